This design comes from an exercise in tuning for small area on the open sky130 flow, not from production work. The RTL was checked by simulation tests, not by an equivalence proof against the original design. Order is by start time. A run may have started before the one above it ended, and the first run may already hold edits. Not every run is shown, and edits may drop behaviour that the tests do not exercise. No activity file was given, so power comes from the tool's default toggle rates.

File: flow/run.sh
#!/bin/bash
# synth_recipe.tcl (not shown) runs the flow's synth.tcl, then flattens the netlist and writes it again
# the make line also repeats each setting of config.mk as NAME=value (left out here)
make -C /OpenROAD-flow-scripts/flow DESIGN_CONFIG=/design/flow/config.mk WORK_HOME=/design/flow/orfs CLKGATE_MAP_FILE= SYNTH_SCRIPT=/design/flow/synth_recipe.tcl finish
File: flow/design.v
module Conv(
  input        clock,
  input        reset,
  input  [1:0] io_mask_0,
  input  [1:0] io_mask_1,
  input  [1:0] io_mask_2,
  input  [1:0] io_mask_3,
  input  [1:0] io_mask_4,
  input  [1:0] io_mask_5,
  input  [1:0] io_mask_6,
  input  [1:0] io_mask_7,
  input  [1:0] io_mask_8,
  input  [1:0] io_mask_9,
  input  [1:0] io_mask_10,
  input  [1:0] io_mask_11,
  input  [1:0] io_mask_12,
  input  [1:0] io_mask_13,
  input  [1:0] io_mask_14,
  input  [1:0] io_mask_15,
  input  [1:0] io_mask_16,
  input  [1:0] io_mask_17,
  input  [1:0] io_mask_18,
  input  [1:0] io_mask_19,
  input  [1:0] io_mask_20,
  input  [1:0] io_mask_21,
  input  [1:0] io_mask_22,
  input  [1:0] io_mask_23,
  input  [1:0] io_mask_24,
  input  [1:0] io_weights_0,
  input  [1:0] io_weights_1,
  input  [1:0] io_weights_2,
  input  [1:0] io_weights_3,
  input  [1:0] io_weights_4,
  input  [1:0] io_weights_5,
  input  [1:0] io_weights_6,
  input  [1:0] io_weights_7,
  input  [1:0] io_weights_8,
  output [3:0] io_out_0,
  output [3:0] io_out_1,
  output [3:0] io_out_2,
  output [3:0] io_out_3,
  output [3:0] io_out_4,
  output [3:0] io_out_5,
  output [3:0] io_out_6,
  output [3:0] io_out_7,
  output [3:0] io_out_8,
  output [3:0] io_out_9,
  output [3:0] io_out_10,
  output [3:0] io_out_11,
  output [3:0] io_out_12,
  output [3:0] io_out_13,
  output [3:0] io_out_14,
  output [3:0] io_out_15,
  output [3:0] io_out_16,
  output [3:0] io_out_17,
  output [3:0] io_out_18,
  output [3:0] io_out_19,
  output [3:0] io_out_20,
  output [3:0] io_out_21,
  output [3:0] io_out_22,
  output [3:0] io_out_23,
  output [3:0] io_out_24
);
  reg  [49:0] m1, m2;
  reg         r1, r2;
  reg  [49:0] res;
  wire [49:0] mask = {io_mask_24, io_mask_23, io_mask_22, io_mask_21, io_mask_20, io_mask_19, io_mask_18, io_mask_17, io_mask_16, io_mask_15, io_mask_14, io_mask_13, io_mask_12, io_mask_11, io_mask_10, io_mask_9, io_mask_8, io_mask_7, io_mask_6, io_mask_5, io_mask_4, io_mask_3, io_mask_2, io_mask_1, io_mask_0};
  wire [17:0] wraw = {io_weights_8, io_weights_7, io_weights_6, io_weights_5, io_weights_4, io_weights_3, io_weights_2, io_weights_1, io_weights_0};
  wire        clr = reset | r1 | r2;
  wire [17:0] w = wraw & {18{~clr}};
  wire [49:0] conv;
  wire [3:0] t0 = {(m2[0] & w[8]), (m2[2] & w[10]), (m2[10] & w[14]), (m2[12] & w[16])};
  wire [3:0] c0 = t0[0] + t0[1] + t0[2] + t0[3];
  assign conv[0] = c0[0];
  assign conv[1] = c0[1] ^ (m2[1] & w[8]) ^ (m2[0] & w[9]) ^ (m2[3] & w[10]) ^ (m2[2] & w[11]) ^ (m2[11] & w[14]) ^ (m2[10] & w[15]) ^ (m2[13] & w[16]) ^ (m2[12] & w[17]);
  wire [5:0] t1 = {(m2[0] & w[6]), (m2[2] & w[8]), (m2[4] & w[10]), (m2[10] & w[12]), (m2[12] & w[14]), (m2[14] & w[16])};
  wire [3:0] c1 = t1[0] + t1[1] + t1[2] + t1[3] + t1[4] + t1[5];
  assign conv[2] = c1[0];
  assign conv[3] = c1[1] ^ (m2[1] & w[6]) ^ (m2[0] & w[7]) ^ (m2[3] & w[8]) ^ (m2[2] & w[9]) ^ (m2[5] & w[10]) ^ (m2[4] & w[11]) ^ (m2[11] & w[12]) ^ (m2[10] & w[13]) ^ (m2[13] & w[14]) ^ (m2[12] & w[15]) ^ (m2[15] & w[16]) ^ (m2[14] & w[17]);
  wire [5:0] t2 = {(m2[2] & w[6]), (m2[4] & w[8]), (m2[6] & w[10]), (m2[12] & w[12]), (m2[14] & w[14]), (m2[16] & w[16])};
  wire [3:0] c2 = t2[0] + t2[1] + t2[2] + t2[3] + t2[4] + t2[5];
  assign conv[4] = c2[0];
  assign conv[5] = c2[1] ^ (m2[3] & w[6]) ^ (m2[2] & w[7]) ^ (m2[5] & w[8]) ^ (m2[4] & w[9]) ^ (m2[7] & w[10]) ^ (m2[6] & w[11]) ^ (m2[13] & w[12]) ^ (m2[12] & w[13]) ^ (m2[15] & w[14]) ^ (m2[14] & w[15]) ^ (m2[17] & w[16]) ^ (m2[16] & w[17]);
  wire [5:0] t3 = {(m2[4] & w[6]), (m2[6] & w[8]), (m2[8] & w[10]), (m2[14] & w[12]), (m2[16] & w[14]), (m2[18] & w[16])};
  wire [3:0] c3 = t3[0] + t3[1] + t3[2] + t3[3] + t3[4] + t3[5];
  assign conv[6] = c3[0];
  assign conv[7] = c3[1] ^ (m2[5] & w[6]) ^ (m2[4] & w[7]) ^ (m2[7] & w[8]) ^ (m2[6] & w[9]) ^ (m2[9] & w[10]) ^ (m2[8] & w[11]) ^ (m2[15] & w[12]) ^ (m2[14] & w[13]) ^ (m2[17] & w[14]) ^ (m2[16] & w[15]) ^ (m2[19] & w[16]) ^ (m2[18] & w[17]);
  wire [3:0] t4 = {(m2[6] & w[6]), (m2[8] & w[8]), (m2[16] & w[12]), (m2[18] & w[14])};
  wire [3:0] c4 = t4[0] + t4[1] + t4[2] + t4[3];
  assign conv[8] = c4[0];
  assign conv[9] = c4[1] ^ (m2[7] & w[6]) ^ (m2[6] & w[7]) ^ (m2[9] & w[8]) ^ (m2[8] & w[9]) ^ (m2[17] & w[12]) ^ (m2[16] & w[13]) ^ (m2[19] & w[14]) ^ (m2[18] & w[15]);
  wire [5:0] t5 = {(m2[0] & w[2]), (m2[2] & w[4]), (m2[10] & w[8]), (m2[12] & w[10]), (m2[20] & w[14]), (m2[22] & w[16])};
  wire [3:0] c5 = t5[0] + t5[1] + t5[2] + t5[3] + t5[4] + t5[5];
  assign conv[10] = c5[0];
  assign conv[11] = c5[1] ^ (m2[1] & w[2]) ^ (m2[0] & w[3]) ^ (m2[3] & w[4]) ^ (m2[2] & w[5]) ^ (m2[11] & w[8]) ^ (m2[10] & w[9]) ^ (m2[13] & w[10]) ^ (m2[12] & w[11]) ^ (m2[21] & w[14]) ^ (m2[20] & w[15]) ^ (m2[23] & w[16]) ^ (m2[22] & w[17]);
  wire [8:0] t6 = {(m2[0] & w[0]), (m2[2] & w[2]), (m2[4] & w[4]), (m2[10] & w[6]), (m2[12] & w[8]), (m2[14] & w[10]), (m2[20] & w[12]), (m2[22] & w[14]), (m2[24] & w[16])};
  wire [3:0] c6 = t6[0] + t6[1] + t6[2] + t6[3] + t6[4] + t6[5] + t6[6] + t6[7] + t6[8];
  assign conv[12] = c6[0];
  assign conv[13] = c6[1] ^ (m2[1] & w[0]) ^ (m2[0] & w[1]) ^ (m2[3] & w[2]) ^ (m2[2] & w[3]) ^ (m2[5] & w[4]) ^ (m2[4] & w[5]) ^ (m2[11] & w[6]) ^ (m2[10] & w[7]) ^ (m2[13] & w[8]) ^ (m2[12] & w[9]) ^ (m2[15] & w[10]) ^ (m2[14] & w[11]) ^ (m2[21] & w[12]) ^ (m2[20] & w[13]) ^ (m2[23] & w[14]) ^ (m2[22] & w[15]) ^ (m2[25] & w[16]) ^ (m2[24] & w[17]);
  wire [8:0] t7 = {(m2[2] & w[0]), (m2[4] & w[2]), (m2[6] & w[4]), (m2[12] & w[6]), (m2[14] & w[8]), (m2[16] & w[10]), (m2[22] & w[12]), (m2[24] & w[14]), (m2[26] & w[16])};
  wire [3:0] c7 = t7[0] + t7[1] + t7[2] + t7[3] + t7[4] + t7[5] + t7[6] + t7[7] + t7[8];
  assign conv[14] = c7[0];
  assign conv[15] = c7[1] ^ (m2[3] & w[0]) ^ (m2[2] & w[1]) ^ (m2[5] & w[2]) ^ (m2[4] & w[3]) ^ (m2[7] & w[4]) ^ (m2[6] & w[5]) ^ (m2[13] & w[6]) ^ (m2[12] & w[7]) ^ (m2[15] & w[8]) ^ (m2[14] & w[9]) ^ (m2[17] & w[10]) ^ (m2[16] & w[11]) ^ (m2[23] & w[12]) ^ (m2[22] & w[13]) ^ (m2[25] & w[14]) ^ (m2[24] & w[15]) ^ (m2[27] & w[16]) ^ (m2[26] & w[17]);
  wire [8:0] t8 = {(m2[4] & w[0]), (m2[6] & w[2]), (m2[8] & w[4]), (m2[14] & w[6]), (m2[16] & w[8]), (m2[18] & w[10]), (m2[24] & w[12]), (m2[26] & w[14]), (m2[28] & w[16])};
  wire [3:0] c8 = t8[0] + t8[1] + t8[2] + t8[3] + t8[4] + t8[5] + t8[6] + t8[7] + t8[8];
  assign conv[16] = c8[0];
  assign conv[17] = c8[1] ^ (m2[5] & w[0]) ^ (m2[4] & w[1]) ^ (m2[7] & w[2]) ^ (m2[6] & w[3]) ^ (m2[9] & w[4]) ^ (m2[8] & w[5]) ^ (m2[15] & w[6]) ^ (m2[14] & w[7]) ^ (m2[17] & w[8]) ^ (m2[16] & w[9]) ^ (m2[19] & w[10]) ^ (m2[18] & w[11]) ^ (m2[25] & w[12]) ^ (m2[24] & w[13]) ^ (m2[27] & w[14]) ^ (m2[26] & w[15]) ^ (m2[29] & w[16]) ^ (m2[28] & w[17]);
  wire [5:0] t9 = {(m2[6] & w[0]), (m2[8] & w[2]), (m2[16] & w[6]), (m2[18] & w[8]), (m2[26] & w[12]), (m2[28] & w[14])};
  wire [3:0] c9 = t9[0] + t9[1] + t9[2] + t9[3] + t9[4] + t9[5];
  assign conv[18] = c9[0];
  assign conv[19] = c9[1] ^ (m2[7] & w[0]) ^ (m2[6] & w[1]) ^ (m2[9] & w[2]) ^ (m2[8] & w[3]) ^ (m2[17] & w[6]) ^ (m2[16] & w[7]) ^ (m2[19] & w[8]) ^ (m2[18] & w[9]) ^ (m2[27] & w[12]) ^ (m2[26] & w[13]) ^ (m2[29] & w[14]) ^ (m2[28] & w[15]);
  wire [5:0] t10 = {(m2[10] & w[2]), (m2[12] & w[4]), (m2[20] & w[8]), (m2[22] & w[10]), (m2[30] & w[14]), (m2[32] & w[16])};
  wire [3:0] c10 = t10[0] + t10[1] + t10[2] + t10[3] + t10[4] + t10[5];
  assign conv[20] = c10[0];
  assign conv[21] = c10[1] ^ (m2[11] & w[2]) ^ (m2[10] & w[3]) ^ (m2[13] & w[4]) ^ (m2[12] & w[5]) ^ (m2[21] & w[8]) ^ (m2[20] & w[9]) ^ (m2[23] & w[10]) ^ (m2[22] & w[11]) ^ (m2[31] & w[14]) ^ (m2[30] & w[15]) ^ (m2[33] & w[16]) ^ (m2[32] & w[17]);
  wire [8:0] t11 = {(m2[10] & w[0]), (m2[12] & w[2]), (m2[14] & w[4]), (m2[20] & w[6]), (m2[22] & w[8]), (m2[24] & w[10]), (m2[30] & w[12]), (m2[32] & w[14]), (m2[34] & w[16])};
  wire [3:0] c11 = t11[0] + t11[1] + t11[2] + t11[3] + t11[4] + t11[5] + t11[6] + t11[7] + t11[8];
  assign conv[22] = c11[0];
  assign conv[23] = c11[1] ^ (m2[11] & w[0]) ^ (m2[10] & w[1]) ^ (m2[13] & w[2]) ^ (m2[12] & w[3]) ^ (m2[15] & w[4]) ^ (m2[14] & w[5]) ^ (m2[21] & w[6]) ^ (m2[20] & w[7]) ^ (m2[23] & w[8]) ^ (m2[22] & w[9]) ^ (m2[25] & w[10]) ^ (m2[24] & w[11]) ^ (m2[31] & w[12]) ^ (m2[30] & w[13]) ^ (m2[33] & w[14]) ^ (m2[32] & w[15]) ^ (m2[35] & w[16]) ^ (m2[34] & w[17]);
  wire [8:0] t12 = {(m2[12] & w[0]), (m2[14] & w[2]), (m2[16] & w[4]), (m2[22] & w[6]), (m2[24] & w[8]), (m2[26] & w[10]), (m2[32] & w[12]), (m2[34] & w[14]), (m2[36] & w[16])};
  wire [3:0] c12 = t12[0] + t12[1] + t12[2] + t12[3] + t12[4] + t12[5] + t12[6] + t12[7] + t12[8];
  assign conv[24] = c12[0];
  assign conv[25] = c12[1] ^ (m2[13] & w[0]) ^ (m2[12] & w[1]) ^ (m2[15] & w[2]) ^ (m2[14] & w[3]) ^ (m2[17] & w[4]) ^ (m2[16] & w[5]) ^ (m2[23] & w[6]) ^ (m2[22] & w[7]) ^ (m2[25] & w[8]) ^ (m2[24] & w[9]) ^ (m2[27] & w[10]) ^ (m2[26] & w[11]) ^ (m2[33] & w[12]) ^ (m2[32] & w[13]) ^ (m2[35] & w[14]) ^ (m2[34] & w[15]) ^ (m2[37] & w[16]) ^ (m2[36] & w[17]);
  wire [8:0] t13 = {(m2[14] & w[0]), (m2[16] & w[2]), (m2[18] & w[4]), (m2[24] & w[6]), (m2[26] & w[8]), (m2[28] & w[10]), (m2[34] & w[12]), (m2[36] & w[14]), (m2[38] & w[16])};
  wire [3:0] c13 = t13[0] + t13[1] + t13[2] + t13[3] + t13[4] + t13[5] + t13[6] + t13[7] + t13[8];
  assign conv[26] = c13[0];
  assign conv[27] = c13[1] ^ (m2[15] & w[0]) ^ (m2[14] & w[1]) ^ (m2[17] & w[2]) ^ (m2[16] & w[3]) ^ (m2[19] & w[4]) ^ (m2[18] & w[5]) ^ (m2[25] & w[6]) ^ (m2[24] & w[7]) ^ (m2[27] & w[8]) ^ (m2[26] & w[9]) ^ (m2[29] & w[10]) ^ (m2[28] & w[11]) ^ (m2[35] & w[12]) ^ (m2[34] & w[13]) ^ (m2[37] & w[14]) ^ (m2[36] & w[15]) ^ (m2[39] & w[16]) ^ (m2[38] & w[17]);
  wire [5:0] t14 = {(m2[16] & w[0]), (m2[18] & w[2]), (m2[26] & w[6]), (m2[28] & w[8]), (m2[36] & w[12]), (m2[38] & w[14])};
  wire [3:0] c14 = t14[0] + t14[1] + t14[2] + t14[3] + t14[4] + t14[5];
  assign conv[28] = c14[0];
  assign conv[29] = c14[1] ^ (m2[17] & w[0]) ^ (m2[16] & w[1]) ^ (m2[19] & w[2]) ^ (m2[18] & w[3]) ^ (m2[27] & w[6]) ^ (m2[26] & w[7]) ^ (m2[29] & w[8]) ^ (m2[28] & w[9]) ^ (m2[37] & w[12]) ^ (m2[36] & w[13]) ^ (m2[39] & w[14]) ^ (m2[38] & w[15]);
  wire [5:0] t15 = {(m2[20] & w[2]), (m2[22] & w[4]), (m2[30] & w[8]), (m2[32] & w[10]), (m2[40] & w[14]), (m2[42] & w[16])};
  wire [3:0] c15 = t15[0] + t15[1] + t15[2] + t15[3] + t15[4] + t15[5];
  assign conv[30] = c15[0];
  assign conv[31] = c15[1] ^ (m2[21] & w[2]) ^ (m2[20] & w[3]) ^ (m2[23] & w[4]) ^ (m2[22] & w[5]) ^ (m2[31] & w[8]) ^ (m2[30] & w[9]) ^ (m2[33] & w[10]) ^ (m2[32] & w[11]) ^ (m2[41] & w[14]) ^ (m2[40] & w[15]) ^ (m2[43] & w[16]) ^ (m2[42] & w[17]);
  wire [8:0] t16 = {(m2[20] & w[0]), (m2[22] & w[2]), (m2[24] & w[4]), (m2[30] & w[6]), (m2[32] & w[8]), (m2[34] & w[10]), (m2[40] & w[12]), (m2[42] & w[14]), (m2[44] & w[16])};
  wire [3:0] c16 = t16[0] + t16[1] + t16[2] + t16[3] + t16[4] + t16[5] + t16[6] + t16[7] + t16[8];
  assign conv[32] = c16[0];
  assign conv[33] = c16[1] ^ (m2[21] & w[0]) ^ (m2[20] & w[1]) ^ (m2[23] & w[2]) ^ (m2[22] & w[3]) ^ (m2[25] & w[4]) ^ (m2[24] & w[5]) ^ (m2[31] & w[6]) ^ (m2[30] & w[7]) ^ (m2[33] & w[8]) ^ (m2[32] & w[9]) ^ (m2[35] & w[10]) ^ (m2[34] & w[11]) ^ (m2[41] & w[12]) ^ (m2[40] & w[13]) ^ (m2[43] & w[14]) ^ (m2[42] & w[15]) ^ (m2[45] & w[16]) ^ (m2[44] & w[17]);
  wire [8:0] t17 = {(m2[22] & w[0]), (m2[24] & w[2]), (m2[26] & w[4]), (m2[32] & w[6]), (m2[34] & w[8]), (m2[36] & w[10]), (m2[42] & w[12]), (m2[44] & w[14]), (m2[46] & w[16])};
  wire [3:0] c17 = t17[0] + t17[1] + t17[2] + t17[3] + t17[4] + t17[5] + t17[6] + t17[7] + t17[8];
  assign conv[34] = c17[0];
  assign conv[35] = c17[1] ^ (m2[23] & w[0]) ^ (m2[22] & w[1]) ^ (m2[25] & w[2]) ^ (m2[24] & w[3]) ^ (m2[27] & w[4]) ^ (m2[26] & w[5]) ^ (m2[33] & w[6]) ^ (m2[32] & w[7]) ^ (m2[35] & w[8]) ^ (m2[34] & w[9]) ^ (m2[37] & w[10]) ^ (m2[36] & w[11]) ^ (m2[43] & w[12]) ^ (m2[42] & w[13]) ^ (m2[45] & w[14]) ^ (m2[44] & w[15]) ^ (m2[47] & w[16]) ^ (m2[46] & w[17]);
  wire [8:0] t18 = {(m2[24] & w[0]), (m2[26] & w[2]), (m2[28] & w[4]), (m2[34] & w[6]), (m2[36] & w[8]), (m2[38] & w[10]), (m2[44] & w[12]), (m2[46] & w[14]), (m2[48] & w[16])};
  wire [3:0] c18 = t18[0] + t18[1] + t18[2] + t18[3] + t18[4] + t18[5] + t18[6] + t18[7] + t18[8];
  assign conv[36] = c18[0];
  assign conv[37] = c18[1] ^ (m2[25] & w[0]) ^ (m2[24] & w[1]) ^ (m2[27] & w[2]) ^ (m2[26] & w[3]) ^ (m2[29] & w[4]) ^ (m2[28] & w[5]) ^ (m2[35] & w[6]) ^ (m2[34] & w[7]) ^ (m2[37] & w[8]) ^ (m2[36] & w[9]) ^ (m2[39] & w[10]) ^ (m2[38] & w[11]) ^ (m2[45] & w[12]) ^ (m2[44] & w[13]) ^ (m2[47] & w[14]) ^ (m2[46] & w[15]) ^ (m2[49] & w[16]) ^ (m2[48] & w[17]);
  wire [5:0] t19 = {(m2[26] & w[0]), (m2[28] & w[2]), (m2[36] & w[6]), (m2[38] & w[8]), (m2[46] & w[12]), (m2[48] & w[14])};
  wire [3:0] c19 = t19[0] + t19[1] + t19[2] + t19[3] + t19[4] + t19[5];
  assign conv[38] = c19[0];
  assign conv[39] = c19[1] ^ (m2[27] & w[0]) ^ (m2[26] & w[1]) ^ (m2[29] & w[2]) ^ (m2[28] & w[3]) ^ (m2[37] & w[6]) ^ (m2[36] & w[7]) ^ (m2[39] & w[8]) ^ (m2[38] & w[9]) ^ (m2[47] & w[12]) ^ (m2[46] & w[13]) ^ (m2[49] & w[14]) ^ (m2[48] & w[15]);
  wire [3:0] t20 = {(m2[30] & w[2]), (m2[32] & w[4]), (m2[40] & w[8]), (m2[42] & w[10])};
  wire [3:0] c20 = t20[0] + t20[1] + t20[2] + t20[3];
  assign conv[40] = c20[0];
  assign conv[41] = c20[1] ^ (m2[31] & w[2]) ^ (m2[30] & w[3]) ^ (m2[33] & w[4]) ^ (m2[32] & w[5]) ^ (m2[41] & w[8]) ^ (m2[40] & w[9]) ^ (m2[43] & w[10]) ^ (m2[42] & w[11]);
  wire [5:0] t21 = {(m2[30] & w[0]), (m2[32] & w[2]), (m2[34] & w[4]), (m2[40] & w[6]), (m2[42] & w[8]), (m2[44] & w[10])};
  wire [3:0] c21 = t21[0] + t21[1] + t21[2] + t21[3] + t21[4] + t21[5];
  assign conv[42] = c21[0];
  assign conv[43] = c21[1] ^ (m2[31] & w[0]) ^ (m2[30] & w[1]) ^ (m2[33] & w[2]) ^ (m2[32] & w[3]) ^ (m2[35] & w[4]) ^ (m2[34] & w[5]) ^ (m2[41] & w[6]) ^ (m2[40] & w[7]) ^ (m2[43] & w[8]) ^ (m2[42] & w[9]) ^ (m2[45] & w[10]) ^ (m2[44] & w[11]);
  wire [5:0] t22 = {(m2[32] & w[0]), (m2[34] & w[2]), (m2[36] & w[4]), (m2[42] & w[6]), (m2[44] & w[8]), (m2[46] & w[10])};
  wire [3:0] c22 = t22[0] + t22[1] + t22[2] + t22[3] + t22[4] + t22[5];
  assign conv[44] = c22[0];
  assign conv[45] = c22[1] ^ (m2[33] & w[0]) ^ (m2[32] & w[1]) ^ (m2[35] & w[2]) ^ (m2[34] & w[3]) ^ (m2[37] & w[4]) ^ (m2[36] & w[5]) ^ (m2[43] & w[6]) ^ (m2[42] & w[7]) ^ (m2[45] & w[8]) ^ (m2[44] & w[9]) ^ (m2[47] & w[10]) ^ (m2[46] & w[11]);
  wire [5:0] t23 = {(m2[34] & w[0]), (m2[36] & w[2]), (m2[38] & w[4]), (m2[44] & w[6]), (m2[46] & w[8]), (m2[48] & w[10])};
  wire [3:0] c23 = t23[0] + t23[1] + t23[2] + t23[3] + t23[4] + t23[5];
  assign conv[46] = c23[0];
  assign conv[47] = c23[1] ^ (m2[35] & w[0]) ^ (m2[34] & w[1]) ^ (m2[37] & w[2]) ^ (m2[36] & w[3]) ^ (m2[39] & w[4]) ^ (m2[38] & w[5]) ^ (m2[45] & w[6]) ^ (m2[44] & w[7]) ^ (m2[47] & w[8]) ^ (m2[46] & w[9]) ^ (m2[49] & w[10]) ^ (m2[48] & w[11]);
  wire [3:0] t24 = {(m2[36] & w[0]), (m2[38] & w[2]), (m2[46] & w[6]), (m2[48] & w[8])};
  wire [3:0] c24 = t24[0] + t24[1] + t24[2] + t24[3];
  assign conv[48] = c24[0];
  assign conv[49] = c24[1] ^ (m2[37] & w[0]) ^ (m2[36] & w[1]) ^ (m2[39] & w[2]) ^ (m2[38] & w[3]) ^ (m2[47] & w[6]) ^ (m2[46] & w[7]) ^ (m2[49] & w[8]) ^ (m2[48] & w[9]);
  always @(posedge clock) begin
    m1  <= mask;
    m2  <= m1;
    r1  <= reset;
    r2  <= r1;
    res <= conv;
  end
  assign io_out_0 = {2'b00, res[1:0]};
  assign io_out_1 = {2'b00, res[3:2]};
  assign io_out_2 = {2'b00, res[5:4]};
  assign io_out_3 = {2'b00, res[7:6]};
  assign io_out_4 = {2'b00, res[9:8]};
  assign io_out_5 = {2'b00, res[11:10]};
  assign io_out_6 = {2'b00, res[13:12]};
  assign io_out_7 = {2'b00, res[15:14]};
  assign io_out_8 = {2'b00, res[17:16]};
  assign io_out_9 = {2'b00, res[19:18]};
  assign io_out_10 = {2'b00, res[21:20]};
  assign io_out_11 = {2'b00, res[23:22]};
  assign io_out_12 = {2'b00, res[25:24]};
  assign io_out_13 = {2'b00, res[27:26]};
  assign io_out_14 = {2'b00, res[29:28]};
  assign io_out_15 = {2'b00, res[31:30]};
  assign io_out_16 = {2'b00, res[33:32]};
  assign io_out_17 = {2'b00, res[35:34]};
  assign io_out_18 = {2'b00, res[37:36]};
  assign io_out_19 = {2'b00, res[39:38]};
  assign io_out_20 = {2'b00, res[41:40]};
  assign io_out_21 = {2'b00, res[43:42]};
  assign io_out_22 = {2'b00, res[45:44]};
  assign io_out_23 = {2'b00, res[47:46]};
  assign io_out_24 = {2'b00, res[49:48]};
endmodule
File: flow/config.mk
export PLATFORM = sky130hd
export DESIGN_NAME = Conv
export DESIGN_NICKNAME = Conv
export VERILOG_FILES = /design/flow/design.v
export SDC_FILE = /design/flow/constraint.sdc
export NUM_CORES = 4
export LEC_CHECK = 0
export CAP_MARGIN = 20
export CORE_MARGIN = 2
export CORE_UTILIZATION = 40
export SLEW_MARGIN = 20
File: flow/constraint.sdc
create_clock -name core_clock -period 6.5 [get_ports {clock}]
set_input_delay 1.3000 -clock core_clock [delete_from_list [all_inputs] [get_ports {clock}]]
set_output_delay 1.3000 -clock core_clock [all_outputs]
set_load 0.01 [all_outputs]
==> results of run 1 <==
==> cell families after synthesis <==
family,count (synthesis),share of synthesized area [%]
fa+ha+maj,80,13.03
buf+inv,170,8.299
other cells,1,0.03299
xor+xnor,385,30.76
flops,152,26.77
simple gates,537,21.10
==> registers in the layout (all words and copies together), names as in the netlist <==
name and count:
r2 1, r1 1, res 50, m2 50
m1 50
==> area by class of cell <==
type,count,area [um^2]
clock buffer,18,439.2
multi-input combinational,1052,7570
fill,2711,14730
timing repair buffer,151,1439
inverter,9,33.78
sequential,152,3043
tap,378,473.0
clock inverter,14,127.6
==> synth_stat cells, drive strengths merged, types with 9 or more instances <==
| cell type | instances | area (um^2) |
|---|---|---|
| and3 | 142 | 888.4 |
| clkbuf | 55 | 211.5 |
| dfxtp | 152 | 3043 |
| ha | 16 | 200.2 |
| xor2 | 77 | 674.4 |
| nor2 | 14 | 52.55 |
| nand3 | 9 | 45.04 |
| nand2 | 367 | 1383 |
| xnor2 | 300 | 2643 |
| inv | 9 | 33.78 |
| buf | 106 | 698.2 |
| fa | 64 | 1281 |
==> final timing paths <==
kind | depth (start not counted) | slack, ns | to
max | 14 | 1.29 | res[27]
min | 0 | 0.33 | m2[45]
max reg2reg | 13 | 2.27 | res[27]
min reg2reg | 0 | 0.33 | m2[45]
==> critical path, stage by stage <==
cell	delay [ns]
clkdlybuf4s50_1	0.44
nor3_2	0.34
and2_1	0.47
nand2_1	0.15
fa_1	0.55
inv_1	0.06
fa_1	0.51
fa_1	0.52
fa_1	0.44
xnor2_1	0.19
xnor2_1	0.16
xnor2_1	0.16
xnor2_1	0.15
xnor2_1	0.13
==> power by group through the flow <==
stage,Combinational [mW],Clock [mW],Sequential [mW]
after floorplan,0.619,0,1.07
after global placement,0.866,0,1.08
after detailed placement,0.876,0,1.08
after CTS,0.879,0.993,1.06
after global routing,0.953,1.04,1.06
final,0.887,0.970,1.06
==> routing by layer <==
layer	wire length, um	vias to the layer above
met5	0	-
met1	14530	4213
li1	-	4062
met2	14430	492
met3	3064	57
met4	660	0
==> metrics by stage <==
step / area [um^2] / instances
6_report: 13130 / 1774
5_1_grt: 13130 / 1774
4_1_cts: 13130 / 1774
3_5_place_dp: 12560 / 1742
3_3_place_gp: 12560 / 1742
2_1_floorplan: 11550 / 1374
==> notes.md, run 1 <==
WHS=about 0.33 ns; CTS clk-pin slew, worst paths=roughly 0.070 ns; H-tree Lvls=4; Hold/Removal Path Class=reg2reg; Mapped Area=11,370 um^2; commonest non-fill, non-tap cell in the layout=nand2_1; final period utilization=80.18%; Seq pwr share=36.3%; outcome=complete, no violations; root buffer cell=clkbuf_16; hold path startpoint=m1[45]; Peak VDD IR=0.1984 mV; Antenna Violating Nets Remaining=0; die area=between 20,000 and 30,000 um^2; setup bufs post-CTS=0; DP HPWL=20.91 mm; final slew viol count=0; initial antenna violation count=0; Routed WL per cell=18.42 um; post-synthesis area per instance=between 8 and 9 um^2; Final Wtd Congestion=around 0.83; synth unique cells=22; Layout Nets=approximately 1,500; Comb pwr share=30.4%; Clk Latency, worst-skew pair=0.44 ns; port bufs=119; Max Root-Sink Buffers=2; worst-margin pin slew=1.192 ns; ANT cells=0; Switch Pwr=about 0.96 mW; Hold Fails Final Rpt=0; met1 GRT Util=31.19%; Setup crit start=reset; crit end category=register; Max Cap Viol=0; gr ovfl total=0; clock power share=33.3%; Core ar.=27,860 um^2; site row count=61; first-pass GRT wire length=50.49 mm; Cells after Synth=approximately 1,300; M3 GR Usage=4.068%; Tot GR Track Use=21.94%; Final Util=47.11%; I/O Pins=170; minimum clock period=between 5 and 6 ns; RSZ-0062 raised after global routing=false; Post-Place Setup Slack=approximately 0.85 ns; final setup fails=0; CTS tree=built; Clock Skews=0.02167 ns; Arrival @ worst endpoint=5.57 ns; sequential share of the synthesized area=26.77%; Data required, critical path=6.86 ns; Iter 0 DRT Violations=850; DRT Wirelength=32.68 mm; Primary FF master, synth=dfxtp_1; Die Ht=172.6 um; Pwr Total=2.915 mW; number of flops mapped to enable cells by yosys=0; relative slew slack=between 20% and 30%; GRT busiest layer=met2; layout cells sized above 1=between 5 and 6%; r2r startpoint=r1; Die Span X=172.6 um; pin count of the biggest net entering global routing=104; clock sinks=152; CTS Hold Bufs=0; startpoint types=input pin; DR pass1 iterations=5; initial core utilization=40.80%; Power Density=222.1 nW/um^2; GR Layer Usage met2=33.62%; crit path kind=in2reg; Power Internal=1.952 mW; sw frac=33.03%; Vias/cell=4.974; synthesis warning total=1; Vias=between 8,000 and 9,000; DRC viols=0; Synth async-reset ratio=0%; largest fanout on the critical path=10; commonest cells after routing, fill and taps aside=nand2_1, xnor2_1, dfxtp_1; Leak=5.909 nW; setup_tns=0 ns; Post-CTS Resized=0; fin worst setup slack=1.288 ns; flops & latches, synth=around 150; Peak Freq=~0.19 GHz; P&R area growth vs syn=15.47%; number of global-route vias before repair=8,694; CTS buffer count=17
==> run 2, diff against run 1 <==
==> flow/design.v (replaced) <==
module ConvFA(input a, input b, input c, output s, output co);
  assign s  = a ^ b ^ c;
  assign co = (a & b) | (a & c) | (b & c);
endmodule
module ConvP1(input m0, input m1, input x, input d1, input d2, input d3, output y);
  assign y = ~((m1 & d1) | (m0 & d2) | (x & d3));
endmodule
module ConvNand(input a, input b, output y);
  assign y = ~(a & b);
endmodule
module ConvNor(input a, input b, output y);
  assign y = ~(a | b);
endmodule
module ConvXor(input a, input b, output y);
  assign y = a ^ b;
endmodule
module ConvXnor(input a, input b, output y);
  assign y = ~(a ^ b);
endmodule
module Conv(input clock, input reset,
  input [1:0] io_mask_0,
  input [1:0] io_mask_1,
  input [1:0] io_mask_2,
  input [1:0] io_mask_3,
  input [1:0] io_mask_4,
  input [1:0] io_mask_5,
  input [1:0] io_mask_6,
  input [1:0] io_mask_7,
  input [1:0] io_mask_8,
  input [1:0] io_mask_9,
  input [1:0] io_mask_10,
  input [1:0] io_mask_11,
  input [1:0] io_mask_12,
  input [1:0] io_mask_13,
  input [1:0] io_mask_14,
  input [1:0] io_mask_15,
  input [1:0] io_mask_16,
  input [1:0] io_mask_17,
  input [1:0] io_mask_18,
  input [1:0] io_mask_19,
  input [1:0] io_mask_20,
  input [1:0] io_mask_21,
  input [1:0] io_mask_22,
  input [1:0] io_mask_23,
  input [1:0] io_mask_24,
  input [1:0] io_weights_0,
  input [1:0] io_weights_1,
  input [1:0] io_weights_2,
  input [1:0] io_weights_3,
  input [1:0] io_weights_4,
  input [1:0] io_weights_5,
  input [1:0] io_weights_6,
  input [1:0] io_weights_7,
  input [1:0] io_weights_8,
  output [3:0] io_out_0,
  output [3:0] io_out_1,
  output [3:0] io_out_2,
  output [3:0] io_out_3,
  output [3:0] io_out_4,
  output [3:0] io_out_5,
  output [3:0] io_out_6,
  output [3:0] io_out_7,
  output [3:0] io_out_8,
  output [3:0] io_out_9,
  output [3:0] io_out_10,
  output [3:0] io_out_11,
  output [3:0] io_out_12,
  output [3:0] io_out_13,
  output [3:0] io_out_14,
  output [3:0] io_out_15,
  output [3:0] io_out_16,
  output [3:0] io_out_17,
  output [3:0] io_out_18,
  output [3:0] io_out_19,
  output [3:0] io_out_20,
  output [3:0] io_out_21,
  output [3:0] io_out_22,
  output [3:0] io_out_23,
  output [3:0] io_out_24
);
  reg [49:0] m1, m2; reg r1, r2; reg [49:0] res;
  wire [49:0] mask = {io_mask_24, io_mask_23, io_mask_22, io_mask_21, io_mask_20, io_mask_19, io_mask_18, io_mask_17, io_mask_16, io_mask_15, io_mask_14, io_mask_13, io_mask_12, io_mask_11, io_mask_10, io_mask_9, io_mask_8, io_mask_7, io_mask_6, io_mask_5, io_mask_4, io_mask_3, io_mask_2, io_mask_1, io_mask_0};
  wire [17:0] w = {io_weights_8, io_weights_7, io_weights_6, io_weights_5, io_weights_4, io_weights_3, io_weights_2, io_weights_1, io_weights_0};
  wire en = ~(reset | r1 | r2);
  wire [8:0] g0, d1, d2, d3; wire [24:0] x;
  assign g0[0] = w[0] & en; assign d1[0] = w[0] & ~w[1] & en; assign d2[0] = ~w[0] & w[1] & en; assign d3[0] = w[0] & w[1] & en;
  assign g0[1] = w[2] & en; assign d1[1] = w[2] & ~w[3] & en; assign d2[1] = ~w[2] & w[3] & en; assign d3[1] = w[2] & w[3] & en;
  assign g0[2] = w[4] & en; assign d1[2] = w[4] & ~w[5] & en; assign d2[2] = ~w[4] & w[5] & en; assign d3[2] = w[4] & w[5] & en;
  assign g0[3] = w[6] & en; assign d1[3] = w[6] & ~w[7] & en; assign d2[3] = ~w[6] & w[7] & en; assign d3[3] = w[6] & w[7] & en;
  assign g0[4] = w[8] & en; assign d1[4] = w[8] & ~w[9] & en; assign d2[4] = ~w[8] & w[9] & en; assign d3[4] = w[8] & w[9] & en;
  assign g0[5] = w[10] & en; assign d1[5] = w[10] & ~w[11] & en; assign d2[5] = ~w[10] & w[11] & en; assign d3[5] = w[10] & w[11] & en;
  assign g0[6] = w[12] & en; assign d1[6] = w[12] & ~w[13] & en; assign d2[6] = ~w[12] & w[13] & en; assign d3[6] = w[12] & w[13] & en;
  assign g0[7] = w[14] & en; assign d1[7] = w[14] & ~w[15] & en; assign d2[7] = ~w[14] & w[15] & en; assign d3[7] = w[14] & w[15] & en;
  assign g0[8] = w[16] & en; assign d1[8] = w[16] & ~w[17] & en; assign d2[8] = ~w[16] & w[17] & en; assign d3[8] = w[16] & w[17] & en;
  ConvXor xp0 (.a(m2[0]), .b(m2[1]), .y(x[0]));
  ConvXor xp1 (.a(m2[2]), .b(m2[3]), .y(x[1]));
  ConvXor xp2 (.a(m2[4]), .b(m2[5]), .y(x[2]));
  ConvXor xp3 (.a(m2[6]), .b(m2[7]), .y(x[3]));
  ConvXor xp4 (.a(m2[8]), .b(m2[9]), .y(x[4]));
  ConvXor xp5 (.a(m2[10]), .b(m2[11]), .y(x[5]));
  ConvXor xp6 (.a(m2[12]), .b(m2[13]), .y(x[6]));
  ConvXor xp7 (.a(m2[14]), .b(m2[15]), .y(x[7]));
  ConvXor xp8 (.a(m2[16]), .b(m2[17]), .y(x[8]));
  ConvXor xp9 (.a(m2[18]), .b(m2[19]), .y(x[9]));
  ConvXor xp10 (.a(m2[20]), .b(m2[21]), .y(x[10]));
  ConvXor xp11 (.a(m2[22]), .b(m2[23]), .y(x[11]));
  ConvXor xp12 (.a(m2[24]), .b(m2[25]), .y(x[12]));
  ConvXor xp13 (.a(m2[26]), .b(m2[27]), .y(x[13]));
  ConvXor xp14 (.a(m2[28]), .b(m2[29]), .y(x[14]));
  ConvXor xp15 (.a(m2[30]), .b(m2[31]), .y(x[15]));
  ConvXor xp16 (.a(m2[32]), .b(m2[33]), .y(x[16]));
  ConvXor xp17 (.a(m2[34]), .b(m2[35]), .y(x[17]));
  ConvXor xp18 (.a(m2[36]), .b(m2[37]), .y(x[18]));
  ConvXor xp19 (.a(m2[38]), .b(m2[39]), .y(x[19]));
  ConvXor xp20 (.a(m2[40]), .b(m2[41]), .y(x[20]));
  ConvXor xp21 (.a(m2[42]), .b(m2[43]), .y(x[21]));
  ConvXor xp22 (.a(m2[44]), .b(m2[45]), .y(x[22]));
  ConvXor xp23 (.a(m2[46]), .b(m2[47]), .y(x[23]));
  ConvXor xp24 (.a(m2[48]), .b(m2[49]), .y(x[24]));
  wire [49:0] conv;
  wire n0_1; ConvNand gn0_1 (.a(m2[0]), .b(g0[4]), .y(n0_1));
  wire n0_2; ConvNand gn0_2 (.a(m2[2]), .b(g0[5]), .y(n0_2));
  wire n0_3; ConvNand gn0_3 (.a(m2[10]), .b(g0[7]), .y(n0_3));
  wire n0_4; ConvNand gn0_4 (.a(m2[12]), .b(g0[8]), .y(n0_4));
  wire n0_5;
  ConvP1 gn0_5 (.m0(m2[0]), .m1(m2[1]), .x(x[0]), .d1(d1[4]), .d2(d2[4]), .d3(d3[4]), .y(n0_5));
  wire n0_6;
  ConvP1 gn0_6 (.m0(m2[2]), .m1(m2[3]), .x(x[1]), .d1(d1[5]), .d2(d2[5]), .d3(d3[5]), .y(n0_6));
  wire n0_7;
  ConvP1 gn0_7 (.m0(m2[10]), .m1(m2[11]), .x(x[5]), .d1(d1[7]), .d2(d2[7]), .d3(d3[7]), .y(n0_7));
  wire n0_8;
  ConvP1 gn0_8 (.m0(m2[12]), .m1(m2[13]), .x(x[6]), .d1(d1[8]), .d2(d2[8]), .d3(d3[8]), .y(n0_8));
  wire n0_9, n0_10; ConvFA gn0_9 (.a(n0_1), .b(n0_2), .c(n0_3), .s(n0_9), .co(n0_10));
  wire n0_11, n0_12; ConvXnor gn0_11 (.a(n0_9), .b(n0_4), .y(n0_11)); ConvNor gn0_12 (.a(n0_9), .b(n0_4), .y(n0_12));
  assign conv[0] = ~n0_11;
  wire n0_13; ConvXor gn0_13 (.a(n0_5), .b(n0_6), .y(n0_13));
  wire n0_14; ConvXor gn0_14 (.a(n0_7), .b(n0_8), .y(n0_14));
  wire n0_15; ConvXor gn0_15 (.a(n0_10), .b(n0_12), .y(n0_15));
  wire n0_16; ConvXor gn0_16 (.a(n0_13), .b(n0_14), .y(n0_16));
  wire n0_17; ConvXnor gn0_17 (.a(n0_16), .b(n0_15), .y(n0_17));
  assign conv[1] = n0_17;
  wire n1_1; ConvNand gn1_1 (.a(m2[0]), .b(g0[3]), .y(n1_1));
  wire n1_2; ConvNand gn1_2 (.a(m2[2]), .b(g0[4]), .y(n1_2));
  wire n1_3; ConvNand gn1_3 (.a(m2[4]), .b(g0[5]), .y(n1_3));
  wire n1_4; ConvNand gn1_4 (.a(m2[10]), .b(g0[6]), .y(n1_4));
  wire n1_5; ConvNand gn1_5 (.a(m2[12]), .b(g0[7]), .y(n1_5));
  wire n1_6; ConvNand gn1_6 (.a(m2[14]), .b(g0[8]), .y(n1_6));
  wire n1_7;
  ConvP1 gn1_7 (.m0(m2[0]), .m1(m2[1]), .x(x[0]), .d1(d1[3]), .d2(d2[3]), .d3(d3[3]), .y(n1_7));
  wire n1_8;
  ConvP1 gn1_8 (.m0(m2[2]), .m1(m2[3]), .x(x[1]), .d1(d1[4]), .d2(d2[4]), .d3(d3[4]), .y(n1_8));
  wire n1_9;
  ConvP1 gn1_9 (.m0(m2[4]), .m1(m2[5]), .x(x[2]), .d1(d1[5]), .d2(d2[5]), .d3(d3[5]), .y(n1_9));
  wire n1_10;
  ConvP1 gn1_10 (.m0(m2[10]), .m1(m2[11]), .x(x[5]), .d1(d1[6]), .d2(d2[6]), .d3(d3[6]), .y(n1_10));
  wire n1_11;
  ConvP1 gn1_11 (.m0(m2[12]), .m1(m2[13]), .x(x[6]), .d1(d1[7]), .d2(d2[7]), .d3(d3[7]), .y(n1_11));
  wire n1_12;
  ConvP1 gn1_12 (.m0(m2[14]), .m1(m2[15]), .x(x[7]), .d1(d1[8]), .d2(d2[8]), .d3(d3[8]), .y(n1_12));
  wire n1_13, n1_14; ConvFA gn1_13 (.a(n1_1), .b(n1_2), .c(n1_3), .s(n1_13), .co(n1_14));
  wire n1_15, n1_16; ConvFA gn1_15 (.a(n1_4), .b(n1_5), .c(n1_6), .s(n1_15), .co(n1_16));
  wire n1_17, n1_18; ConvXnor gn1_17 (.a(n1_13), .b(n1_15), .y(n1_17)); ConvNor gn1_18 (.a(n1_13), .b(n1_15), .y(n1_18));
  assign conv[2] = ~n1_17;
  wire n1_19; ConvXor gn1_19 (.a(n1_7), .b(n1_8), .y(n1_19));
  wire n1_20; ConvXor gn1_20 (.a(n1_9), .b(n1_10), .y(n1_20));
  wire n1_21; ConvXor gn1_21 (.a(n1_11), .b(n1_12), .y(n1_21));
  wire n1_22; ConvXor gn1_22 (.a(n1_14), .b(n1_16), .y(n1_22));
  wire n1_23; ConvXor gn1_23 (.a(n1_19), .b(n1_20), .y(n1_23));
  wire n1_24; ConvXor gn1_24 (.a(n1_21), .b(n1_22), .y(n1_24));
  wire n1_25; ConvXor gn1_25 (.a(n1_23), .b(n1_24), .y(n1_25));
  wire n1_26; ConvXor gn1_26 (.a(n1_25), .b(n1_18), .y(n1_26));
  assign conv[3] = n1_26;
  wire n2_1; ConvNand gn2_1 (.a(m2[2]), .b(g0[3]), .y(n2_1));
  wire n2_2; ConvNand gn2_2 (.a(m2[4]), .b(g0[4]), .y(n2_2));
  wire n2_3; ConvNand gn2_3 (.a(m2[6]), .b(g0[5]), .y(n2_3));
  wire n2_4; ConvNand gn2_4 (.a(m2[12]), .b(g0[6]), .y(n2_4));
  wire n2_5; ConvNand gn2_5 (.a(m2[14]), .b(g0[7]), .y(n2_5));
  wire n2_6; ConvNand gn2_6 (.a(m2[16]), .b(g0[8]), .y(n2_6));
  wire n2_7;
  ConvP1 gn2_7 (.m0(m2[2]), .m1(m2[3]), .x(x[1]), .d1(d1[3]), .d2(d2[3]), .d3(d3[3]), .y(n2_7));
  wire n2_8;
  ConvP1 gn2_8 (.m0(m2[4]), .m1(m2[5]), .x(x[2]), .d1(d1[4]), .d2(d2[4]), .d3(d3[4]), .y(n2_8));
  wire n2_9;
  ConvP1 gn2_9 (.m0(m2[6]), .m1(m2[7]), .x(x[3]), .d1(d1[5]), .d2(d2[5]), .d3(d3[5]), .y(n2_9));
  wire n2_10;
  ConvP1 gn2_10 (.m0(m2[12]), .m1(m2[13]), .x(x[6]), .d1(d1[6]), .d2(d2[6]), .d3(d3[6]), .y(n2_10));
  wire n2_11;
  ConvP1 gn2_11 (.m0(m2[14]), .m1(m2[15]), .x(x[7]), .d1(d1[7]), .d2(d2[7]), .d3(d3[7]), .y(n2_11));
  wire n2_12;
  ConvP1 gn2_12 (.m0(m2[16]), .m1(m2[17]), .x(x[8]), .d1(d1[8]), .d2(d2[8]), .d3(d3[8]), .y(n2_12));
  wire n2_13, n2_14; ConvFA gn2_13 (.a(n2_1), .b(n2_2), .c(n2_3), .s(n2_13), .co(n2_14));
  wire n2_15, n2_16; ConvFA gn2_15 (.a(n2_4), .b(n2_5), .c(n2_6), .s(n2_15), .co(n2_16));
  wire n2_17, n2_18; ConvXnor gn2_17 (.a(n2_13), .b(n2_15), .y(n2_17)); ConvNor gn2_18 (.a(n2_13), .b(n2_15), .y(n2_18));
  assign conv[4] = ~n2_17;
  wire n2_19; ConvXor gn2_19 (.a(n2_7), .b(n2_8), .y(n2_19));
  wire n2_20; ConvXor gn2_20 (.a(n2_9), .b(n2_10), .y(n2_20));
  wire n2_21; ConvXor gn2_21 (.a(n2_11), .b(n2_12), .y(n2_21));
  wire n2_22; ConvXor gn2_22 (.a(n2_14), .b(n2_16), .y(n2_22));
  wire n2_23; ConvXor gn2_23 (.a(n2_19), .b(n2_20), .y(n2_23));
  wire n2_24; ConvXor gn2_24 (.a(n2_21), .b(n2_22), .y(n2_24));
  wire n2_25; ConvXor gn2_25 (.a(n2_23), .b(n2_24), .y(n2_25));
  wire n2_26; ConvXor gn2_26 (.a(n2_25), .b(n2_18), .y(n2_26));
  assign conv[5] = n2_26;
  wire n3_1; ConvNand gn3_1 (.a(m2[4]), .b(g0[3]), .y(n3_1));
  wire n3_2; ConvNand gn3_2 (.a(m2[6]), .b(g0[4]), .y(n3_2));
  wire n3_3; ConvNand gn3_3 (.a(m2[8]), .b(g0[5]), .y(n3_3));
  wire n3_4; ConvNand gn3_4 (.a(m2[14]), .b(g0[6]), .y(n3_4));
  wire n3_5; ConvNand gn3_5 (.a(m2[16]), .b(g0[7]), .y(n3_5));
  wire n3_6; ConvNand gn3_6 (.a(m2[18]), .b(g0[8]), .y(n3_6));
  wire n3_7;
  ConvP1 gn3_7 (.m0(m2[4]), .m1(m2[5]), .x(x[2]), .d1(d1[3]), .d2(d2[3]), .d3(d3[3]), .y(n3_7));
  wire n3_8;
  ConvP1 gn3_8 (.m0(m2[6]), .m1(m2[7]), .x(x[3]), .d1(d1[4]), .d2(d2[4]), .d3(d3[4]), .y(n3_8));
  wire n3_9;
  ConvP1 gn3_9 (.m0(m2[8]), .m1(m2[9]), .x(x[4]), .d1(d1[5]), .d2(d2[5]), .d3(d3[5]), .y(n3_9));
  wire n3_10;
  ConvP1 gn3_10 (.m0(m2[14]), .m1(m2[15]), .x(x[7]), .d1(d1[6]), .d2(d2[6]), .d3(d3[6]), .y(n3_10));
  wire n3_11;
  ConvP1 gn3_11 (.m0(m2[16]), .m1(m2[17]), .x(x[8]), .d1(d1[7]), .d2(d2[7]), .d3(d3[7]), .y(n3_11));
  wire n3_12;
  ConvP1 gn3_12 (.m0(m2[18]), .m1(m2[19]), .x(x[9]), .d1(d1[8]), .d2(d2[8]), .d3(d3[8]), .y(n3_12));
  wire n3_13, n3_14; ConvFA gn3_13 (.a(n3_1), .b(n3_2), .c(n3_3), .s(n3_13), .co(n3_14));
  wire n3_15, n3_16; ConvFA gn3_15 (.a(n3_4), .b(n3_5), .c(n3_6), .s(n3_15), .co(n3_16));
  wire n3_17, n3_18; ConvXnor gn3_17 (.a(n3_13), .b(n3_15), .y(n3_17)); ConvNor gn3_18 (.a(n3_13), .b(n3_15), .y(n3_18));
  assign conv[6] = ~n3_17;
  wire n3_19; ConvXor gn3_19 (.a(n3_7), .b(n3_8), .y(n3_19));
  wire n3_20; ConvXor gn3_20 (.a(n3_9), .b(n3_10), .y(n3_20));
  wire n3_21; ConvXor gn3_21 (.a(n3_11), .b(n3_12), .y(n3_21));
  wire n3_22; ConvXor gn3_22 (.a(n3_14), .b(n3_16), .y(n3_22));
  wire n3_23; ConvXor gn3_23 (.a(n3_19), .b(n3_20), .y(n3_23));
  wire n3_24; ConvXor gn3_24 (.a(n3_21), .b(n3_22), .y(n3_24));
  wire n3_25; ConvXor gn3_25 (.a(n3_23), .b(n3_24), .y(n3_25));
  wire n3_26; ConvXor gn3_26 (.a(n3_25), .b(n3_18), .y(n3_26));
  assign conv[7] = n3_26;
  wire n4_1; ConvNand gn4_1 (.a(m2[6]), .b(g0[3]), .y(n4_1));
  wire n4_2; ConvNand gn4_2 (.a(m2[8]), .b(g0[4]), .y(n4_2));
  wire n4_3; ConvNand gn4_3 (.a(m2[16]), .b(g0[6]), .y(n4_3));
  wire n4_4; ConvNand gn4_4 (.a(m2[18]), .b(g0[7]), .y(n4_4));
  wire n4_5;
  ConvP1 gn4_5 (.m0(m2[6]), .m1(m2[7]), .x(x[3]), .d1(d1[3]), .d2(d2[3]), .d3(d3[3]), .y(n4_5));
  wire n4_6;
  ConvP1 gn4_6 (.m0(m2[8]), .m1(m2[9]), .x(x[4]), .d1(d1[4]), .d2(d2[4]), .d3(d3[4]), .y(n4_6));
  wire n4_7;
  ConvP1 gn4_7 (.m0(m2[16]), .m1(m2[17]), .x(x[8]), .d1(d1[6]), .d2(d2[6]), .d3(d3[6]), .y(n4_7));
  wire n4_8;
  ConvP1 gn4_8 (.m0(m2[18]), .m1(m2[19]), .x(x[9]), .d1(d1[7]), .d2(d2[7]), .d3(d3[7]), .y(n4_8));
  wire n4_9, n4_10; ConvFA gn4_9 (.a(n4_1), .b(n4_2), .c(n4_3), .s(n4_9), .co(n4_10));
  wire n4_11, n4_12; ConvXnor gn4_11 (.a(n4_9), .b(n4_4), .y(n4_11)); ConvNor gn4_12 (.a(n4_9), .b(n4_4), .y(n4_12));
  assign conv[8] = ~n4_11;
  wire n4_13; ConvXor gn4_13 (.a(n4_5), .b(n4_6), .y(n4_13));
  wire n4_14; ConvXor gn4_14 (.a(n4_7), .b(n4_8), .y(n4_14));
  wire n4_15; ConvXor gn4_15 (.a(n4_10), .b(n4_12), .y(n4_15));
  wire n4_16; ConvXor gn4_16 (.a(n4_13), .b(n4_14), .y(n4_16));
  wire n4_17; ConvXnor gn4_17 (.a(n4_16), .b(n4_15), .y(n4_17));
  assign conv[9] = n4_17;
  wire n5_1; ConvNand gn5_1 (.a(m2[0]), .b(g0[1]), .y(n5_1));
  wire n5_2; ConvNand gn5_2 (.a(m2[2]), .b(g0[2]), .y(n5_2));
  wire n5_3; ConvNand gn5_3 (.a(m2[10]), .b(g0[4]), .y(n5_3));
  wire n5_4; ConvNand gn5_4 (.a(m2[12]), .b(g0[5]), .y(n5_4));
  wire n5_5; ConvNand gn5_5 (.a(m2[20]), .b(g0[7]), .y(n5_5));
  wire n5_6; ConvNand gn5_6 (.a(m2[22]), .b(g0[8]), .y(n5_6));
  wire n5_7;
  ConvP1 gn5_7 (.m0(m2[0]), .m1(m2[1]), .x(x[0]), .d1(d1[1]), .d2(d2[1]), .d3(d3[1]), .y(n5_7));
  wire n5_8;
  ConvP1 gn5_8 (.m0(m2[2]), .m1(m2[3]), .x(x[1]), .d1(d1[2]), .d2(d2[2]), .d3(d3[2]), .y(n5_8));
  wire n5_9;
  ConvP1 gn5_9 (.m0(m2[10]), .m1(m2[11]), .x(x[5]), .d1(d1[4]), .d2(d2[4]), .d3(d3[4]), .y(n5_9));
  wire n5_10;
  ConvP1 gn5_10 (.m0(m2[12]), .m1(m2[13]), .x(x[6]), .d1(d1[5]), .d2(d2[5]), .d3(d3[5]), .y(n5_10));
  wire n5_11;
  ConvP1 gn5_11 (.m0(m2[20]), .m1(m2[21]), .x(x[10]), .d1(d1[7]), .d2(d2[7]), .d3(d3[7]), .y(n5_11));
  wire n5_12;
  ConvP1 gn5_12 (.m0(m2[22]), .m1(m2[23]), .x(x[11]), .d1(d1[8]), .d2(d2[8]), .d3(d3[8]), .y(n5_12));
  wire n5_13, n5_14; ConvFA gn5_13 (.a(n5_1), .b(n5_2), .c(n5_3), .s(n5_13), .co(n5_14));
  wire n5_15, n5_16; ConvFA gn5_15 (.a(n5_4), .b(n5_5), .c(n5_6), .s(n5_15), .co(n5_16));
  wire n5_17, n5_18; ConvXnor gn5_17 (.a(n5_13), .b(n5_15), .y(n5_17)); ConvNor gn5_18 (.a(n5_13), .b(n5_15), .y(n5_18));
  assign conv[10] = ~n5_17;
  wire n5_19; ConvXor gn5_19 (.a(n5_7), .b(n5_8), .y(n5_19));
  wire n5_20; ConvXor gn5_20 (.a(n5_9), .b(n5_10), .y(n5_20));
  wire n5_21; ConvXor gn5_21 (.a(n5_11), .b(n5_12), .y(n5_21));
  wire n5_22; ConvXor gn5_22 (.a(n5_14), .b(n5_16), .y(n5_22));
  wire n5_23; ConvXor gn5_23 (.a(n5_19), .b(n5_20), .y(n5_23));
  wire n5_24; ConvXor gn5_24 (.a(n5_21), .b(n5_22), .y(n5_24));
  wire n5_25; ConvXor gn5_25 (.a(n5_23), .b(n5_24), .y(n5_25));
  wire n5_26; ConvXor gn5_26 (.a(n5_25), .b(n5_18), .y(n5_26));
  assign conv[11] = n5_26;
  wire n6_1; ConvNand gn6_1 (.a(m2[0]), .b(g0[0]), .y(n6_1));
  wire n6_2; ConvNand gn6_2 (.a(m2[2]), .b(g0[1]), .y(n6_2));
  wire n6_3; ConvNand gn6_3 (.a(m2[4]), .b(g0[2]), .y(n6_3));
  wire n6_4; ConvNand gn6_4 (.a(m2[10]), .b(g0[3]), .y(n6_4));
  wire n6_5; ConvNand gn6_5 (.a(m2[12]), .b(g0[4]), .y(n6_5));
  wire n6_6; ConvNand gn6_6 (.a(m2[14]), .b(g0[5]), .y(n6_6));
  wire n6_7; ConvNand gn6_7 (.a(m2[20]), .b(g0[6]), .y(n6_7));
  wire n6_8; ConvNand gn6_8 (.a(m2[22]), .b(g0[7]), .y(n6_8));
  wire n6_9; ConvNand gn6_9 (.a(m2[24]), .b(g0[8]), .y(n6_9));
  wire n6_10;
  ConvP1 gn6_10 (.m0(m2[0]), .m1(m2[1]), .x(x[0]), .d1(d1[0]), .d2(d2[0]), .d3(d3[0]), .y(n6_10));
  wire n6_11;
  ConvP1 gn6_11 (.m0(m2[2]), .m1(m2[3]), .x(x[1]), .d1(d1[1]), .d2(d2[1]), .d3(d3[1]), .y(n6_11));
  wire n6_12;
  ConvP1 gn6_12 (.m0(m2[4]), .m1(m2[5]), .x(x[2]), .d1(d1[2]), .d2(d2[2]), .d3(d3[2]), .y(n6_12));
  wire n6_13;
  ConvP1 gn6_13 (.m0(m2[10]), .m1(m2[11]), .x(x[5]), .d1(d1[3]), .d2(d2[3]), .d3(d3[3]), .y(n6_13));
  wire n6_14;
  ConvP1 gn6_14 (.m0(m2[12]), .m1(m2[13]), .x(x[6]), .d1(d1[4]), .d2(d2[4]), .d3(d3[4]), .y(n6_14));
  wire n6_15;
  ConvP1 gn6_15 (.m0(m2[14]), .m1(m2[15]), .x(x[7]), .d1(d1[5]), .d2(d2[5]), .d3(d3[5]), .y(n6_15));
  wire n6_16;
  ConvP1 gn6_16 (.m0(m2[20]), .m1(m2[21]), .x(x[10]), .d1(d1[6]), .d2(d2[6]), .d3(d3[6]), .y(n6_16));
  wire n6_17;
  ConvP1 gn6_17 (.m0(m2[22]), .m1(m2[23]), .x(x[11]), .d1(d1[7]), .d2(d2[7]), .d3(d3[7]), .y(n6_17));
  wire n6_18;
  ConvP1 gn6_18 (.m0(m2[24]), .m1(m2[25]), .x(x[12]), .d1(d1[8]), .d2(d2[8]), .d3(d3[8]), .y(n6_18));
  wire n6_19, n6_20; ConvFA gn6_19 (.a(n6_1), .b(n6_2), .c(n6_3), .s(n6_19), .co(n6_20));
  wire n6_21, n6_22; ConvFA gn6_21 (.a(n6_4), .b(n6_5), .c(n6_6), .s(n6_21), .co(n6_22));
  wire n6_23, n6_24; ConvFA gn6_23 (.a(n6_7), .b(n6_8), .c(n6_9), .s(n6_23), .co(n6_24));
  wire n6_25, n6_26; ConvFA gn6_25 (.a(n6_19), .b(n6_21), .c(n6_23), .s(n6_25), .co(n6_26));
  assign conv[12] = ~n6_25;
  wire n6_27; ConvXor gn6_27 (.a(n6_10), .b(n6_11), .y(n6_27));
  wire n6_28; ConvXor gn6_28 (.a(n6_12), .b(n6_13), .y(n6_28));
  wire n6_29; ConvXor gn6_29 (.a(n6_14), .b(n6_15), .y(n6_29));
  wire n6_30; ConvXor gn6_30 (.a(n6_16), .b(n6_17), .y(n6_30));
  wire n6_31; ConvXor gn6_31 (.a(n6_18), .b(n6_20), .y(n6_31));
  wire n6_32; ConvXor gn6_32 (.a(n6_22), .b(n6_24), .y(n6_32));
  wire n6_33; ConvXor gn6_33 (.a(n6_27), .b(n6_28), .y(n6_33));
  wire n6_34; ConvXor gn6_34 (.a(n6_29), .b(n6_30), .y(n6_34));
  wire n6_35; ConvXor gn6_35 (.a(n6_31), .b(n6_32), .y(n6_35));
  wire n6_36; ConvXor gn6_36 (.a(n6_33), .b(n6_34), .y(n6_36));
  wire n6_37; ConvXor gn6_37 (.a(n6_35), .b(n6_26), .y(n6_37));
  wire n6_38; ConvXnor gn6_38 (.a(n6_36), .b(n6_37), .y(n6_38));
  assign conv[13] = n6_38;
  wire n7_1; ConvNand gn7_1 (.a(m2[2]), .b(g0[0]), .y(n7_1));
  wire n7_2; ConvNand gn7_2 (.a(m2[4]), .b(g0[1]), .y(n7_2));
  wire n7_3; ConvNand gn7_3 (.a(m2[6]), .b(g0[2]), .y(n7_3));
  wire n7_4; ConvNand gn7_4 (.a(m2[12]), .b(g0[3]), .y(n7_4));
  wire n7_5; ConvNand gn7_5 (.a(m2[14]), .b(g0[4]), .y(n7_5));
  wire n7_6; ConvNand gn7_6 (.a(m2[16]), .b(g0[5]), .y(n7_6));
  wire n7_7; ConvNand gn7_7 (.a(m2[22]), .b(g0[6]), .y(n7_7));
  wire n7_8; ConvNand gn7_8 (.a(m2[24]), .b(g0[7]), .y(n7_8));
  wire n7_9; ConvNand gn7_9 (.a(m2[26]), .b(g0[8]), .y(n7_9));
  wire n7_10;
  ConvP1 gn7_10 (.m0(m2[2]), .m1(m2[3]), .x(x[1]), .d1(d1[0]), .d2(d2[0]), .d3(d3[0]), .y(n7_10));
  wire n7_11;
  ConvP1 gn7_11 (.m0(m2[4]), .m1(m2[5]), .x(x[2]), .d1(d1[1]), .d2(d2[1]), .d3(d3[1]), .y(n7_11));
  wire n7_12;
  ConvP1 gn7_12 (.m0(m2[6]), .m1(m2[7]), .x(x[3]), .d1(d1[2]), .d2(d2[2]), .d3(d3[2]), .y(n7_12));
  wire n7_13;
  ConvP1 gn7_13 (.m0(m2[12]), .m1(m2[13]), .x(x[6]), .d1(d1[3]), .d2(d2[3]), .d3(d3[3]), .y(n7_13));
  wire n7_14;
  ConvP1 gn7_14 (.m0(m2[14]), .m1(m2[15]), .x(x[7]), .d1(d1[4]), .d2(d2[4]), .d3(d3[4]), .y(n7_14));
  wire n7_15;
  ConvP1 gn7_15 (.m0(m2[16]), .m1(m2[17]), .x(x[8]), .d1(d1[5]), .d2(d2[5]), .d3(d3[5]), .y(n7_15));
  wire n7_16;
  ConvP1 gn7_16 (.m0(m2[22]), .m1(m2[23]), .x(x[11]), .d1(d1[6]), .d2(d2[6]), .d3(d3[6]), .y(n7_16));
  wire n7_17;
  ConvP1 gn7_17 (.m0(m2[24]), .m1(m2[25]), .x(x[12]), .d1(d1[7]), .d2(d2[7]), .d3(d3[7]), .y(n7_17));
  wire n7_18;
  ConvP1 gn7_18 (.m0(m2[26]), .m1(m2[27]), .x(x[13]), .d1(d1[8]), .d2(d2[8]), .d3(d3[8]), .y(n7_18));
  wire n7_19, n7_20; ConvFA gn7_19 (.a(n7_1), .b(n7_2), .c(n7_3), .s(n7_19), .co(n7_20));
  wire n7_21, n7_22; ConvFA gn7_21 (.a(n7_4), .b(n7_5), .c(n7_6), .s(n7_21), .co(n7_22));
  wire n7_23, n7_24; ConvFA gn7_23 (.a(n7_7), .b(n7_8), .c(n7_9), .s(n7_23), .co(n7_24));
  wire n7_25, n7_26; ConvFA gn7_25 (.a(n7_19), .b(n7_21), .c(n7_23), .s(n7_25), .co(n7_26));
  assign conv[14] = ~n7_25;
  wire n7_27; ConvXor gn7_27 (.a(n7_10), .b(n7_11), .y(n7_27));
  wire n7_28; ConvXor gn7_28 (.a(n7_12), .b(n7_13), .y(n7_28));
  wire n7_29; ConvXor gn7_29 (.a(n7_14), .b(n7_15), .y(n7_29));
  wire n7_30; ConvXor gn7_30 (.a(n7_16), .b(n7_17), .y(n7_30));
  wire n7_31; ConvXor gn7_31 (.a(n7_18), .b(n7_20), .y(n7_31));
  wire n7_32; ConvXor gn7_32 (.a(n7_22), .b(n7_24), .y(n7_32));
  wire n7_33; ConvXor gn7_33 (.a(n7_27), .b(n7_28), .y(n7_33));
  wire n7_34; ConvXor gn7_34 (.a(n7_29), .b(n7_30), .y(n7_34));
  wire n7_35; ConvXor gn7_35 (.a(n7_31), .b(n7_32), .y(n7_35));
  wire n7_36; ConvXor gn7_36 (.a(n7_33), .b(n7_34), .y(n7_36));
  wire n7_37; ConvXor gn7_37 (.a(n7_35), .b(n7_26), .y(n7_37));
  wire n7_38; ConvXnor gn7_38 (.a(n7_36), .b(n7_37), .y(n7_38));
  assign conv[15] = n7_38;
  wire n8_1; ConvNand gn8_1 (.a(m2[4]), .b(g0[0]), .y(n8_1));
  wire n8_2; ConvNand gn8_2 (.a(m2[6]), .b(g0[1]), .y(n8_2));
  wire n8_3; ConvNand gn8_3 (.a(m2[8]), .b(g0[2]), .y(n8_3));
  wire n8_4; ConvNand gn8_4 (.a(m2[14]), .b(g0[3]), .y(n8_4));
  wire n8_5; ConvNand gn8_5 (.a(m2[16]), .b(g0[4]), .y(n8_5));
  wire n8_6; ConvNand gn8_6 (.a(m2[18]), .b(g0[5]), .y(n8_6));
  wire n8_7; ConvNand gn8_7 (.a(m2[24]), .b(g0[6]), .y(n8_7));
  wire n8_8; ConvNand gn8_8 (.a(m2[26]), .b(g0[7]), .y(n8_8));
  wire n8_9; ConvNand gn8_9 (.a(m2[28]), .b(g0[8]), .y(n8_9));
  wire n8_10;
  ConvP1 gn8_10 (.m0(m2[4]), .m1(m2[5]), .x(x[2]), .d1(d1[0]), .d2(d2[0]), .d3(d3[0]), .y(n8_10));
  wire n8_11;
  ConvP1 gn8_11 (.m0(m2[6]), .m1(m2[7]), .x(x[3]), .d1(d1[1]), .d2(d2[1]), .d3(d3[1]), .y(n8_11));
  wire n8_12;
  ConvP1 gn8_12 (.m0(m2[8]), .m1(m2[9]), .x(x[4]), .d1(d1[2]), .d2(d2[2]), .d3(d3[2]), .y(n8_12));
  wire n8_13;
  ConvP1 gn8_13 (.m0(m2[14]), .m1(m2[15]), .x(x[7]), .d1(d1[3]), .d2(d2[3]), .d3(d3[3]), .y(n8_13));
  wire n8_14;
  ConvP1 gn8_14 (.m0(m2[16]), .m1(m2[17]), .x(x[8]), .d1(d1[4]), .d2(d2[4]), .d3(d3[4]), .y(n8_14));
  wire n8_15;
  ConvP1 gn8_15 (.m0(m2[18]), .m1(m2[19]), .x(x[9]), .d1(d1[5]), .d2(d2[5]), .d3(d3[5]), .y(n8_15));
  wire n8_16;
  ConvP1 gn8_16 (.m0(m2[24]), .m1(m2[25]), .x(x[12]), .d1(d1[6]), .d2(d2[6]), .d3(d3[6]), .y(n8_16));
  wire n8_17;
  ConvP1 gn8_17 (.m0(m2[26]), .m1(m2[27]), .x(x[13]), .d1(d1[7]), .d2(d2[7]), .d3(d3[7]), .y(n8_17));
  wire n8_18;
  ConvP1 gn8_18 (.m0(m2[28]), .m1(m2[29]), .x(x[14]), .d1(d1[8]), .d2(d2[8]), .d3(d3[8]), .y(n8_18));
  wire n8_19, n8_20; ConvFA gn8_19 (.a(n8_1), .b(n8_2), .c(n8_3), .s(n8_19), .co(n8_20));
  wire n8_21, n8_22; ConvFA gn8_21 (.a(n8_4), .b(n8_5), .c(n8_6), .s(n8_21), .co(n8_22));
  wire n8_23, n8_24; ConvFA gn8_23 (.a(n8_7), .b(n8_8), .c(n8_9), .s(n8_23), .co(n8_24));
  wire n8_25, n8_26; ConvFA gn8_25 (.a(n8_19), .b(n8_21), .c(n8_23), .s(n8_25), .co(n8_26));
  assign conv[16] = ~n8_25;
  wire n8_27; ConvXor gn8_27 (.a(n8_10), .b(n8_11), .y(n8_27));
  wire n8_28; ConvXor gn8_28 (.a(n8_12), .b(n8_13), .y(n8_28));
  wire n8_29; ConvXor gn8_29 (.a(n8_14), .b(n8_15), .y(n8_29));
  wire n8_30; ConvXor gn8_30 (.a(n8_16), .b(n8_17), .y(n8_30));
  wire n8_31; ConvXor gn8_31 (.a(n8_18), .b(n8_20), .y(n8_31));
  wire n8_32; ConvXor gn8_32 (.a(n8_22), .b(n8_24), .y(n8_32));
  wire n8_33; ConvXor gn8_33 (.a(n8_27), .b(n8_28), .y(n8_33));
  wire n8_34; ConvXor gn8_34 (.a(n8_29), .b(n8_30), .y(n8_34));
  wire n8_35; ConvXor gn8_35 (.a(n8_31), .b(n8_32), .y(n8_35));
  wire n8_36; ConvXor gn8_36 (.a(n8_33), .b(n8_34), .y(n8_36));
  wire n8_37; ConvXor gn8_37 (.a(n8_35), .b(n8_26), .y(n8_37));
  wire n8_38; ConvXnor gn8_38 (.a(n8_36), .b(n8_37), .y(n8_38));
  assign conv[17] = n8_38;
  wire n9_1; ConvNand gn9_1 (.a(m2[6]), .b(g0[0]), .y(n9_1));
  wire n9_2; ConvNand gn9_2 (.a(m2[8]), .b(g0[1]), .y(n9_2));
  wire n9_3; ConvNand gn9_3 (.a(m2[16]), .b(g0[3]), .y(n9_3));
  wire n9_4; ConvNand gn9_4 (.a(m2[18]), .b(g0[4]), .y(n9_4));
  wire n9_5; ConvNand gn9_5 (.a(m2[26]), .b(g0[6]), .y(n9_5));
  wire n9_6; ConvNand gn9_6 (.a(m2[28]), .b(g0[7]), .y(n9_6));
  wire n9_7;
  ConvP1 gn9_7 (.m0(m2[6]), .m1(m2[7]), .x(x[3]), .d1(d1[0]), .d2(d2[0]), .d3(d3[0]), .y(n9_7));
  wire n9_8;
  ConvP1 gn9_8 (.m0(m2[8]), .m1(m2[9]), .x(x[4]), .d1(d1[1]), .d2(d2[1]), .d3(d3[1]), .y(n9_8));
  wire n9_9;
  ConvP1 gn9_9 (.m0(m2[16]), .m1(m2[17]), .x(x[8]), .d1(d1[3]), .d2(d2[3]), .d3(d3[3]), .y(n9_9));
  wire n9_10;
  ConvP1 gn9_10 (.m0(m2[18]), .m1(m2[19]), .x(x[9]), .d1(d1[4]), .d2(d2[4]), .d3(d3[4]), .y(n9_10));
  wire n9_11;
  ConvP1 gn9_11 (.m0(m2[26]), .m1(m2[27]), .x(x[13]), .d1(d1[6]), .d2(d2[6]), .d3(d3[6]), .y(n9_11));
  wire n9_12;
  ConvP1 gn9_12 (.m0(m2[28]), .m1(m2[29]), .x(x[14]), .d1(d1[7]), .d2(d2[7]), .d3(d3[7]), .y(n9_12));
  wire n9_13, n9_14; ConvFA gn9_13 (.a(n9_1), .b(n9_2), .c(n9_3), .s(n9_13), .co(n9_14));
  wire n9_15, n9_16; ConvFA gn9_15 (.a(n9_4), .b(n9_5), .c(n9_6), .s(n9_15), .co(n9_16));
  wire n9_17, n9_18; ConvXnor gn9_17 (.a(n9_13), .b(n9_15), .y(n9_17)); ConvNor gn9_18 (.a(n9_13), .b(n9_15), .y(n9_18));
  assign conv[18] = ~n9_17;
  wire n9_19; ConvXor gn9_19 (.a(n9_7), .b(n9_8), .y(n9_19));
  wire n9_20; ConvXor gn9_20 (.a(n9_9), .b(n9_10), .y(n9_20));
  wire n9_21; ConvXor gn9_21 (.a(n9_11), .b(n9_12), .y(n9_21));
  wire n9_22; ConvXor gn9_22 (.a(n9_14), .b(n9_16), .y(n9_22));
  wire n9_23; ConvXor gn9_23 (.a(n9_19), .b(n9_20), .y(n9_23));
  wire n9_24; ConvXor gn9_24 (.a(n9_21), .b(n9_22), .y(n9_24));
  wire n9_25; ConvXor gn9_25 (.a(n9_23), .b(n9_24), .y(n9_25));
  wire n9_26; ConvXor gn9_26 (.a(n9_25), .b(n9_18), .y(n9_26));
  assign conv[19] = n9_26;
  wire n10_1; ConvNand gn10_1 (.a(m2[10]), .b(g0[1]), .y(n10_1));
  wire n10_2; ConvNand gn10_2 (.a(m2[12]), .b(g0[2]), .y(n10_2));
  wire n10_3; ConvNand gn10_3 (.a(m2[20]), .b(g0[4]), .y(n10_3));
  wire n10_4; ConvNand gn10_4 (.a(m2[22]), .b(g0[5]), .y(n10_4));
  wire n10_5; ConvNand gn10_5 (.a(m2[30]), .b(g0[7]), .y(n10_5));
  wire n10_6; ConvNand gn10_6 (.a(m2[32]), .b(g0[8]), .y(n10_6));
  wire n10_7;
  ConvP1 gn10_7 (.m0(m2[10]), .m1(m2[11]), .x(x[5]), .d1(d1[1]), .d2(d2[1]), .d3(d3[1]), .y(n10_7));
  wire n10_8;
  ConvP1 gn10_8 (.m0(m2[12]), .m1(m2[13]), .x(x[6]), .d1(d1[2]), .d2(d2[2]), .d3(d3[2]), .y(n10_8));
  wire n10_9;
  ConvP1 gn10_9 (.m0(m2[20]), .m1(m2[21]), .x(x[10]), .d1(d1[4]), .d2(d2[4]), .d3(d3[4]), .y(n10_9));
  wire n10_10;
  ConvP1 gn10_10 (.m0(m2[22]), .m1(m2[23]), .x(x[11]), .d1(d1[5]), .d2(d2[5]), .d3(d3[5]), .y(n10_10));
  wire n10_11;
  ConvP1 gn10_11 (.m0(m2[30]), .m1(m2[31]), .x(x[15]), .d1(d1[7]), .d2(d2[7]), .d3(d3[7]), .y(n10_11));
  wire n10_12;
  ConvP1 gn10_12 (.m0(m2[32]), .m1(m2[33]), .x(x[16]), .d1(d1[8]), .d2(d2[8]), .d3(d3[8]), .y(n10_12));
  wire n10_13, n10_14; ConvFA gn10_13 (.a(n10_1), .b(n10_2), .c(n10_3), .s(n10_13), .co(n10_14));
  wire n10_15, n10_16; ConvFA gn10_15 (.a(n10_4), .b(n10_5), .c(n10_6), .s(n10_15), .co(n10_16));
  wire n10_17, n10_18; ConvXnor gn10_17 (.a(n10_13), .b(n10_15), .y(n10_17)); ConvNor gn10_18 (.a(n10_13), .b(n10_15), .y(n10_18));
  assign conv[20] = ~n10_17;
  wire n10_19; ConvXor gn10_19 (.a(n10_7), .b(n10_8), .y(n10_19));
  wire n10_20; ConvXor gn10_20 (.a(n10_9), .b(n10_10), .y(n10_20));
  wire n10_21; ConvXor gn10_21 (.a(n10_11), .b(n10_12), .y(n10_21));
  wire n10_22; ConvXor gn10_22 (.a(n10_14), .b(n10_16), .y(n10_22));
  wire n10_23; ConvXor gn10_23 (.a(n10_19), .b(n10_20), .y(n10_23));
  wire n10_24; ConvXor gn10_24 (.a(n10_21), .b(n10_22), .y(n10_24));
  wire n10_25; ConvXor gn10_25 (.a(n10_23), .b(n10_24), .y(n10_25));
  wire n10_26; ConvXor gn10_26 (.a(n10_25), .b(n10_18), .y(n10_26));
  assign conv[21] = n10_26;
  wire n11_1; ConvNand gn11_1 (.a(m2[10]), .b(g0[0]), .y(n11_1));
  wire n11_2; ConvNand gn11_2 (.a(m2[12]), .b(g0[1]), .y(n11_2));
  wire n11_3; ConvNand gn11_3 (.a(m2[14]), .b(g0[2]), .y(n11_3));
  wire n11_4; ConvNand gn11_4 (.a(m2[20]), .b(g0[3]), .y(n11_4));
  wire n11_5; ConvNand gn11_5 (.a(m2[22]), .b(g0[4]), .y(n11_5));
  wire n11_6; ConvNand gn11_6 (.a(m2[24]), .b(g0[5]), .y(n11_6));
  wire n11_7; ConvNand gn11_7 (.a(m2[30]), .b(g0[6]), .y(n11_7));
  wire n11_8; ConvNand gn11_8 (.a(m2[32]), .b(g0[7]), .y(n11_8));
  wire n11_9; ConvNand gn11_9 (.a(m2[34]), .b(g0[8]), .y(n11_9));
  wire n11_10;
  ConvP1 gn11_10 (.m0(m2[10]), .m1(m2[11]), .x(x[5]), .d1(d1[0]), .d2(d2[0]), .d3(d3[0]), .y(n11_10));
  wire n11_11;
  ConvP1 gn11_11 (.m0(m2[12]), .m1(m2[13]), .x(x[6]), .d1(d1[1]), .d2(d2[1]), .d3(d3[1]), .y(n11_11));
  wire n11_12;
  ConvP1 gn11_12 (.m0(m2[14]), .m1(m2[15]), .x(x[7]), .d1(d1[2]), .d2(d2[2]), .d3(d3[2]), .y(n11_12));
  wire n11_13;
  ConvP1 gn11_13 (.m0(m2[20]), .m1(m2[21]), .x(x[10]), .d1(d1[3]), .d2(d2[3]), .d3(d3[3]), .y(n11_13));
  wire n11_14;
  ConvP1 gn11_14 (.m0(m2[22]), .m1(m2[23]), .x(x[11]), .d1(d1[4]), .d2(d2[4]), .d3(d3[4]), .y(n11_14));
  wire n11_15;
  ConvP1 gn11_15 (.m0(m2[24]), .m1(m2[25]), .x(x[12]), .d1(d1[5]), .d2(d2[5]), .d3(d3[5]), .y(n11_15));
  wire n11_16;
  ConvP1 gn11_16 (.m0(m2[30]), .m1(m2[31]), .x(x[15]), .d1(d1[6]), .d2(d2[6]), .d3(d3[6]), .y(n11_16));
  wire n11_17;
  ConvP1 gn11_17 (.m0(m2[32]), .m1(m2[33]), .x(x[16]), .d1(d1[7]), .d2(d2[7]), .d3(d3[7]), .y(n11_17));
  wire n11_18;
  ConvP1 gn11_18 (.m0(m2[34]), .m1(m2[35]), .x(x[17]), .d1(d1[8]), .d2(d2[8]), .d3(d3[8]), .y(n11_18));
  wire n11_19, n11_20; ConvFA gn11_19 (.a(n11_1), .b(n11_2), .c(n11_3), .s(n11_19), .co(n11_20));
  wire n11_21, n11_22; ConvFA gn11_21 (.a(n11_4), .b(n11_5), .c(n11_6), .s(n11_21), .co(n11_22));
  wire n11_23, n11_24; ConvFA gn11_23 (.a(n11_7), .b(n11_8), .c(n11_9), .s(n11_23), .co(n11_24));
  wire n11_25, n11_26; ConvFA gn11_25 (.a(n11_19), .b(n11_21), .c(n11_23), .s(n11_25), .co(n11_26));
  assign conv[22] = ~n11_25;
  wire n11_27; ConvXor gn11_27 (.a(n11_10), .b(n11_11), .y(n11_27));
  wire n11_28; ConvXor gn11_28 (.a(n11_12), .b(n11_13), .y(n11_28));
  wire n11_29; ConvXor gn11_29 (.a(n11_14), .b(n11_15), .y(n11_29));
  wire n11_30; ConvXor gn11_30 (.a(n11_16), .b(n11_17), .y(n11_30));
  wire n11_31; ConvXor gn11_31 (.a(n11_18), .b(n11_20), .y(n11_31));
  wire n11_32; ConvXor gn11_32 (.a(n11_22), .b(n11_24), .y(n11_32));
  wire n11_33; ConvXor gn11_33 (.a(n11_27), .b(n11_28), .y(n11_33));
  wire n11_34; ConvXor gn11_34 (.a(n11_29), .b(n11_30), .y(n11_34));
  wire n11_35; ConvXor gn11_35 (.a(n11_31), .b(n11_32), .y(n11_35));
  wire n11_36; ConvXor gn11_36 (.a(n11_33), .b(n11_34), .y(n11_36));
  wire n11_37; ConvXor gn11_37 (.a(n11_35), .b(n11_26), .y(n11_37));
  wire n11_38; ConvXnor gn11_38 (.a(n11_36), .b(n11_37), .y(n11_38));
  assign conv[23] = n11_38;
  wire n12_1; ConvNand gn12_1 (.a(m2[12]), .b(g0[0]), .y(n12_1));
  wire n12_2; ConvNand gn12_2 (.a(m2[14]), .b(g0[1]), .y(n12_2));
  wire n12_3; ConvNand gn12_3 (.a(m2[16]), .b(g0[2]), .y(n12_3));
  wire n12_4; ConvNand gn12_4 (.a(m2[22]), .b(g0[3]), .y(n12_4));
  wire n12_5; ConvNand gn12_5 (.a(m2[24]), .b(g0[4]), .y(n12_5));
  wire n12_6; ConvNand gn12_6 (.a(m2[26]), .b(g0[5]), .y(n12_6));
  wire n12_7; ConvNand gn12_7 (.a(m2[32]), .b(g0[6]), .y(n12_7));
  wire n12_8; ConvNand gn12_8 (.a(m2[34]), .b(g0[7]), .y(n12_8));
  wire n12_9; ConvNand gn12_9 (.a(m2[36]), .b(g0[8]), .y(n12_9));
  wire n12_10;
  ConvP1 gn12_10 (.m0(m2[12]), .m1(m2[13]), .x(x[6]), .d1(d1[0]), .d2(d2[0]), .d3(d3[0]), .y(n12_10));
  wire n12_11;
  ConvP1 gn12_11 (.m0(m2[14]), .m1(m2[15]), .x(x[7]), .d1(d1[1]), .d2(d2[1]), .d3(d3[1]), .y(n12_11));
  wire n12_12;
  ConvP1 gn12_12 (.m0(m2[16]), .m1(m2[17]), .x(x[8]), .d1(d1[2]), .d2(d2[2]), .d3(d3[2]), .y(n12_12));
  wire n12_13;
  ConvP1 gn12_13 (.m0(m2[22]), .m1(m2[23]), .x(x[11]), .d1(d1[3]), .d2(d2[3]), .d3(d3[3]), .y(n12_13));
  wire n12_14;
  ConvP1 gn12_14 (.m0(m2[24]), .m1(m2[25]), .x(x[12]), .d1(d1[4]), .d2(d2[4]), .d3(d3[4]), .y(n12_14));
  wire n12_15;
  ConvP1 gn12_15 (.m0(m2[26]), .m1(m2[27]), .x(x[13]), .d1(d1[5]), .d2(d2[5]), .d3(d3[5]), .y(n12_15));
  wire n12_16;
  ConvP1 gn12_16 (.m0(m2[32]), .m1(m2[33]), .x(x[16]), .d1(d1[6]), .d2(d2[6]), .d3(d3[6]), .y(n12_16));
  wire n12_17;
  ConvP1 gn12_17 (.m0(m2[34]), .m1(m2[35]), .x(x[17]), .d1(d1[7]), .d2(d2[7]), .d3(d3[7]), .y(n12_17));
  wire n12_18;
  ConvP1 gn12_18 (.m0(m2[36]), .m1(m2[37]), .x(x[18]), .d1(d1[8]), .d2(d2[8]), .d3(d3[8]), .y(n12_18));
  wire n12_19, n12_20; ConvFA gn12_19 (.a(n12_1), .b(n12_2), .c(n12_3), .s(n12_19), .co(n12_20));
  wire n12_21, n12_22; ConvFA gn12_21 (.a(n12_4), .b(n12_5), .c(n12_6), .s(n12_21), .co(n12_22));
  wire n12_23, n12_24; ConvFA gn12_23 (.a(n12_7), .b(n12_8), .c(n12_9), .s(n12_23), .co(n12_24));
  wire n12_25, n12_26; ConvFA gn12_25 (.a(n12_19), .b(n12_21), .c(n12_23), .s(n12_25), .co(n12_26));
  assign conv[24] = ~n12_25;
  wire n12_27; ConvXor gn12_27 (.a(n12_10), .b(n12_11), .y(n12_27));
  wire n12_28; ConvXor gn12_28 (.a(n12_12), .b(n12_13), .y(n12_28));
  wire n12_29; ConvXor gn12_29 (.a(n12_14), .b(n12_15), .y(n12_29));
  wire n12_30; ConvXor gn12_30 (.a(n12_16), .b(n12_17), .y(n12_30));
  wire n12_31; ConvXor gn12_31 (.a(n12_18), .b(n12_20), .y(n12_31));
  wire n12_32; ConvXor gn12_32 (.a(n12_22), .b(n12_24), .y(n12_32));
  wire n12_33; ConvXor gn12_33 (.a(n12_27), .b(n12_28), .y(n12_33));
  wire n12_34; ConvXor gn12_34 (.a(n12_29), .b(n12_30), .y(n12_34));
  wire n12_35; ConvXor gn12_35 (.a(n12_31), .b(n12_32), .y(n12_35));
  wire n12_36; ConvXor gn12_36 (.a(n12_33), .b(n12_34), .y(n12_36));
  wire n12_37; ConvXor gn12_37 (.a(n12_35), .b(n12_26), .y(n12_37));
  wire n12_38; ConvXnor gn12_38 (.a(n12_36), .b(n12_37), .y(n12_38));
  assign conv[25] = n12_38;
  wire n13_1; ConvNand gn13_1 (.a(m2[14]), .b(g0[0]), .y(n13_1));
  wire n13_2; ConvNand gn13_2 (.a(m2[16]), .b(g0[1]), .y(n13_2));
  wire n13_3; ConvNand gn13_3 (.a(m2[18]), .b(g0[2]), .y(n13_3));
  wire n13_4; ConvNand gn13_4 (.a(m2[24]), .b(g0[3]), .y(n13_4));
  wire n13_5; ConvNand gn13_5 (.a(m2[26]), .b(g0[4]), .y(n13_5));
  wire n13_6; ConvNand gn13_6 (.a(m2[28]), .b(g0[5]), .y(n13_6));
  wire n13_7; ConvNand gn13_7 (.a(m2[34]), .b(g0[6]), .y(n13_7));
  wire n13_8; ConvNand gn13_8 (.a(m2[36]), .b(g0[7]), .y(n13_8));
  wire n13_9; ConvNand gn13_9 (.a(m2[38]), .b(g0[8]), .y(n13_9));
  wire n13_10;
  ConvP1 gn13_10 (.m0(m2[14]), .m1(m2[15]), .x(x[7]), .d1(d1[0]), .d2(d2[0]), .d3(d3[0]), .y(n13_10));
  wire n13_11;
  ConvP1 gn13_11 (.m0(m2[16]), .m1(m2[17]), .x(x[8]), .d1(d1[1]), .d2(d2[1]), .d3(d3[1]), .y(n13_11));
  wire n13_12;
  ConvP1 gn13_12 (.m0(m2[18]), .m1(m2[19]), .x(x[9]), .d1(d1[2]), .d2(d2[2]), .d3(d3[2]), .y(n13_12));
  wire n13_13;
  ConvP1 gn13_13 (.m0(m2[24]), .m1(m2[25]), .x(x[12]), .d1(d1[3]), .d2(d2[3]), .d3(d3[3]), .y(n13_13));
  wire n13_14;
  ConvP1 gn13_14 (.m0(m2[26]), .m1(m2[27]), .x(x[13]), .d1(d1[4]), .d2(d2[4]), .d3(d3[4]), .y(n13_14));
  wire n13_15;
  ConvP1 gn13_15 (.m0(m2[28]), .m1(m2[29]), .x(x[14]), .d1(d1[5]), .d2(d2[5]), .d3(d3[5]), .y(n13_15));
  wire n13_16;
  ConvP1 gn13_16 (.m0(m2[34]), .m1(m2[35]), .x(x[17]), .d1(d1[6]), .d2(d2[6]), .d3(d3[6]), .y(n13_16));
  wire n13_17;
  ConvP1 gn13_17 (.m0(m2[36]), .m1(m2[37]), .x(x[18]), .d1(d1[7]), .d2(d2[7]), .d3(d3[7]), .y(n13_17));
  wire n13_18;
  ConvP1 gn13_18 (.m0(m2[38]), .m1(m2[39]), .x(x[19]), .d1(d1[8]), .d2(d2[8]), .d3(d3[8]), .y(n13_18));
  wire n13_19, n13_20; ConvFA gn13_19 (.a(n13_1), .b(n13_2), .c(n13_3), .s(n13_19), .co(n13_20));
  wire n13_21, n13_22; ConvFA gn13_21 (.a(n13_4), .b(n13_5), .c(n13_6), .s(n13_21), .co(n13_22));
  wire n13_23, n13_24; ConvFA gn13_23 (.a(n13_7), .b(n13_8), .c(n13_9), .s(n13_23), .co(n13_24));
  wire n13_25, n13_26; ConvFA gn13_25 (.a(n13_19), .b(n13_21), .c(n13_23), .s(n13_25), .co(n13_26));
  assign conv[26] = ~n13_25;
  wire n13_27; ConvXor gn13_27 (.a(n13_10), .b(n13_11), .y(n13_27));
  wire n13_28; ConvXor gn13_28 (.a(n13_12), .b(n13_13), .y(n13_28));
  wire n13_29; ConvXor gn13_29 (.a(n13_14), .b(n13_15), .y(n13_29));
  wire n13_30; ConvXor gn13_30 (.a(n13_16), .b(n13_17), .y(n13_30));
  wire n13_31; ConvXor gn13_31 (.a(n13_18), .b(n13_20), .y(n13_31));
  wire n13_32; ConvXor gn13_32 (.a(n13_22), .b(n13_24), .y(n13_32));
  wire n13_33; ConvXor gn13_33 (.a(n13_27), .b(n13_28), .y(n13_33));
  wire n13_34; ConvXor gn13_34 (.a(n13_29), .b(n13_30), .y(n13_34));
  wire n13_35; ConvXor gn13_35 (.a(n13_31), .b(n13_32), .y(n13_35));
  wire n13_36; ConvXor gn13_36 (.a(n13_33), .b(n13_34), .y(n13_36));
  wire n13_37; ConvXor gn13_37 (.a(n13_35), .b(n13_26), .y(n13_37));
  wire n13_38; ConvXnor gn13_38 (.a(n13_36), .b(n13_37), .y(n13_38));
  assign conv[27] = n13_38;
  wire n14_1; ConvNand gn14_1 (.a(m2[16]), .b(g0[0]), .y(n14_1));
  wire n14_2; ConvNand gn14_2 (.a(m2[18]), .b(g0[1]), .y(n14_2));
  wire n14_3; ConvNand gn14_3 (.a(m2[26]), .b(g0[3]), .y(n14_3));
  wire n14_4; ConvNand gn14_4 (.a(m2[28]), .b(g0[4]), .y(n14_4));
  wire n14_5; ConvNand gn14_5 (.a(m2[36]), .b(g0[6]), .y(n14_5));
  wire n14_6; ConvNand gn14_6 (.a(m2[38]), .b(g0[7]), .y(n14_6));
  wire n14_7;
  ConvP1 gn14_7 (.m0(m2[16]), .m1(m2[17]), .x(x[8]), .d1(d1[0]), .d2(d2[0]), .d3(d3[0]), .y(n14_7));
  wire n14_8;
  ConvP1 gn14_8 (.m0(m2[18]), .m1(m2[19]), .x(x[9]), .d1(d1[1]), .d2(d2[1]), .d3(d3[1]), .y(n14_8));
  wire n14_9;
  ConvP1 gn14_9 (.m0(m2[26]), .m1(m2[27]), .x(x[13]), .d1(d1[3]), .d2(d2[3]), .d3(d3[3]), .y(n14_9));
  wire n14_10;
  ConvP1 gn14_10 (.m0(m2[28]), .m1(m2[29]), .x(x[14]), .d1(d1[4]), .d2(d2[4]), .d3(d3[4]), .y(n14_10));
  wire n14_11;
  ConvP1 gn14_11 (.m0(m2[36]), .m1(m2[37]), .x(x[18]), .d1(d1[6]), .d2(d2[6]), .d3(d3[6]), .y(n14_11));
  wire n14_12;
  ConvP1 gn14_12 (.m0(m2[38]), .m1(m2[39]), .x(x[19]), .d1(d1[7]), .d2(d2[7]), .d3(d3[7]), .y(n14_12));
  wire n14_13, n14_14; ConvFA gn14_13 (.a(n14_1), .b(n14_2), .c(n14_3), .s(n14_13), .co(n14_14));
  wire n14_15, n14_16; ConvFA gn14_15 (.a(n14_4), .b(n14_5), .c(n14_6), .s(n14_15), .co(n14_16));
  wire n14_17, n14_18; ConvXnor gn14_17 (.a(n14_13), .b(n14_15), .y(n14_17)); ConvNor gn14_18 (.a(n14_13), .b(n14_15), .y(n14_18));
  assign conv[28] = ~n14_17;
  wire n14_19; ConvXor gn14_19 (.a(n14_7), .b(n14_8), .y(n14_19));
  wire n14_20; ConvXor gn14_20 (.a(n14_9), .b(n14_10), .y(n14_20));
  wire n14_21; ConvXor gn14_21 (.a(n14_11), .b(n14_12), .y(n14_21));
  wire n14_22; ConvXor gn14_22 (.a(n14_14), .b(n14_16), .y(n14_22));
  wire n14_23; ConvXor gn14_23 (.a(n14_19), .b(n14_20), .y(n14_23));
  wire n14_24; ConvXor gn14_24 (.a(n14_21), .b(n14_22), .y(n14_24));
  wire n14_25; ConvXor gn14_25 (.a(n14_23), .b(n14_24), .y(n14_25));
  wire n14_26; ConvXor gn14_26 (.a(n14_25), .b(n14_18), .y(n14_26));
  assign conv[29] = n14_26;
  wire n15_1; ConvNand gn15_1 (.a(m2[20]), .b(g0[1]), .y(n15_1));
  wire n15_2; ConvNand gn15_2 (.a(m2[22]), .b(g0[2]), .y(n15_2));
  wire n15_3; ConvNand gn15_3 (.a(m2[30]), .b(g0[4]), .y(n15_3));
  wire n15_4; ConvNand gn15_4 (.a(m2[32]), .b(g0[5]), .y(n15_4));
  wire n15_5; ConvNand gn15_5 (.a(m2[40]), .b(g0[7]), .y(n15_5));
  wire n15_6; ConvNand gn15_6 (.a(m2[42]), .b(g0[8]), .y(n15_6));
  wire n15_7;
  ConvP1 gn15_7 (.m0(m2[20]), .m1(m2[21]), .x(x[10]), .d1(d1[1]), .d2(d2[1]), .d3(d3[1]), .y(n15_7));
  wire n15_8;
  ConvP1 gn15_8 (.m0(m2[22]), .m1(m2[23]), .x(x[11]), .d1(d1[2]), .d2(d2[2]), .d3(d3[2]), .y(n15_8));
  wire n15_9;
  ConvP1 gn15_9 (.m0(m2[30]), .m1(m2[31]), .x(x[15]), .d1(d1[4]), .d2(d2[4]), .d3(d3[4]), .y(n15_9));
  wire n15_10;
  ConvP1 gn15_10 (.m0(m2[32]), .m1(m2[33]), .x(x[16]), .d1(d1[5]), .d2(d2[5]), .d3(d3[5]), .y(n15_10));
  wire n15_11;
  ConvP1 gn15_11 (.m0(m2[40]), .m1(m2[41]), .x(x[20]), .d1(d1[7]), .d2(d2[7]), .d3(d3[7]), .y(n15_11));
  wire n15_12;
  ConvP1 gn15_12 (.m0(m2[42]), .m1(m2[43]), .x(x[21]), .d1(d1[8]), .d2(d2[8]), .d3(d3[8]), .y(n15_12));
  wire n15_13, n15_14; ConvFA gn15_13 (.a(n15_1), .b(n15_2), .c(n15_3), .s(n15_13), .co(n15_14));
  wire n15_15, n15_16; ConvFA gn15_15 (.a(n15_4), .b(n15_5), .c(n15_6), .s(n15_15), .co(n15_16));
  wire n15_17, n15_18; ConvXnor gn15_17 (.a(n15_13), .b(n15_15), .y(n15_17)); ConvNor gn15_18 (.a(n15_13), .b(n15_15), .y(n15_18));
  assign conv[30] = ~n15_17;
  wire n15_19; ConvXor gn15_19 (.a(n15_7), .b(n15_8), .y(n15_19));
  wire n15_20; ConvXor gn15_20 (.a(n15_9), .b(n15_10), .y(n15_20));
  wire n15_21; ConvXor gn15_21 (.a(n15_11), .b(n15_12), .y(n15_21));
  wire n15_22; ConvXor gn15_22 (.a(n15_14), .b(n15_16), .y(n15_22));
  wire n15_23; ConvXor gn15_23 (.a(n15_19), .b(n15_20), .y(n15_23));
  wire n15_24; ConvXor gn15_24 (.a(n15_21), .b(n15_22), .y(n15_24));
  wire n15_25; ConvXor gn15_25 (.a(n15_23), .b(n15_24), .y(n15_25));
  wire n15_26; ConvXor gn15_26 (.a(n15_25), .b(n15_18), .y(n15_26));
  assign conv[31] = n15_26;
  wire n16_1; ConvNand gn16_1 (.a(m2[20]), .b(g0[0]), .y(n16_1));
  wire n16_2; ConvNand gn16_2 (.a(m2[22]), .b(g0[1]), .y(n16_2));
  wire n16_3; ConvNand gn16_3 (.a(m2[24]), .b(g0[2]), .y(n16_3));
  wire n16_4; ConvNand gn16_4 (.a(m2[30]), .b(g0[3]), .y(n16_4));
  wire n16_5; ConvNand gn16_5 (.a(m2[32]), .b(g0[4]), .y(n16_5));
  wire n16_6; ConvNand gn16_6 (.a(m2[34]), .b(g0[5]), .y(n16_6));
  wire n16_7; ConvNand gn16_7 (.a(m2[40]), .b(g0[6]), .y(n16_7));
  wire n16_8; ConvNand gn16_8 (.a(m2[42]), .b(g0[7]), .y(n16_8));
  wire n16_9; ConvNand gn16_9 (.a(m2[44]), .b(g0[8]), .y(n16_9));
  wire n16_10;
  ConvP1 gn16_10 (.m0(m2[20]), .m1(m2[21]), .x(x[10]), .d1(d1[0]), .d2(d2[0]), .d3(d3[0]), .y(n16_10));
  wire n16_11;
  ConvP1 gn16_11 (.m0(m2[22]), .m1(m2[23]), .x(x[11]), .d1(d1[1]), .d2(d2[1]), .d3(d3[1]), .y(n16_11));
  wire n16_12;
  ConvP1 gn16_12 (.m0(m2[24]), .m1(m2[25]), .x(x[12]), .d1(d1[2]), .d2(d2[2]), .d3(d3[2]), .y(n16_12));
  wire n16_13;
  ConvP1 gn16_13 (.m0(m2[30]), .m1(m2[31]), .x(x[15]), .d1(d1[3]), .d2(d2[3]), .d3(d3[3]), .y(n16_13));
  wire n16_14;
  ConvP1 gn16_14 (.m0(m2[32]), .m1(m2[33]), .x(x[16]), .d1(d1[4]), .d2(d2[4]), .d3(d3[4]), .y(n16_14));
  wire n16_15;
  ConvP1 gn16_15 (.m0(m2[34]), .m1(m2[35]), .x(x[17]), .d1(d1[5]), .d2(d2[5]), .d3(d3[5]), .y(n16_15));
  wire n16_16;
  ConvP1 gn16_16 (.m0(m2[40]), .m1(m2[41]), .x(x[20]), .d1(d1[6]), .d2(d2[6]), .d3(d3[6]), .y(n16_16));
  wire n16_17;
  ConvP1 gn16_17 (.m0(m2[42]), .m1(m2[43]), .x(x[21]), .d1(d1[7]), .d2(d2[7]), .d3(d3[7]), .y(n16_17));
  wire n16_18;
  ConvP1 gn16_18 (.m0(m2[44]), .m1(m2[45]), .x(x[22]), .d1(d1[8]), .d2(d2[8]), .d3(d3[8]), .y(n16_18));
  wire n16_19, n16_20; ConvFA gn16_19 (.a(n16_1), .b(n16_2), .c(n16_3), .s(n16_19), .co(n16_20));
  wire n16_21, n16_22; ConvFA gn16_21 (.a(n16_4), .b(n16_5), .c(n16_6), .s(n16_21), .co(n16_22));
  wire n16_23, n16_24; ConvFA gn16_23 (.a(n16_7), .b(n16_8), .c(n16_9), .s(n16_23), .co(n16_24));
  wire n16_25, n16_26; ConvFA gn16_25 (.a(n16_19), .b(n16_21), .c(n16_23), .s(n16_25), .co(n16_26));
  assign conv[32] = ~n16_25;
  wire n16_27; ConvXor gn16_27 (.a(n16_10), .b(n16_11), .y(n16_27));
  wire n16_28; ConvXor gn16_28 (.a(n16_12), .b(n16_13), .y(n16_28));
  wire n16_29; ConvXor gn16_29 (.a(n16_14), .b(n16_15), .y(n16_29));
  wire n16_30; ConvXor gn16_30 (.a(n16_16), .b(n16_17), .y(n16_30));
  wire n16_31; ConvXor gn16_31 (.a(n16_18), .b(n16_20), .y(n16_31));
  wire n16_32; ConvXor gn16_32 (.a(n16_22), .b(n16_24), .y(n16_32));
  wire n16_33; ConvXor gn16_33 (.a(n16_27), .b(n16_28), .y(n16_33));
  wire n16_34; ConvXor gn16_34 (.a(n16_29), .b(n16_30), .y(n16_34));
  wire n16_35; ConvXor gn16_35 (.a(n16_31), .b(n16_32), .y(n16_35));
  wire n16_36; ConvXor gn16_36 (.a(n16_33), .b(n16_34), .y(n16_36));
  wire n16_37; ConvXor gn16_37 (.a(n16_35), .b(n16_26), .y(n16_37));
  wire n16_38; ConvXnor gn16_38 (.a(n16_36), .b(n16_37), .y(n16_38));
  assign conv[33] = n16_38;
  wire n17_1; ConvNand gn17_1 (.a(m2[22]), .b(g0[0]), .y(n17_1));
  wire n17_2; ConvNand gn17_2 (.a(m2[24]), .b(g0[1]), .y(n17_2));
  wire n17_3; ConvNand gn17_3 (.a(m2[26]), .b(g0[2]), .y(n17_3));
  wire n17_4; ConvNand gn17_4 (.a(m2[32]), .b(g0[3]), .y(n17_4));
  wire n17_5; ConvNand gn17_5 (.a(m2[34]), .b(g0[4]), .y(n17_5));
  wire n17_6; ConvNand gn17_6 (.a(m2[36]), .b(g0[5]), .y(n17_6));
  wire n17_7; ConvNand gn17_7 (.a(m2[42]), .b(g0[6]), .y(n17_7));
  wire n17_8; ConvNand gn17_8 (.a(m2[44]), .b(g0[7]), .y(n17_8));
  wire n17_9; ConvNand gn17_9 (.a(m2[46]), .b(g0[8]), .y(n17_9));
  wire n17_10;
  ConvP1 gn17_10 (.m0(m2[22]), .m1(m2[23]), .x(x[11]), .d1(d1[0]), .d2(d2[0]), .d3(d3[0]), .y(n17_10));
  wire n17_11;
  ConvP1 gn17_11 (.m0(m2[24]), .m1(m2[25]), .x(x[12]), .d1(d1[1]), .d2(d2[1]), .d3(d3[1]), .y(n17_11));
  wire n17_12;
  ConvP1 gn17_12 (.m0(m2[26]), .m1(m2[27]), .x(x[13]), .d1(d1[2]), .d2(d2[2]), .d3(d3[2]), .y(n17_12));
  wire n17_13;
  ConvP1 gn17_13 (.m0(m2[32]), .m1(m2[33]), .x(x[16]), .d1(d1[3]), .d2(d2[3]), .d3(d3[3]), .y(n17_13));
  wire n17_14;
  ConvP1 gn17_14 (.m0(m2[34]), .m1(m2[35]), .x(x[17]), .d1(d1[4]), .d2(d2[4]), .d3(d3[4]), .y(n17_14));
  wire n17_15;
  ConvP1 gn17_15 (.m0(m2[36]), .m1(m2[37]), .x(x[18]), .d1(d1[5]), .d2(d2[5]), .d3(d3[5]), .y(n17_15));
  wire n17_16;
  ConvP1 gn17_16 (.m0(m2[42]), .m1(m2[43]), .x(x[21]), .d1(d1[6]), .d2(d2[6]), .d3(d3[6]), .y(n17_16));
  wire n17_17;
  ConvP1 gn17_17 (.m0(m2[44]), .m1(m2[45]), .x(x[22]), .d1(d1[7]), .d2(d2[7]), .d3(d3[7]), .y(n17_17));
  wire n17_18;
  ConvP1 gn17_18 (.m0(m2[46]), .m1(m2[47]), .x(x[23]), .d1(d1[8]), .d2(d2[8]), .d3(d3[8]), .y(n17_18));
  wire n17_19, n17_20; ConvFA gn17_19 (.a(n17_1), .b(n17_2), .c(n17_3), .s(n17_19), .co(n17_20));
  wire n17_21, n17_22; ConvFA gn17_21 (.a(n17_4), .b(n17_5), .c(n17_6), .s(n17_21), .co(n17_22));
  wire n17_23, n17_24; ConvFA gn17_23 (.a(n17_7), .b(n17_8), .c(n17_9), .s(n17_23), .co(n17_24));
  wire n17_25, n17_26; ConvFA gn17_25 (.a(n17_19), .b(n17_21), .c(n17_23), .s(n17_25), .co(n17_26));
  assign conv[34] = ~n17_25;
  wire n17_27; ConvXor gn17_27 (.a(n17_10), .b(n17_11), .y(n17_27));
  wire n17_28; ConvXor gn17_28 (.a(n17_12), .b(n17_13), .y(n17_28));
  wire n17_29; ConvXor gn17_29 (.a(n17_14), .b(n17_15), .y(n17_29));
  wire n17_30; ConvXor gn17_30 (.a(n17_16), .b(n17_17), .y(n17_30));
  wire n17_31; ConvXor gn17_31 (.a(n17_18), .b(n17_20), .y(n17_31));
  wire n17_32; ConvXor gn17_32 (.a(n17_22), .b(n17_24), .y(n17_32));
  wire n17_33; ConvXor gn17_33 (.a(n17_27), .b(n17_28), .y(n17_33));
  wire n17_34; ConvXor gn17_34 (.a(n17_29), .b(n17_30), .y(n17_34));
  wire n17_35; ConvXor gn17_35 (.a(n17_31), .b(n17_32), .y(n17_35));
  wire n17_36; ConvXor gn17_36 (.a(n17_33), .b(n17_34), .y(n17_36));
  wire n17_37; ConvXor gn17_37 (.a(n17_35), .b(n17_26), .y(n17_37));
  wire n17_38; ConvXnor gn17_38 (.a(n17_36), .b(n17_37), .y(n17_38));
  assign conv[35] = n17_38;
  wire n18_1; ConvNand gn18_1 (.a(m2[24]), .b(g0[0]), .y(n18_1));
  wire n18_2; ConvNand gn18_2 (.a(m2[26]), .b(g0[1]), .y(n18_2));
  wire n18_3; ConvNand gn18_3 (.a(m2[28]), .b(g0[2]), .y(n18_3));
  wire n18_4; ConvNand gn18_4 (.a(m2[34]), .b(g0[3]), .y(n18_4));
  wire n18_5; ConvNand gn18_5 (.a(m2[36]), .b(g0[4]), .y(n18_5));
  wire n18_6; ConvNand gn18_6 (.a(m2[38]), .b(g0[5]), .y(n18_6));
  wire n18_7; ConvNand gn18_7 (.a(m2[44]), .b(g0[6]), .y(n18_7));
  wire n18_8; ConvNand gn18_8 (.a(m2[46]), .b(g0[7]), .y(n18_8));
  wire n18_9; ConvNand gn18_9 (.a(m2[48]), .b(g0[8]), .y(n18_9));
  wire n18_10;
  ConvP1 gn18_10 (.m0(m2[24]), .m1(m2[25]), .x(x[12]), .d1(d1[0]), .d2(d2[0]), .d3(d3[0]), .y(n18_10));
  wire n18_11;
  ConvP1 gn18_11 (.m0(m2[26]), .m1(m2[27]), .x(x[13]), .d1(d1[1]), .d2(d2[1]), .d3(d3[1]), .y(n18_11));
  wire n18_12;
  ConvP1 gn18_12 (.m0(m2[28]), .m1(m2[29]), .x(x[14]), .d1(d1[2]), .d2(d2[2]), .d3(d3[2]), .y(n18_12));
  wire n18_13;
  ConvP1 gn18_13 (.m0(m2[34]), .m1(m2[35]), .x(x[17]), .d1(d1[3]), .d2(d2[3]), .d3(d3[3]), .y(n18_13));
  wire n18_14;
  ConvP1 gn18_14 (.m0(m2[36]), .m1(m2[37]), .x(x[18]), .d1(d1[4]), .d2(d2[4]), .d3(d3[4]), .y(n18_14));
  wire n18_15;
  ConvP1 gn18_15 (.m0(m2[38]), .m1(m2[39]), .x(x[19]), .d1(d1[5]), .d2(d2[5]), .d3(d3[5]), .y(n18_15));
  wire n18_16;
  ConvP1 gn18_16 (.m0(m2[44]), .m1(m2[45]), .x(x[22]), .d1(d1[6]), .d2(d2[6]), .d3(d3[6]), .y(n18_16));
  wire n18_17;
  ConvP1 gn18_17 (.m0(m2[46]), .m1(m2[47]), .x(x[23]), .d1(d1[7]), .d2(d2[7]), .d3(d3[7]), .y(n18_17));
  wire n18_18;
  ConvP1 gn18_18 (.m0(m2[48]), .m1(m2[49]), .x(x[24]), .d1(d1[8]), .d2(d2[8]), .d3(d3[8]), .y(n18_18));
  wire n18_19, n18_20; ConvFA gn18_19 (.a(n18_1), .b(n18_2), .c(n18_3), .s(n18_19), .co(n18_20));
  wire n18_21, n18_22; ConvFA gn18_21 (.a(n18_4), .b(n18_5), .c(n18_6), .s(n18_21), .co(n18_22));
  wire n18_23, n18_24; ConvFA gn18_23 (.a(n18_7), .b(n18_8), .c(n18_9), .s(n18_23), .co(n18_24));
  wire n18_25, n18_26; ConvFA gn18_25 (.a(n18_19), .b(n18_21), .c(n18_23), .s(n18_25), .co(n18_26));
  assign conv[36] = ~n18_25;
  wire n18_27; ConvXor gn18_27 (.a(n18_10), .b(n18_11), .y(n18_27));
  wire n18_28; ConvXor gn18_28 (.a(n18_12), .b(n18_13), .y(n18_28));
  wire n18_29; ConvXor gn18_29 (.a(n18_14), .b(n18_15), .y(n18_29));
  wire n18_30; ConvXor gn18_30 (.a(n18_16), .b(n18_17), .y(n18_30));
  wire n18_31; ConvXor gn18_31 (.a(n18_18), .b(n18_20), .y(n18_31));
  wire n18_32; ConvXor gn18_32 (.a(n18_22), .b(n18_24), .y(n18_32));
  wire n18_33; ConvXor gn18_33 (.a(n18_27), .b(n18_28), .y(n18_33));
  wire n18_34; ConvXor gn18_34 (.a(n18_29), .b(n18_30), .y(n18_34));
  wire n18_35; ConvXor gn18_35 (.a(n18_31), .b(n18_32), .y(n18_35));
  wire n18_36; ConvXor gn18_36 (.a(n18_33), .b(n18_34), .y(n18_36));
  wire n18_37; ConvXor gn18_37 (.a(n18_35), .b(n18_26), .y(n18_37));
  wire n18_38; ConvXnor gn18_38 (.a(n18_36), .b(n18_37), .y(n18_38));
  assign conv[37] = n18_38;
  wire n19_1; ConvNand gn19_1 (.a(m2[26]), .b(g0[0]), .y(n19_1));
  wire n19_2; ConvNand gn19_2 (.a(m2[28]), .b(g0[1]), .y(n19_2));
  wire n19_3; ConvNand gn19_3 (.a(m2[36]), .b(g0[3]), .y(n19_3));
  wire n19_4; ConvNand gn19_4 (.a(m2[38]), .b(g0[4]), .y(n19_4));
  wire n19_5; ConvNand gn19_5 (.a(m2[46]), .b(g0[6]), .y(n19_5));
  wire n19_6; ConvNand gn19_6 (.a(m2[48]), .b(g0[7]), .y(n19_6));
  wire n19_7;
  ConvP1 gn19_7 (.m0(m2[26]), .m1(m2[27]), .x(x[13]), .d1(d1[0]), .d2(d2[0]), .d3(d3[0]), .y(n19_7));
  wire n19_8;
  ConvP1 gn19_8 (.m0(m2[28]), .m1(m2[29]), .x(x[14]), .d1(d1[1]), .d2(d2[1]), .d3(d3[1]), .y(n19_8));
  wire n19_9;
  ConvP1 gn19_9 (.m0(m2[36]), .m1(m2[37]), .x(x[18]), .d1(d1[3]), .d2(d2[3]), .d3(d3[3]), .y(n19_9));
  wire n19_10;
  ConvP1 gn19_10 (.m0(m2[38]), .m1(m2[39]), .x(x[19]), .d1(d1[4]), .d2(d2[4]), .d3(d3[4]), .y(n19_10));
  wire n19_11;
  ConvP1 gn19_11 (.m0(m2[46]), .m1(m2[47]), .x(x[23]), .d1(d1[6]), .d2(d2[6]), .d3(d3[6]), .y(n19_11));
  wire n19_12;
  ConvP1 gn19_12 (.m0(m2[48]), .m1(m2[49]), .x(x[24]), .d1(d1[7]), .d2(d2[7]), .d3(d3[7]), .y(n19_12));
  wire n19_13, n19_14; ConvFA gn19_13 (.a(n19_1), .b(n19_2), .c(n19_3), .s(n19_13), .co(n19_14));
  wire n19_15, n19_16; ConvFA gn19_15 (.a(n19_4), .b(n19_5), .c(n19_6), .s(n19_15), .co(n19_16));
  wire n19_17, n19_18; ConvXnor gn19_17 (.a(n19_13), .b(n19_15), .y(n19_17)); ConvNor gn19_18 (.a(n19_13), .b(n19_15), .y(n19_18));
  assign conv[38] = ~n19_17;
  wire n19_19; ConvXor gn19_19 (.a(n19_7), .b(n19_8), .y(n19_19));
  wire n19_20; ConvXor gn19_20 (.a(n19_9), .b(n19_10), .y(n19_20));
  wire n19_21; ConvXor gn19_21 (.a(n19_11), .b(n19_12), .y(n19_21));
  wire n19_22; ConvXor gn19_22 (.a(n19_14), .b(n19_16), .y(n19_22));
  wire n19_23; ConvXor gn19_23 (.a(n19_19), .b(n19_20), .y(n19_23));
  wire n19_24; ConvXor gn19_24 (.a(n19_21), .b(n19_22), .y(n19_24));
  wire n19_25; ConvXor gn19_25 (.a(n19_23), .b(n19_24), .y(n19_25));
  wire n19_26; ConvXor gn19_26 (.a(n19_25), .b(n19_18), .y(n19_26));
  assign conv[39] = n19_26;
  wire n20_1; ConvNand gn20_1 (.a(m2[30]), .b(g0[1]), .y(n20_1));
  wire n20_2; ConvNand gn20_2 (.a(m2[32]), .b(g0[2]), .y(n20_2));
  wire n20_3; ConvNand gn20_3 (.a(m2[40]), .b(g0[4]), .y(n20_3));
  wire n20_4; ConvNand gn20_4 (.a(m2[42]), .b(g0[5]), .y(n20_4));
  wire n20_5;
  ConvP1 gn20_5 (.m0(m2[30]), .m1(m2[31]), .x(x[15]), .d1(d1[1]), .d2(d2[1]), .d3(d3[1]), .y(n20_5));
  wire n20_6;
  ConvP1 gn20_6 (.m0(m2[32]), .m1(m2[33]), .x(x[16]), .d1(d1[2]), .d2(d2[2]), .d3(d3[2]), .y(n20_6));
  wire n20_7;
  ConvP1 gn20_7 (.m0(m2[40]), .m1(m2[41]), .x(x[20]), .d1(d1[4]), .d2(d2[4]), .d3(d3[4]), .y(n20_7));
  wire n20_8;
  ConvP1 gn20_8 (.m0(m2[42]), .m1(m2[43]), .x(x[21]), .d1(d1[5]), .d2(d2[5]), .d3(d3[5]), .y(n20_8));
  wire n20_9, n20_10; ConvFA gn20_9 (.a(n20_1), .b(n20_2), .c(n20_3), .s(n20_9), .co(n20_10));
  wire n20_11, n20_12; ConvXnor gn20_11 (.a(n20_9), .b(n20_4), .y(n20_11)); ConvNor gn20_12 (.a(n20_9), .b(n20_4), .y(n20_12));
  assign conv[40] = ~n20_11;
  wire n20_13; ConvXor gn20_13 (.a(n20_5), .b(n20_6), .y(n20_13));
  wire n20_14; ConvXor gn20_14 (.a(n20_7), .b(n20_8), .y(n20_14));
  wire n20_15; ConvXor gn20_15 (.a(n20_10), .b(n20_12), .y(n20_15));
  wire n20_16; ConvXor gn20_16 (.a(n20_13), .b(n20_14), .y(n20_16));
  wire n20_17; ConvXnor gn20_17 (.a(n20_16), .b(n20_15), .y(n20_17));
  assign conv[41] = n20_17;
  wire n21_1; ConvNand gn21_1 (.a(m2[30]), .b(g0[0]), .y(n21_1));
  wire n21_2; ConvNand gn21_2 (.a(m2[32]), .b(g0[1]), .y(n21_2));
  wire n21_3; ConvNand gn21_3 (.a(m2[34]), .b(g0[2]), .y(n21_3));
  wire n21_4; ConvNand gn21_4 (.a(m2[40]), .b(g0[3]), .y(n21_4));
  wire n21_5; ConvNand gn21_5 (.a(m2[42]), .b(g0[4]), .y(n21_5));
  wire n21_6; ConvNand gn21_6 (.a(m2[44]), .b(g0[5]), .y(n21_6));
  wire n21_7;
  ConvP1 gn21_7 (.m0(m2[30]), .m1(m2[31]), .x(x[15]), .d1(d1[0]), .d2(d2[0]), .d3(d3[0]), .y(n21_7));
  wire n21_8;
  ConvP1 gn21_8 (.m0(m2[32]), .m1(m2[33]), .x(x[16]), .d1(d1[1]), .d2(d2[1]), .d3(d3[1]), .y(n21_8));
  wire n21_9;
  ConvP1 gn21_9 (.m0(m2[34]), .m1(m2[35]), .x(x[17]), .d1(d1[2]), .d2(d2[2]), .d3(d3[2]), .y(n21_9));
  wire n21_10;
  ConvP1 gn21_10 (.m0(m2[40]), .m1(m2[41]), .x(x[20]), .d1(d1[3]), .d2(d2[3]), .d3(d3[3]), .y(n21_10));
  wire n21_11;
  ConvP1 gn21_11 (.m0(m2[42]), .m1(m2[43]), .x(x[21]), .d1(d1[4]), .d2(d2[4]), .d3(d3[4]), .y(n21_11));
  wire n21_12;
  ConvP1 gn21_12 (.m0(m2[44]), .m1(m2[45]), .x(x[22]), .d1(d1[5]), .d2(d2[5]), .d3(d3[5]), .y(n21_12));
  wire n21_13, n21_14; ConvFA gn21_13 (.a(n21_1), .b(n21_2), .c(n21_3), .s(n21_13), .co(n21_14));
  wire n21_15, n21_16; ConvFA gn21_15 (.a(n21_4), .b(n21_5), .c(n21_6), .s(n21_15), .co(n21_16));
  wire n21_17, n21_18; ConvXnor gn21_17 (.a(n21_13), .b(n21_15), .y(n21_17)); ConvNor gn21_18 (.a(n21_13), .b(n21_15), .y(n21_18));
  assign conv[42] = ~n21_17;
  wire n21_19; ConvXor gn21_19 (.a(n21_7), .b(n21_8), .y(n21_19));
  wire n21_20; ConvXor gn21_20 (.a(n21_9), .b(n21_10), .y(n21_20));
  wire n21_21; ConvXor gn21_21 (.a(n21_11), .b(n21_12), .y(n21_21));
  wire n21_22; ConvXor gn21_22 (.a(n21_14), .b(n21_16), .y(n21_22));
  wire n21_23; ConvXor gn21_23 (.a(n21_19), .b(n21_20), .y(n21_23));
  wire n21_24; ConvXor gn21_24 (.a(n21_21), .b(n21_22), .y(n21_24));
  wire n21_25; ConvXor gn21_25 (.a(n21_23), .b(n21_24), .y(n21_25));
  wire n21_26; ConvXor gn21_26 (.a(n21_25), .b(n21_18), .y(n21_26));
  assign conv[43] = n21_26;
  wire n22_1; ConvNand gn22_1 (.a(m2[32]), .b(g0[0]), .y(n22_1));
  wire n22_2; ConvNand gn22_2 (.a(m2[34]), .b(g0[1]), .y(n22_2));
  wire n22_3; ConvNand gn22_3 (.a(m2[36]), .b(g0[2]), .y(n22_3));
  wire n22_4; ConvNand gn22_4 (.a(m2[42]), .b(g0[3]), .y(n22_4));
  wire n22_5; ConvNand gn22_5 (.a(m2[44]), .b(g0[4]), .y(n22_5));
  wire n22_6; ConvNand gn22_6 (.a(m2[46]), .b(g0[5]), .y(n22_6));
  wire n22_7;
  ConvP1 gn22_7 (.m0(m2[32]), .m1(m2[33]), .x(x[16]), .d1(d1[0]), .d2(d2[0]), .d3(d3[0]), .y(n22_7));
  wire n22_8;
  ConvP1 gn22_8 (.m0(m2[34]), .m1(m2[35]), .x(x[17]), .d1(d1[1]), .d2(d2[1]), .d3(d3[1]), .y(n22_8));
  wire n22_9;
  ConvP1 gn22_9 (.m0(m2[36]), .m1(m2[37]), .x(x[18]), .d1(d1[2]), .d2(d2[2]), .d3(d3[2]), .y(n22_9));
  wire n22_10;
  ConvP1 gn22_10 (.m0(m2[42]), .m1(m2[43]), .x(x[21]), .d1(d1[3]), .d2(d2[3]), .d3(d3[3]), .y(n22_10));
  wire n22_11;
  ConvP1 gn22_11 (.m0(m2[44]), .m1(m2[45]), .x(x[22]), .d1(d1[4]), .d2(d2[4]), .d3(d3[4]), .y(n22_11));
  wire n22_12;
  ConvP1 gn22_12 (.m0(m2[46]), .m1(m2[47]), .x(x[23]), .d1(d1[5]), .d2(d2[5]), .d3(d3[5]), .y(n22_12));
  wire n22_13, n22_14; ConvFA gn22_13 (.a(n22_1), .b(n22_2), .c(n22_3), .s(n22_13), .co(n22_14));
  wire n22_15, n22_16; ConvFA gn22_15 (.a(n22_4), .b(n22_5), .c(n22_6), .s(n22_15), .co(n22_16));
  wire n22_17, n22_18; ConvXnor gn22_17 (.a(n22_13), .b(n22_15), .y(n22_17)); ConvNor gn22_18 (.a(n22_13), .b(n22_15), .y(n22_18));
  assign conv[44] = ~n22_17;
  wire n22_19; ConvXor gn22_19 (.a(n22_7), .b(n22_8), .y(n22_19));
  wire n22_20; ConvXor gn22_20 (.a(n22_9), .b(n22_10), .y(n22_20));
  wire n22_21; ConvXor gn22_21 (.a(n22_11), .b(n22_12), .y(n22_21));
  wire n22_22; ConvXor gn22_22 (.a(n22_14), .b(n22_16), .y(n22_22));
  wire n22_23; ConvXor gn22_23 (.a(n22_19), .b(n22_20), .y(n22_23));
  wire n22_24; ConvXor gn22_24 (.a(n22_21), .b(n22_22), .y(n22_24));
  wire n22_25; ConvXor gn22_25 (.a(n22_23), .b(n22_24), .y(n22_25));
  wire n22_26; ConvXor gn22_26 (.a(n22_25), .b(n22_18), .y(n22_26));
  assign conv[45] = n22_26;
  wire n23_1; ConvNand gn23_1 (.a(m2[34]), .b(g0[0]), .y(n23_1));
  wire n23_2; ConvNand gn23_2 (.a(m2[36]), .b(g0[1]), .y(n23_2));
  wire n23_3; ConvNand gn23_3 (.a(m2[38]), .b(g0[2]), .y(n23_3));
  wire n23_4; ConvNand gn23_4 (.a(m2[44]), .b(g0[3]), .y(n23_4));
  wire n23_5; ConvNand gn23_5 (.a(m2[46]), .b(g0[4]), .y(n23_5));
  wire n23_6; ConvNand gn23_6 (.a(m2[48]), .b(g0[5]), .y(n23_6));
  wire n23_7;
  ConvP1 gn23_7 (.m0(m2[34]), .m1(m2[35]), .x(x[17]), .d1(d1[0]), .d2(d2[0]), .d3(d3[0]), .y(n23_7));
  wire n23_8;
  ConvP1 gn23_8 (.m0(m2[36]), .m1(m2[37]), .x(x[18]), .d1(d1[1]), .d2(d2[1]), .d3(d3[1]), .y(n23_8));
  wire n23_9;
  ConvP1 gn23_9 (.m0(m2[38]), .m1(m2[39]), .x(x[19]), .d1(d1[2]), .d2(d2[2]), .d3(d3[2]), .y(n23_9));
  wire n23_10;
  ConvP1 gn23_10 (.m0(m2[44]), .m1(m2[45]), .x(x[22]), .d1(d1[3]), .d2(d2[3]), .d3(d3[3]), .y(n23_10));
  wire n23_11;
  ConvP1 gn23_11 (.m0(m2[46]), .m1(m2[47]), .x(x[23]), .d1(d1[4]), .d2(d2[4]), .d3(d3[4]), .y(n23_11));
  wire n23_12;
  ConvP1 gn23_12 (.m0(m2[48]), .m1(m2[49]), .x(x[24]), .d1(d1[5]), .d2(d2[5]), .d3(d3[5]), .y(n23_12));
  wire n23_13, n23_14; ConvFA gn23_13 (.a(n23_1), .b(n23_2), .c(n23_3), .s(n23_13), .co(n23_14));
  wire n23_15, n23_16; ConvFA gn23_15 (.a(n23_4), .b(n23_5), .c(n23_6), .s(n23_15), .co(n23_16));
  wire n23_17, n23_18; ConvXnor gn23_17 (.a(n23_13), .b(n23_15), .y(n23_17)); ConvNor gn23_18 (.a(n23_13), .b(n23_15), .y(n23_18));
  assign conv[46] = ~n23_17;
  wire n23_19; ConvXor gn23_19 (.a(n23_7), .b(n23_8), .y(n23_19));
  wire n23_20; ConvXor gn23_20 (.a(n23_9), .b(n23_10), .y(n23_20));
  wire n23_21; ConvXor gn23_21 (.a(n23_11), .b(n23_12), .y(n23_21));
  wire n23_22; ConvXor gn23_22 (.a(n23_14), .b(n23_16), .y(n23_22));
  wire n23_23; ConvXor gn23_23 (.a(n23_19), .b(n23_20), .y(n23_23));
  wire n23_24; ConvXor gn23_24 (.a(n23_21), .b(n23_22), .y(n23_24));
  wire n23_25; ConvXor gn23_25 (.a(n23_23), .b(n23_24), .y(n23_25));
  wire n23_26; ConvXor gn23_26 (.a(n23_25), .b(n23_18), .y(n23_26));
  assign conv[47] = n23_26;
  wire n24_1; ConvNand gn24_1 (.a(m2[36]), .b(g0[0]), .y(n24_1));
  wire n24_2; ConvNand gn24_2 (.a(m2[38]), .b(g0[1]), .y(n24_2));
  wire n24_3; ConvNand gn24_3 (.a(m2[46]), .b(g0[3]), .y(n24_3));
  wire n24_4; ConvNand gn24_4 (.a(m2[48]), .b(g0[4]), .y(n24_4));
  wire n24_5;
  ConvP1 gn24_5 (.m0(m2[36]), .m1(m2[37]), .x(x[18]), .d1(d1[0]), .d2(d2[0]), .d3(d3[0]), .y(n24_5));
  wire n24_6;
  ConvP1 gn24_6 (.m0(m2[38]), .m1(m2[39]), .x(x[19]), .d1(d1[1]), .d2(d2[1]), .d3(d3[1]), .y(n24_6));
  wire n24_7;
  ConvP1 gn24_7 (.m0(m2[46]), .m1(m2[47]), .x(x[23]), .d1(d1[3]), .d2(d2[3]), .d3(d3[3]), .y(n24_7));
  wire n24_8;
  ConvP1 gn24_8 (.m0(m2[48]), .m1(m2[49]), .x(x[24]), .d1(d1[4]), .d2(d2[4]), .d3(d3[4]), .y(n24_8));
  wire n24_9, n24_10; ConvFA gn24_9 (.a(n24_1), .b(n24_2), .c(n24_3), .s(n24_9), .co(n24_10));
  wire n24_11, n24_12; ConvXnor gn24_11 (.a(n24_9), .b(n24_4), .y(n24_11)); ConvNor gn24_12 (.a(n24_9), .b(n24_4), .y(n24_12));
  assign conv[48] = ~n24_11;
  wire n24_13; ConvXor gn24_13 (.a(n24_5), .b(n24_6), .y(n24_13));
  wire n24_14; ConvXor gn24_14 (.a(n24_7), .b(n24_8), .y(n24_14));
  wire n24_15; ConvXor gn24_15 (.a(n24_10), .b(n24_12), .y(n24_15));
  wire n24_16; ConvXor gn24_16 (.a(n24_13), .b(n24_14), .y(n24_16));
  wire n24_17; ConvXnor gn24_17 (.a(n24_16), .b(n24_15), .y(n24_17));
  assign conv[49] = n24_17;
  always @(posedge clock) begin m1<=mask; m2<=m1; r1<=reset; r2<=r1; res<=conv; end
  assign io_out_0 = {2'b00, res[1:0]};
  assign io_out_1 = {2'b00, res[3:2]};
  assign io_out_2 = {2'b00, res[5:4]};
  assign io_out_3 = {2'b00, res[7:6]};
  assign io_out_4 = {2'b00, res[9:8]};
  assign io_out_5 = {2'b00, res[11:10]};
  assign io_out_6 = {2'b00, res[13:12]};
  assign io_out_7 = {2'b00, res[15:14]};
  assign io_out_8 = {2'b00, res[17:16]};
  assign io_out_9 = {2'b00, res[19:18]};
  assign io_out_10 = {2'b00, res[21:20]};
  assign io_out_11 = {2'b00, res[23:22]};
  assign io_out_12 = {2'b00, res[25:24]};
  assign io_out_13 = {2'b00, res[27:26]};
  assign io_out_14 = {2'b00, res[29:28]};
  assign io_out_15 = {2'b00, res[31:30]};
  assign io_out_16 = {2'b00, res[33:32]};
  assign io_out_17 = {2'b00, res[35:34]};
  assign io_out_18 = {2'b00, res[37:36]};
  assign io_out_19 = {2'b00, res[39:38]};
  assign io_out_20 = {2'b00, res[41:40]};
  assign io_out_21 = {2'b00, res[43:42]};
  assign io_out_22 = {2'b00, res[45:44]};
  assign io_out_23 = {2'b00, res[47:46]};
  assign io_out_24 = {2'b00, res[49:48]};
endmodule
--- a/flow/config.mk
+++ b/flow/config.mk
@@ -10,2 +10,3 @@
 export CORE_UTILIZATION = 40
 export SLEW_MARGIN = 20
+export SYNTH_HIERARCHICAL = 1
==> run 2 against run 1 <==
- non-clock buffer count shrank 11
- sequential cell count is the same
- sequential share of layout area grew 2.0 points
- total power shrank 9.8%
- design area shrank 7.8%
- synthesized area shrank 13%
- fmax grew 14%
- final cell count shrank 19%
- clock skew shrank 0.011 ns
- utilization grew 2.8 points
- worst setup slack gained 0.65 ns
- global-route usage grew 2.8 points
- critical endpoint unchanged
==> notes.md, run 2 <==
Post-CTS Resized=0 (unchanged); WP buf/inv=2 (unchanged); Met3 Routed Length=4.050 mm (+32%); final setup fails=0 (unchanged); CP cell instances=clkdlybuf4s50_1 -> nor3_2 -> and2_1 -> buf_4 -> nand2_1 -> fa_1 -> fa_1 -> xor2_1 -> xnor2_1; area of all placed cells without fillers=12,100 um^2 (-7.8%); Max Cap Viol=0 (unchanged); r2r setup slk=2.93 ns (+0.66 ns); largest fanout on the critical path=18 (+8); Core ar.=24,250 um^2 (-13%); Layout Nets=1,241 (-19%); Cells after Synth=952 (-28%); outcome=complete, no violations; Reg2Reg Capture Point=res[27]; setup_tns=0 ns (unchanged); CTS Hold Bufs=0 (unchanged); number of flops mapped to enable cells by yosys=0 (unchanged); commonest cells after routing, fill and taps aside=xor2_1, nand2_1, a222oi_1; largest family of logic cells by synthesized area=XOR/XNOR gates; Power Density=217.3 nW/um^2 (-2.1%); Die Span X=160.9 um (-6.8%); Antenna Violating Nets Remaining=0 (unchanged); Peak VDD IR=0.1331 mV (-33%); Die Ht=160.9 um (-6.8%); port bufs=119 (unchanged); initial core utilization=40.60% (-0.21 points); Crit path max-delay family=simple AND/OR/NAND/NOR gates; DRT Wirelength=32.61 mm (-0.23%); layout cells sized above 1=5.898% (+0.88 points); final period utilization=70.14% (-10 points); WL met1=13.03 mm (-10%); Iter 0 DRT Violations=2,100 (+150%); Clk Latency, worst-skew pair=0.43 ns (about the same); CTS tree=built; r2r startpoint=r1; Synth area leader=dfxtp_1; Post-Synth Adder-Cell Area=13.01% (-0.018 points); Leak=4.380 nW (-26%); gr ovfl total=0 (unchanged); Largest regs=m1: 50 flops, m2: 50 flops, res: 50 flops; sequential share of the synthesized area=30.91% (+4.1 points); synthesis warning total=7 (+6); CTS buffer count=17 (unchanged); initial antenna violation count=0 (unchanged); die area=25,880 um^2 (-13%); Pwr Total=2.630 mW (-9.8%); root buffer cell=clkbuf_16; H-tree Lvls=4 (unchanged); Final Instance Count excl. Fillers=1,443 (-19%); Worst path max stage delay=0.68 ns (+0.13 ns); Synth Area in Compound Gates=17.18% (+17 points); Vias=8,718 (-1.2%); Final Wtd Congestion=0.8166 (-2.2%); minimum clock period=4.559 ns (-0.6531 ns); crit end category=register; site row count=57 (-6.6%); DR top layer=met4; Hold Fails Final Rpt=0 (unchanged); dominant cell by count in the synthesized netlist=xor2_1; routed wl met2=14.12 mm (-2.2%); largest cells by area after synthesis=dfxtp_1, xor2_1, a222oi_1; worst reg2reg path depth=8 (-5); flops & latches, synth=152 (unchanged); CP max-delay cell=nor3_2; clock sinks=152 (unchanged); hold path startpoint=m1[35]; relative slew slack=17.68% (-2.6 points); Synth Area in Simple Gates=10.24% (-11 points); Clock Skews=0.01073 ns (-0.01094 ns); Primary FF master, synth=dfxtp_1; P&R area growth vs syn=22.93%; Vias/cell=6.042 (+21%); commonest non-fill, non-tap cell in the layout=xor2_1; crit path kind=in2reg; Data required, critical path=6.81 ns (-0.05 ns); Synth top area share=30.91% (+4.1 points); worst-margin pin slew=1.234 ns (+0.04189 ns); Hold/Removal Path Class=reg2reg; number of global-route vias before repair=8,705 (+0.13%); fin worst setup slack=1.941 ns (+0.6531 ns); Synth async-reset ratio=0% (unchanged); startpoint types=input pin; DR pass1 iterations=16 (+11); post-synthesis area per instance=10.34 um^2 (+21%); Max Root-Sink Buffers=2 (unchanged); setup bufs post-CTS=0 (unchanged); DP HPWL=18.90 mm (-9.7%); Final Util=49.91% (+2.8 points); Peak Freq=0.2194 GHz (+14%); RSZ-0062 raised after global routing=false; synth unique cells=18 (-18%); most used cell, CP=fa_1; Synth Area in XOR/XNOR=23.58% (-7.2 points); Hold Path End=m2[35]; Mapped Area=9844 um^2 (-13%); Placed Instances=1,409 (-19%); WHS=0.3198 ns (-0.006410 ns); Routed WL per cell=22.60 um (+23%); post-synthesis mux area share=0% (unchanged); DRC viols=0 (unchanged); Post-synth top cells=xor2_1, a222oi_1, nand2_1, dfxtp_1, fa_1; ANT cells=0 (unchanged); Arrival @ worst endpoint=4.87 ns (-0.70 ns); worst hold stages=0 (unchanged); Tot GR Track Use=24.70% (+2.8 points); fill count=2,321 (-14%); final slew viol count=0 (unchanged); first-pass GRT wire length=49.11 mm (-2.7%); I/O Pins=170 (unchanged); Cell Area, Placed=11,450 um^2 (-8.9%); pin count of the biggest net entering global routing=26 (-75%); Post-Place Setup Slack=1.545 ns (+0.6912 ns); CTS clk-pin slew, worst paths=0.06 ns (about the same)
[run 2: cell type report]
| type | instances | area, um^2 | share of cell area (%) |
|---|---|---|---|
| clock buffer | 20 | 436.7 | 3.608 |
| multi-input combinational | 771 | 6579 | 54.36 |
| tap | 324 | 405.4 | 3.350 |
| clock inverter | 11 | 172.7 | 1.427 |
| sequential | 152 | 3043 | 25.14 |
| timing repair buffer | 140 | 1371 | 11.33 |
| inverter | 25 | 93.84 | 0.7754 |
[run 2: worst max-delay path by stage]
stage | start | end | depth (start not counted)
3_3_place_gp | reset | res[35] | 8
5_1_grt | reset | res[43] | 9
2_1_floorplan | reset | res[19] | 8
4_1_cts | reset | res[25] | 8
3_5_place_dp | reset | res[25] | 8
6_report | reset | res[27] | 9
[run 2: routing by layer]
metal  GRT usage, %  up-vias
met3          6.379      114
met5              0        -
met1          32.82     4176
met2          37.14      661
met4          12.58        0
li1               -     3767
[run 2: cells by family after synthesis]
logic type      Yosys count
fa+ha+maj                64
other cells               1
xor+xnor                265
buf+inv                  78
simple gates            223
compound gates          169
flops                   152
[run 2: Yosys stat by module (local to each module, per instance)]
module | cells | flops+latches
ConvXnor | 1 | 0
ConvNor | 1 | 0
ConvXor | 1 | 0
Conv | 269 | 152
ConvNand | 1 | 0
ConvP1 | 1 | 0
ConvFA | 1 | 0
[run 2: power by group]
group	total (mW)	switching [mW]	leakage (nW)	internal, mW
Sequential	1.10	0.0767	1.28	1.02
Combinational	0.486	0.254	2.81	0.232
Clock	1.05	0.406	0.295	0.643
==> run 3, diff against run 2 <==
--- a/flow/design.v
+++ b/flow/design.v
@@ -132,6 +132,6 @@
   ConvP1 gn0_8 (.m0(m2[12]), .m1(m2[13]), .x(x[6]), .d1(d1[8]), .d2(d2[8]), .d3(d3[8]), .y(n0_8));
   wire n0_9, n0_10; ConvFA gn0_9 (.a(n0_1), .b(n0_2), .c(n0_3), .s(n0_9), .co(n0_10));
-  wire n0_11, n0_12; ConvXnor gn0_11 (.a(n0_9), .b(n0_4), .y(n0_11)); ConvNor gn0_12 (.a(n0_9), .b(n0_4), .y(n0_12));
-  assign conv[0] = ~n0_11;
+  wire n0_11, n0_12; ConvXor gn0_11 (.a(n0_9), .b(n0_4), .y(n0_11)); ConvNor gn0_12 (.a(n0_9), .b(n0_4), .y(n0_12));
+  assign conv[0] = n0_11;
   wire n0_13; ConvXor gn0_13 (.a(n0_5), .b(n0_6), .y(n0_13));
   wire n0_14; ConvXor gn0_14 (.a(n0_7), .b(n0_8), .y(n0_14));
@@ -160,6 +160,6 @@
   wire n1_13, n1_14; ConvFA gn1_13 (.a(n1_1), .b(n1_2), .c(n1_3), .s(n1_13), .co(n1_14));
   wire n1_15, n1_16; ConvFA gn1_15 (.a(n1_4), .b(n1_5), .c(n1_6), .s(n1_15), .co(n1_16));
-  wire n1_17, n1_18; ConvXnor gn1_17 (.a(n1_13), .b(n1_15), .y(n1_17)); ConvNor gn1_18 (.a(n1_13), .b(n1_15), .y(n1_18));
-  assign conv[2] = ~n1_17;
+  wire n1_17, n1_18; ConvXor gn1_17 (.a(n1_13), .b(n1_15), .y(n1_17)); ConvNor gn1_18 (.a(n1_13), .b(n1_15), .y(n1_18));
+  assign conv[2] = n1_17;
   wire n1_19; ConvXor gn1_19 (.a(n1_7), .b(n1_8), .y(n1_19));
   wire n1_20; ConvXor gn1_20 (.a(n1_9), .b(n1_10), .y(n1_20));
@@ -191,6 +191,6 @@
   wire n2_13, n2_14; ConvFA gn2_13 (.a(n2_1), .b(n2_2), .c(n2_3), .s(n2_13), .co(n2_14));
   wire n2_15, n2_16; ConvFA gn2_15 (.a(n2_4), .b(n2_5), .c(n2_6), .s(n2_15), .co(n2_16));
-  wire n2_17, n2_18; ConvXnor gn2_17 (.a(n2_13), .b(n2_15), .y(n2_17)); ConvNor gn2_18 (.a(n2_13), .b(n2_15), .y(n2_18));
-  assign conv[4] = ~n2_17;
+  wire n2_17, n2_18; ConvXor gn2_17 (.a(n2_13), .b(n2_15), .y(n2_17)); ConvNor gn2_18 (.a(n2_13), .b(n2_15), .y(n2_18));
+  assign conv[4] = n2_17;
   wire n2_19; ConvXor gn2_19 (.a(n2_7), .b(n2_8), .y(n2_19));
   wire n2_20; ConvXor gn2_20 (.a(n2_9), .b(n2_10), .y(n2_20));
@@ -222,6 +222,6 @@
   wire n3_13, n3_14; ConvFA gn3_13 (.a(n3_1), .b(n3_2), .c(n3_3), .s(n3_13), .co(n3_14));
   wire n3_15, n3_16; ConvFA gn3_15 (.a(n3_4), .b(n3_5), .c(n3_6), .s(n3_15), .co(n3_16));
-  wire n3_17, n3_18; ConvXnor gn3_17 (.a(n3_13), .b(n3_15), .y(n3_17)); ConvNor gn3_18 (.a(n3_13), .b(n3_15), .y(n3_18));
-  assign conv[6] = ~n3_17;
+  wire n3_17, n3_18; ConvXor gn3_17 (.a(n3_13), .b(n3_15), .y(n3_17)); ConvNor gn3_18 (.a(n3_13), .b(n3_15), .y(n3_18));
+  assign conv[6] = n3_17;
   wire n3_19; ConvXor gn3_19 (.a(n3_7), .b(n3_8), .y(n3_19));
   wire n3_20; ConvXor gn3_20 (.a(n3_9), .b(n3_10), .y(n3_20));
@@ -246,6 +246,6 @@
   ConvP1 gn4_8 (.m0(m2[18]), .m1(m2[19]), .x(x[9]), .d1(d1[7]), .d2(d2[7]), .d3(d3[7]), .y(n4_8));
   wire n4_9, n4_10; ConvFA gn4_9 (.a(n4_1), .b(n4_2), .c(n4_3), .s(n4_9), .co(n4_10));
-  wire n4_11, n4_12; ConvXnor gn4_11 (.a(n4_9), .b(n4_4), .y(n4_11)); ConvNor gn4_12 (.a(n4_9), .b(n4_4), .y(n4_12));
-  assign conv[8] = ~n4_11;
+  wire n4_11, n4_12; ConvXor gn4_11 (.a(n4_9), .b(n4_4), .y(n4_11)); ConvNor gn4_12 (.a(n4_9), .b(n4_4), .y(n4_12));
+  assign conv[8] = n4_11;
   wire n4_13; ConvXor gn4_13 (.a(n4_5), .b(n4_6), .y(n4_13));
   wire n4_14; ConvXor gn4_14 (.a(n4_7), .b(n4_8), .y(n4_14));
@@ -274,6 +274,6 @@
   wire n5_13, n5_14; ConvFA gn5_13 (.a(n5_1), .b(n5_2), .c(n5_3), .s(n5_13), .co(n5_14));
   wire n5_15, n5_16; ConvFA gn5_15 (.a(n5_4), .b(n5_5), .c(n5_6), .s(n5_15), .co(n5_16));
-  wire n5_17, n5_18; ConvXnor gn5_17 (.a(n5_13), .b(n5_15), .y(n5_17)); ConvNor gn5_18 (.a(n5_13), .b(n5_15), .y(n5_18));
-  assign conv[10] = ~n5_17;
+  wire n5_17, n5_18; ConvXor gn5_17 (.a(n5_13), .b(n5_15), .y(n5_17)); ConvNor gn5_18 (.a(n5_13), .b(n5_15), .y(n5_18));
+  assign conv[10] = n5_17;
   wire n5_19; ConvXor gn5_19 (.a(n5_7), .b(n5_8), .y(n5_19));
   wire n5_20; ConvXor gn5_20 (.a(n5_9), .b(n5_10), .y(n5_20));
@@ -440,6 +440,6 @@
   wire n9_13, n9_14; ConvFA gn9_13 (.a(n9_1), .b(n9_2), .c(n9_3), .s(n9_13), .co(n9_14));
   wire n9_15, n9_16; ConvFA gn9_15 (.a(n9_4), .b(n9_5), .c(n9_6), .s(n9_15), .co(n9_16));
-  wire n9_17, n9_18; ConvXnor gn9_17 (.a(n9_13), .b(n9_15), .y(n9_17)); ConvNor gn9_18 (.a(n9_13), .b(n9_15), .y(n9_18));
-  assign conv[18] = ~n9_17;
+  wire n9_17, n9_18; ConvXor gn9_17 (.a(n9_13), .b(n9_15), .y(n9_17)); ConvNor gn9_18 (.a(n9_13), .b(n9_15), .y(n9_18));
+  assign conv[18] = n9_17;
   wire n9_19; ConvXor gn9_19 (.a(n9_7), .b(n9_8), .y(n9_19));
   wire n9_20; ConvXor gn9_20 (.a(n9_9), .b(n9_10), .y(n9_20));
@@ -471,6 +471,6 @@
   wire n10_13, n10_14; ConvFA gn10_13 (.a(n10_1), .b(n10_2), .c(n10_3), .s(n10_13), .co(n10_14));
   wire n10_15, n10_16; ConvFA gn10_15 (.a(n10_4), .b(n10_5), .c(n10_6), .s(n10_15), .co(n10_16));
-  wire n10_17, n10_18; ConvXnor gn10_17 (.a(n10_13), .b(n10_15), .y(n10_17)); ConvNor gn10_18 (.a(n10_13), .b(n10_15), .y(n10_18));
-  assign conv[20] = ~n10_17;
+  wire n10_17, n10_18; ConvXor gn10_17 (.a(n10_13), .b(n10_15), .y(n10_17)); ConvNor gn10_18 (.a(n10_13), .b(n10_15), .y(n10_18));
+  assign conv[20] = n10_17;
   wire n10_19; ConvXor gn10_19 (.a(n10_7), .b(n10_8), .y(n10_19));
   wire n10_20; ConvXor gn10_20 (.a(n10_9), .b(n10_10), .y(n10_20));
@@ -637,6 +637,6 @@
   wire n14_13, n14_14; ConvFA gn14_13 (.a(n14_1), .b(n14_2), .c(n14_3), .s(n14_13), .co(n14_14));
   wire n14_15, n14_16; ConvFA gn14_15 (.a(n14_4), .b(n14_5), .c(n14_6), .s(n14_15), .co(n14_16));
-  wire n14_17, n14_18; ConvXnor gn14_17 (.a(n14_13), .b(n14_15), .y(n14_17)); ConvNor gn14_18 (.a(n14_13), .b(n14_15), .y(n14_18));
-  assign conv[28] = ~n14_17;
+  wire n14_17, n14_18; ConvXor gn14_17 (.a(n14_13), .b(n14_15), .y(n14_17)); ConvNor gn14_18 (.a(n14_13), .b(n14_15), .y(n14_18));
+  assign conv[28] = n14_17;
   wire n14_19; ConvXor gn14_19 (.a(n14_7), .b(n14_8), .y(n14_19));
   wire n14_20; ConvXor gn14_20 (.a(n14_9), .b(n14_10), .y(n14_20));
@@ -668,6 +668,6 @@
   wire n15_13, n15_14; ConvFA gn15_13 (.a(n15_1), .b(n15_2), .c(n15_3), .s(n15_13), .co(n15_14));
   wire n15_15, n15_16; ConvFA gn15_15 (.a(n15_4), .b(n15_5), .c(n15_6), .s(n15_15), .co(n15_16));
-  wire n15_17, n15_18; ConvXnor gn15_17 (.a(n15_13), .b(n15_15), .y(n15_17)); ConvNor gn15_18 (.a(n15_13), .b(n15_15), .y(n15_18));
-  assign conv[30] = ~n15_17;
+  wire n15_17, n15_18; ConvXor gn15_17 (.a(n15_13), .b(n15_15), .y(n15_17)); ConvNor gn15_18 (.a(n15_13), .b(n15_15), .y(n15_18));
+  assign conv[30] = n15_17;
   wire n15_19; ConvXor gn15_19 (.a(n15_7), .b(n15_8), .y(n15_19));
   wire n15_20; ConvXor gn15_20 (.a(n15_9), .b(n15_10), .y(n15_20));
@@ -834,6 +834,6 @@
   wire n19_13, n19_14; ConvFA gn19_13 (.a(n19_1), .b(n19_2), .c(n19_3), .s(n19_13), .co(n19_14));
   wire n19_15, n19_16; ConvFA gn19_15 (.a(n19_4), .b(n19_5), .c(n19_6), .s(n19_15), .co(n19_16));
-  wire n19_17, n19_18; ConvXnor gn19_17 (.a(n19_13), .b(n19_15), .y(n19_17)); ConvNor gn19_18 (.a(n19_13), .b(n19_15), .y(n19_18));
-  assign conv[38] = ~n19_17;
+  wire n19_17, n19_18; ConvXor gn19_17 (.a(n19_13), .b(n19_15), .y(n19_17)); ConvNor gn19_18 (.a(n19_13), .b(n19_15), .y(n19_18));
+  assign conv[38] = n19_17;
   wire n19_19; ConvXor gn19_19 (.a(n19_7), .b(n19_8), .y(n19_19));
   wire n19_20; ConvXor gn19_20 (.a(n19_9), .b(n19_10), .y(n19_20));
@@ -858,6 +858,6 @@
   ConvP1 gn20_8 (.m0(m2[42]), .m1(m2[43]), .x(x[21]), .d1(d1[5]), .d2(d2[5]), .d3(d3[5]), .y(n20_8));
   wire n20_9, n20_10; ConvFA gn20_9 (.a(n20_1), .b(n20_2), .c(n20_3), .s(n20_9), .co(n20_10));
-  wire n20_11, n20_12; ConvXnor gn20_11 (.a(n20_9), .b(n20_4), .y(n20_11)); ConvNor gn20_12 (.a(n20_9), .b(n20_4), .y(n20_12));
-  assign conv[40] = ~n20_11;
+  wire n20_11, n20_12; ConvXor gn20_11 (.a(n20_9), .b(n20_4), .y(n20_11)); ConvNor gn20_12 (.a(n20_9), .b(n20_4), .y(n20_12));
+  assign conv[40] = n20_11;
   wire n20_13; ConvXor gn20_13 (.a(n20_5), .b(n20_6), .y(n20_13));
   wire n20_14; ConvXor gn20_14 (.a(n20_7), .b(n20_8), .y(n20_14));
@@ -886,6 +886,6 @@
   wire n21_13, n21_14; ConvFA gn21_13 (.a(n21_1), .b(n21_2), .c(n21_3), .s(n21_13), .co(n21_14));
   wire n21_15, n21_16; ConvFA gn21_15 (.a(n21_4), .b(n21_5), .c(n21_6), .s(n21_15), .co(n21_16));
-  wire n21_17, n21_18; ConvXnor gn21_17 (.a(n21_13), .b(n21_15), .y(n21_17)); ConvNor gn21_18 (.a(n21_13), .b(n21_15), .y(n21_18));
-  assign conv[42] = ~n21_17;
+  wire n21_17, n21_18; ConvXor gn21_17 (.a(n21_13), .b(n21_15), .y(n21_17)); ConvNor gn21_18 (.a(n21_13), .b(n21_15), .y(n21_18));
+  assign conv[42] = n21_17;
   wire n21_19; ConvXor gn21_19 (.a(n21_7), .b(n21_8), .y(n21_19));
   wire n21_20; ConvXor gn21_20 (.a(n21_9), .b(n21_10), .y(n21_20));
@@ -917,6 +917,6 @@
   wire n22_13, n22_14; ConvFA gn22_13 (.a(n22_1), .b(n22_2), .c(n22_3), .s(n22_13), .co(n22_14));
   wire n22_15, n22_16; ConvFA gn22_15 (.a(n22_4), .b(n22_5), .c(n22_6), .s(n22_15), .co(n22_16));
-  wire n22_17, n22_18; ConvXnor gn22_17 (.a(n22_13), .b(n22_15), .y(n22_17)); ConvNor gn22_18 (.a(n22_13), .b(n22_15), .y(n22_18));
-  assign conv[44] = ~n22_17;
+  wire n22_17, n22_18; ConvXor gn22_17 (.a(n22_13), .b(n22_15), .y(n22_17)); ConvNor gn22_18 (.a(n22_13), .b(n22_15), .y(n22_18));
+  assign conv[44] = n22_17;
   wire n22_19; ConvXor gn22_19 (.a(n22_7), .b(n22_8), .y(n22_19));
   wire n22_20; ConvXor gn22_20 (.a(n22_9), .b(n22_10), .y(n22_20));
@@ -948,6 +948,6 @@
   wire n23_13, n23_14; ConvFA gn23_13 (.a(n23_1), .b(n23_2), .c(n23_3), .s(n23_13), .co(n23_14));
   wire n23_15, n23_16; ConvFA gn23_15 (.a(n23_4), .b(n23_5), .c(n23_6), .s(n23_15), .co(n23_16));
-  wire n23_17, n23_18; ConvXnor gn23_17 (.a(n23_13), .b(n23_15), .y(n23_17)); ConvNor gn23_18 (.a(n23_13), .b(n23_15), .y(n23_18));
-  assign conv[46] = ~n23_17;
+  wire n23_17, n23_18; ConvXor gn23_17 (.a(n23_13), .b(n23_15), .y(n23_17)); ConvNor gn23_18 (.a(n23_13), .b(n23_15), .y(n23_18));
+  assign conv[46] = n23_17;
   wire n23_19; ConvXor gn23_19 (.a(n23_7), .b(n23_8), .y(n23_19));
   wire n23_20; ConvXor gn23_20 (.a(n23_9), .b(n23_10), .y(n23_20));
@@ -972,6 +972,6 @@
   ConvP1 gn24_8 (.m0(m2[48]), .m1(m2[49]), .x(x[24]), .d1(d1[4]), .d2(d2[4]), .d3(d3[4]), .y(n24_8));
   wire n24_9, n24_10; ConvFA gn24_9 (.a(n24_1), .b(n24_2), .c(n24_3), .s(n24_9), .co(n24_10));
-  wire n24_11, n24_12; ConvXnor gn24_11 (.a(n24_9), .b(n24_4), .y(n24_11)); ConvNor gn24_12 (.a(n24_9), .b(n24_4), .y(n24_12));
-  assign conv[48] = ~n24_11;
+  wire n24_11, n24_12; ConvXor gn24_11 (.a(n24_9), .b(n24_4), .y(n24_11)); ConvNor gn24_12 (.a(n24_9), .b(n24_4), .y(n24_12));
+  assign conv[48] = n24_11;
   wire n24_13; ConvXor gn24_13 (.a(n24_5), .b(n24_6), .y(n24_13));
   wire n24_14; ConvXor gn24_14 (.a(n24_7), .b(n24_8), .y(n24_14));
==> flow/flow/run.sh (new file) <==
#!/bin/bash
# The standard layout with three changes: ports are buffered with the smallest buffer
# (buf_1); the clock tree is built from clkbuf_8 without dummy loads; and the constant-0
# outputs share the one tie cell synthesis made instead of getting a tie cell each.
# make's full output goes to standard_make.log here; ORFS keeps each step's log in orfs/logs.
set -euo pipefail
bash standard.sh \
  "BUFFER_PORTS_ARGS=-buffer_cell sky130_fd_sc_hd__buf_1" \
  "CTS_ARGS=-sink_clustering_enable -repair_clock_nets -buf_list sky130_fd_sc_hd__clkbuf_8 -dont_use_dummy_load" \
  SKIP_REPAIR_TIE_FANOUT=1 \
  finish > standard_make.log 2>&1
==> flow/standard.sh (new file) <==
#!/bin/bash
# synth_recipe.tcl (not shown) runs the flow's synth.tcl, then flattens the netlist and writes it again
# the make line also repeats each setting of config.mk as NAME=value (left out here)
make -C /OpenROAD-flow-scripts/flow DESIGN_CONFIG=/design/flow/config.mk WORK_HOME=/design/flow/orfs CLKGATE_MAP_FILE= SYNTH_SCRIPT=/design/flow/synth_recipe.tcl "${@:-finish}"
removed: flow/run.sh
==> run 3 against run 2 <==
- still clean
- routed wire length fell by 2.1%
- sequential cell count did not move
- critical path depth fell by 1
- first-iteration DRC count rose by 2.5%
- non-clock buffer count fell by 1
- final cell count fell by 5.5%
- clock skew rose by 0.014 ns
- synthesized cell count fell by 1.7%
- clock-buffer cell count fell by 3
- design area fell by 11%
- worst hold slack got worse by 0.011 ns
==> notes.md, run 3 <==
first-pass GRT wire length=47.73 mm (-2.8%); CTS Hold Bufs=0 (unchanged); initial core utilization=40.47% (-0.13 points); fill count=2,422 (+4.4%); Clk Latency, worst-skew pair=0.46 ns (+0.03 ns); Synth Area in Compound Gates=17.29% (+0.11 points); Max Cap Viol=0 (unchanged); Post-Place Setup Slack=1.880 ns (+0.3344 ns); most used cell, CP=fa_1; Seq pwr share=54.0% (+12 points); CP cell instances=buf_1 -> nor3_2 -> and2_1 -> nand2_1 -> fa_1 -> fa_1 -> xor2_1 -> xnor2_1; Synth Area in XOR/XNOR=23.72% (+0.14 points); outcome=complete, no violations; die area=25,730 um^2 (-0.60%); Max Root-Sink Buffers=2 (unchanged); minimum clock period=4.181 ns (-0.3777 ns); Worst path max stage delay=0.87 ns (+0.19 ns); synthesis warning total=7 (unchanged); relative slew slack=18.71% (+1.0 points); WP buf/inv=1 (-1); Hold Fails Final Rpt=0 (unchanged); DR pass1 iterations=14 (-2); Power Internal=1.386 mW (-27%); Arrival @ worst endpoint=4.50 ns (-0.37 ns); fin worst setup slack=2.319 ns (+0.3777 ns); Post-Synth Adder-Cell Area=13.09% (+0.080 points); Vias=8,474 (-2.8%); M3 GR Usage=5.449% (-0.93 points); Final Wtd Congestion=0.8489 (+4.0%); Hold/Removal Path Class=reg2reg; Layout Nets=1,175 (-5.3%); Data required, critical path=6.82 ns (about the same); Power Density=188.4 nW/um^2 (-13%); final period utilization=64.33% (-5.8 points); CTS clk-pin slew, worst paths=0.08 ns (+0.02 ns); setup_tns=0 ns (unchanged); H-tree Lvls=4 (unchanged); sequential share of the synthesized area=31.10% (+0.19 points); post-synthesis mux area share=0% (unchanged); Comb pwr share=19.3% (+0.8 points); commonest cells after routing, fill and taps aside=xor2_1, nand2_1, a222oi_1; clock sinks=152 (unchanged); largest fanout on the critical path=18 (unchanged); Post-synth top cells=xor2_1, a222oi_1, nand2_1, dfxtp_1, fa_1; Synth top area share=31.10% (+0.19 points); Synth Area in Simple Gates=10.31% (+0.063 points); DRC viols=0 (unchanged); number of global-route vias before repair=8,351 (-4.1%); WHS=0.3092 ns (-0.01068 ns); worst hold stages=0 (unchanged); CTS buffer count=17 (unchanged); Switch Pwr=0.6357 mW (-14%); Cells after Synth=936 (-1.7%); largest cells by area after synthesis=dfxtp_1, xor2_1, a222oi_1; Crit path max-delay family=simple AND/OR/NAND/NOR gates; CP max-delay cell=and2_1; initial antenna violation count=0 (unchanged); port bufs=119 (unchanged); Mapped Area=9784 um^2 (-0.61%); crit end category=register; ANT cells=0 (unchanged); dominant cell by count in the synthesized netlist=xor2_1; Antenna Violating Nets Remaining=0 (unchanged); Synth area leader=dfxtp_1; GRT busiest layer=met2; Die Ht=160.4 um (-0.30%); Iter 0 DRT Violations=2,153 (+2.5%); root buffer cell=clkbuf_8; layout cells sized above 1=5.197% (-0.70 points); Pwr Total=2.022 mW (-23%); Largest regs=m1: 50 flops, m2: 50 flops, res: 50 flops; Synth async-reset ratio=0% (unchanged); RSZ-0062 raised after global routing=false; Peak VDD IR=0.09615 mV (-28%); crit path kind=in2reg; synth unique cells=18 (unchanged); number of cells on the critical path=8 (-1); site row count=57 (unchanged); Primary FF master, synth=dfxtp_1; largest family of logic cells by synthesized area=XOR/XNOR gates; pin count of the biggest net entering global routing=51 (+96%); Leak=3.585 nW (-18%); gr ovfl total=0 (unchanged); r2r setup slk=2.93 ns (about the same); post-synthesis area per instance=10.45 um^2 (+1.1%); commonest non-fill, non-tap cell in the layout=xor2_1; Clock Skews=0.02452 ns (+0.01378 ns); Die Span X=160.4 um (-0.30%); setup bufs post-CTS=0 (unchanged); DRT Wirelength=31.93 mm (-2.1%); Routed WL per cell=23.43 um (+3.7%); final slew viol count=0 (unchanged); I/O Pins=170 (unchanged); Cell Area, Placed=10,460 um^2 (-8.7%); worst reg2reg path depth=7 (-1); Peak Freq=0.2392 GHz (+9.0%); Post-CTS Resized=0 (unchanged); final setup fails=0 (unchanged); P&R area growth vs syn=9.668%; CTS tree=built; startpoint types=input pin; area of all placed cells without fillers=10,730 um^2 (-11%); sw frac=31.44% (+3.4 points); flops & latches, synth=152 (unchanged); GR Layer Usage met2=36.54% (-0.60 points); Vias/cell=6.217 (+2.9%); number of flops mapped to enable cells by yosys=0 (unchanged); worst-margin pin slew=1.218 ns (-0.01545 ns); clock power share=26.7% (-13 points); Tot GR Track Use=24.16% (-0.54 points); Core ar.=24,180 um^2 (-0.29%); met1 GRT Util=33.46% (+0.64 points); DP HPWL=18.91 mm (about the same)
-- run 3: cell types whose count changed after synthesis, sizes merged --
cell / change
inv: -16
xor2: +16
xnor2: -16
-- run 3: area by class of cell --
type,count,area [um^2],area share (%)
multi-input combinational,722,6395,59.60
sequential,152,3043,28.36
timing repair buffer,139,619.3,5.772
tap,324,405.4,3.778
clock buffer,17,234.0,2.180
inverter,9,33.78,0.3148
-- run 3: final timing paths --
check                               end   start
worst max-delay path            res[25]   reset
worst min-delay path             m2[49]  m1[49]
worst max register to register  res[25]      r1
worst min register to register   m2[49]  m1[49]
-- run 3: worst reg2reg max path, stage by stage, from the launching register on --
cell	delay, ns
dfxtp_1	0.33
nor3_2	0.70
and2_1	0.88
nand2_1	0.23
fa_1	0.57
fa_1	0.44
xor2_1	0.18
xnor2_1	0.13
-- run 3: through the flow --
step / std cells / utilization, %
floorplan: 936 / -
global placement: 1342 / 43.19
detailed placement: 1343 / 43.24
CTS: 1360 / 44.21
global route: 1363 / 44.38
finish: 1363 / 44.38
-- run 3: kinds of logic (layout without fill, tap and decap cells) --
family,count (synthesis),after routing
other,1,1
adders and majority gates,64,64
and+or+nand+nor,223,223
buffers and inverters,62,165
xor gates and xnor gates,265,265
DFF,152,152
AOI/OAI and AO/OA,169,169
-- run 3: power groups by stage --
stage / Combinational [mW] / Sequential (mW) / Clock (mW)
after floorplan: 0.242 / 1.12 / 0
after global placement: 0.380 / 1.11 / 0
after detailed placement: 0.384 / 1.11 / 0
after CTS: 0.385 / 1.09 / 0.569
after global routing: 0.422 / 1.10 / 0.601
final: 0.391 / 1.09 / 0.539
-- run 3: per-layer routing --
layer,vias to the layer above,share of wire (%)
met5,-,0
met4,0,3.3
met3,97,13
met2,665,44
met1,4052,40
li1,3660,-
-- run 3: modules after synthesis, one instance, submodules excluded --
module	cells	flip-flops and latches	area, um^2	times used
ConvXor	1	0	8.758	252
ConvNor	1	0	3.754	16
ConvP1	1	0	10.01	169
ConvXnor	1	0	8.758	13
ConvFA	1	0	20.02	64
Conv	253	152	3796	1
ConvNand	1	0	3.754	169
==> run 4, diff against run 3 <==
--- a/flow/design.v
+++ b/flow/design.v
@@ -15,4 +15,16 @@
   assign y = a ^ b;
 endmodule
+module ConvAnd2(input a, input b, output y);
+  assign y = a & b;
+endmodule
+module ConvAnd3(input a, input b, input c, output y);
+  assign y = a & b & c;
+endmodule
+module ConvAnd3b(input a, input bn, input c, output y);
+  assign y = a & ~bn & c;
+endmodule
+module ConvNor3(input a, input b, input c, output y);
+  assign y = ~(a | b | c);
+endmodule
 module ConvXnor(input a, input b, output y);
   assign y = ~(a ^ b);
@@ -82,15 +94,42 @@
   wire [49:0] mask = {io_mask_24, io_mask_23, io_mask_22, io_mask_21, io_mask_20, io_mask_19, io_mask_18, io_mask_17, io_mask_16, io_mask_15, io_mask_14, io_mask_13, io_mask_12, io_mask_11, io_mask_10, io_mask_9, io_mask_8, io_mask_7, io_mask_6, io_mask_5, io_mask_4, io_mask_3, io_mask_2, io_mask_1, io_mask_0};
   wire [17:0] w = {io_weights_8, io_weights_7, io_weights_6, io_weights_5, io_weights_4, io_weights_3, io_weights_2, io_weights_1, io_weights_0};
-  wire en = ~(reset | r1 | r2);
+  wire en; ConvNor3 gen (.a(reset), .b(r1), .c(r2), .y(en));
   wire [8:0] g0, d1, d2, d3; wire [24:0] x;
-  assign g0[0] = w[0] & en; assign d1[0] = w[0] & ~w[1] & en; assign d2[0] = ~w[0] & w[1] & en; assign d3[0] = w[0] & w[1] & en;
-  assign g0[1] = w[2] & en; assign d1[1] = w[2] & ~w[3] & en; assign d2[1] = ~w[2] & w[3] & en; assign d3[1] = w[2] & w[3] & en;
-  assign g0[2] = w[4] & en; assign d1[2] = w[4] & ~w[5] & en; assign d2[2] = ~w[4] & w[5] & en; assign d3[2] = w[4] & w[5] & en;
-  assign g0[3] = w[6] & en; assign d1[3] = w[6] & ~w[7] & en; assign d2[3] = ~w[6] & w[7] & en; assign d3[3] = w[6] & w[7] & en;
-  assign g0[4] = w[8] & en; assign d1[4] = w[8] & ~w[9] & en; assign d2[4] = ~w[8] & w[9] & en; assign d3[4] = w[8] & w[9] & en;
-  assign g0[5] = w[10] & en; assign d1[5] = w[10] & ~w[11] & en; assign d2[5] = ~w[10] & w[11] & en; assign d3[5] = w[10] & w[11] & en;
-  assign g0[6] = w[12] & en; assign d1[6] = w[12] & ~w[13] & en; assign d2[6] = ~w[12] & w[13] & en; assign d3[6] = w[12] & w[13] & en;
-  assign g0[7] = w[14] & en; assign d1[7] = w[14] & ~w[15] & en; assign d2[7] = ~w[14] & w[15] & en; assign d3[7] = w[14] & w[15] & en;
-  assign g0[8] = w[16] & en; assign d1[8] = w[16] & ~w[17] & en; assign d2[8] = ~w[16] & w[17] & en; assign d3[8] = w[16] & w[17] & en;
+  ConvAnd2 ga0 (.a(w[0]), .b(en), .y(g0[0]));
+  ConvAnd3b gb0 (.a(w[0]), .bn(w[1]), .c(en), .y(d1[0]));
+  ConvAnd3b gc0 (.a(w[1]), .bn(w[0]), .c(en), .y(d2[0]));
+  ConvAnd3 gd0 (.a(w[0]), .b(w[1]), .c(en), .y(d3[0]));
+  ConvAnd2 ga1 (.a(w[2]), .b(en), .y(g0[1]));
+  ConvAnd3b gb1 (.a(w[2]), .bn(w[3]), .c(en), .y(d1[1]));
+  ConvAnd3b gc1 (.a(w[3]), .bn(w[2]), .c(en), .y(d2[1]));
+  ConvAnd3 gd1 (.a(w[2]), .b(w[3]), .c(en), .y(d3[1]));
+  ConvAnd2 ga2 (.a(w[4]), .b(en), .y(g0[2]));
+  ConvAnd3b gb2 (.a(w[4]), .bn(w[5]), .c(en), .y(d1[2]));
+  ConvAnd3b gc2 (.a(w[5]), .bn(w[4]), .c(en), .y(d2[2]));
+  ConvAnd3 gd2 (.a(w[4]), .b(w[5]), .c(en), .y(d3[2]));
+  ConvAnd2 ga3 (.a(w[6]), .b(en), .y(g0[3]));
+  ConvAnd3b gb3 (.a(w[6]), .bn(w[7]), .c(en), .y(d1[3]));
+  ConvAnd3b gc3 (.a(w[7]), .bn(w[6]), .c(en), .y(d2[3]));
+  ConvAnd3 gd3 (.a(w[6]), .b(w[7]), .c(en), .y(d3[3]));
+  ConvAnd2 ga4 (.a(w[8]), .b(en), .y(g0[4]));
+  ConvAnd3b gb4 (.a(w[8]), .bn(w[9]), .c(en), .y(d1[4]));
+  ConvAnd3b gc4 (.a(w[9]), .bn(w[8]), .c(en), .y(d2[4]));
+  ConvAnd3 gd4 (.a(w[8]), .b(w[9]), .c(en), .y(d3[4]));
+  ConvAnd2 ga5 (.a(w[10]), .b(en), .y(g0[5]));
+  ConvAnd3b gb5 (.a(w[10]), .bn(w[11]), .c(en), .y(d1[5]));
+  ConvAnd3b gc5 (.a(w[11]), .bn(w[10]), .c(en), .y(d2[5]));
+  ConvAnd3 gd5 (.a(w[10]), .b(w[11]), .c(en), .y(d3[5]));
+  ConvAnd2 ga6 (.a(w[12]), .b(en), .y(g0[6]));
+  ConvAnd3b gb6 (.a(w[12]), .bn(w[13]), .c(en), .y(d1[6]));
+  ConvAnd3b gc6 (.a(w[13]), .bn(w[12]), .c(en), .y(d2[6]));
+  ConvAnd3 gd6 (.a(w[12]), .b(w[13]), .c(en), .y(d3[6]));
+  ConvAnd2 ga7 (.a(w[14]), .b(en), .y(g0[7]));
+  ConvAnd3b gb7 (.a(w[14]), .bn(w[15]), .c(en), .y(d1[7]));
+  ConvAnd3b gc7 (.a(w[15]), .bn(w[14]), .c(en), .y(d2[7]));
+  ConvAnd3 gd7 (.a(w[14]), .b(w[15]), .c(en), .y(d3[7]));
+  ConvAnd2 ga8 (.a(w[16]), .b(en), .y(g0[8]));
+  ConvAnd3b gb8 (.a(w[16]), .bn(w[17]), .c(en), .y(d1[8]));
+  ConvAnd3b gc8 (.a(w[17]), .bn(w[16]), .c(en), .y(d2[8]));
+  ConvAnd3 gd8 (.a(w[16]), .b(w[17]), .c(en), .y(d3[8]));
   ConvXor xp0 (.a(m2[0]), .b(m2[1]), .y(x[0]));
   ConvXor xp1 (.a(m2[2]), .b(m2[3]), .y(x[1]));
==> run 4 against run 3 <==
- fmax up 6.7%
- register-to-register slack better by 0.25 ns
- clock power about the same
- critical path type unchanged
- clock-buffer cell count unchanged
- non-clock buffer count down 12
- synthesized area down 0.61%
- critical endpoint unchanged
- worst setup slack better by 0.26 ns
- utilization shrank 0.84 points
- final cell count shrank 0.95%
- sequential power about the same
- synthesized cell count shrank 0.43%
==> notes.md, run 4 <==
Hold Path End=m2[3]; number of flops mapped to enable cells by yosys=0 (unchanged); number of global-route vias before repair=8,469 (+1.4%); Post-CTS Resized=0 (unchanged); Antenna Violating Nets Remaining=0 (unchanged); CTS buffer count=17 (unchanged); Max Root-Sink Buffers=2 (unchanged); worst-margin pin slew=1.133 ns (-0.08457 ns); Hold Fails Final Rpt=0 (unchanged); commonest cells after routing, fill and taps aside=xor2_1, nand2_1, a222oi_1; Tot GR Track Use=24.08% (-0.079 points); pin count of the biggest net entering global routing=51 (unchanged); final period utilization=60.29% (-4.0 points); root buffer cell=clkbuf_8; worst reg2reg path depth=8 (+1); Core ar.=24,110 um^2 (-0.29%); Mapped Area=9724 um^2 (-0.61%); Largest regs=m1: 50 flops, m2: 50 flops, res: 50 flops; RSZ-0062 raised after global routing=false; Routed WL per cell=23.46 um (+0.13%); I/O Pins=170 (unchanged); clock sinks=152 (unchanged); setup_tns=0 ns (unchanged); FF/Latch Area=3043 um^2 (unchanged); Iter 0 DRT Violations=2,196 (+2.0%); port bufs=119 (unchanged); crit end category=register; layout cells sized above 1=2.632% (-2.6 points); Final Wtd Congestion=0.8345 (-1.7%); most used cell, CP=fa_1; die area=25,570 um^2 (-0.60%); Clock Skews=0.02593 ns (+0.001413 ns); H-tree Lvls=4 (unchanged); CTS clk-pin slew, worst paths=0.09 ns (about the same); DP HPWL=18.48 mm (-2.3%); relative slew slack=24.43% (+5.7 points); r2r startpoint=r1; final setup fails=0 (unchanged); synth unique cells=14 (-4); hold path startpoint=m1[3]; flops & latches, synth=152 (unchanged); Hold/Removal Path Class=reg2reg; Arrival @ worst endpoint=4.24 ns (-0.26 ns); Synth async-reset ratio=0% (unchanged); DRT Wirelength=31.67 mm (-0.83%); Cells after Synth=932 (-0.43%); Worst path max stage delay=0.89 ns (+0.02 ns); crit path kind=in2reg; Synth area leader=dfxtp_1; setup bufs post-CTS=0 (unchanged); commonest non-fill, non-tap cell in the layout=xor2_1; largest fanout on the critical path=36 (+18); CP cell instances=buf_1 -> nor3_2 -> buf_4 -> and2_1 -> nand2_1 -> fa_1 -> fa_1 -> xor2_1 -> xnor2_1; CP max-delay cell=and2_1; P&R area growth vs syn=7.939%; post-synthesis area per instance=10.43 um^2 (-0.19%); Reg2Reg Capture Point=res[25]; Vias=8,467 (-0.083%); sequential share of the synthesized area=31.29% (+0.19 points); site row count=57 (unchanged); r2r setup slk=3.18 ns (+0.25 ns); Leak=3.567 nW (-0.51%); DRC viols=0 (unchanged); Synth top area share=31.29% (+0.19 points); Die Ht=159.9 um (-0.30%); Primary FF master, synth=dfxtp_1; Post-synth top cells=xor2_1, a222oi_1, nand2_1, dfxtp_1, fa_1; ANT cells=0 (unchanged); DR pass1 iterations=16 (+2); CTS tree=built; area of all placed cells without fillers=10,500 um^2 (-2.2%); final slew viol count=0 (unchanged); fill count=2,486 (+2.6%); initial core utilization=40.34% (-0.13 points); synthesis warning total=7 (unchanged); Peak Freq=0.2552 GHz (+6.7%); Cell Area, Placed=10,260 um^2 (-1.9%); Data required, critical path=6.82 ns (about the same); Power Density=191.6 nW/um^2 (+1.7%); worst hold stages=0 (unchanged); first-pass GRT wire length=47.58 mm (-0.33%); minimum clock period=3.919 ns (-0.2625 ns); outcome=complete, no violations; dominant cell by count in the synthesized netlist=xor2_1; startpoint types=input pin; largest cells by area after synthesis=dfxtp_1, xor2_1, a222oi_1; CTS Hold Bufs=0 (unchanged); gr ovfl total=0 (unchanged); Max Cap Viol=0 (unchanged); multi-input logic area=6274 um^2 (-1.9%); Peak VDD IR=0.09622 mV (about the same); Die Span X=159.9 um (-0.30%); Layout Nets=1,162 (-1.1%); initial antenna violation count=0 (unchanged); Clk Latency, worst-skew pair=0.47 ns (about the same); Vias/cell=6.272 (+0.88%)
run 4: final cells by class:
class | instances | share of cell area (%)
Clock buffer | 17 | 2.229
Inverter | 9 | 0.3219
Multi-Input combinational cell | 721 | 59.77
Sequential cell | 152 | 28.99
Tap cell | 324 | 3.862
Timing Repair Buffer | 127 | 4.828
run 4: worst max-delay path by stage:
stage | startpoint | end | slack (ns) | cells past startpoint
global route | reset | res[25] | 2.46 | 9
global placement | reset | res[23] | 2.26 | 9
CTS | reset | res[25] | 2.65 | 9
floorplan | reset | res[13] | 2.40 | 7
detailed placement | reset | res[25] | 2.15 | 9
finish | reset | res[25] | 2.58 | 9
run 4: cells by family after synthesis:
logic type | count (synthesis) | share of synthesized area [%]
buf+inv | 59 | 4.207
simple gates | 222 | 10.02
xor+xnor | 265 | 23.87
other cells | 1 | 0.03856
flops | 152 | 31.29
fa+ha+maj | 64 | 13.18
compound gates | 169 | 17.40
run 4: power breakdown:
group          switching (mW)  internal [mW]
registers              0.0803           1.02
clock network           0.308          0.230
logic                   0.242          0.132
run 4: layer usage:
layer | vias to the layer above | GRT usage, % | wire [um]
li1 | 3639 | - | -
met1 | 4052 | 31.23 | 12470
met2 | 665 | 36.40 | 13730
met3 | 111 | 7.351 | 4147
met4 | 0 | 12.12 | 1326
met5 | - | 0 | 0
run 4: metrics by stage:
step	setup slack (ns)	instances	hold slack [ns]	utilization (%)	power, mW
3_3_place_gp	2.258	1333	0.3116	42.57	1.483
2_1_floorplan	2.399	932	0.3096	-	1.358
5_1_grt	2.465	1350	0.3006	43.54	2.113
4_1_cts	2.646	1350	0.2949	43.54	2.035
3_5_place_dp	2.151	1333	0.3121	42.57	1.486
6_report	2.581	1350	0.2999	43.54	2.011
run 4: modules after synthesis, one instance, submodules excluded:
module	copies in the design	flops+latches
Conv	1	152
ConvAnd2	9	0
ConvAnd3	9	0
ConvAnd3b	18	0
ConvFA	64	0
ConvNand	169	0
ConvNor	16	0
ConvNor3	1	0
ConvP1	169	0
ConvXnor	13	0
ConvXor	252	0
run 4: critical path, delay by kind of cell:
family | cells | cell delay, ns
adder cells (fa/ha/maj) | 2 | 0.99
buffers and inverters | 2 | 0.36
AND/OR/NAND/NOR | 3 | 1.26
XOR/XNOR | 2 | 0.32
==> run 5, diff against run 4 <==
==> flow/run.sh (new file) <==
#!/bin/bash
# synth_recipe.tcl (not shown) runs the flow's synth.tcl, then flattens the netlist and writes it again
# the make line also repeats each setting of config.mk as NAME=value (left out here)
make -C /OpenROAD-flow-scripts/flow DESIGN_CONFIG=/design/flow/config.mk WORK_HOME=/design/flow/orfs CLKGATE_MAP_FILE= SYNTH_SCRIPT=/design/flow/synth_recipe.tcl finish
--- a/flow/config.mk
+++ b/flow/config.mk
@@ -9,4 +9,5 @@
 export CORE_MARGIN = 2
 export CORE_UTILIZATION = 40
+export CTS_BUF_LIST = sky130_fd_sc_hd__clkbuf_8
 export SLEW_MARGIN = 20
 export SYNTH_HIERARCHICAL = 1
removed: flow/flow/run.sh
removed: flow/standard.sh
==> run 5 against run 4 <==
- sequential power about the same
- worst hold slack improved by 0.019 ns
- sequential share of layout area fell by 2.7 points
- utilization up 4.4 points
- fmax shrank 17%
- first-iteration DRC count grew 16%
- clock-buffer cell count stayed put
- routed wire length increased by 2.0%
- die area unchanged
- synthesized area is the same
- final cell count rose by 4.4%
==> notes.md, run 5 <==
outcome=complete, no violations; CTS Hold Bufs=0 (unchanged); gr ovfl total=0 (unchanged); flops & latches, synth=152 (unchanged); worst reg2reg path depth=8 (unchanged); Hold/Removal Path Class=reg2reg; Final Instance Count excl. Fillers=1,410 (+4.4%); DRT Wirelength=32.30 mm (+2.0%); Peak VDD IR=0.1377 mV (+43%); Max Root-Sink Buffers=2 (unchanged); Post-CTS Resized=0 (unchanged); number of global-route vias before repair=8,139 (-3.9%); CP max-delay cell=and2_1; crit end category=register; synth unique cells=14 (unchanged); Data required, critical path=6.85 ns (+0.03 ns); Clk Latency, worst-skew pair=0.47 ns (about the same); Cells after Synth=932 (unchanged); Synth async-reset ratio=0% (unchanged); Tot GR Track Use=24.26% (+0.18 points); CP cell instances=clkdlybuf4s50_1 -> nor3_2 -> buf_4 -> and2_1 -> nand2_1 -> fa_1 -> fa_1 -> xor2_1 -> xnor2_1; Max Cap Viol=0 (unchanged); Primary FF master, synth=dfxtp_1; Routed WL per cell=22.91 um (-2.4%); Die Span X=159.9 um (unchanged); DR pass1 iterations=16 (unchanged); worst-margin pin slew=1.176 ns (+0.04293 ns); Vias/cell=6.077 (-3.1%); setup_tns=0 ns (unchanged); site row count=57 (unchanged); fill count=2,362 (-5.0%); first-pass GRT wire length=47.42 mm (-0.32%); commonest non-fill, non-tap cell in the layout=xor2_1; CTS buffer count=17 (unchanged); relative slew slack=21.57% (-2.9 points); CTS clk-pin slew, worst paths=0.09 ns (about the same); startpoint types=input pin; post-synthesis area per instance=10.43 um^2 (unchanged); synthesis warning total=7 (unchanged); Power Density=198.7 nW/um^2 (+3.7%); Core ar.=24,110 um^2 (unchanged); RSZ-0062 raised after global routing=false; Hold Fails Final Rpt=0 (unchanged); I/O Pins=170 (unchanged); DP HPWL=18.35 mm (-0.68%); Synth area leader=dfxtp_1; crit path kind=in2reg; minimum clock period=4.726 ns (+0.8069 ns); dominant cell by count in the synthesized netlist=xor2_1; Placed Instances=1,378 (+3.4%); final slew viol count=0 (unchanged); largest fanout on the critical path=20 (-44%); FF/Latch Area=3043 um^2 (unchanged); final period utilization=72.70% (+12 points); Layout Nets=1,207 (+3.9%); number of flops mapped to enable cells by yosys=0 (unchanged); layout cells sized above 1=3.499% (+0.87 points); Worst path max stage delay=0.92 ns (+0.03 ns); P&R area growth vs syn=18.80%; Mapped Area=9724 um^2 (unchanged); Antenna Violating Nets Remaining=0 (unchanged); setup bufs post-CTS=0 (unchanged); largest cells by area after synthesis=dfxtp_1, xor2_1, a222oi_1; Peak Freq=0.2116 GHz (-17%); Final Wtd Congestion=0.8112 (-2.8%); multi-input logic area=6461 um^2 (+3.0%); most used cell, CP=fa_1; Largest regs=m1: 50 flops, m2: 50 flops, res: 50 flops; DRC viols=0 (unchanged); clock sinks=152 (unchanged); port bufs=119 (unchanged); Vias=8,568 (+1.2%); die area=25,570 um^2 (unchanged); Arrival @ worst endpoint=5.08 ns (+0.84 ns); fin worst setup slack=1.774 ns (-0.8069 ns); ANT cells=0 (unchanged); Post-synth top cells=xor2_1, a222oi_1, nand2_1, dfxtp_1, fa_1; Synth top area share=31.29% (unchanged); worst hold stages=0 (unchanged); Post-Place Setup Slack=1.376 ns (-0.7759 ns); commonest cells after routing, fill and taps aside=xor2_1, nand2_1, a222oi_1; pin count of the biggest net entering global routing=26 (-49%); initial core utilization=40.34% (unchanged); Iter 0 DRT Violations=2,551 (+16%); H-tree Lvls=4 (unchanged); Clock Skews=0.01566 ns (-0.01027 ns); final setup fails=0 (unchanged); sequential share of the synthesized area=31.29% (unchanged); initial antenna violation count=0 (unchanged); CTS tree=built; Leak=4.092 nW (+15%); Die Ht=159.9 um (unchanged); root buffer cell=clkbuf_8
run 5: layout make-up:
cell class              instances  area share (%)
multi-input cells             770           55.93
flip-flops and latches        152           26.34
repair buffers                123           10.57
well taps                     324           3.509
clock buffers                  17           2.025
clock inverters                15           1.332
inverters                       9          0.2924
run 5: routing by layer:
metal | GRT usage, % | part of all wire (%)
met3 | 5.662 | 13
met1 | 32.84 | 39
met2 | 37.60 | 44
met4 | 9.582 | 3.4
met5 | 0 | 0
run 5: report_power, final:
group          internal (mW)  leakage [nW]  switching [mW]
sequential              1.02          1.28          0.0866
clock                  0.342         0.198           0.389
combinational          0.222          2.62           0.238
run 5: through the flow:
step	power (mW)	instance area (um^2)	utilization [%]	hold WS, ns
6_report	2.296	11550	47.92	0.3186
5_1_grt	2.389	11550	47.92	0.3242
4_1_cts	2.311	11550	47.91	0.3177
3_5_place_dp	1.576	11160	46.30	0.3121
3_3_place_gp	1.573	11160	46.29	0.3118
2_1_floorplan	1.358	9908	-	0.3096
run 5: modules after synthesis (local to each module, per instance), a selection:
module     area (um^2)  copies in the design
Conv              3456                     1
ConvAnd2         6.256                     9
ConvFA           20.02                    64
ConvAnd3         6.256                     9
ConvXor          8.758                   252
ConvNand         3.754                   169
ConvNor          3.754                    16
ConvXnor         8.758                    13
ConvAnd3b        8.758                    18
run 5: final timing paths:
kind	end	from	slack, ns
setup / recovery	res[17]	reset	1.77
hold / removal	m2[17]	m1[17]	0.32
setup reg to reg	res[17]	r1	2.71
hold reg to reg	m2[17]	m1[17]	0.32
run 5: logic make-up (layout without fill, tap and decap cells):
logic type / after synthesis / after routing / synth area share (%)
xor+xnor: 265 / 265 / 23.87
simple gates: 222 / 222 / 10.02
compound gates: 169 / 169 / 17.40
flops: 152 / 152 / 31.29
fa+ha+maj: 64 / 64 / 13.18
buf+inv: 59 / 164 / 4.207
other cells: 1 / 50 / 0.03856
run 5: critical path, delay by kind of cell:
family / cells / cell delay [ns]
adders and majority gates: 2 / 1.02
and+or+nand+nor: 3 / 1.68
buffers and inverters: 2 / 0.75
xor gates and xnor gates: 2 / 0.31

-- separate check: timing with driven ports --
In the flow no input, the clock included, has a driving cell. The finished layouts below were timed again as built, in two steps. Step 1 sets driving cells, clkbuf_16 on the clock port and buf_2 on the other inputs (assumed; they add their load-dependent delay and slew). Step 2 moves the port delays by t, midway between the first and last clock arrival at a register: inputs arrive t later, outputs are due t later. That takes back most of the time a late clock gives input paths. Three values: ideal ports, drivers, drivers and shift; two values: the first two.
| run | t (ns) | slack for setup (ns) | worst setup path at the end | worst slew at a driven data input, ns | pins driven straight from the clock port |
|---|---|---|---|---|---|
| run 1 | 0.480 | 1.288 / 1.309 / 0.829 | input to register | 0.04 | 1 |
| run 2 | 0.472 | 1.941 / 1.963 / 1.491 | input to register | 0.04 | 1 |
| run 3 | 0.487 | 2.319 / 2.343 / 1.856 | input to register | 0.06 | 1 |
| run 4 | 0.492 | 2.581 / 2.602 / 2.109 | input to register | 0.06 | 1 |
| run 5 | 0.506 | 1.774 / 1.793 / 1.288 | input to register | 0.04 | 1 |
After both steps setup and hold are still met in every run listed. The setup slack of run 5, which loses most, moves by +0.019 ns with the drivers and by -0.486 ns with both steps.
